From an optimization exercise on the open Yosys and OpenROAD flow, aimed at small area; shortcuts taken in it are not production practice. At most, simulation tests tie the RTL to the original design; equivalence was not proved. Order is by start time. A run may have started before the one above it ended, and the first run may already hold edits. Not every run is shown, and edits may drop behaviour that the tests do not exercise. Function not checked in runs 7 and 8: the RTL went through the layout flow alone. The clock port is modelled as an ideal driver; clocking choices that lean on that would not hold on a real chip.

## config.mk

```make
export PLATFORM = sky130hd
export DESIGN_NAME = main
export DESIGN_NICKNAME = main
export VERILOG_FILES = /design/flow/design.v
export SDC_FILE = /design/flow/constraint.sdc
export NUM_CORES = 4
export LEC_CHECK = 0
export ABC_AREA = 1
export CAP_MARGIN = 20
export CORE_MARGIN = 2
export CORE_UTILIZATION = 40
export PLACE_DENSITY = 0.6
export SLEW_MARGIN = 20
```

## constraint.sdc

```tcl
create_clock -name core_clock -period 20.0 [get_ports {clk}]
set_input_delay 4.0000 -clock core_clock [delete_from_list [all_inputs] [get_ports {clk}]]
set_output_delay 4.0000 -clock core_clock [all_outputs]
set_load 0.01 [all_outputs]
```

## design.v

```verilog
`timescale 1ns / 1ps
`default_nettype none
module counterModN #(
    parameter X = 5,   
    parameter N = 20   
) (
    input wire clk,       
    input wire ce,        
    input wire en,        
    input wire reset,     
    output reg [X-1:0] count  
);
    always @(posedge clk) begin
        if (reset) begin
            count <= 0;
        end else if (ce && en) begin
            if (count == N - 1) begin
                count <= 0;
            end else begin
                count <= count + 1;
            end
        end
    end
endmodule
`timescale 1ns / 1ps
`default_nettype none
module clockDivider #(
    parameter N = 500_000   
)(
    input wire clk,        
    input wire en,         
    input wire rst,        
    output reg clk_out,    
    output wire tick       
);
    wire [31:0] count;     
    counterModN #(.X(32), .N(N)) counterMod (
        .clk(clk),
        .ce(1'b1),
        .reset(rst),
        .en(en),
        .count(count)
    );
    assign tick = (count == N - 1) && !clk_out;
    always @(posedge clk) begin
        if (rst) begin
            clk_out <= 1'b0;
        end else if (count == N - 1) begin
            clk_out <= ~clk_out;
        end
    end
endmodule
`timescale 1ns / 1ps
`default_nettype none
module debouncer(
    input wire clk,        
    input wire ce,         
    input wire rst,        
    input wire in,         
    output wire out         
);
    reg q1, q2, q3;
    always @(posedge clk) begin
        if (rst) begin
            q1 <= 1'b0;
            q2 <= 1'b0;
            q3 <= 1'b0;
        end else if (ce) begin
            q1 <= in;
            q2 <= q1;
            q3 <= q2;
        end 
    end
    assign out = (rst == 1'b1) ? 1'b0 : (q1 & q2 & q3);
endmodule
`timescale 1ns / 1ps
`default_nettype none
module synchronizer(
    input wire clk,       
    input wire ce,        
    input wire rst,       
    input wire in,        
    output wire out       
);
    reg q1, q2;
    always @(posedge clk) begin
        if (rst) begin
            q1 <= 1'b0;
            q2 <= 1'b0;
        end else if (ce) begin
            q1 <= in;
            q2 <= q1;
        end
    end
    assign out = (rst) ? 1'b0 : q2;
endmodule
`timescale 1ns / 1ps
`default_nettype none
module shift_left_register(
    input wire        clk,     
    input wire        ce,      
    input wire        rst,     
    input wire        load,    
    input wire        en,      
    input wire [7:0]  Num,     
    output reg [15:0] Out      
);
    integer i;
    always @(posedge clk) begin
        if (rst) begin
            Out <= 16'b0;
        end else if (ce) begin
            if (load) begin
                Out <= {8'b0, Num};
            end else if (en) begin
                for (i = 15; i > 0; i = i - 1) begin
                    Out[i] <= Out[i - 1];
                end
                Out[0] <= 1'b0;
            end
        end
    end
endmodule
`timescale 1ns / 1ps
`default_nettype none
module shift_right_register(
    input wire clk,          
    input wire ce,           
    input wire rst,          
    input wire load,         
    input wire en,           
    input wire [7:0] Num,    
    output reg [7:0] Out     
);
    integer i;
    always @(posedge clk) begin
        if (rst) begin
            Out <= 8'b0;
        end else if (ce) begin
            if (load) begin
                Out <= Num;   
            end else if (en) begin
                for (i = 7; i > 0; i = i - 1) begin
                    Out[i - 1] <= Out[i];
                end
                Out[7] <= 1'b0;   
            end
        end
    end
endmodule
`timescale 1ns / 1ps
`default_nettype none
module CU(
    input wire b0,        
    input wire z,         
    input wire load,      
    output wire Psel,     
    output wire EP,       
    output wire EA,       
    output wire EB,       
    output wire LA,       
    output wire LB,       
    output wire RstP      
);
    assign Psel = b0;
    assign EP = (b0 & ~load);
    assign EA = (~z | load);
    assign EB = (~z | load);
    assign LA = load;
    assign LB = load;
    assign RstP = load;
endmodule
`timescale 1ns / 1ps
`default_nettype none
module BCD #(
    parameter W = 18   
)(
    input wire [W-1:0] bin,            
    output reg [W+(W-4)/3:0] bcd       
);
    integer i, j;
    always @(bin) begin
        for (i = 0; i <= W + (W-4)/3; i = i + 1) begin
            bcd[i] = 1'b0;
        end
        bcd[W-1:0] = bin;
        for (i = 0; i <= W - 4; i = i + 1) begin
            for (j = 0; j <= i / 3; j = j + 1) begin
                if (bcd[W - i + 4*j -: 4] > 4) begin                   
                    bcd[W - i + 4*j -: 4] = bcd[W - i + 4*j -: 4] + 4'd3;
                end
            end
        end
    end
endmodule
`timescale 1ns / 1ps
`default_nettype none
module seven_seg_decoder(
    input wire en,           
    input wire [3:0] num,    
    output reg [6:0] seg     
);
    always @ (num or en) begin
        if (en) begin
            case(num)
                4'd0: seg = 7'b1000000;   
                4'd1: seg = 7'b1111001;   
                4'd2: seg = 7'b0100100;   
                4'd3: seg = 7'b0110000;   
                4'd4: seg = 7'b0011001;   
                4'd5: seg = 7'b0010010;   
                4'd6: seg = 7'b0000010;   
                4'd7: seg = 7'b1111000;   
                4'd8: seg = 7'b0000000;   
                4'd9: seg = 7'b0010000;   
                default: seg = 7'b1111111;  
            endcase
        end else begin
            seg = 7'b1111111;   
        end
    end
endmodule
`timescale 1ns / 1ps
`default_nettype none
module seven_segment_scroller #(
    parameter DIV = 250000            
)(
    input wire clk,                   
    input wire reset,                 
    input wire button_left,           
    input wire button_right,          
    input wire [19:0] product,        
    input wire sign,                  
    output reg [6:0] seg,             
    output reg [3:0] an               
);
    wire slow_tick;                            
    wire slow_level;
    wire [1:0] switch_position;                
    wire debounced_button_left, debounced_button_right;
    wire final_button_left, final_button_right;
    wire [6:0] segment_internal[4:0];          
    reg [2:0] digit_selection;        
    clockDivider #(DIV) clk_divider (
        .clk(clk),
        .en(1'b1),
        .rst(reset),
        .clk_out(slow_level),
        .tick(slow_tick)
    );
    counterModN #(.X(2), .N(4)) position_counter (
        .clk(clk),
        .ce(slow_tick),
        .reset(reset),
        .en(1'b1),
        .count(switch_position)
    );
    debouncer btn_debouncer_left (
        .clk(clk),
        .ce(slow_tick),
        .rst(reset),
        .in(button_left),
        .out(debounced_button_left)
    );
    synchronizer btn_synchronizer_left (
        .clk(clk),
        .ce(slow_tick),
        .rst(reset),
        .in(debounced_button_left),
        .out(final_button_left)
    );
    debouncer btn_debouncer_right (
        .clk(clk),
        .ce(slow_tick),
        .rst(reset),
        .in(button_right),
        .out(debounced_button_right)
    );
    synchronizer btn_synchronizer_right (
        .clk(clk),
        .ce(slow_tick),
        .rst(reset),
        .in(debounced_button_right),
        .out(final_button_right)
    );
    reg button_right_old, button_left_old;
    reg button_right_raise, button_left_raise;  
    always @(posedge clk) begin
        if (reset) begin
            digit_selection <= 3'b000;
            button_right_old <= 0;
            button_left_old <= 0;
            button_right_raise <= 0;
            button_left_raise <= 0;
        end else if (slow_tick) begin
            button_right_raise <= (button_right_old != final_button_right && final_button_right == 1'b1);
            button_left_raise <= (button_left_old != final_button_left && final_button_left == 1'b1);
            button_right_old <= final_button_right;
            button_left_old <= final_button_left;
            if (button_right_raise) begin
                if (digit_selection > 0) begin
                    digit_selection <= digit_selection - 1;
                end
                button_right_raise <= 0;
            end
            if (button_left_raise) begin
                if (digit_selection < 2) begin
                    digit_selection <= digit_selection + 1;
                end
                button_left_raise <= 0;
            end
        end
    end
    seven_seg_decoder decoder_digit_0 (.en(1'b1), .num(product[3:0]), .seg(segment_internal[0]));
    seven_seg_decoder decoder_digit_1 (.en(1'b1), .num(product[7:4]), .seg(segment_internal[1]));
    seven_seg_decoder decoder_digit_2 (.en(1'b1), .num(product[11:8]), .seg(segment_internal[2]));
    seven_seg_decoder decoder_digit_3 (.en(1'b1), .num(product[15:12]), .seg(segment_internal[3]));
    seven_seg_decoder decoder_digit_4 (.en(1'b1), .num(product[19:16]), .seg(segment_internal[4]));
    always @(*) begin
        case (switch_position)
            2'b00: begin
                an = 4'b1110;
                seg = segment_internal[digit_selection];
            end
            2'b01: begin
                an = 4'b1101;
                seg = segment_internal[digit_selection + 1];
            end
            2'b10: begin
                an = 4'b1011;
                seg = segment_internal[digit_selection + 2];
            end
            2'b11: begin
                an = 4'b0111;
                if (sign == 1)
                    seg = 7'b0111111; 
                else
                    seg = 7'b1111111;
            end
            default: begin
                an = 4'b1111;
                seg = 7'b0000000;
            end
        endcase
    end
endmodule
`timescale 1ns / 1ps
`default_nettype none
module main #(
    parameter MAIN_DIV = 8,      
    parameter SCAN_DIV = 4       
)(
    input wire clk,
    input wire rst,    
    input wire btnC,   
    input wire btnL,   
    input wire btnR,   
    input wire [7:0] num1,   
    input wire [7:0] num2,   
    output wire [6:0] seg,            
    output wire [3:0] an,              
    output wire multiplicationFinished    
);
    wire dividedClock;   
    wire dividedTick;    
    clockDivider #(MAIN_DIV) clockDiv(
        .clk(clk),
        .rst(rst),
        .en(1'b1),
        .clk_out(dividedClock),
        .tick(dividedTick)
    );
    wire [7:0] num1Complement, num2Complement;
    wire [7:0] multiplier, multiplicand;
    wire [7:0] multiplicandShifted;
    wire [15:0] multiplierShifted;
    reg  [15:0] productReg;
    reg signReg;
    wire tempSign;
    wire [19:0] bcdOutput;
    wire [15:0] tempOutput;
    assign num1Complement = ~num1 + 1'b1;
    assign num2Complement = ~num2 + 1'b1;
    assign multiplier = (num1[7] == 1) ? num1Complement : num1;
    assign multiplicand = (num2[7] == 1) ? num2Complement : num2;
    wire enableDebounce, enableSync;
    debouncer debounceInst(
        .clk(clk),
        .ce(dividedTick),
        .rst(rst),
        .in(btnC),
        .out(enableDebounce)
    );
    synchronizer syncInst(
        .clk(clk),
        .ce(dividedTick),
        .rst(rst),
        .in(enableDebounce),
        .out(enableSync)
    );
    wire Psel, EP, EA, EB, LA, LB, RstP;
    shift_right_register shiftRightReg(
        .clk(clk),
        .ce(dividedTick),
        .rst(rst),
        .load(LB),
        .en(EB),
        .Num(multiplicand),
        .Out(multiplicandShifted)
    );
    shift_left_register shiftLeftReg(
        .clk(clk),
        .ce(dividedTick),
        .rst(rst),
        .load(LA),
        .en(EA),
        .Num(multiplier),
        .Out(multiplierShifted)
    );
    CU controlUnit(
        .b0(multiplicandShifted[0]),
        .z(multiplicationFinished),  
        .load(enableSync),
        .Psel(Psel),
        .EP(EP),
        .EA(EA),
        .EB(EB),
        .LA(LA),
        .LB(LB),
        .RstP(RstP)
    );
    assign multiplicationFinished = ~(multiplicandShifted[0] | multiplicandShifted[1] | multiplicandShifted[2] | multiplicandShifted[3] | multiplicandShifted[4] | multiplicandShifted[5] | multiplicandShifted[6] | multiplicandShifted[7]);
    always @(posedge clk) begin
        if (rst) begin
            productReg <= 16'b0;
            signReg <= 1'b0;
        end else if (!dividedTick) begin
            productReg <= productReg;
        end else if (RstP == 1) begin
            productReg <= 16'b0;
            signReg <= (num1[7] ^ num2[7]) && num1 != 0 && num2 != 0;
        end else if (EP == 1) begin
            productReg <= (Psel == 1) ? productReg + multiplierShifted : productReg;
        end else begin
            productReg <= productReg;
        end
    end
    assign tempOutput = productReg;
    assign tempSign = signReg;
    BCD #(16) bcdConverter(
        .bin(tempOutput),
        .bcd(bcdOutput)
    );
    seven_segment_scroller #(SCAN_DIV) sevenSegScroller(
        .clk(clk),
        .reset(rst | RstP),
        .button_left(btnL),
        .button_right(btnR),
        .product(bcdOutput),
        .sign(tempSign),
        .seg(seg),
        .an(an)
    );
endmodule
```

## run.sh

```bash
#!/bin/bash
# synth_recipe.tcl (not shown) runs the flow's synth.tcl, then flattens the netlist and writes it again
# the make line also repeats each setting of config.mk as NAME=value (left out here)
make -C /OpenROAD-flow-scripts/flow DESIGN_CONFIG=/design/flow/config.mk WORK_HOME=/design/flow/orfs CLKGATE_MAP_FILE= SYNTH_SCRIPT=/design/flow/synth_recipe.tcl finish
```

==> results.json, run 1 <==
{
  "avgSynthCellArea_sq_um": 6.02,
  "slew_headroom_pct": 29.7,
  "routed_via_density": 5.03,
  "end_kind": "output pin",
  "slowest_stage": "clkdlybuf4s50_1",
  "synthFlopType": "dfxtp_1",
  "fin_crit_ns": 13.67,
  "setup_viol": 0,
  "syn_nets": 2223,
  "r2r_setup_slack_ns": 15.88,
  "synthCells": 2103,
  "holdWs_ns": 0.448,
  "rr_endpoint": "sevenSegScroller.clk_divider.counterMod.count[30]",
  "setup_slack_ns": 6.33,
  "ys_ff_latch": 131,
  "critPathLaunch": "productReg[14]",
  "grt_pass1_wl_um": 52200,
  "hold_class": "reg2reg",
  "fin_tns_setup_ns": 0,
  "pin_count": 33,
  "dp_slack_ns": 6.81,
  "vias": 12808,
  "dpl.hpwl_um": 23700,
  "finalHoldViolations": 0,
  "row_count": 65,
  "yosysSeqAreaShare_pct": 20.7,
  "critPathMaxFanout": 6,
  "cts-root-buf": "clkbuf_16",
  "status": "complete, no violations",
  "fin_crit_sh_pct": 68.3,
  "yosysTopAreaCell": "dfxtp_1",
  "fmax_ghz": 0.0732,
  "clk_pin_slew_ns": 0.05,
  "dieHeight_um": 182,
  "async_flop_share_pct": 0,
  "path_class": "reg2out",
  "cts_htree_levels": 4,
  "critical_path.endpoint": "seg[0]",
  "antenna_found_initial": 0,
  "met3_usage_pct": 2.73,
  "synth_most_common_cell": "nand2_1",
  "first_pass_iters": 5,
  "synth_enable_flop_cells": 0,
  "yosysWarningCount": 14,
  "busiest_layer": "met2",
  "rsz0062_at_grt": "no",
  "routabilityCongestion": 0.904,
  "drive_gt1_share_pct": 9.60,
  "initial_core_util_pct": 40.3,
  "required_ns": 16.00,
  "cap_viol_max_count": 0,
  "rr_worst_depth": 21,
  "track_usage_pct": 18.4,
  "met1_usage_pct": 24.0,
  "ant_nets": 0,
  "final_cell_area_sq_um": 14000,
  "arrival_ns": 9.67,
  "finClkSkew_ns": 0.00891,
  "place_area_sq_um": 13400,
  "dieWidth_um": 182,
  "post_cts_buffers": 0,
  "wl_per_cell_um": 11.8,
  "fin_nets": 2252,
  "ys_types": 54,
  "path_common_cell": "nand2_1",
  "diodes": 0,
  "grt_overflow": 0,
  "die-area_sq_um": 33100,
  "max_stage_delay_ns": 0.48,
  "grt_max_degree": 30,
  "yosys-top-cells-area": "dfxtp_1, nand2_1, ha_1, nand3_1, inv_1",
  "cts_sinks": 131,
  "area_growth_pct": 10.9,
  "use_met2_pct": 31.7,
  "portBuffers": 32,
  "core_sq_um": 31400,
  "drt_iter0_drc": 693,
  "crit_path_start_kind": "flop",
  "r2r_start": "sevenSegScroller.clk_divider.counterMod.count[0]",
  "cts_resized": 0,
  "cts_tree": "yes",
  "yosys-top-cells-count": "nand2_1, inv_1, nand3_1, nor2_1, dfxtp_1",
  "synth_top_area_share_pct": 20.7,
  "insertion_delay_ns": 0.42,
  "grt_pass1_vias": 11814,
  "routed_wl_um": 29900,
  "cts_buffers": 17,
  "drcViolationCount": 0,
  "clk_path_buf_depth": 2,
  "drv_slew": 0,
  "tightest_slew_ns": 1.05,
  "syn_area_sq_um": 12700,
  "hold_buffers": 0
}
[worst max-delay path: cells and delay by family, from the launching register on]
family	cells	cell delay [ns]
adder cells (fa/ha/maj)	9	1.89
flip-flops	1	0.36
buffers and inverters	13	1.48
AND/OR/NAND/NOR	44	4.45
AO/OA/AOI/OAI	4	1.06
[registers in the layout (all words and copies together) (netlist names), 2 cells and up]
register,cells
sevenSegScroller.position_counter.count,2
shiftRightReg.Out,8
clockDiv.counterMod.count,32
sevenSegScroller.digit_selection,3
shiftLeftReg.Out,16
productReg,16
sevenSegScroller.clk_divider.counterMod.count,32
[per-layer routing]
layer	routed length, um	part of all wire [%]	vias up
met3	1290	4.3	38
met2	13400	45	211
met5	0	0	-
li1	-	-	6834
met1	14700	49	5725
met4	493	1.6	0
[final cells by class]
class | count | area (sq um)
Sequential cell | 131 | 2620
Fill cell | 3325 | 17300
Inverter | 351 | 1320
Multi-Input combinational cell | 1594 | 8610
Timing Repair Buffer | 37 | 358
Clock buffer | 19 | 453
Tap cell | 402 | 503
Clock inverter | 13 | 183
[how the worst min path moves through the flow]
stage | cells after the start | from | to | slack (ns)
after floorplan | 1 | clockDiv.counterMod.count[0] | clockDiv.counterMod.count[0] | 0.42
after global placement | 1 | sevenSegScroller.clk_divider.counterMod.count[0] | sevenSegScroller.clk_divider.counterMod.count[0] | 0.43
after detailed placement | 1 | sevenSegScroller.clk_divider.counterMod.count[0] | sevenSegScroller.clk_divider.counterMod.count[0] | 0.45
after CTS | 1 | sevenSegScroller.clk_divider.counterMod.count[0] | sevenSegScroller.clk_divider.counterMod.count[0] | 0.45
after global routing | 2 | sevenSegScroller.btn_synchronizer_right.q1 | sevenSegScroller.btn_synchronizer_right.q1 | 0.48
final | 1 | sevenSegScroller.clk_divider.counterMod.count[0] | sevenSegScroller.clk_divider.counterMod.count[0] | 0.45
[cells by family (layout without fill, tap and decap cells)]
kind of cell | Yosys count | in the layout | share of synthesized area (%)
flip-flops | 131 | 131 | 20.7
AO/OA/AOI/OAI | 226 | 226 | 10.9
adder cells (fa/ha/maj) | 99 | 99 | 9.84
buffers and inverters | 378 | 420 | 11.3
AND/OR/NAND/NOR | 1241 | 1241 | 45.1
XOR/XNOR | 28 | 28 | 2.11
[layout by cell type, fill, tap and decap left out, types with 24 or more instances in the layout]
master	instances
inv_1	306
nand2_2	70
nand3_1	240
ha_1	98
clkdlybuf4s50_1	32
a21oi_1	65
nor2_1	179
dfxtp_1	131
inv_2	35
nand3_2	24
nand2_1	578
nand4_1	40
o21ai_0	76
nor3_1	37
[per-stage QoR]
step | cells | utilization (%)
floorplan | 2103 | -
global placement | 2515 | 42.7
detailed placement | 2515 | 42.7
CTS | 2547 | 44.7
global route | 2547 | 44.7
finish | 2547 | 44.7
Power of run 1 is not shown: the default activity estimate is doubtful for this run.
==> inputs of run 2 (changes only) <==
--- a/design.v
+++ b/design.v
@@ -357,108 +357,224 @@
     input wire btnR,   
     input wire [7:0] num1,   
     input wire [7:0] num2,   
-    output wire [6:0] seg,            
-    output wire [3:0] an,              
+    output reg [6:0] seg,            
+    output reg [3:0] an,              
     output wire multiplicationFinished    
 );
-    wire dividedClock;   
-    wire dividedTick;    
-    clockDivider #(MAIN_DIV) clockDiv(
-        .clk(clk),
-        .rst(rst),
-        .en(1'b1),
-        .clk_out(dividedClock),
-        .tick(dividedTick)
-    );
-    wire [7:0] num1Complement, num2Complement;
-    wire [7:0] multiplier, multiplicand;
-    wire [7:0] multiplicandShifted;
-    wire [15:0] multiplierShifted;
-    reg  [15:0] productReg;
-    reg signReg;
-    wire tempSign;
-    wire [19:0] bcdOutput;
-    wire [15:0] tempOutput;
-    assign num1Complement = ~num1 + 1'b1;
-    assign num2Complement = ~num2 + 1'b1;
-    assign multiplier = (num1[7] == 1) ? num1Complement : num1;
-    assign multiplicand = (num2[7] == 1) ? num2Complement : num2;
-    wire enableDebounce, enableSync;
-    debouncer debounceInst(
-        .clk(clk),
-        .ce(dividedTick),
-        .rst(rst),
-        .in(btnC),
-        .out(enableDebounce)
-    );
-    synchronizer syncInst(
-        .clk(clk),
-        .ce(dividedTick),
-        .rst(rst),
-        .in(enableDebounce),
-        .out(enableSync)
-    );
-    wire Psel, EP, EA, EB, LA, LB, RstP;
-    shift_right_register shiftRightReg(
-        .clk(clk),
-        .ce(dividedTick),
-        .rst(rst),
-        .load(LB),
-        .en(EB),
-        .Num(multiplicand),
-        .Out(multiplicandShifted)
-    );
-    shift_left_register shiftLeftReg(
-        .clk(clk),
-        .ce(dividedTick),
-        .rst(rst),
-        .load(LA),
-        .en(EA),
-        .Num(multiplier),
-        .Out(multiplierShifted)
-    );
-    CU controlUnit(
-        .b0(multiplicandShifted[0]),
-        .z(multiplicationFinished),  
-        .load(enableSync),
-        .Psel(Psel),
-        .EP(EP),
-        .EA(EA),
-        .EB(EB),
-        .LA(LA),
-        .LB(LB),
-        .RstP(RstP)
-    );
-    assign multiplicationFinished = ~(multiplicandShifted[0] | multiplicandShifted[1] | multiplicandShifted[2] | multiplicandShifted[3] | multiplicandShifted[4] | multiplicandShifted[5] | multiplicandShifted[6] | multiplicandShifted[7]);
+    function [3:0] inc4(input [3:0] q);
+        inc4 = {q[3] ^ (q[2] & q[1] & q[0]), q[2] ^ (q[1] & q[0]), q[1] ^ q[0], ~q[0]};
+    endfunction
+    function [4:0] inc5(input [4:0] q);
+        inc5 = {q[4] ^ (q[3] & q[2] & q[1] & q[0]), inc4(q[3:0])};
+    endfunction
+    function [1:0] sat3(input [1:0] q);
+        sat3 = {q[1] | q[0], q[1] | ~q[0]};
+    endfunction
+    reg [3:0] mdiv;
+    wire mtick = &mdiv;
+    always @(posedge clk) begin
+        if (rst) mdiv <= 4'd8;
+        else     mdiv <= inc4(mdiv);
+    end
+    reg [1:0] crun;
+    reg cs1, cs2;
+    wire load = cs2;
+    always @(posedge clk) begin
+        if (rst) begin
+            crun <= 2'd0;
+            cs1 <= 1'b0;
+            cs2 <= 1'b0;
+        end else if (mtick) begin
+            crun <= btnC ? sat3(crun) : 2'd0;
+            cs1 <= (crun == 2'd3);
+            cs2 <= cs1;
+        end
+    end
+    function [7:0] absval(input [7:0] x);
+        integer k;
+        reg seen;
+        begin
+            seen = 1'b0;
+            for (k = 0; k < 8; k = k + 1) begin
+                absval[k] = x[k] ^ (x[7] & seen);
+                seen = seen | x[k];
+            end
+        end
+    endfunction
+    wire [7:0] mag1 = absval(num1);
+    wire [7:0] mag2 = absval(num2);
+    function [3:0] add3(input [3:0] d);
+        case (d)
+            4'd5: add3 = 4'd8;
+            4'd6: add3 = 4'd9;
+            4'd7: add3 = 4'd10;
+            4'd8: add3 = 4'd11;
+            4'd9: add3 = 4'd12;
+            default: add3 = d;
+        endcase
+    endfunction
+    reg [8:0] mag1_bcd;
+    reg [11:0] dd;
+    integer i;
+    always @(*) begin
+        dd = 12'd0;
+        for (i = 7; i >= 0; i = i - 1) begin
+            dd[3:0] = add3(dd[3:0]);
+            dd[7:4] = add3(dd[7:4]);
+            dd = {dd[10:0], mag1[i]};
+        end
+        mag1_bcd = dd[8:0];
+    end
+    reg [7:0] mcand;         
+    reg [16:0] mplier;       
+    reg [16:0] prod;         
+    reg sign;
+    assign multiplicationFinished = (mcand == 8'd0);
+    function ge5(input [3:0] d);
+        ge5 = d[3] | (d[2] & (d[1] | d[0]));
+    endfunction
+    function [3:0] dbl_digit(input [3:0] d, input cin);
+        dbl_digit = {(d[2] & ~d[1] & ~d[0]) | (d[3] & d[0]),
+                     (d[1] & (~d[2] | d[0])) | (d[3] & ~d[0]),
+                     (~d[3] & ~d[2] & d[0]) | (d[2] & d[1] & ~d[0]) | (d[3] & ~d[0]),
+                     cin};
+    endfunction
+    wire [16:0] mplier_dbl;
+    assign mplier_dbl[3:0]   = dbl_digit(mplier[3:0], 1'b0);
+    assign mplier_dbl[7:4]   = dbl_digit(mplier[7:4], ge5(mplier[3:0]));
+    assign mplier_dbl[11:8]  = dbl_digit(mplier[11:8], ge5(mplier[7:4]));
+    assign mplier_dbl[15:12] = dbl_digit(mplier[15:12], ge5(mplier[11:8]));
+    assign mplier_dbl[16]    = ge5(mplier[15:12]);
+    function [4:0] add_digit(input [3:0] a, input [3:0] b, input cin);
+        reg [4:0] s;
+        reg c, k;
+        integer n;
+        begin
+            c = cin;
+            for (n = 0; n < 4; n = n + 1) begin
+                s[n] = a[n] ^ b[n] ^ c;
+                c = (a[n] & b[n]) | (c & (a[n] ^ b[n]));
+            end
+            s[4] = c;
+            k = s[4] | (s[3] & (s[2] | s[1]));
+            add_digit = {k, s[3] ^ (k & (s[2] | s[1])), s[2] ^ (k & ~s[1]), s[1] ^ k, s[0]};
+        end
+    endfunction
+    wire add_en = mtick & ~load & mcand[0];
+    wire [16:0] addend = mplier & {17{add_en}};
+    wire [4:0] s0 = add_digit(prod[3:0],   addend[3:0],   1'b0);
+    wire [4:0] s1 = add_digit(prod[7:4],   addend[7:4],   s0[4]);
+    wire [4:0] s2 = add_digit(prod[11:8],  addend[11:8],  s1[4]);
+    wire [4:0] s3 = add_digit(prod[15:12], addend[15:12], s2[4]);
+    wire [16:0] sum = {prod[16] ^ addend[16] ^ s3[4], s3[3:0], s2[3:0], s1[3:0], s0[3:0]};
     always @(posedge clk) begin
         if (rst) begin
-            productReg <= 16'b0;
-            signReg <= 1'b0;
-        end else if (!dividedTick) begin
-            productReg <= productReg;
-        end else if (RstP == 1) begin
-            productReg <= 16'b0;
-            signReg <= (num1[7] ^ num2[7]) && num1 != 0 && num2 != 0;
-        end else if (EP == 1) begin
-            productReg <= (Psel == 1) ? productReg + multiplierShifted : productReg;
+            mcand <= 8'd0;
+            sign <= 1'b0;
+        end else if (mtick) begin
+            if (load) begin
+                mcand <= mag2;
+                sign <= (num1[7] ^ num2[7]) && num1 != 8'd0 && num2 != 8'd0;
+            end else begin
+                mcand <= {1'b0, mcand[7:1]};
+            end
+        end
+    end
+    always @(posedge clk) begin
+        if (rst || (mtick && load)) prod <= 17'd0;
+        else                        prod <= sum;
+    end
+    always @(posedge clk) begin
+        if (mtick) begin
+            if (load) mplier <= {8'd0, mag1_bcd};
+            else      mplier <= mplier_dbl;
+        end
+    end
+    wire dreset = rst | load;
+    reg [1:0] pos;
+    wire stick = (mdiv[2:0] == 3'd3);
+    always @(posedge clk) begin
+        if (dreset)     pos <= 2'd0;
+        else if (stick) pos <= {pos[1] ^ pos[0], ~pos[0]};
+    end
+    reg [1:0] lrun, rrun;
+    reg [2:0] lpend, rpend;
+    wire lraise = (lpend == 3'd1);
+    wire rraise = (rpend == 3'd1);
+    reg [1:0] wsel;
+    function [2:0] dec3(input [2:0] q);
+        case (q)
+            3'd4: dec3 = 3'd3;
+            3'd3: dec3 = 3'd2;
+            3'd2: dec3 = 3'd1;
+            default: dec3 = 3'd0;
+        endcase
+    endfunction
+    always @(posedge clk) begin
+        if (dreset) begin
+            lrun <= 2'd0;
+            rrun <= 2'd0;
+            lpend <= 3'd0;
+            rpend <= 3'd0;
+            wsel <= 2'd0;
+        end else if (stick) begin
+            lrun <= btnL ? sat3(lrun) : 2'd0;
+            rrun <= btnR ? sat3(rrun) : 2'd0;
+            lpend <= (btnL && lrun == 2'd2) ? 3'd4 : dec3(lpend);
+            rpend <= (btnR && rrun == 2'd2) ? 3'd4 : dec3(rpend);
+            if (lraise && wsel != 2'd2)
+                wsel <= {wsel[0], ~wsel[0]};
+            else if (rraise && wsel != 2'd0)
+                wsel <= {1'b0, wsel[1]};
+        end
+    end
+    reg [2:0] idx;
+    always @(*) begin
+        case ({wsel, pos})
+            4'b0000: idx = 3'd0;
+            4'b0001: idx = 3'd1;
+            4'b0010: idx = 3'd2;
+            4'b0100: idx = 3'd1;
+            4'b0101: idx = 3'd2;
+            4'b0110: idx = 3'd3;
+            4'b1000: idx = 3'd2;
+            4'b1001: idx = 3'd3;
+            4'b1010: idx = 3'd4;
+            default: idx = 3'd0;
+        endcase
+    end
+    reg [3:0] digit;
+    always @(*) begin
+        case (idx)
+            3'd0: digit = prod[3:0];
+            3'd1: digit = prod[7:4];
+            3'd2: digit = prod[11:8];
+            3'd3: digit = prod[15:12];
+            default: digit = {3'd0, prod[16]};
+        endcase
+    end
+    always @(*) begin
+        case (pos)
+            2'd0: an = 4'b1110;
+            2'd1: an = 4'b1101;
+            2'd2: an = 4'b1011;
+            default: an = 4'b0111;
+        endcase
+        if (pos == 2'd3) begin
+            seg = sign ? 7'b0111111 : 7'b1111111;
         end else begin
-            productReg <= productReg;
+            case (digit)
+                4'd0: seg = 7'b1000000;
+                4'd1: seg = 7'b1111001;
+                4'd2: seg = 7'b0100100;
+                4'd3: seg = 7'b0110000;
+                4'd4: seg = 7'b0011001;
+                4'd5: seg = 7'b0010010;
+                4'd6: seg = 7'b0000010;
+                4'd7: seg = 7'b1111000;
+                4'd8: seg = 7'b0000000;
+                default: seg = 7'b0010000;
+            endcase
         end
     end
-    assign tempOutput = productReg;
-    assign tempSign = signReg;
-    BCD #(16) bcdConverter(
-        .bin(tempOutput),
-        .bcd(bcdOutput)
-    );
-    seven_segment_scroller #(SCAN_DIV) sevenSegScroller(
-        .clk(clk),
-        .reset(rst | RstP),
-        .button_left(btnL),
-        .button_right(btnR),
-        .product(bcdOutput),
-        .sign(tempSign),
-        .seg(seg),
-        .an(an)
-    );
 endmodule
==> run 2 against run 1 <==
Sequential share of layout area up 11 points. Register-to-register slack got worse by 5.9 ns. Cell count shrank 70%. Worst setup slack improved by 3.7 ns. Non-clock buffer count decreased by 5. Hold slack better by 0.0053 ns. Area after synthesis decreased by 65%. Critical path depth shrank 26. Die area is 64% lower. Via count decreased by 71%. Design area fell by 64%. Core utilization grew 1.9 points. Highest routed layer unchanged.
==> results.json, run 2 <==
{
  "final_common_cell": "nand2_1",
  "regArea_sq_um": 1470,
  "synthCells": 592,
  "final_cell_mix": "nand2_1, inv_1, nor2_1",
  "regMostFlops": "prod",
  "fmax_ghz": 0.100,
  "clk_pin_slew_ns": 0.08,
  "holdWs_ns": 0.453,
  "syn_area_sq_um": 4390,
  "synth_most_common_cell": "nand2_1",
  "yosys-top-cells-count": "nand2_1, inv_1, nor2_1, dfxtp_1, a21oi_1",
  "yosys-top-cells-area": "dfxtp_1, edfxtp_1, nand2_1, inv_1, fa_1",
  "row_count": 38,
  "ant_nets": 0,
  "synth_top_area_share_pct": 21.9,
  "syn_nets": 646,
  "critPathLaunch": "mdiv[0]",
  "tightest_slew_ns": 0.677,
  "track_usage_pct": 16.7,
  "core_sq_um": 10800,
  "yosysTopAreaCell": "dfxtp_1",
  "cap_viol_max_count": 0,
  "avgSynthCellArea_sq_um": 7.42,
  "slew_headroom_pct": 54.7,
  "drcViolationCount": 0,
  "yosysWarningCount": 1,
  "cts_resized": 0,
  "path_common_cell": "fa_1",
  "die-area_sq_um": 11800,
  "post_cts_buffers": 0,
  "finClkSkew_ns": 0.0187,
  "dp_slack_ns": 9.96,
  "dpl.hpwl_um": 7050,
  "drv_slew": 0,
  "diodes": 0,
  "critPathMaxFanout": 20,
  "initial_core_util_pct": 40.7,
  "dieHeight_um": 109,
  "fin_nets": 678,
  "cts_buffers": 9,
  "insertion_delay_ns": 0.36,
  "routed_wl_um": 8930,
  "hold_buffers": 0,
  "vias": 3761,
  "routed_via_density": 4.89,
  "top_regs": "prod (17), mplier (15), mcand (8)",
  "ys_types": 43,
  "min_from": "mdiv[0]",
  "antenna_found_initial": 0,
  "grt_max_degree": 21,
  "ys_ff_latch": 65,
  "grt_pass1_wl_um": 15800,
  "synthFlopType": "dfxtp_1",
  "rsz0062_at_grt": "no",
  "finalHoldViolations": 0,
  "cts_sinks": 65,
  "grt_pass1_vias": 3671,
  "portBuffers": 32,
  "fin_crit_sh_pct": 50.0,
  "n_fill_cell": 1064,
  "path_class": "reg2reg",
  "clk_path_buf_depth": 2,
  "status": "complete, no violations",
  "end_kind": "flop",
  "max_stage_delay_ns": 0.59,
  "fin_crit_ns": 9.99,
  "arrival_ns": 10.21,
  "use_met2_pct": 30.0,
  "crit_path_start_kind": "flop",
  "drt_iter0_drc": 137,
  "wl_per_cell_um": 11.6,
  "dieWidth_um": 109,
  "met1_usage_pct": 20.0,
  "multi_input_area_sq_um": 2490,
  "required_ns": 20.22,
  "largest_register_ff_count": 17,
  "fin_tns_setup_ns": 0,
  "area_growth_pct": 14.6,
  "synth_enable_flop_cells": 17,
  "first_pass_iters": 4,
  "pin_count": 33,
  "busiest_layer": "met2",
  "grt_overflow": 0,
  "r2r_start": "mdiv[0]",
  "routabilityCongestion": 0.805,
  "hold_class": "reg2reg",
  "slowest_stage": "nor2_1",
  "async_flop_share_pct": 0,
  "met3_usage_pct": 2.39,
  "cts-root-buf": "clkbuf_8",
  "yosysSeqAreaShare_pct": 33.5,
  "cts_tree": "yes",
  "drive_gt1_share_pct": 8.74,
  "cts_htree_levels": 3,
  "setup_viol": 0,
  "setup_slack_ns": 10.01
}
run 2: final timing paths:
path / to / slack, ns / depth (start not counted)
worst min-delay path: mdiv[0] / 0.45 / 1
worst max-delay path: prod[14] / 10.01 / 44
worst max register to register: prod[14] / 10.01 / 44
worst min register to register: mdiv[0] / 0.45 / 1
run 2: metal layers:
layer	share of wire, %	routed length (um)
met5	0	0
met4	1.2	106
met3	2.4	212
met2	49	4330
met1	48	4280
run 2: area by class of cell:
cell class                 count  share of cell area (%)
inverter                     101                    7.53
clock inverter                 7                    1.52
multi-input combinational    415                    49.4
timing repair buffer          32                    6.36
sequential                    65                    29.2
clock buffer                   9                    2.46
tap                          140                    3.48
run 2: cell families after synthesis:
kind of cell	share of synthesized area, %
compound gates	14.3
xor+xnor	2.96
fa+ha+maj	12.0
simple gates	27.4
flops	33.5
buf+inv	9.86
run 2: critical path: cells and delay by family (launching register included):
kind                     cells  cell delay (ns)
AND/OR/NAND/NOR             13             2.84
buffers and inverters       12             0.89
XOR/XNOR                     1             0.13
flip-flops                   1             0.36
adder cells (fa/ha/maj)     18             5.65
run 2: metrics by stage:
stage	std cells	util [%]	area [sq um]
2_1_floorplan	592	-	4390
6_report	769	46.6	5030
5_1_grt	769	46.6	5030
3_3_place_gp	753	44.8	4830
4_1_cts	769	46.6	5030
3_5_place_dp	753	44.8	4830
Power of run 2 is not shown: the default activity estimate is doubtful for this run.
==> inputs of run 3 (changes only) <==
--- a/design.v
+++ b/design.v
@@ -346,63 +346,18 @@
 endmodule
 `timescale 1ns / 1ps
 `default_nettype none
-module main #(
-    parameter MAIN_DIV = 8,      
-    parameter SCAN_DIV = 4       
-)(
-    input wire clk,
-    input wire rst,    
-    input wire btnC,   
-    input wire btnL,   
-    input wire btnR,   
-    input wire [7:0] num1,   
-    input wire [7:0] num2,   
-    output reg [6:0] seg,            
-    output reg [3:0] an,              
-    output wire multiplicationFinished    
-);
-    function [3:0] inc4(input [3:0] q);
-        inc4 = {q[3] ^ (q[2] & q[1] & q[0]), q[2] ^ (q[1] & q[0]), q[1] ^ q[0], ~q[0]};
-    endfunction
-    function [4:0] inc5(input [4:0] q);
-        inc5 = {q[4] ^ (q[3] & q[2] & q[1] & q[0]), inc4(q[3:0])};
-    endfunction
-    function [1:0] sat3(input [1:0] q);
-        sat3 = {q[1] | q[0], q[1] | ~q[0]};
-    endfunction
-    reg [3:0] mdiv;
-    wire mtick = &mdiv;
-    always @(posedge clk) begin
-        if (rst) mdiv <= 4'd8;
-        else     mdiv <= inc4(mdiv);
-    end
-    reg [1:0] crun;
-    reg cs1, cs2;
-    wire load = cs2;
-    always @(posedge clk) begin
-        if (rst) begin
-            crun <= 2'd0;
-            cs1 <= 1'b0;
-            cs2 <= 1'b0;
-        end else if (mtick) begin
-            crun <= btnC ? sat3(crun) : 2'd0;
-            cs1 <= (crun == 2'd3);
-            cs2 <= cs1;
+module abs8(input wire [7:0] x, output reg [7:0] y);
+    integer k;
+    reg seen;
+    always @(*) begin
+        seen = 1'b0;
+        for (k = 0; k < 8; k = k + 1) begin
+            y[k] = x[k] ^ (x[7] & seen);
+            seen = seen | x[k];
         end
     end
-    function [7:0] absval(input [7:0] x);
-        integer k;
-        reg seen;
-        begin
-            seen = 1'b0;
-            for (k = 0; k < 8; k = k + 1) begin
-                absval[k] = x[k] ^ (x[7] & seen);
-                seen = seen | x[k];
-            end
-        end
-    endfunction
-    wire [7:0] mag1 = absval(num1);
-    wire [7:0] mag2 = absval(num2);
+endmodule
+module bin2bcd8(input wire [7:0] bin, output wire [8:0] bcd);
     function [3:0] add3(input [3:0] d);
         case (d)
             4'd5: add3 = 4'd8;
@@ -413,7 +368,6 @@
             default: add3 = d;
         endcase
     endfunction
-    reg [8:0] mag1_bcd;
     reg [11:0] dd;
     integer i;
     always @(*) begin
@@ -421,15 +375,12 @@
         for (i = 7; i >= 0; i = i - 1) begin
             dd[3:0] = add3(dd[3:0]);
             dd[7:4] = add3(dd[7:4]);
-            dd = {dd[10:0], mag1[i]};
+            dd = {dd[10:0], bin[i]};
         end
-        mag1_bcd = dd[8:0];
     end
-    reg [7:0] mcand;         
-    reg [16:0] mplier;       
-    reg [16:0] prod;         
-    reg sign;
-    assign multiplicationFinished = (mcand == 8'd0);
+    assign bcd = dd[8:0];
+endmodule
+module bcd_dbl(input wire [16:0] x, output wire [16:0] y);
     function ge5(input [3:0] d);
         ge5 = d[3] | (d[2] & (d[1] | d[0]));
     endfunction
@@ -439,12 +390,13 @@
                      (~d[3] & ~d[2] & d[0]) | (d[2] & d[1] & ~d[0]) | (d[3] & ~d[0]),
                      cin};
     endfunction
-    wire [16:0] mplier_dbl;
-    assign mplier_dbl[3:0]   = dbl_digit(mplier[3:0], 1'b0);
-    assign mplier_dbl[7:4]   = dbl_digit(mplier[7:4], ge5(mplier[3:0]));
-    assign mplier_dbl[11:8]  = dbl_digit(mplier[11:8], ge5(mplier[7:4]));
-    assign mplier_dbl[15:12] = dbl_digit(mplier[15:12], ge5(mplier[11:8]));
-    assign mplier_dbl[16]    = ge5(mplier[15:12]);
+    assign y[3:0]   = dbl_digit(x[3:0], 1'b0);
+    assign y[7:4]   = dbl_digit(x[7:4], ge5(x[3:0]));
+    assign y[11:8]  = dbl_digit(x[11:8], ge5(x[7:4]));
+    assign y[15:12] = dbl_digit(x[15:12], ge5(x[11:8]));
+    assign y[16]    = ge5(x[15:12]);
+endmodule
+module bcd_add(input wire [16:0] a, input wire [16:0] b, output wire [16:0] y);
     function [4:0] add_digit(input [3:0] a, input [3:0] b, input cin);
         reg [4:0] s;
         reg c, k;
@@ -460,74 +412,87 @@
             add_digit = {k, s[3] ^ (k & (s[2] | s[1])), s[2] ^ (k & ~s[1]), s[1] ^ k, s[0]};
         end
     endfunction
-    wire add_en = mtick & ~load & mcand[0];
-    wire [16:0] addend = mplier & {17{add_en}};
-    wire [4:0] s0 = add_digit(prod[3:0],   addend[3:0],   1'b0);
-    wire [4:0] s1 = add_digit(prod[7:4],   addend[7:4],   s0[4]);
-    wire [4:0] s2 = add_digit(prod[11:8],  addend[11:8],  s1[4]);
-    wire [4:0] s3 = add_digit(prod[15:12], addend[15:12], s2[4]);
-    wire [16:0] sum = {prod[16] ^ addend[16] ^ s3[4], s3[3:0], s2[3:0], s1[3:0], s0[3:0]};
+    wire [4:0] s0 = add_digit(a[3:0],   b[3:0],   1'b0);
+    wire [4:0] s1 = add_digit(a[7:4],   b[7:4],   s0[4]);
+    wire [4:0] s2 = add_digit(a[11:8],  b[11:8],  s1[4]);
+    wire [4:0] s3 = add_digit(a[15:12], b[15:12], s2[4]);
+    assign y = {a[16] ^ b[16] ^ s3[4], s3[3:0], s2[3:0], s1[3:0], s0[3:0]};
+endmodule
+module step_ctrl(
+    input wire clk, input wire rst, input wire btnC,
+    output wire mtick, output wire stick, output wire load
+);
+    reg [3:0] mdiv;
+    assign mtick = &mdiv;
+    assign stick = (mdiv[2:0] == 3'd3);
+    always @(posedge clk) begin
+        if (rst) mdiv <= 4'd8;
+        else     mdiv <= {mdiv[3] ^ (&mdiv[2:0]), mdiv[2] ^ (&mdiv[1:0]), mdiv[1] ^ mdiv[0], ~mdiv[0]};
+    end
+    reg [1:0] crun;
+    reg cs1, cs2;
+    assign load = cs2;
     always @(posedge clk) begin
         if (rst) begin
-            mcand <= 8'd0;
-            sign <= 1'b0;
+            crun <= 2'd0;
+            cs1 <= 1'b0;
+            cs2 <= 1'b0;
         end else if (mtick) begin
-            if (load) begin
-                mcand <= mag2;
-                sign <= (num1[7] ^ num2[7]) && num1 != 8'd0 && num2 != 8'd0;
-            end else begin
-                mcand <= {1'b0, mcand[7:1]};
-            end
+            crun <= btnC ? {crun[1] | crun[0], crun[1] | ~crun[0]} : 2'd0;
+            cs1 <= &crun;
+            cs2 <= cs1;
         end
     end
+endmodule
+module scroll_btn(
+    input wire clk, input wire rst, input wire ce, input wire btn,
+    output wire raise
+);
+    reg [1:0] run;
+    reg [2:0] pend;
+    assign raise = (pend == 3'd1);
     always @(posedge clk) begin
-        if (rst || (mtick && load)) prod <= 17'd0;
-        else                        prod <= sum;
-    end
-    always @(posedge clk) begin
-        if (mtick) begin
-            if (load) mplier <= {8'd0, mag1_bcd};
-            else      mplier <= mplier_dbl;
+        if (rst) begin
+            run <= 2'd0;
+            pend <= 3'd0;
+        end else if (ce) begin
+            run <= btn ? {run[1] | run[0], run[1] | ~run[0]} : 2'd0;
+            if (btn && run == 2'd2) pend <= 3'd4;
+            else case (pend)
+                3'd4: pend <= 3'd3;
+                3'd3: pend <= 3'd2;
+                3'd2: pend <= 3'd1;
+                default: pend <= 3'd0;
+            endcase
         end
     end
-    wire dreset = rst | load;
-    reg [1:0] pos;
-    wire stick = (mdiv[2:0] == 3'd3);
-    always @(posedge clk) begin
-        if (dreset)     pos <= 2'd0;
-        else if (stick) pos <= {pos[1] ^ pos[0], ~pos[0]};
-    end
-    reg [1:0] lrun, rrun;
-    reg [2:0] lpend, rpend;
-    wire lraise = (lpend == 3'd1);
-    wire rraise = (rpend == 3'd1);
-    reg [1:0] wsel;
-    function [2:0] dec3(input [2:0] q);
-        case (q)
-            3'd4: dec3 = 3'd3;
-            3'd3: dec3 = 3'd2;
-            3'd2: dec3 = 3'd1;
-            default: dec3 = 3'd0;
-        endcase
-    endfunction
+endmodule
+module scroller(
+    input wire clk, input wire rst, input wire stick,
+    input wire btnL, input wire btnR,
+    output reg [1:0] pos, output reg [1:0] wsel
+);
+    wire lraise, rraise;
+    scroll_btn left(.clk(clk), .rst(rst), .ce(stick), .btn(btnL), .raise(lraise));
+    scroll_btn right(.clk(clk), .rst(rst), .ce(stick), .btn(btnR), .raise(rraise));
     always @(posedge clk) begin
-        if (dreset) begin
-            lrun <= 2'd0;
-            rrun <= 2'd0;
-            lpend <= 3'd0;
-            rpend <= 3'd0;
+        if (rst) begin
+            pos <= 2'd0;
             wsel <= 2'd0;
         end else if (stick) begin
-            lrun <= btnL ? sat3(lrun) : 2'd0;
-            rrun <= btnR ? sat3(rrun) : 2'd0;
-            lpend <= (btnL && lrun == 2'd2) ? 3'd4 : dec3(lpend);
-            rpend <= (btnR && rrun == 2'd2) ? 3'd4 : dec3(rpend);
+            pos <= {pos[1] ^ pos[0], ~pos[0]};
             if (lraise && wsel != 2'd2)
                 wsel <= {wsel[0], ~wsel[0]};
             else if (rraise && wsel != 2'd0)
                 wsel <= {1'b0, wsel[1]};
         end
     end
+endmodule
+module display(
+    input wire [1:0] pos, input wire [1:0] wsel,
+    input wire [16:0] prod, input wire sign,
+    output reg [6:0] seg, output reg [3:0] an
+);
     reg [2:0] idx;
     always @(*) begin
         case ({wsel, pos})
@@ -578,3 +543,63 @@
         end
     end
 endmodule
+module main #(
+    parameter MAIN_DIV = 8,      
+    parameter SCAN_DIV = 4       
+)(
+    input wire clk,
+    input wire rst,    
+    input wire btnC,   
+    input wire btnL,   
+    input wire btnR,   
+    input wire [7:0] num1,   
+    input wire [7:0] num2,   
+    output wire [6:0] seg,            
+    output wire [3:0] an,              
+    output wire multiplicationFinished    
+);
+    wire mtick, stick, load;
+    step_ctrl ctrl(.clk(clk), .rst(rst), .btnC(btnC), .mtick(mtick), .stick(stick), .load(load));
+    wire [7:0] mag1, mag2;
+    wire [8:0] mag1_bcd;
+    abs8 abs1(.x(num1), .y(mag1));
+    abs8 abs2(.x(num2), .y(mag2));
+    bin2bcd8 conv(.bin(mag1), .bcd(mag1_bcd));
+    reg [7:0] mcand;         
+    reg [16:0] mplier;       
+    reg [16:0] prod;         
+    reg sign;
+    assign multiplicationFinished = (mcand == 8'd0);
+    wire [16:0] mplier_dbl;
+    bcd_dbl dbl(.x(mplier), .y(mplier_dbl));
+    wire add_en = mtick & ~load & mcand[0];
+    wire [16:0] sum;
+    bcd_add adder(.a(prod), .b(mplier & {17{add_en}}), .y(sum));
+    always @(posedge clk) begin
+        if (rst) begin
+            mcand <= 8'd0;
+            sign <= 1'b0;
+        end else if (mtick) begin
+            if (load) begin
+                mcand <= mag2;
+                sign <= (num1[7] ^ num2[7]) && num1 != 8'd0 && num2 != 8'd0;
+            end else begin
+                mcand <= {1'b0, mcand[7:1]};
+            end
+        end
+    end
+    always @(posedge clk) begin
+        if (rst || (mtick && load)) prod <= 17'd0;
+        else                        prod <= sum;
+    end
+    always @(posedge clk) begin
+        if (mtick) begin
+            if (load) mplier <= {8'd0, mag1_bcd};
+            else      mplier <= mplier_dbl;
+        end
+    end
+    wire [1:0] pos, wsel;
+    scroller scr(.clk(clk), .rst(rst | load), .stick(stick), .btnL(btnL), .btnR(btnR),
+                 .pos(pos), .wsel(wsel));
+    display disp(.pos(pos), .wsel(wsel), .prod(prod), .sign(sign), .seg(seg), .an(an));
+endmodule
==> flow/run.sh (new file) <==
#!/bin/bash
# Own layout flow: the standard synthesis, then the combinational logic
# between the registers re-mapped by ABC for area (registers, their names
# and cell types untouched), then the standard layout with small port
# buffers and small clock buffers.
set -euo pipefail
WORK=$(pwd)
FLOW=$WORK/flow
R=$WORK/orfs/results/${FLOW_PLATFORM}/main/base
LIB=$FLOW_HOME/platforms/${FLOW_PLATFORM}/lib/sky130_fd_sc_hd__tt_025C_1v80.lib

# 1. standard synthesis
bash standard.sh synth > $WORK/flow_synth.log 2>&1

# 2. re-map the logic
cp $R/1_2_yosys.v $WORK/std_netlist.v
python3 $FLOW/genmodels.py $LIB > $WORK/cell_models.v 2> $WORK/flow_genmodels.log
DU=$(sed -n '/DONT_USE_CELLS +=/,/^#/p' $FLOW_HOME/platforms/${FLOW_PLATFORM}/config.mk \
     | grep -o "sky130_fd_sc_hd__[a-z0-9_]*" | sed 's/^/-dont_use /' | tr '\n' ' ')
yosys -l $WORK/flow_resynth.log -p "
read_verilog $WORK/cell_models.v
read_verilog $WORK/std_netlist.v
hierarchy -top $FLOW_TOP
flatten
opt -purge
techmap
opt -fast -purge
abc -liberty $LIB $DU -script $FLOW/resynth.abc
opt_clean -purge
hilomap -singleton -hicell sky130_fd_sc_hd__conb_1 HI -locell sky130_fd_sc_hd__conb_1 LO
insbuf -buf sky130_fd_sc_hd__buf_1 A X
splitnets
opt_clean -purge
stat -liberty $LIB
write_verilog -noattr -nohex -nodec $WORK/resynth_netlist.v
" > /dev/null

# keep the registers: same instance names and cell types as the standard synthesis
regs() { grep -oE "sky130_fd_sc_hd__[a-z0-9]*df[a-z0-9_]* +[^ (]+" "$1" | sort; }
if [[ "$(regs $WORK/std_netlist.v)" != "$(regs $WORK/resynth_netlist.v)" ]]; then
  echo "register mismatch after resynthesis; using the standard netlist" >> $WORK/flow_resynth.log
else
  cp $WORK/resynth_netlist.v $R/1_2_yosys.v
  touch $R/1_2_yosys.v
fi

# 3. layout
bash standard.sh \
  "BUFFER_PORTS_ARGS=-buffer_cell sky130_fd_sc_hd__buf_1" \
  "CTS_ARGS=${FLOW_CTS_ARGS:--sink_clustering_enable -repair_clock_nets -dont_use_dummy_load -buf_list {sky130_fd_sc_hd__clkbuf_4 sky130_fd_sc_hd__clkbuf_8}}" \
  finish > $WORK/flow_layout.log 2>&1
==> flow/genmodels.py (new file) <==
# Generate Verilog models of sky130hd cells from the liberty: combinational
# cells as assigns, sequential cells as blackboxes (or behavioural with -sim).
import re, sys
lib = sys.argv[1]; sim = len(sys.argv) > 2 and sys.argv[2] == '-sim'
txt = open(lib).read()
out = []
# split into cells
for m in re.finditer(r'\n\s*cell\s*\(\s*"?([\w]+)"?\s*\)\s*\{', txt):
    name = m.group(1); start = m.end()
    depth = 1; i = start
    while depth:
        c = txt[i]
        if c == '{': depth += 1
        elif c == '}': depth -= 1
        i += 1
    body = txt[start:i]
    pins = []
    for pm in re.finditer(r'\n\s*pin\s*\(\s*"?(\w+)"?\s*\)\s*\{', body):
        ps = pm.end(); d = 1; j = ps
        while d:
            c = body[j]
            if c == '{': d += 1
            elif c == '}': d -= 1
            j += 1
        pb = body[ps:j]
        dm = re.search(r'direction\s*:\s*"?(\w+)"?', pb)
        fm = re.search(r'\bfunction\s*:\s*"([^"]*)"', pb)
        pins.append((pm.group(1), dm.group(1) if dm else None, fm.group(1) if fm else None))
    seq = re.search(r'\n\s*(ff|latch|statetable)\s*\(', body) is not None
    seen=set(); pins=[p for p in pins if not (p[0] in seen or seen.add(p[0]))]
    if not pins: continue
    ins = [p for p in pins if p[1] == 'input']
    outs = [p for p in pins if p[1] == 'output']
    if not outs: continue
    ports = [p[0] for p in ins + outs]
    if seq:
        if not sim:
            out.append(f"(* blackbox *)\nmodule {name}(" + ", ".join(ports) + ");")
            for p in ins: out.append(f"  input {p[0]};")
            for p in outs: out.append(f"  output {p[0]};")
            out.append("endmodule")
        continue
    if any(p[2] is None for p in outs): continue
    out.append(f"module {name}(" + ", ".join(ports) + ");")
    for p in ins: out.append(f"  input {p[0]};")
    for p in outs:
        f = p[2].replace('!', '~').replace('+', '|').replace('*', '&')
        f = re.sub(r'(\w)\s+(?=[\w(~])', r'\1 & ', f)  # implicit AND by space
        out.append(f"  output {p[0]};\n  assign {p[0]} = {f};")
    out.append("endmodule")
if sim:
    out.append("""module sky130_fd_sc_hd__dfxtp_1(CLK, D, Q); input CLK, D; output reg Q; always @(posedge CLK) Q <= D; endmodule
module sky130_fd_sc_hd__dfxtp_2(CLK, D, Q); input CLK, D; output reg Q; always @(posedge CLK) Q <= D; endmodule
module sky130_fd_sc_hd__dfxtp_4(CLK, D, Q); input CLK, D; output reg Q; always @(posedge CLK) Q <= D; endmodule
module sky130_fd_sc_hd__edfxtp_1(CLK, D, DE, Q); input CLK, D, DE; output reg Q; always @(posedge CLK) if (DE) Q <= D; endmodule""")
print("\n".join(out))
==> flow/resynth.abc (new file) <==
strash
dc2
balance; rewrite; refactor; balance; rewrite; rewrite -z; balance; refactor -z; rewrite -z; balance
dch -f
amap
topo
==> standard.sh (new file) <==
#!/bin/bash
# synth_recipe.tcl (not shown) runs the flow's synth.tcl, then flattens the netlist and writes it again
# the make line also repeats each setting of config.mk as NAME=value (left out here)
make -C /OpenROAD-flow-scripts/flow DESIGN_CONFIG=/design/flow/config.mk WORK_HOME=/design/flow/orfs CLKGATE_MAP_FILE= SYNTH_SCRIPT=/design/flow/synth_recipe.tcl "${@:-finish}"
removed: run.sh
==> run 3 against run 2 <==
First-iteration DRC count is 46% higher. Critical path depth is 12 higher. Sequential share of layout area is 5.5 points higher. Worst setup slack better by 0.71 ns. Clock skew is 0.0081 ns higher. Via count is 1.4% higher. Sequential cell count stayed put. Register-to-register slack better by 0.71 ns. Core utilization is 0.76 points lower. Die area is 13% lower.
==> results.json, run 3 <==
{
  "regMostFlops": "prod",
  "arrival_ns": 9.51,
  "cts_htree_levels": 3,
  "insertion_delay_ns": 0.35,
  "placedCellCount": 699,
  "routed_wl_um": 8930,
  "area_growth_pct": 11.2,
  "grt_pass1_wl_um": 15300,
  "hold_buffers": 0,
  "grt_overflow": 0,
  "cts_tree": "yes",
  "routed_via_density": 5.38,
  "hold_class": "reg2reg",
  "max_stage_delay_ns": 0.38,
  "fin_cells": 708,
  "cts_buffers": 9,
  "final_cell_mix": "nor2_1, clkinv_1, o21ai_0",
  "syn_nets": 556,
  "drive_gt1_share_pct": 2.07,
  "first_pass_iters": 5,
  "drv_slew": 0,
  "r2r_start": "ctrl.mdiv[0]",
  "top_regs": "prod (17), mplier (15), mcand (8)",
  "min_path_cells": 1,
  "fin_tns_setup_ns": 0,
  "dieHeight_um": 102,
  "row_count": 35,
  "required_ns": 20.23,
  "end_kind": "flop",
  "fin_crit_sh_pct": 46.4,
  "holdPathEnd": "ctrl.mdiv[0]",
  "regArea_sq_um": 1470,
  "path_class": "reg2reg",
  "avgSynthCellArea_sq_um": 7.12,
  "grt_max_degree": 20,
  "portBuffers": 32,
  "setup_viol": 0,
  "rsz0062_at_grt": "no",
  "finClkSkew_ns": 0.0268,
  "rr_endpoint": "prod[13]",
  "wl_per_cell_um": 12.6,
  "routabilityCongestion": 0.820,
  "multi_input_area_sq_um": 2130,
  "fin_crit_ns": 9.28,
  "post_cts_buffers": 0,
  "drt_iter0_drc": 200,
  "grt_pass1_vias": 3369,
  "r2r_setup_slack_ns": 10.72,
  "cts_resized": 0,
  "final_common_cell": "nor2_1",
  "critPathMaxFanout": 18,
  "finalHoldViolations": 0,
  "holdWs_ns": 0.428,
  "clk_path_buf_depth": 2,
  "synthCells": 535,
  "track_usage_pct": 18.6,
  "tightest_slew_ns": 0.666,
  "slew_headroom_pct": 55.6,
  "rr_worst_depth": 56,
  "ant_nets": 0,
  "clk_pin_slew_ns": 0.06,
  "largest_register_ff_count": 17,
  "syn_area_sq_um": 3810,
  "die-area_sq_um": 10300,
  "fmax_ghz": 0.108,
  "status": "complete, no violations",
  "cts_sinks": 65,
  "vias": 3812,
  "initial_core_util_pct": 41.2,
  "n_fill_cell": 945,
  "slowest_stage": "nand2_1",
  "path_common_cell": "nor2_1",
  "min_from": "ctrl.mdiv[0]",
  "cap_viol_max_count": 0,
  "dieWidth_um": 102,
  "pin_count": 33,
  "diodes": 0,
  "dpl.hpwl_um": 6740,
  "core_sq_um": 9240,
  "crit_path_start_kind": "flop",
  "cts-root-buf": "clkbuf_8",
  "antenna_found_initial": 0,
  "fin_nets": 602,
  "yosysWarningCount": 9,
  "drcViolationCount": 0
}
## run 3: area by class of cell
class / instances / area share [%]
Multi-Input combinational cell: 415 / 50.3
Inverter: 55 / 4.87
Timing Repair Buffer: 35 / 3.36
Tap cell: 129 / 3.81
Clock buffer: 9 / 2.92
Sequential cell: 65 / 34.7
## run 3: worst max-delay path by stage
stage	from	endpoint	slack, ns	depth (start not counted)
after floorplan	ctrl.mdiv[0]	prod[14]	11.64	56
after global placement	ctrl.mdiv[0]	prod[14]	11.45	57
after detailed placement	ctrl.mdiv[0]	prod[14]	10.98	57
after CTS	ctrl.mdiv[0]	prod[13]	10.94	56
after global routing	ctrl.mdiv[0]	prod[13]	9.32	56
final	ctrl.mdiv[0]	prod[13]	10.72	56
## run 3: through the flow
stage / util [%] / setup slack [ns] / instance area, sq um
global placement: 44.5 / 11.45 / 4120
global route: 45.9 / 9.32 / 4240
detailed placement: 44.5 / 10.98 / 4120
finish: 45.9 / 10.72 / 4240
CTS: 45.9 / 10.94 / 4240
floorplan: - / 11.64 / 3810
## run 3: layer usage
layer / routed length, um / vias to the layer above / track usage (%)
met2: 4160 / 69 / 30.7
li1: - / 2028 / -
met1: 4360 / 1707 / 24.8
met4: 95 / 0 / 4.99
met5: 0 / - / 0
met3: 311 / 8 / 4.00
## run 3: worst max-delay path: cells and delay by family (launching register included)
family / cells / cell delay (ns)
AO/OA/AOI/OAI: 23 / 4.43
AND/OR/NAND/NOR: 29 / 3.76
buffers and inverters: 4 / 0.61
flip-flops: 1 / 0.35
Power of run 3 is not shown: the default activity estimate is doubtful for this run.
==> inputs of run 4 (changes only) <==
--- a/flow/run.sh
+++ b/flow/run.sh
@@ -47,5 +47,5 @@
 # 3. layout
 bash standard.sh \
   "BUFFER_PORTS_ARGS=-buffer_cell sky130_fd_sc_hd__buf_1" \
-  "CTS_ARGS=${FLOW_CTS_ARGS:--sink_clustering_enable -repair_clock_nets -dont_use_dummy_load -buf_list {sky130_fd_sc_hd__clkbuf_4 sky130_fd_sc_hd__clkbuf_8}}" \
+  "CTS_ARGS=${FLOW_CTS_ARGS:--sink_clustering_enable -repair_clock_nets -dont_use_dummy_load -sink_clustering_size 33 -sink_clustering_max_diameter 150 -buf_list {sky130_fd_sc_hd__clkbuf_16}}" \
   finish > $WORK/flow_layout.log 2>&1
==> run 4 against run 3 <==
Critical endpoint unchanged. Highest routed layer unchanged. Design area increased by 2.4%. Critical path depth unchanged. Clock-buffer cell count unchanged. Global-route usage decreased by 0.058 points. Worst setup slack got worse by 0.0042 ns.
==> results.json, run 4 <==
{
  "dieHeight_um": 102,
  "n_fill_cell": 934,
  "pin_count": 33,
  "routabilityCongestion": 0.820,
  "rsz0062_at_grt": "no",
  "drcViolationCount": 0,
  "synthCells": 535,
  "routed_via_density": 5.40,
  "slew_headroom_pct": 55.5,
  "rr_worst_depth": 56,
  "core_sq_um": 9240,
  "dieWidth_um": 102,
  "path_common_cell": "nor2_1",
  "diodes": 0,
  "routed_wl_um": 8980,
  "dp_slack_ns": 10.98,
  "cts_tree": "yes",
  "drive_gt1_share_pct": 2.07,
  "portBuffers": 32,
  "fin_crit_sh_pct": 46.4,
  "fin_nets": 602,
  "grt_pass1_wl_um": 15400,
  "ant_nets": 0,
  "critPathBufInv": 4,
  "cts-root-buf": "clkbuf_16",
  "die-area_sq_um": 10300,
  "fin_crit_ns": 9.29,
  "largest_register_ff_count": 17,
  "fmax_ghz": 0.108,
  "post_cts_buffers": 0,
  "setup_slack_ns": 10.71,
  "regMostFlops": "prod",
  "hold_buffers": 0,
  "wl_per_cell_um": 12.7,
  "avgSynthCellArea_sq_um": 7.12,
  "top_regs": "prod (17), mplier (15), mcand (8)",
  "yosysWarningCount": 9,
  "area_growth_pct": 13.9,
  "critPathMaxFanout": 18,
  "min_path_cells": 1,
  "grt_pass1_vias": 3421,
  "insertion_delay_ns": 0.33,
  "crit_family": "compound AO/OA/AOI/OAI gates",
  "arrival_ns": 9.49,
  "crit_path_start_kind": "flop",
  "hold_class": "reg2reg",
  "dpl.hpwl_um": 6740,
  "final_common_cell": "nor2_1",
  "row_count": 35,
  "cts_resized": 0,
  "cts_sinks": 65,
  "grt_overflow": 0,
  "slowest_stage": "nand2_1",
  "finalHoldViolations": 0,
  "syn_area_sq_um": 3810,
  "grt_max_degree": 20,
  "path_class": "reg2reg",
  "cap_viol_max_count": 0,
  "final_cell_mix": "nor2_1, clkinv_1, o21ai_0",
  "antenna_found_initial": 0,
  "track_usage_pct": 18.6,
  "initial_core_util_pct": 41.2,
  "cts_buffers": 9,
  "vias": 3820,
  "syn_nets": 556,
  "required_ns": 20.20,
  "drt_iter0_drc": 216,
  "cts_htree_levels": 3,
  "clk_path_buf_depth": 2,
  "end_kind": "flop",
  "fin_tns_setup_ns": 0,
  "max_stage_delay_ns": 0.37,
  "first_pass_iters": 7,
  "clk_pin_slew_ns": 0.05,
  "status": "complete, no violations",
  "drv_slew": 0,
  "cp.depth": 56,
  "setup_viol": 0,
  "finClkSkew_ns": 0.0178,
  "tightest_slew_ns": 0.666
}
run 4: cell types whose count changed in the layout (fill, tap and decap cells not counted):
cell       change
clkbuf_16      +9
clkbuf_8       -9
run 4: final timing paths:
kind / start / end / slack [ns]
max: ctrl.mdiv[0] / prod[13] / 10.71
min: ctrl.mdiv[0] / ctrl.mdiv[0] / 0.43
max reg2reg: ctrl.mdiv[0] / prod[13] / 10.71
min reg2reg: ctrl.mdiv[0] / ctrl.mdiv[0] / 0.43
run 4: metal layers:
layer / vias up / routed length, um / part of all wire (%) / GRT usage (%)
met5: - / 0 / 0 / 0
met4: 0 / 82 / 0.91 / 3.74
met3: 9 / 351 / 3.9 / 3.59
met2: 67 / 4240 / 47 / 31.4
met1: 1712 / 4300 / 48 / 24.8
li1: 2032 / - / - / -
run 4: worst reg2reg max path, delay by kind of cell (launching register included):
kind / cells / cell delay [ns]
compound gates: 23 / 4.45
simple gates: 29 / 3.78
buf+inv: 4 / 0.61
flops: 1 / 0.35
run 4: per-stage QoR:
step                area (sq um)  std cells  hold slack (ns)  util [%]
floorplan                   3810        535            0.398         -
global placement            4120        699            0.413      44.5
detailed placement          4120        699            0.418      44.5
CTS                         4340        708            0.429      47.0
global route                4340        708            0.443      47.0
finish                      4340        708            0.426      47.0
run 4: cell type report:
type                            count  area [sq um]  area share, %
Sequential cell                    65          1470           33.9
Multi-Input combinational cell    415          2130           49.1
Timing Repair Buffer               35           143           3.29
Tap cell                          129           161           3.72
Clock buffer                        9           225           5.19
Inverter                           55           206           4.76
Power of run 4 is not shown: the default activity estimate is doubtful for this run.
==> inputs of run 5 (changes only) <==
--- a/flow/run.sh
+++ b/flow/run.sh
@@ -47,5 +47,5 @@
 # 3. layout
 bash standard.sh \
   "BUFFER_PORTS_ARGS=-buffer_cell sky130_fd_sc_hd__buf_1" \
-  "CTS_ARGS=${FLOW_CTS_ARGS:--sink_clustering_enable -repair_clock_nets -dont_use_dummy_load -sink_clustering_size 33 -sink_clustering_max_diameter 150 -buf_list {sky130_fd_sc_hd__clkbuf_16}}" \
+  "CTS_ARGS=${FLOW_CTS_ARGS:--sink_clustering_enable -repair_clock_nets -dont_use_dummy_load -sink_clustering_size 22 -sink_clustering_max_diameter 100 -buf_list {sky130_fd_sc_hd__clkbuf_8}}" \
   finish > $WORK/flow_layout.log 2>&1
==> run 5 against run 4 <==
Area after synthesis unchanged. Sequential share of layout area is 0.81 points higher. Register-to-register slack hardly changed. Design area fell by 2.3%. Cell count unchanged. Fmax about the same. Routed wire length down 0.55%.
==> results.json, run 5 <==
{
  "cts_htree_levels": 3,
  "routed_via_density": 5.38,
  "antenna_found_initial": 0,
  "dp_slack_ns": 10.98,
  "initial_core_util_pct": 41.2,
  "max_stage_delay_ns": 0.38,
  "drcViolationCount": 0,
  "final_cell_mix": "nor2_1, clkinv_1, o21ai_0",
  "crit_family": "compound AO/OA/AOI/OAI gates",
  "busiest_layer": "met2",
  "finalHoldViolations": 0,
  "holdPathEnd": "ctrl.mdiv[0]",
  "grt_max_degree": 20,
  "hold_buffers": 0,
  "slowest_stage": "nand2_1",
  "post_cts_buffers": 0,
  "grt_pass1_vias": 3369,
  "row_count": 35,
  "setup_viol": 0,
  "drt_iter0_drc": 200,
  "grt_overflow": 0,
  "routed_wl_um": 8930,
  "cts_buffers": 9,
  "dieWidth_um": 102,
  "cts_sinks": 65,
  "min_path_cells": 1,
  "synthCells": 535,
  "multi_input_area_sq_um": 2130,
  "tightest_slew_ns": 0.666,
  "diodes": 0,
  "finClkSkew_ns": 0.0268,
  "fmax_ghz": 0.108,
  "grt_pass1_wl_um": 15300,
  "top_regs": "prod (17), mplier (15), mcand (8)",
  "n_fill_cell": 945,
  "crit_path_start_kind": "flop",
  "r2r_setup_slack_ns": 10.72,
  "cts-root-buf": "clkbuf_8",
  "pin_count": 33,
  "portBuffers": 32,
  "cts_tree": "yes",
  "syn_nets": 556,
  "status": "complete, no violations",
  "fin_crit_sh_pct": 46.4,
  "path_common_cell": "nor2_1",
  "fin_nets": 602,
  "insertion_delay_ns": 0.35,
  "r2r_start": "ctrl.mdiv[0]",
  "wl_per_cell_um": 12.6,
  "setup_slack_ns": 10.72,
  "use_met2_pct": 30.7,
  "largest_register_ff_count": 17,
  "holdWs_ns": 0.428,
  "die-area_sq_um": 10300,
  "ant_nets": 0,
  "path_class": "reg2reg",
  "fin_crit_ns": 9.28,
  "syn_area_sq_um": 3810,
  "drive_gt1_share_pct": 2.07,
  "rsz0062_at_grt": "no",
  "regArea_sq_um": 1470,
  "critPathBufInv": 4,
  "track_usage_pct": 18.6,
  "clk_pin_slew_ns": 0.06,
  "arrival_ns": 9.51,
  "met1_usage_pct": 24.8,
  "end_kind": "flop",
  "min_from": "ctrl.mdiv[0]",
  "rr_worst_depth": 56,
  "avgSynthCellArea_sq_um": 7.12,
  "clk_path_buf_depth": 2,
  "dpl.hpwl_um": 6740,
  "core_sq_um": 9240,
  "drv_slew": 0,
  "routabilityCongestion": 0.820,
  "required_ns": 20.23,
  "cts_resized": 0,
  "critPathMaxFanout": 18,
  "rr_endpoint": "prod[13]",
  "slew_headroom_pct": 55.6,
  "vias": 3812,
  "area_growth_pct": 11.2,
  "first_pass_iters": 5,
  "fin_tns_setup_ns": 0,
  "hold_class": "reg2reg",
  "cap_viol_max_count": 0,
  "yosysWarningCount": 9,
  "dieHeight_um": 102,
  "met3_usage_pct": 4.00,
  "regMostFlops": "prod",
  "final_common_cell": "nor2_1"
}
## run 5: stage by stage
stage               instance area (sq um)  util, %  std cells
global route                         4240     45.9        708
detailed placement                   4120     44.5        699
global placement                     4120     44.5        699
floorplan                            3810        -        535
CTS                                  4240     45.9        708
finish                               4240     45.9        708
## run 5: worst register-to-register path, delay by kind of cell, from the launching register on
kind            cells  cell delay (ns)
compound gates     23             4.43
simple gates       29             3.77
flops               1             0.35
buf+inv             4             0.61
## run 5: per-layer routing
metal,up-vias,part of all wire (%)
met5,-,0
met4,0,1.1
met3,8,3.5
met2,69,47
met1,1707,49
li1,2028,-
## run 5: how the worst max path moves through the flow
stage,startpoint,end,depth (start not counted)
after floorplan,ctrl.mdiv[0],prod[14],56
after global placement,ctrl.mdiv[0],prod[14],57
after detailed placement,ctrl.mdiv[0],prod[14],57
after CTS,ctrl.mdiv[0],prod[13],56
after global routing,ctrl.mdiv[0],prod[13],56
final,ctrl.mdiv[0],prod[13],56
## run 5: final cells by class
class | instances | area share [%]
clock buffer | 9 | 2.92
inverter | 55 | 4.87
multi-input combinational | 415 | 50.3
sequential | 65 | 34.7
tap | 129 | 3.81
timing repair buffer | 35 | 3.36
Power of run 5 is not shown: the default activity estimate is doubtful for this run.
==> inputs of run 6 (changes only) <==
--- a/design.v
+++ b/design.v
@@ -357,30 +357,7 @@
         end
     end
 endmodule
-module bin2bcd8(input wire [7:0] bin, output wire [8:0] bcd);
-    function [3:0] add3(input [3:0] d);
-        case (d)
-            4'd5: add3 = 4'd8;
-            4'd6: add3 = 4'd9;
-            4'd7: add3 = 4'd10;
-            4'd8: add3 = 4'd11;
-            4'd9: add3 = 4'd12;
-            default: add3 = d;
-        endcase
-    endfunction
-    reg [11:0] dd;
-    integer i;
-    always @(*) begin
-        dd = 12'd0;
-        for (i = 7; i >= 0; i = i - 1) begin
-            dd[3:0] = add3(dd[3:0]);
-            dd[7:4] = add3(dd[7:4]);
-            dd = {dd[10:0], bin[i]};
-        end
-    end
-    assign bcd = dd[8:0];
-endmodule
-module bcd_dbl(input wire [16:0] x, output wire [16:0] y);
+module bcd_dbl(input wire [16:0] x, input wire cin, output wire [16:0] y);
     function ge5(input [3:0] d);
         ge5 = d[3] | (d[2] & (d[1] | d[0]));
     endfunction
@@ -390,7 +367,7 @@
                      (~d[3] & ~d[2] & d[0]) | (d[2] & d[1] & ~d[0]) | (d[3] & ~d[0]),
                      cin};
     endfunction
-    assign y[3:0]   = dbl_digit(x[3:0], 1'b0);
+    assign y[3:0]   = dbl_digit(x[3:0], cin);
     assign y[7:4]   = dbl_digit(x[7:4], ge5(x[3:0]));
     assign y[11:8]  = dbl_digit(x[11:8], ge5(x[7:4]));
     assign y[15:12] = dbl_digit(x[15:12], ge5(x[11:8]));
@@ -420,10 +397,11 @@
 endmodule
 module step_ctrl(
     input wire clk, input wire rst, input wire btnC,
-    output wire mtick, output wire stick, output wire load
+    output wire mtick, output wire stick, output wire load, output wire mdiv3
 );
     reg [3:0] mdiv;
     assign mtick = &mdiv;
+    assign mdiv3 = mdiv[3];
     assign stick = (mdiv[2:0] == 3'd3);
     always @(posedge clk) begin
         if (rst) mdiv <= 4'd8;
@@ -448,22 +426,23 @@
     input wire clk, input wire rst, input wire ce, input wire btn,
     output wire raise
 );
-    reg [1:0] run;
-    reg [2:0] pend;
-    assign raise = (pend == 3'd1);
+    reg [1:0] r, p;
+    assign raise = (p == 2'd1);
+    wire r2 = (r == 2'd2);
     always @(posedge clk) begin
         if (rst) begin
-            run <= 2'd0;
-            pend <= 3'd0;
+            r <= 2'd0;
+            p <= 2'd0;
         end else if (ce) begin
-            run <= btn ? {run[1] | run[0], run[1] | ~run[0]} : 2'd0;
-            if (btn && run == 2'd2) pend <= 3'd4;
-            else case (pend)
-                3'd4: pend <= 3'd3;
-                3'd3: pend <= 3'd2;
-                3'd2: pend <= 3'd1;
-                default: pend <= 3'd0;
+            if (!btn) r <= 2'd0;
+            else case (r)
+                2'd0: r <= 2'd1;
+                2'd1: r <= 2'd2;
+                2'd2: r <= (p == 2'd3) ? 2'd3 : 2'd2;
+                default: r <= 2'd3;
             endcase
+            if (r2 && (btn || p == 2'd3)) p <= 2'd3;
+            else p <= {p[1] & p[0], p[1] & ~p[0]};
         end
     end
 endmodule
@@ -558,20 +537,20 @@
     output wire [3:0] an,              
     output wire multiplicationFinished    
 );
-    wire mtick, stick, load;
-    step_ctrl ctrl(.clk(clk), .rst(rst), .btnC(btnC), .mtick(mtick), .stick(stick), .load(load));
+    wire mtick, stick, load, mdiv3;
+    step_ctrl ctrl(.clk(clk), .rst(rst), .btnC(btnC), .mtick(mtick), .stick(stick), .load(load), .mdiv3(mdiv3));
     wire [7:0] mag1, mag2;
-    wire [8:0] mag1_bcd;
     abs8 abs1(.x(num1), .y(mag1));
     abs8 abs2(.x(num2), .y(mag2));
-    bin2bcd8 conv(.bin(mag1), .bcd(mag1_bcd));
     reg [7:0] mcand;         
     reg [16:0] mplier;       
     reg [16:0] prod;         
     reg sign;
     assign multiplicationFinished = (mcand == 8'd0);
+    reg cvt;                 
+    wire cvt_step = cvt & ~mdiv3;
     wire [16:0] mplier_dbl;
-    bcd_dbl dbl(.x(mplier), .y(mplier_dbl));
+    bcd_dbl dbl(.x(mplier), .cin(cvt_step & mplier[16]), .y(mplier_dbl));
     wire add_en = mtick & ~load & mcand[0];
     wire [16:0] sum;
     bcd_add adder(.a(prod), .b(mplier & {17{add_en}}), .y(sum));
@@ -593,9 +572,14 @@
         else                        prod <= sum;
     end
     always @(posedge clk) begin
+        if (mtick) cvt <= load;
+    end
+    always @(posedge clk) begin
         if (mtick) begin
-            if (load) mplier <= {8'd0, mag1_bcd};
+            if (load) mplier <= {mag1, 9'd0};
             else      mplier <= mplier_dbl;
+        end else if (cvt_step) begin
+            mplier <= {mplier[15:9], 1'b0, mplier_dbl[8:0]};
         end
     end
     wire [1:0] pos, wsel;
--- a/flow/run.sh
+++ b/flow/run.sh
@@ -47,5 +47,5 @@
 # 3. layout
 bash standard.sh \
   "BUFFER_PORTS_ARGS=-buffer_cell sky130_fd_sc_hd__buf_1" \
-  "CTS_ARGS=${FLOW_CTS_ARGS:--sink_clustering_enable -repair_clock_nets -dont_use_dummy_load -sink_clustering_size 22 -sink_clustering_max_diameter 100 -buf_list {sky130_fd_sc_hd__clkbuf_8}}" \
+  "CTS_ARGS=${FLOW_CTS_ARGS:--sink_clustering_enable -repair_clock_nets -dont_use_dummy_load -buf_list {sky130_fd_sc_hd__clkbuf_4 sky130_fd_sc_hd__clkbuf_8}}" \
   finish > $WORK/flow_layout.log 2>&1
==> run 6 against run 5 <==
Core utilization grew 0.083 points. Fmax shrank 1.3%. Global-route usage shrank 0.31 points. Critical endpoint unchanged.
==> results.json, run 6 <==
{
  "cts_sinks": 64,
  "fin_nets": 571,
  "hold_class": "reg2reg",
  "cts-root-buf": "clkbuf_8",
  "cts_buffers": 9,
  "yosysWarningCount": 8,
  "top_regs": "prod (17), mplier (15), mcand (8)",
  "initial_core_util_pct": 41.5,
  "drive_gt1_share_pct": 2.01,
  "dp_slack_ns": 10.70,
  "grt_max_degree": 24,
  "final_cell_mix": "nor2_1, o21ai_0, clkinv_1",
  "setup_slack_ns": 10.60,
  "first_pass_iters": 7,
  "die-area_sq_um": 9860,
  "slew_headroom_pct": 47.5,
  "rr_worst_depth": 59,
  "avgSynthCellArea_sq_um": 7.20,
  "finalHoldViolations": 0,
  "slowest_stage": "nand2_1",
  "path_common_cell": "nor2_1",
  "status": "complete, no violations",
  "end_kind": "flop",
  "post_cts_buffers": 0,
  "dieHeight_um": 99.3,
  "core_sq_um": 8760,
  "max_stage_delay_ns": 0.45,
  "rr_endpoint": "prod[13]",
  "clk_pin_slew_ns": 0.07,
  "min_path_cells": 1,
  "fin_crit_ns": 9.40,
  "finClkSkew_ns": 0.0232,
  "fin_cells": 656,
  "hold_buffers": 0,
  "r2r_start": "ctrl.mdiv[0]",
  "drt_iter0_drc": 192,
  "placedCellCount": 647,
  "drcViolationCount": 0,
  "fmax_ghz": 0.106,
  "critPathMaxFanout": 23,
  "grt_pass1_vias": 3255,
  "routed_via_density": 5.45,
  "largest_register_ff_count": 17,
  "routabilityCongestion": 0.830,
  "row_count": 34,
  "setup_viol": 0,
  "syn_nets": 526,
  "cts_resized": 0,
  "arrival_ns": 9.60,
  "synthCells": 505,
  "drv_slew": 0,
  "clk_path_buf_depth": 2,
  "grt_pass1_wl_um": 14700,
  "path_class": "reg2reg",
  "fin_crit_sh_pct": 47.0,
  "track_usage_pct": 18.3,
  "vias": 3577,
  "area_growth_pct": 10.8,
  "crit_path_start_kind": "flop",
  "regMostFlops": "prod",
  "required_ns": 20.20,
  "r2r_setup_slack_ns": 10.60,
  "portBuffers": 32,
  "wl_per_cell_um": 13.0,
  "rsz0062_at_grt": "no",
  "diodes": 0,
  "holdPathEnd": "ctrl.mdiv[0]",
  "antenna_found_initial": 0,
  "routed_wl_um": 8560,
  "min_from": "ctrl.mdiv[0]",
  "dieWidth_um": 99.3,
  "final_common_cell": "nor2_1",
  "dpl.hpwl_um": 6480,
  "insertion_delay_ns": 0.34,
  "pin_count": 33,
  "cts_tree": "yes",
  "cts_htree_levels": 3,
  "fin_tns_setup_ns": 0,
  "ant_nets": 0,
  "tightest_slew_ns": 0.785,
  "grt_overflow": 0,
  "syn_area_sq_um": 3630,
  "cap_viol_max_count": 0
}
run 6: how the worst max path moves through the flow:
stage | from | endpoint | slack, ns | depth (start not counted)
floorplan | ctrl.mdiv[0] | prod[13] | 11.49 | 59
global placement | ctrl.mdiv[0] | prod[13] | 11.18 | 59
detailed placement | ctrl.mdiv[0] | prod[13] | 10.70 | 59
CTS | ctrl.mdiv[0] | prod[13] | 10.67 | 59
global route | ctrl.mdiv[0] | prod[13] | 8.68 | 59
finish | ctrl.mdiv[0] | prod[13] | 10.60 | 59
run 6: final cells by class:
type / count / area (sq um)
Clock buffer: 9 / 124
Tap cell: 108 / 135
Sequential cell: 64 / 1460
Timing Repair Buffer: 34 / 135
Fill cell: 906 / 4740
Multi-Input combinational cell: 386 / 1970
Inverter: 55 / 206
run 6: worst max-delay path: cells and delay by family, from the launching register on:
kind	cells	cell delay [ns]
flip-flops	1	0.35
buffers and inverters	4	0.50
AND/OR/NAND/NOR	32	4.27
AO/OA/AOI/OAI	23	4.15
run 6: per-layer routing:
metal | up-vias | routed length [um] | global-route usage (%)
met5 | - | 0 | 0
met4 | 0 | 91 | 4.95
met3 | 7 | 322 | 4.01
met2 | 73 | 3760 | 28.7
met1 | 1605 | 4380 | 25.7
li1 | 1892 | - | -
run 6: through the flow:
step	hold slack, ns	instance area (sq um)	utilization [%]
after CTS	0.455	4030	46.0
after global routing	0.479	4030	46.0
after floorplan	0.398	3630	-
after global placement	0.411	3900	44.5
final	0.442	4030	46.0
after detailed placement	0.440	3900	44.5
Power of run 6 is not shown: the default activity estimate is doubtful for this run.
==> inputs of run 7 (changes only) <==
--- a/design.v
+++ b/design.v
@@ -507,18 +507,13 @@
         if (pos == 2'd3) begin
             seg = sign ? 7'b0111111 : 7'b1111111;
         end else begin
-            case (digit)
-                4'd0: seg = 7'b1000000;
-                4'd1: seg = 7'b1111001;
-                4'd2: seg = 7'b0100100;
-                4'd3: seg = 7'b0110000;
-                4'd4: seg = 7'b0011001;
-                4'd5: seg = 7'b0010010;
-                4'd6: seg = 7'b0000010;
-                4'd7: seg = 7'b1111000;
-                4'd8: seg = 7'b0000000;
-                default: seg = 7'b0010000;
-            endcase
+            seg[0] = (digit[0] & ~digit[1] & ~digit[2] & ~digit[3]) | (~digit[0] & ~digit[1] & digit[2]);
+            seg[1] = (digit[0] & ~digit[1] & digit[2]) | (~digit[0] & digit[1] & digit[2]);
+            seg[2] = (~digit[0] & digit[1] & ~digit[2]);
+            seg[3] = (digit[0] & ~digit[1] & ~digit[2] & ~digit[3]) | (~digit[0] & ~digit[1] & digit[2]) | (digit[0] & digit[1] & digit[2]);
+            seg[4] = (digit[0]) | (~digit[1] & digit[2]);
+            seg[5] = (digit[0] & ~digit[2] & ~digit[3]) | (digit[1] & ~digit[2]) | (digit[0] & digit[1]);
+            seg[6] = (~digit[1] & ~digit[2] & ~digit[3]) | (digit[0] & digit[1] & digit[2]);
         end
     end
 endmodule
==> flow/run.sh (replaced) <==
#!/bin/bash
# Own layout flow: the standard synthesis; then the combinational logic
# between the registers re-mapped by ABC for area with a few scripts, keeping
# the smallest netlist (registers, their names and cell types untouched);
# then the standard layout with small port buffers and no CTS dummy loads.
set -euo pipefail
WORK=$(pwd)
FLOW=$WORK/flow
R=$WORK/orfs/results/${FLOW_PLATFORM}/main/base
LIB=$FLOW_HOME/platforms/${FLOW_PLATFORM}/lib/sky130_fd_sc_hd__tt_025C_1v80.lib

# 1. standard synthesis
bash standard.sh synth > $WORK/flow_synth.log 2>&1

# 2. re-map the logic
cp $R/1_2_yosys.v $WORK/std_netlist.v
python3 $FLOW/genmodels.py $LIB > $WORK/cell_models.v 2> $WORK/flow_genmodels.log
DU=$(sed -n '/DONT_USE_CELLS +=/,/^#/p' $FLOW_HOME/platforms/${FLOW_PLATFORM}/config.mk \
     | grep -o "sky130_fd_sc_hd__[a-z0-9_]*" | sed 's/^/-dont_use /' | tr '\n' ' ')
regs() { grep -oE "sky130_fd_sc_hd__[a-z0-9]*df[a-z0-9_]* +[^ (]+" "$1" | sort; }
best=""; best_area=""
for S in $FLOW/resynth_*.abc; do
  n=$(basename $S .abc)
  yosys -l $WORK/flow_$n.log -p "
read_verilog $WORK/cell_models.v
read_verilog $WORK/std_netlist.v
hierarchy -top $FLOW_TOP
flatten
opt -purge
techmap
opt -fast -purge
abc -liberty $LIB $DU -script $S
opt_clean -purge
hilomap -singleton -hicell sky130_fd_sc_hd__conb_1 HI -locell sky130_fd_sc_hd__conb_1 LO
insbuf -buf sky130_fd_sc_hd__buf_1 A X
splitnets
opt_clean -purge
tee -o $WORK/$n.stat stat -liberty $LIB
write_verilog -noattr -nohex -nodec $WORK/$n.v
" > /dev/null 2>&1 || continue
  area=$(grep "Chip area" $WORK/$n.stat | grep -oE "[0-9.]+$" || true)
  [[ -n "$area" ]] || continue
  # keep the registers: same instance names and cell types as the standard synthesis
  [[ "$(regs $WORK/std_netlist.v)" == "$(regs $WORK/$n.v)" ]] || { echo "$n: register mismatch" >> $WORK/flow_pick.log; continue; }
  echo "$n: $area" >> $WORK/flow_pick.log
  if [[ -z "$best" ]] || awk "BEGIN{exit !($area < $best_area)}"; then best=$n; best_area=$area; fi
done
echo "picked: ${best:-standard}" >> $WORK/flow_pick.log
if [[ -n "$best" ]]; then
  cp $WORK/$best.v $R/1_2_yosys.v
  touch $R/1_2_yosys.v
fi

# 3. layout
bash standard.sh \
  "BUFFER_PORTS_ARGS=-buffer_cell sky130_fd_sc_hd__buf_1" \
  "CTS_ARGS=-sink_clustering_enable -repair_clock_nets -dont_use_dummy_load -buf_list {sky130_fd_sc_hd__clkbuf_4}" \
  finish > $WORK/flow_layout.log 2>&1
==> flow/resynth_a1.abc (new file) <==
strash
dc2
balance; rewrite; refactor; balance; rewrite; rewrite -z; balance; refactor -z; rewrite -z; balance
dch -f
amap
topo
==> flow/resynth_a4.abc (new file) <==
strash
&get -n
&deepsyn -T 20
&put
dch -f
amap
topo
==> flow/resynth_a5.abc (new file) <==
strash
dc2
balance; rewrite; refactor; balance; rewrite; rewrite -z; balance; refactor -z; rewrite -z; balance
dch -f
amap
mfs2
strash
dch -f
amap
topo
==> flow/resynth_a7.abc (new file) <==
strash
ifraig
scorr
dc2
balance; rewrite; refactor; balance; rewrite; rewrite -z; balance; refactor -z; rewrite -z; balance
dch -f
amap
topo
removed: flow/resynth.abc
==> run 7 against run 6 <==
Sequential cell count unchanged. Global-route usage about the same. First-iteration DRC count increased by 9.4%. Register-to-register slack got worse by 0.59 ns. Synthesized cell count decreased by 2.0%. Clock skew increased by 0.026 ns. Largest cell class unchanged.
==> results.json, run 7 <==
{
  "fmax_ghz": 0.100,
  "final_cell_mix": "nor2_1, clkinv_1, dfxtp_1",
  "finalHoldViolations": 0,
  "cts_sinks": 64,
  "arrival_ns": 10.26,
  "r2r_setup_slack_ns": 10.01,
  "drcViolationCount": 0,
  "grt_overflow": 0,
  "rr_worst_depth": 55,
  "routabilityCongestion": 0.843,
  "core_sq_um": 8720,
  "cts-root-buf": "clkbuf_4",
  "slew_headroom_pct": 51.8,
  "rsz0062_at_grt": "no",
  "row_count": 34,
  "min_path_cells": 1,
  "slowest_stage": "nand2_1",
  "drt_iter0_drc": 210,
  "path_common_cell": "nor2_1",
  "fin_crit_sh_pct": 49.9,
  "critPathBufInv": 5,
  "rr_endpoint": "prod[14]",
  "cts_htree_levels": 3,
  "first_pass_iters": 5,
  "yosysWarningCount": 8,
  "grt_pass1_vias": 3238,
  "wl_per_cell_um": 13.4,
  "required_ns": 20.27,
  "initial_core_util_pct": 41.3,
  "routed_wl_um": 8650,
  "fin_nets": 562,
  "hold_buffers": 0,
  "fin_tns_setup_ns": 0,
  "pin_count": 33,
  "holdPathEnd": "ctrl.mdiv[0]",
  "critPathMaxFanout": 22,
  "min_from": "ctrl.mdiv[0]",
  "diodes": 0,
  "post_cts_buffers": 0,
  "routed_via_density": 5.56,
  "grt_pass1_wl_um": 14600,
  "largest_register_ff_count": 17,
  "syn_nets": 516,
  "synthCells": 495,
  "setup_viol": 0,
  "fin_cells": 647,
  "placedCellCount": 638,
  "drv_slew": 0,
  "crit_path_start_kind": "flop",
  "path_class": "reg2reg",
  "top_regs": "prod (17), mplier (15), mcand (8)",
  "syn_area_sq_um": 3600,
  "regArea_sq_um": 1460,
  "r2r_start": "ctrl.mdiv[0]",
  "clk_pin_slew_ns": 0.12,
  "track_usage_pct": 18.3,
  "fin_crit_ns": 9.99,
  "vias": 3596,
  "dieWidth_um": 98.9,
  "area_growth_pct": 9.58,
  "portBuffers": 32,
  "insertion_delay_ns": 0.41,
  "final_common_cell": "nor2_1",
  "antenna_found_initial": 0,
  "drive_gt1_share_pct": 2.23,
  "status": "complete, no violations",
  "end_kind": "flop",
  "clk_path_buf_depth": 2,
  "hold_class": "reg2reg",
  "cts_tree": "yes",
  "ant_nets": 0,
  "grt_max_degree": 24,
  "tightest_slew_ns": 0.721,
  "die-area_sq_um": 9780,
  "cap_viol_max_count": 0,
  "regMostFlops": "prod",
  "dieHeight_um": 98.9,
  "dpl.hpwl_um": 6560,
  "finClkSkew_ns": 0.0488,
  "multi_input_area_sq_um": 1930,
  "cts_buffers": 9,
  "n_fill_cell": 893,
  "max_stage_delay_ns": 0.45,
  "cts_resized": 0,
  "avgSynthCellArea_sq_um": 7.28,
  "crit_family": "simple AND/OR/NAND/NOR gates"
}
## run 7: how the worst max path moves through the flow
stage	start	to	slack [ns]	cells past startpoint
after floorplan	ctrl.mdiv[0]	prod[14]	11.42	54
after detailed placement	ctrl.mdiv[0]	prod[14]	10.23	55
after global routing	ctrl.mdiv[0]	prod[14]	8.24	55
after global placement	ctrl.mdiv[0]	prod[14]	10.68	55
final	ctrl.mdiv[0]	prod[14]	10.01	55
after CTS	ctrl.mdiv[0]	prod[14]	10.15	55
## run 7: per-stage QoR
| step | hold slack, ns | utilization, % | worst slack (ns) | instance area, sq um |
|---|---|---|---|---|
| finish | 0.438 | 45.3 | 10.01 | 3950 |
| global placement | 0.411 | 44.5 | 10.68 | 3880 |
| floorplan | 0.398 | - | 11.42 | 3600 |
| detailed placement | 0.419 | 44.5 | 10.23 | 3880 |
| CTS | 0.441 | 45.3 | 10.15 | 3950 |
| global route | 0.467 | 45.3 | 8.24 | 3950 |
## run 7: layout make-up
| type | count | area share, % |
|---|---|---|
| clock buffers | 9 | 1.71 |
| multi-input cells | 375 | 48.9 |
| well taps | 108 | 3.42 |
| repair buffers | 35 | 3.61 |
| inverters | 56 | 5.32 |
| flip-flops and latches | 64 | 37.0 |
## run 7: per-layer routing
| metal | wire length [um] | global-route usage (%) | up-vias | share of wire, % |
|---|---|---|---|---|
| met5 | 0 | 0 | - | 0 |
| met4 | 119 | 6.32 | 0 | 1.4 |
| met3 | 388 | 2.48 | 10 | 4.5 |
| met2 | 3830 | 29.8 | 81 | 44 |
| met1 | 4310 | 25.0 | 1635 | 50 |
| li1 | - | - | 1870 | - |
Power of run 7 is not shown: the default activity estimate is doubtful for this run.
==> inputs of run 8 (changes only) <==
--- a/flow/run.sh
+++ b/flow/run.sh
@@ -54,5 +54,5 @@
 # 3. layout
 bash standard.sh \
   "BUFFER_PORTS_ARGS=-buffer_cell sky130_fd_sc_hd__buf_1" \
-  "CTS_ARGS=-sink_clustering_enable -repair_clock_nets -dont_use_dummy_load -buf_list {sky130_fd_sc_hd__clkbuf_4}" \
+  "CTS_ARGS=-sink_clustering_enable -repair_clock_nets -dont_use_dummy_load -buf_list {sky130_fd_sc_hd__clkbuf_4 sky130_fd_sc_hd__clkbuf_8}" \
   finish > $WORK/flow_layout.log 2>&1
==> run 8 against run 7 <==
Hold slack got worse by 0.010 ns. Worst setup slack improved by 0.023 ns. Synthesized cell count did not move. Via count rose by 0.31%. Fmax rose by 0.23%. First-iteration DRC count fell by 20%. Register-to-register slack improved by 0.02 ns. Sequential cell count did not move. Core utilization rose by 0.65 points. Design area rose by 1.4%. Area after synthesis did not move. Non-clock buffer count did not move. Critical endpoint unchanged. Largest cell class unchanged.
==> results.json, run 8 <==
{
  "status": "complete, no violations",
  "syn_area_sq_um": 3600,
  "cts_htree_levels": 3,
  "fin_cells": 647,
  "cts_resized": 0,
  "fin_tns_setup_ns": 0,
  "routed_wl_um": 8710,
  "diodes": 0,
  "dieWidth_um": 98.9,
  "placedCellCount": 638,
  "crit_path_start_kind": "flop",
  "cts_tree": "yes",
  "initial_core_util_pct": 41.3,
  "rr_worst_depth": 55,
  "cts-root-buf": "clkbuf_8",
  "arrival_ns": 10.17,
  "pin_count": 33,
  "die-area_sq_um": 9780,
  "cts_buffers": 9,
  "ant_nets": 0,
  "required_ns": 20.21,
  "insertion_delay_ns": 0.34,
  "antenna_found_initial": 0,
  "fin_crit_ns": 9.97,
  "grt_overflow": 0,
  "grt_pass1_vias": 3242,
  "syn_nets": 516,
  "setup_slack_ns": 10.03,
  "drive_gt1_share_pct": 2.23,
  "hold_class": "reg2reg",
  "wl_per_cell_um": 13.5,
  "hold_buffers": 0,
  "clk_pin_slew_ns": 0.07,
  "path_common_cell": "nor2_1",
  "vias": 3607,
  "dp_slack_ns": 10.23,
  "finalHoldViolations": 0,
  "grt_max_degree": 24,
  "n_fill_cell": 893,
  "slowest_stage": "nand2_1",
  "track_usage_pct": 18.2,
  "multi_input_area_sq_um": 1930,
  "drv_slew": 0,
  "fin_nets": 562,
  "yosysWarningCount": 8,
  "grt_pass1_wl_um": 14600,
  "cap_viol_max_count": 0,
  "largest_register_ff_count": 17,
  "routed_via_density": 5.57,
  "post_cts_buffers": 0,
  "setup_viol": 0,
  "fmax_ghz": 0.100,
  "min_path_cells": 1,
  "dieHeight_um": 98.9,
  "cts_sinks": 64,
  "tightest_slew_ns": 0.738,
  "area_growth_pct": 11.1,
  "row_count": 34,
  "slew_headroom_pct": 50.8,
  "critPathMaxFanout": 22,
  "dpl.hpwl_um": 6560,
  "final_cell_mix": "nor2_1, clkinv_1, dfxtp_1",
  "clk_path_buf_depth": 2,
  "end_kind": "flop",
  "fin_crit_sh_pct": 49.8,
  "regArea_sq_um": 1460,
  "routabilityCongestion": 0.843,
  "top_regs": "prod (17), mplier (15), mcand (8)",
  "final_common_cell": "nor2_1",
  "synthCells": 495,
  "first_pass_iters": 5,
  "regMostFlops": "prod",
  "drcViolationCount": 0,
  "path_class": "reg2reg",
  "max_stage_delay_ns": 0.45,
  "finClkSkew_ns": 0.0274,
  "rsz0062_at_grt": "no",
  "portBuffers": 32,
  "core_sq_um": 8720,
  "avgSynthCellArea_sq_um": 7.28,
  "drt_iter0_drc": 169
}
## run 8: cell types whose count changed in the layout (fill, tap and decap cells not counted)
cell | previous run | this run
clkbuf_4 | 9 | 0
clkbuf_8 | 0 | 9
## run 8: worst paths after layout
| kind | startpoint | to | slack [ns] |
|---|---|---|---|
| max | ctrl.mdiv[0] | prod[14] | 10.03 |
| min | ctrl.mdiv[0] | ctrl.mdiv[0] | 0.43 |
| max reg2reg | ctrl.mdiv[0] | prod[14] | 10.03 |
| min reg2reg | ctrl.mdiv[0] | ctrl.mdiv[0] | 0.43 |
## run 8: area by class of cell
type	instances	share of cell area [%]
Timing Repair Buffer	35	3.56
Sequential cell	64	36.5
Inverter	56	5.25
Tap cell	108	3.37
Multi-Input combinational cell	375	48.2
Clock buffer	9	3.09
## run 8: critical path, delay by kind of cell, from the launching register on
| kind | cells | cell delay (ns) |
|---|---|---|
| flip-flops | 1 | 0.35 |
| AO/OA/AOI/OAI | 19 | 3.98 |
| buffers and inverters | 5 | 0.77 |
| AND/OR/NAND/NOR | 31 | 4.71 |
## run 8: per-layer routing
metal	vias up	track usage [%]	wire, um
li1	1867	-	-
met1	1634	25.0	4210
met2	97	29.9	3920
met3	9	2.70	485
met4	0	5.37	95
met5	-	0	0
## run 8: through the flow
| stage | hold slack [ns] | area, sq um | util (%) |
|---|---|---|---|
| 2_1_floorplan | 0.398 | 3600 | - |
| 3_3_place_gp | 0.411 | 3880 | 44.5 |
| 3_5_place_dp | 0.419 | 3880 | 44.5 |
| 4_1_cts | 0.435 | 4010 | 45.9 |
| 5_1_grt | 0.457 | 4010 | 45.9 |
| 6_report | 0.427 | 4010 | 45.9 |
Power of run 8 is not shown: the default activity estimate is doubtful for this run.
==> inputs of run 9 (changes only) <==
--- a/design.v
+++ b/design.v
@@ -385,7 +385,7 @@
                 c = (a[n] & b[n]) | (c & (a[n] ^ b[n]));
             end
             s[4] = c;
-            k = s[4] | (s[3] & (s[2] | s[1]));
+            k = s[4];
             add_digit = {k, s[3] ^ (k & (s[2] | s[1])), s[2] ^ (k & ~s[1]), s[1] ^ k, s[0]};
         end
     endfunction
@@ -494,7 +494,7 @@
             3'd1: digit = prod[7:4];
             3'd2: digit = prod[11:8];
             3'd3: digit = prod[15:12];
-            default: digit = {3'd0, prod[16]};
+            default: digit = {3'b011, prod[16]};
         endcase
     end
     always @(*) begin
@@ -507,13 +507,13 @@
         if (pos == 2'd3) begin
             seg = sign ? 7'b0111111 : 7'b1111111;
         end else begin
-            seg[0] = (digit[0] & ~digit[1] & ~digit[2] & ~digit[3]) | (~digit[0] & ~digit[1] & digit[2]);
-            seg[1] = (digit[0] & ~digit[1] & digit[2]) | (~digit[0] & digit[1] & digit[2]);
-            seg[2] = (~digit[0] & digit[1] & ~digit[2]);
-            seg[3] = (digit[0] & ~digit[1] & ~digit[2] & ~digit[3]) | (~digit[0] & ~digit[1] & digit[2]) | (digit[0] & digit[1] & digit[2]);
-            seg[4] = (digit[0]) | (~digit[1] & digit[2]);
-            seg[5] = (digit[0] & ~digit[2] & ~digit[3]) | (digit[1] & ~digit[2]) | (digit[0] & digit[1]);
-            seg[6] = (~digit[1] & ~digit[2] & ~digit[3]) | (digit[0] & digit[1] & digit[2]);
+            seg[0] = (~digit[0] & digit[1] & ~digit[2]) | (digit[0] & ~digit[3]);
+            seg[1] = (digit[0] & digit[1] & ~digit[2]) | (~digit[0] & ~digit[1] & digit[2]);
+            seg[2] = (~digit[0] & ~digit[1] & ~digit[2]);
+            seg[3] = (~digit[0] & digit[1] & ~digit[2]) | (digit[0] & ~digit[1] & digit[2]) | (digit[0] & ~digit[3]);
+            seg[4] = (digit[0]) | (digit[1] & ~digit[2]);
+            seg[5] = (~digit[1] & ~digit[2]) | (digit[0] & ~digit[3]) | (digit[0] & ~digit[1]);
+            seg[6] = (digit[0] & ~digit[1] & digit[2]) | (~digit[3]);
         end
     end
 endmodule
@@ -563,7 +563,7 @@
         end
     end
     always @(posedge clk) begin
-        if (rst || (mtick && load)) prod <= 17'd0;
+        if (rst || (mtick && load)) prod <= 17'h06666;
         else                        prod <= sum;
     end
     always @(posedge clk) begin
--- a/flow/run.sh
+++ b/flow/run.sh
@@ -21,7 +21,7 @@
 best=""; best_area=""
 for S in $FLOW/resynth_*.abc; do
   n=$(basename $S .abc)
-  yosys -l $WORK/flow_$n.log -p "
+  timeout 600 yosys -l $WORK/flow_$n.log -p "
 read_verilog $WORK/cell_models.v
 read_verilog $WORK/std_netlist.v
 hierarchy -top $FLOW_TOP
@@ -54,5 +54,5 @@
 # 3. layout
 bash standard.sh \
   "BUFFER_PORTS_ARGS=-buffer_cell sky130_fd_sc_hd__buf_1" \
-  "CTS_ARGS=-sink_clustering_enable -repair_clock_nets -dont_use_dummy_load -buf_list {sky130_fd_sc_hd__clkbuf_4 sky130_fd_sc_hd__clkbuf_8}" \
+  "CTS_ARGS=-sink_clustering_enable -repair_clock_nets -dont_use_dummy_load -buf_list {sky130_fd_sc_hd__clkbuf_4}" \
   finish > $WORK/flow_layout.log 2>&1
==> flow/resynth_b1.abc (new file) <==
strash
dc2
balance; rewrite; refactor; balance; rewrite; rewrite -z; balance; refactor -z; rewrite -z; balance
&get -n
&deepsyn -T 60
&put
dch -f
amap
mfs2
strash
dch -f
amap
topo
==> run 9 against run 8 <==
Still clean. Hold slack better by 0.017 ns. Register-to-register slack improved by 1.5 ns. Clock-buffer cell count unchanged. Sequential share of layout area rose by 1.0 points. Cell count fell by 0.62%. Via count is 4.4% lower. Non-clock buffer count fell by 1. Critical endpoint is now prod[15]. Largest cell class unchanged. Highest routed layer unchanged.
==> results.json, run 9 <==
{
  "status": "complete, no violations",
  "dieWidth_um": 98.4,
  "grt_pass1_vias": 3045,
  "fin_tns_setup_ns": 0,
  "antenna_found_initial": 0,
  "path_common_cell": "nor2_1",
  "die-area_sq_um": 9670,
  "critPathMaxFanout": 18,
  "grt_max_degree": 24,
  "cts_sinks": 64,
  "cap_viol_max_count": 0,
  "arrival_ns": 8.72,
  "fmax_ghz": 0.118,
  "grt_pass1_wl_um": 13900,
  "core_sq_um": 8680,
  "cts_resized": 0,
  "max_stage_delay_ns": 0.42,
  "routabilityCongestion": 0.841,
  "syn_nets": 513,
  "drt_iter0_drc": 121,
  "cts_tree": "yes",
  "end_kind": "flop",
  "cts_buffers": 9,
  "post_cts_buffers": 0,
  "initial_core_util_pct": 41.0,
  "fin_nets": 558,
  "portBuffers": 32,
  "crit_family": "compound AO/OA/AOI/OAI gates",
  "drv_slew": 0,
  "hold_buffers": 0,
  "yosysWarningCount": 8,
  "top_regs": "prod (17), mplier (15), mcand (8)",
  "synthCells": 492,
  "dpl.hpwl_um": 6390,
  "regMostFlops": "prod",
  "rsz0062_at_grt": "no",
  "area_growth_pct": 9.49,
  "pin_count": 33,
  "clk_pin_slew_ns": 0.11,
  "cts-root-buf": "clkbuf_4",
  "slew_headroom_pct": 43.1,
  "cts_htree_levels": 3,
  "grt_overflow": 0,
  "path_class": "reg2reg",
  "avgSynthCellArea_sq_um": 7.24,
  "diodes": 0,
  "ant_nets": 0,
  "vias": 3447,
  "drive_gt1_share_pct": 2.06,
  "fin_crit_ns": 8.45,
  "insertion_delay_ns": 0.42,
  "row_count": 34,
  "tightest_slew_ns": 0.833,
  "required_ns": 20.28,
  "first_pass_iters": 4,
  "finClkSkew_ns": 0.0298,
  "syn_area_sq_um": 3560,
  "n_fill_cell": 900,
  "critPathBufInv": 2,
  "setup_viol": 0,
  "slowest_stage": "nand2_1",
  "crit_path_start_kind": "flop",
  "hold_class": "reg2reg",
  "drcViolationCount": 0,
  "routed_wl_um": 8310,
  "finalHoldViolations": 0,
  "wl_per_cell_um": 12.9,
  "final_cell_mix": "nor2_1, clkinv_1, o21ai_0",
  "final_common_cell": "nor2_1",
  "track_usage_pct": 17.8,
  "dieHeight_um": 98.4,
  "routed_via_density": 5.36,
  "largest_register_ff_count": 17,
  "clk_path_buf_depth": 2,
  "fin_crit_sh_pct": 42.2
}
run 9: worst register-to-register path, delay by kind of cell (launching register included):
| family | cells | cell delay [ns] |
|---|---|---|
| compound gates | 20 | 4.60 |
| simple gates | 22 | 3.03 |
| buf+inv | 2 | 0.35 |
| flops | 1 | 0.34 |
run 9: final timing paths:
path,startpoint,to,slack [ns],cells past startpoint
max reg2reg,ctrl.mdiv[0],prod[15],11.55,44
max,ctrl.mdiv[0],prod[15],11.55,44
min,ctrl.mdiv[0],ctrl.mdiv[0],0.44,1
min reg2reg,ctrl.mdiv[0],ctrl.mdiv[0],0.44,1
run 9: per-layer routing:
layer	global-route usage, %	wire, um
met5	0	0
met4	6.32	140
met1	24.8	4240
met3	3.72	368
met2	27.5	3560
run 9: through the flow:
step                      area [sq um]  instances  util (%)  hold slack (ns)  setup WS, ns
after CTS                         3900        643      44.9            0.448         11.65
after global routing              3900        643      44.9            0.480         10.11
after floorplan                   3560        492         -            0.398         12.99
after detailed placement          3830        634      44.1            0.425         11.74
after global placement            3830        634      44.1            0.415         12.22
final                             3900        643      44.9            0.444         11.55
run 9: layout make-up:
cell class                      count  area (sq um)  share of cell area [%]
Inverter                           63           236                    6.07
Tap cell                          108           135                    3.47
Timing Repair Buffer               34           135                    3.47
Clock buffer                        9          67.6                    1.73
Multi-Input combinational cell    365          1860                    47.8
Sequential cell                    64          1460                    37.5
Power of run 9 is not shown: the default activity estimate is doubtful for this run.
==> inputs of run 10 (changes only) <==
--- a/design.v
+++ b/design.v
@@ -386,7 +386,7 @@
             end
             s[4] = c;
             k = s[4];
-            add_digit = {k, s[3] ^ (k & (s[2] | s[1])), s[2] ^ (k & ~s[1]), s[1] ^ k, s[0]};
+            add_digit = {k, s[3] | (k & (s[2] | s[1])), s[2] ^ (k & ~s[1]), s[1] ^ k, s[0]};
         end
     endfunction
     wire [4:0] s0 = add_digit(a[3:0],   b[3:0],   1'b0);
@@ -428,21 +428,15 @@
 );
     reg [1:0] r, p;
     assign raise = (p == 2'd1);
-    wire r2 = (r == 2'd2);
     always @(posedge clk) begin
         if (rst) begin
             r <= 2'd0;
             p <= 2'd0;
         end else if (ce) begin
-            if (!btn) r <= 2'd0;
-            else case (r)
-                2'd0: r <= 2'd1;
-                2'd1: r <= 2'd2;
-                2'd2: r <= (p == 2'd3) ? 2'd3 : 2'd2;
-                default: r <= 2'd3;
-            endcase
-            if (r2 && (btn || p == 2'd3)) p <= 2'd3;
-            else p <= {p[1] & p[0], p[1] & ~p[0]};
+            p[0] <= (~p[0] & p[1]) | (btn & ~r[0] & r[1]) | (p[1] & ~r[0] & r[1]);
+            p[1] <= (p[0] & p[1]) | (btn & ~r[0] & r[1]);
+            r[0] <= (btn & ~r[0] & ~r[1]) | (btn & r[0] & r[1]) | (btn & p[1] & r[1]);
+            r[1] <= btn & (r[0] | r[1]);
         end
     end
 endmodule
@@ -460,10 +454,8 @@
             wsel <= 2'd0;
         end else if (stick) begin
             pos <= {pos[1] ^ pos[0], ~pos[0]};
-            if (lraise && wsel != 2'd2)
-                wsel <= {wsel[0], ~wsel[0]};
-            else if (rraise && wsel != 2'd0)
-                wsel <= {1'b0, wsel[1]};
+            wsel[0] <= (lraise & ~wsel[0] & ~wsel[1]) | (~lraise & ~rraise & wsel[0]) | (rraise & wsel[1]);
+            wsel[1] <= (~rraise & wsel[1]) | (lraise & wsel[0]);
         end
     end
 endmodule
@@ -472,21 +464,10 @@
     input wire [16:0] prod, input wire sign,
     output reg [6:0] seg, output reg [3:0] an
 );
-    reg [2:0] idx;
-    always @(*) begin
-        case ({wsel, pos})
-            4'b0000: idx = 3'd0;
-            4'b0001: idx = 3'd1;
-            4'b0010: idx = 3'd2;
-            4'b0100: idx = 3'd1;
-            4'b0101: idx = 3'd2;
-            4'b0110: idx = 3'd3;
-            4'b1000: idx = 3'd2;
-            4'b1001: idx = 3'd3;
-            4'b1010: idx = 3'd4;
-            default: idx = 3'd0;
-        endcase
-    end
+    wire [2:0] idx;
+    assign idx[0] = pos[0] ^ wsel[0];
+    assign idx[1] = (pos[1] & ~wsel[1]) | (pos[0] & wsel[0]) | (~pos[1] & wsel[1]);
+    assign idx[2] = pos[1] & wsel[1];
     reg [3:0] digit;
     always @(*) begin
         case (idx)
==> run 10 against run 9 <==
Global-route usage increased by 0.56 points. Highest routed layer unchanged. Register-to-register slack got worse by 0.28 ns. Cell count decreased by 2.5%. Sequential share of layout area increased by 0.39 points. Design area decreased by 1.0%. Area after synthesis decreased by 1.3%. First-iteration DRC count increased by 73%.
==> results.json, run 10 <==
{
  "path_common_cell": "nor3_1",
  "r2r_setup_slack_ns": 11.27,
  "regMostFlops": "prod",
  "wl_per_cell_um": 13.6,
  "cts_htree_levels": 3,
  "cts_buffers": 9,
  "insertion_delay_ns": 0.43,
  "largest_register_ff_count": 17,
  "cap_viol_max_count": 0,
  "critPathMaxFanout": 25,
  "fin_crit_sh_pct": 43.6,
  "final_common_cell": "nor2_1",
  "finalHoldViolations": 0,
  "post_cts_buffers": 0,
  "clk_pin_slew_ns": 0.12,
  "drive_gt1_share_pct": 2.31,
  "first_pass_iters": 4,
  "routabilityCongestion": 0.892,
  "slew_headroom_pct": 50.7,
  "tightest_slew_ns": 0.738,
  "dpl.hpwl_um": 6490,
  "crit_path_start_kind": "flop",
  "top_regs": "prod (17), mplier (15), mcand (8)",
  "path_class": "reg2reg",
  "ant_nets": 0,
  "dieHeight_um": 97.7,
  "routed_wl_um": 8550,
  "syn_nets": 496,
  "antenna_found_initial": 0,
  "syn_area_sq_um": 3510,
  "clk_path_buf_depth": 2,
  "hold_buffers": 0,
  "critical_path.endpoint": "prod[14]",
  "critPathLaunch": "ctrl.mdiv[0]",
  "cts_tree": "yes",
  "rr_worst_depth": 44,
  "fin_crit_ns": 8.73,
  "portBuffers": 32,
  "fin_tns_setup_ns": 0,
  "arrival_ns": 9.02,
  "slowest_stage": "nand2_1",
  "max_stage_delay_ns": 0.46,
  "vias": 3474,
  "finClkSkew_ns": 0.0371,
  "grt_overflow": 0,
  "area_growth_pct": 9.83,
  "grt_pass1_wl_um": 14300,
  "routed_via_density": 5.54,
  "row_count": 34,
  "place_area_sq_um": 3790,
  "setup_slack_ns": 11.27,
  "cts-root-buf": "clkbuf_4",
  "dp_slack_ns": 11.48,
  "required_ns": 20.30,
  "grt_pass1_vias": 3217,
  "setup_viol": 0,
  "rsz0062_at_grt": "no",
  "fin_nets": 542,
  "end_kind": "flop",
  "drv_slew": 0,
  "drcViolationCount": 0,
  "status": "complete, no violations",
  "cts_resized": 0,
  "final_cell_area_sq_um": 3860,
  "cts_sinks": 64,
  "avgSynthCellArea_sq_um": 7.40,
  "regArea_sq_um": 1460,
  "r2r_start": "ctrl.mdiv[0]",
  "hold_class": "reg2reg",
  "synthCells": 475,
  "core_sq_um": 8640,
  "initial_core_util_pct": 40.7,
  "final_cell_mix": "nor2_1, clkinv_1, dfxtp_1",
  "holdWs_ns": 0.444,
  "diodes": 0,
  "grt_max_degree": 26,
  "yosysWarningCount": 8,
  "fmax_ghz": 0.115,
  "n_fill_cell": 905,
  "die-area_sq_um": 9550,
  "drt_iter0_drc": 209,
  "rr_endpoint": "prod[14]",
  "dieWidth_um": 97.7,
  "pin_count": 33,
  "multi_input_area_sq_um": 1810,
  "track_usage_pct": 18.4
}
## run 10: worst min path at each step
stage / start / endpoint / slack, ns / cells past startpoint
finish: ctrl.mdiv[0] / ctrl.mdiv[0] / 0.44 / 1
global route: ctrl.mdiv[0] / ctrl.mdiv[0] / 0.48 / 1
CTS: ctrl.mdiv[0] / ctrl.mdiv[0] / 0.45 / 1
detailed placement: ctrl.mdiv[0] / ctrl.mdiv[0] / 0.42 / 1
global placement: ctrl.mdiv[0] / ctrl.mdiv[0] / 0.41 / 1
floorplan: ctrl.mdiv[0] / ctrl.mdiv[0] / 0.40 / 1
## run 10: layer usage
| layer | share of wire [%] | global-route usage (%) | vias to the layer above |
|---|---|---|---|
| met3 | 3.7 | 3.96 | 12 |
| li1 | - | - | 1810 |
| met1 | 48 | 23.7 | 1580 |
| met2 | 47 | 29.9 | 72 |
| met4 | 1.5 | 7.80 | 0 |
| met5 | 0 | 0 | - |
## run 10: cell type report
type                            instances  share of cell area, %
Tap cell                              108                   3.50
Inverter                               64                   6.23
Sequential cell                        64                   37.9
Multi-Input combinational cell        347                   47.0
Timing Repair Buffer                   35                   3.70
Clock buffer                            9                   1.75
## run 10: through the flow
step / util (%) / std cells
final: 44.7 / 627
after global routing: 44.7 / 627
after CTS: 44.7 / 627
after detailed placement: 43.9 / 618
after global placement: 43.9 / 618
after floorplan: - / 475
## run 10: worst max-delay path, delay by kind of cell, from the launching register on
kind | cells | cell delay (ns)
AO/OA/AOI/OAI | 13 | 2.27
AND/OR/NAND/NOR | 28 | 5.58
buffers and inverters | 3 | 0.36
flip-flops | 1 | 0.37
Power of run 10 is not shown: the default activity estimate is doubtful for this run.
==> inputs of run 11 (changes only) <==
--- a/flow/run.sh
+++ b/flow/run.sh
@@ -54,5 +54,5 @@
 # 3. layout
 bash standard.sh \
   "BUFFER_PORTS_ARGS=-buffer_cell sky130_fd_sc_hd__buf_1" \
-  "CTS_ARGS=-sink_clustering_enable -repair_clock_nets -dont_use_dummy_load -buf_list {sky130_fd_sc_hd__clkbuf_4}" \
+  "CTS_ARGS=-sink_clustering_enable -repair_clock_nets -dont_use_dummy_load -sink_clustering_size 16 -sink_clustering_max_diameter 300 -buf_list {sky130_fd_sc_hd__clkbuf_4}" \
   finish > $WORK/flow_layout.log 2>&1
==> run 11 against run 10 <==
Cell count did not move. Fmax did not move. Die area did not move. Worst setup slack did not move. Largest cell class unchanged.
==> results.json, run 11 <==
{
  "grt_pass1_wl_um": 14300,
  "status": "complete, no violations",
  "path_class": "reg2reg",
  "final_common_cell": "nor2_1",
  "cts_sinks": 64,
  "cts_resized": 0,
  "syn_area_sq_um": 3510,
  "synthCells": 475,
  "r2r_start": "ctrl.mdiv[0]",
  "fmax_ghz": 0.115,
  "fin_cells": 627,
  "rsz0062_at_grt": "no",
  "required_ns": 20.30,
  "drcViolationCount": 0,
  "grt_overflow": 0,
  "diodes": 0,
  "drt_iter0_drc": 209,
  "grt_pass1_vias": 3217,
  "critPathLaunch": "ctrl.mdiv[0]",
  "cts-root-buf": "clkbuf_4",
  "vias": 3474,
  "critPathMaxFanout": 25,
  "pin_count": 33,
  "utilization_pct": 44.7,
  "finalHoldViolations": 0,
  "arrival_ns": 9.02,
  "row_count": 34,
  "drv_slew": 0,
  "portBuffers": 32,
  "cts_tree": "yes",
  "largest_register_ff_count": 17,
  "dieWidth_um": 97.7,
  "area_growth_pct": 9.83,
  "fin_crit_ns": 8.73,
  "rr_endpoint": "prod[14]",
  "crit_path_start_kind": "flop",
  "routed_via_density": 5.54,
  "fin_tns_setup_ns": 0,
  "n_fill_cell": 905,
  "tightest_slew_ns": 0.738,
  "die-area_sq_um": 9550,
  "fin_crit_sh_pct": 43.6,
  "avgSynthCellArea_sq_um": 7.40,
  "setup_viol": 0,
  "critical_path.endpoint": "prod[14]",
  "slew_headroom_pct": 50.7,
  "hold_buffers": 0,
  "cap_viol_max_count": 0,
  "cts_buffers": 9,
  "placedCellCount": 618,
  "post_cts_buffers": 0,
  "syn_nets": 496,
  "wl_per_cell_um": 13.6,
  "multi_input_area_sq_um": 1810,
  "core_sq_um": 8640,
  "dieHeight_um": 97.7,
  "slowest_stage": "nand2_1",
  "fin_nets": 542,
  "path_common_cell": "nor3_1",
  "track_usage_pct": 18.4,
  "yosysWarningCount": 8,
  "clk_pin_slew_ns": 0.12,
  "insertion_delay_ns": 0.43,
  "top_regs": "prod (17), mplier (15), mcand (8)",
  "end_kind": "flop",
  "dpl.hpwl_um": 6490,
  "cts_htree_levels": 3,
  "routabilityCongestion": 0.892,
  "first_pass_iters": 4,
  "clk_path_buf_depth": 2,
  "ant_nets": 0,
  "max_stage_delay_ns": 0.46,
  "regMostFlops": "prod",
  "rr_worst_depth": 44,
  "drive_gt1_share_pct": 2.31,
  "antenna_found_initial": 0,
  "initial_core_util_pct": 40.7,
  "hold_class": "reg2reg",
  "finClkSkew_ns": 0.0371,
  "regArea_sq_um": 1460,
  "grt_max_degree": 26,
  "r2r_setup_slack_ns": 11.27,
  "final_cell_mix": "nor2_1, clkinv_1, dfxtp_1",
  "routed_wl_um": 8550
}
-- run 11: cell counts in the layout (fill, tap and decap cells not counted) --
Identical to the previous run, type by type.
-- run 11: how the worst min path moves through the flow --
stage / slack, ns / from / endpoint / depth (start not counted)
after floorplan: 0.40 / ctrl.mdiv[0] / ctrl.mdiv[0] / 1
after global placement: 0.41 / ctrl.mdiv[0] / ctrl.mdiv[0] / 1
after detailed placement: 0.42 / ctrl.mdiv[0] / ctrl.mdiv[0] / 1
after CTS: 0.45 / ctrl.mdiv[0] / ctrl.mdiv[0] / 1
after global routing: 0.48 / ctrl.mdiv[0] / ctrl.mdiv[0] / 1
final: 0.44 / ctrl.mdiv[0] / ctrl.mdiv[0] / 1
-- run 11: per-stage QoR --
step                      area (sq um)  hold slack, ns  worst slack (ns)
final                             3860           0.444             11.27
after floorplan                   3510           0.398             12.31
after global routing              3860           0.479              9.70
after detailed placement          3790           0.425             11.48
after global placement            3790           0.414             12.01
after CTS                         3860           0.450             11.39
-- run 11: critical path: cells and delay by family (launching register included) --
family,cells,cell delay (ns)
AOI/OAI and AO/OA,13,2.27
buffers and inverters,3,0.36
and+or+nand+nor,28,5.58
DFF,1,0.37
-- run 11: routing by layer --
metal / wire, um / vias up / track usage [%]
li1: - / 1810 / -
met1: 4090 / 1580 / 23.7
met2: 4020 / 72 / 29.9
met3: 315 / 12 / 3.96
met4: 127 / 0 / 7.80
met5: 0 / - / 0
-- run 11: area by class of cell --
cell class                 instances  share of cell area (%)
inverter                          64                    6.23
clock buffer                       9                    1.75
tap                              108                    3.50
sequential                        64                    37.9
multi-input combinational        347                    47.0
timing repair buffer              35                    3.70
Power of run 11 is not shown: the default activity estimate is doubtful for this run.
==> inputs of run 12 (changes only) <==
--- a/flow/run.sh
+++ b/flow/run.sh
@@ -54,5 +54,5 @@
 # 3. layout
 bash standard.sh \
   "BUFFER_PORTS_ARGS=-buffer_cell sky130_fd_sc_hd__buf_1" \
-  "CTS_ARGS=-sink_clustering_enable -repair_clock_nets -dont_use_dummy_load -sink_clustering_size 16 -sink_clustering_max_diameter 300 -buf_list {sky130_fd_sc_hd__clkbuf_4}" \
+  "CTS_ARGS=-repair_clock_nets -dont_use_dummy_load -buf_list {sky130_fd_sc_hd__clkbuf_4}" \
   finish > $WORK/flow_layout.log 2>&1
==> run 12 against run 11 <==
Routed wire length is the same. Fmax is the same. Critical path depth is the same. Worst setup slack is the same. Die area is the same. Area after synthesis is the same. Core utilization is the same. Clock skew is the same. Sequential share of layout area is the same. Critical path type unchanged. Largest cell class unchanged.
==> results.json, run 12 <==
{
  "status": "complete, no violations",
  "portBuffers": 32,
  "drv_slew": 0,
  "avgSynthCellArea_sq_um": 7.40,
  "cts-root-buf": "clkbuf_4",
  "tightest_slew_ns": 0.738,
  "rr_endpoint": "prod[14]",
  "synthCells": 475,
  "largest_register_ff_count": 17,
  "routed_via_density": 5.54,
  "r2r_start": "ctrl.mdiv[0]",
  "drcViolationCount": 0,
  "grt_overflow": 0,
  "first_pass_iters": 4,
  "pin_count": 33,
  "post_cts_buffers": 0,
  "wl_per_cell_um": 13.6,
  "cts_htree_levels": 3,
  "path_common_cell": "nor3_1",
  "dpl.hpwl_um": 6490,
  "clk_pin_slew_ns": 0.12,
  "final_common_cell": "nor2_1",
  "max_stage_delay_ns": 0.46,
  "initial_core_util_pct": 40.7,
  "rsz0062_at_grt": "no",
  "grt_pass1_wl_um": 14300,
  "die-area_sq_um": 9550,
  "drive_gt1_share_pct": 2.31,
  "cts_tree": "yes",
  "regMostFlops": "prod",
  "core_sq_um": 8640,
  "final_cell_mix": "nor2_1, clkinv_1, dfxtp_1",
  "end_kind": "flop",
  "insertion_delay_ns": 0.43,
  "grt_max_degree": 26,
  "crit_path_start_kind": "flop",
  "r2r_setup_slack_ns": 11.27,
  "antenna_found_initial": 0,
  "cts_buffers": 9,
  "arrival_ns": 9.02,
  "cts_resized": 0,
  "grt_pass1_vias": 3217,
  "area_growth_pct": 9.83,
  "ant_nets": 0,
  "yosysWarningCount": 8,
  "cts_sinks": 64,
  "critPathLaunch": "ctrl.mdiv[0]",
  "dieWidth_um": 97.7,
  "clk_path_buf_depth": 2,
  "critical_path.endpoint": "prod[14]",
  "syn_area_sq_um": 3510,
  "drt_iter0_drc": 209,
  "hold_buffers": 0,
  "fin_tns_setup_ns": 0,
  "slew_headroom_pct": 50.7,
  "rr_worst_depth": 44,
  "dieHeight_um": 97.7,
  "syn_nets": 496,
  "hold_class": "reg2reg",
  "fin_crit_ns": 8.73,
  "critPathMaxFanout": 25,
  "diodes": 0,
  "cap_viol_max_count": 0,
  "fmax_ghz": 0.115,
  "routabilityCongestion": 0.892,
  "row_count": 34,
  "setup_viol": 0,
  "vias": 3474,
  "top_regs": "prod (17), mplier (15), mcand (8)",
  "path_class": "reg2reg",
  "routed_wl_um": 8550,
  "fin_nets": 542,
  "finClkSkew_ns": 0.0371,
  "slowest_stage": "nand2_1",
  "required_ns": 20.30,
  "finalHoldViolations": 0,
  "fin_crit_sh_pct": 43.6,
  "track_usage_pct": 18.4
}
## run 12: how the worst min path moves through the flow
stage / startpoint / to / cells past startpoint
after detailed placement: ctrl.mdiv[0] / ctrl.mdiv[0] / 1
after CTS: ctrl.mdiv[0] / ctrl.mdiv[0] / 1
final: ctrl.mdiv[0] / ctrl.mdiv[0] / 1
after global routing: ctrl.mdiv[0] / ctrl.mdiv[0] / 1
after global placement: ctrl.mdiv[0] / ctrl.mdiv[0] / 1
after floorplan: ctrl.mdiv[0] / ctrl.mdiv[0] / 1
## run 12: layer usage
metal / wire length [um] / up-vias / GRT usage [%]
met5: 0 / - / 0
met4: 127 / 0 / 7.80
met3: 315 / 12 / 3.96
met2: 4020 / 72 / 29.9
met1: 4090 / 1580 / 23.7
li1: - / 1810 / -
## run 12: final cells by class
type,instances,area [sq um]
Fill cell,905,4780
Clock buffer,9,67.6
Tap cell,108,135
Inverter,64,240
Timing Repair Buffer,35,143
Multi-Input combinational cell,347,1810
Sequential cell,64,1460
## run 12: metrics by stage
stage | cell area, sq um | setup WS, ns | util, % | instances | hold WS (ns)
final | 3860 | 11.27 | 44.7 | 627 | 0.444
after global routing | 3860 | 9.70 | 44.7 | 627 | 0.479
after detailed placement | 3790 | 11.48 | 43.9 | 618 | 0.425
after floorplan | 3510 | 12.31 | - | 475 | 0.398
after CTS | 3860 | 11.39 | 44.7 | 627 | 0.450
after global placement | 3790 | 12.01 | 43.9 | 618 | 0.414
## run 12: worst max-delay path: cells and delay by family, from the launching register on
kind | cells | cell delay [ns]
simple gates | 28 | 5.58
compound gates | 13 | 2.27
flops | 1 | 0.37
buf+inv | 3 | 0.36
Power of run 12 is not shown: the default activity estimate is doubtful for this run.
==> inputs of run 13 (changes only) <==
--- a/flow/run.sh
+++ b/flow/run.sh
@@ -51,8 +51,14 @@
   touch $R/1_2_yosys.v
 fi
 
-# 3. layout
-bash standard.sh \
-  "BUFFER_PORTS_ARGS=-buffer_cell sky130_fd_sc_hd__buf_1" \
-  "CTS_ARGS=-repair_clock_nets -dont_use_dummy_load -buf_list {sky130_fd_sc_hd__clkbuf_4}" \
-  finish > $WORK/flow_layout.log 2>&1
+# 3. layout up to clock tree synthesis
+CTS_ARGS="-sink_clustering_enable -repair_clock_nets -dont_use_dummy_load -buf_list {sky130_fd_sc_hd__clkbuf_4}"
+bash standard.sh "BUFFER_PORTS_ARGS=-buffer_cell sky130_fd_sc_hd__buf_1" "CTS_ARGS=$CTS_ARGS" cts > $WORK/flow_layout_cts.log 2>&1
+
+# 4. upsize the clock buffers with the largest fanout
+CTS_ODB=$R/4_cts.odb CTS_SMALL_BUF=sky130_fd_sc_hd__clkbuf_4 CTS_BIG_BUF=sky130_fd_sc_hd__clkbuf_8 CTS_MAX_FANOUT=10 \
+  openroad -no_init -exit $FLOW/cts_fix.tcl > $WORK/flow_cts_fix.log 2>&1
+touch $R/4_cts.odb
+
+# 5. rest of the layout
+bash standard.sh "BUFFER_PORTS_ARGS=-buffer_cell sky130_fd_sc_hd__buf_1" "CTS_ARGS=$CTS_ARGS" finish > $WORK/flow_layout.log 2>&1
==> flow/cts_fix.tcl (new file) <==
# Upsize clock buffers that drive many flip-flops, so that every clock pin's
# slew stays well inside the limit; then re-legalise the placement.
read_db $::env(CTS_ODB)
set db [ord::get_db]
set block [ord::get_db_block]
set big [$db findMaster $::env(CTS_BIG_BUF)]
set n 0
foreach inst [$block getInsts] {
  if {[[$inst getMaster] getName] ne $::env(CTS_SMALL_BUF)} { continue }
  set it [$inst findITerm X]
  if {$it eq "NULL"} { continue }
  set net [$it getNet]
  if {$net eq "NULL"} { continue }
  set fo [expr {[llength [$net getITerms]] - 1}]
  if {$fo > $::env(CTS_MAX_FANOUT)} {
    puts "upsizing [$inst getName] (fanout $fo)"
    $inst swapMaster $big
    incr n
  }
}
puts "upsized $n clock buffers"
if {$n > 0} {
  detailed_placement
  check_placement
}
write_db $::env(CTS_ODB)
==> run 13 against run 12 <==
Still clean on timing, DRC and antenna. Die area did not move. Fmax increased by 0.78%. First-iteration DRC count is 12% lower. Worst setup slack better by 0.067 ns. Area after synthesis unchanged. Core utilization grew 0.072 points. Design area up 0.16%.
==> results.json, run 13 <==
{
  "rsz0062_at_grt": "no",
  "r2r_setup_slack_ns": 11.34,
  "regMostFlops": "prod",
  "cts_resized": 0,
  "critPathMaxFanout": 25,
  "core_sq_um": 8640,
  "rr_worst_depth": 44,
  "antenna_found_initial": 0,
  "synthCells": 475,
  "largest_register_ff_count": 17,
  "path_class": "reg2reg",
  "row_count": 34,
  "initial_core_util_pct": 40.7,
  "clk_pin_slew_ns": 0.08,
  "grt_pass1_vias": 3212,
  "first_pass_iters": 4,
  "n_fill_cell": 903,
  "ant_nets": 0,
  "drive_gt1_share_pct": 2.31,
  "wl_per_cell_um": 13.6,
  "drcViolationCount": 0,
  "fin_crit_sh_pct": 43.3,
  "critPathBufInv": 3,
  "crit_family": "simple AND/OR/NAND/NOR gates",
  "routed_wl_um": 8550,
  "fin_crit_ns": 8.66,
  "portBuffers": 32,
  "fmax_ghz": 0.115,
  "cts_htree_levels": 3,
  "cts_buffers": 9,
  "end_kind": "flop",
  "slowest_stage": "nand2_1",
  "diodes": 0,
  "critical_path.endpoint": "prod[14]",
  "max_stage_delay_ns": 0.47,
  "fin_tns_setup_ns": 0,
  "routabilityCongestion": 0.892,
  "critPathLaunch": "ctrl.mdiv[0]",
  "cts_sinks": 64,
  "cp.depth": 44,
  "die-area_sq_um": 9550,
  "grt_max_degree": 26,
  "finClkSkew_ns": 0.0202,
  "routed_via_density": 5.56,
  "slew_headroom_pct": 49.8,
  "hold_buffers": 0,
  "cap_viol_max_count": 0,
  "cts-root-buf": "clkbuf_4",
  "syn_area_sq_um": 3510,
  "arrival_ns": 8.95,
  "fin_nets": 542,
  "syn_nets": 496,
  "dieHeight_um": 97.7,
  "area_growth_pct": 10.0,
  "tightest_slew_ns": 0.751,
  "avgSynthCellArea_sq_um": 7.40,
  "crit_path_start_kind": "flop",
  "r2r_start": "ctrl.mdiv[0]",
  "drv_slew": 0,
  "grt_overflow": 0,
  "clk_path_buf_depth": 2,
  "dieWidth_um": 97.7,
  "track_usage_pct": 18.3,
  "status": "complete, no violations",
  "final_common_cell": "nor2_1",
  "final_cell_mix": "nor2_1, clkinv_1, dfxtp_1",
  "post_cts_buffers": 0,
  "dpl.hpwl_um": 6490,
  "required_ns": 20.29,
  "rr_endpoint": "prod[14]",
  "finalHoldViolations": 0,
  "setup_viol": 0,
  "vias": 3489,
  "insertion_delay_ns": 0.41,
  "grt_pass1_wl_um": 14200,
  "pin_count": 33,
  "top_regs": "prod (17), mplier (15), mcand (8)",
  "drt_iter0_drc": 183,
  "yosysWarningCount": 8,
  "path_common_cell": "nor3_1",
  "hold_class": "reg2reg",
  "cts_tree": "yes"
}
run 13: cell types whose count changed in the layout (fill, tap and decap cells not counted):
cell | previous run | this run
clkbuf_4 | 9 | 8
clkbuf_8 | 0 | 1
run 13: stage by stage:
stage / hold WS, ns / cells / utilization (%) / setup slack, ns / area (sq um)
after floorplan: 0.398 / 475 / - / 12.31 / 3510
after global placement: 0.414 / 618 / 43.9 / 12.01 / 3790
after detailed placement: 0.425 / 618 / 43.9 / 11.48 / 3790
after CTS: 0.450 / 627 / 44.7 / 11.39 / 3860
after global routing: 0.472 / 627 / 44.8 / 9.77 / 3860
final: 0.436 / 627 / 44.8 / 11.34 / 3860
run 13: worst min-delay path by stage:
stage / startpoint / to / slack [ns] / depth (start not counted)
6_report: ctrl.mdiv[0] / ctrl.mdiv[0] / 0.44 / 1
5_1_grt: ctrl.mdiv[0] / ctrl.mdiv[0] / 0.47 / 1
4_1_cts: ctrl.mdiv[0] / ctrl.mdiv[0] / 0.45 / 1
3_5_place_dp: ctrl.mdiv[0] / ctrl.mdiv[0] / 0.42 / 1
3_3_place_gp: ctrl.mdiv[0] / ctrl.mdiv[0] / 0.41 / 1
2_1_floorplan: ctrl.mdiv[0] / ctrl.mdiv[0] / 0.40 / 1
run 13: worst reg2reg max path, delay by kind of cell (launching register included):
kind | cells | cell delay [ns]
simple gates | 28 | 5.57
compound gates | 13 | 2.27
buf+inv | 3 | 0.36
flops | 1 | 0.35
run 13: metal layers:
| metal | part of all wire [%] | GRT usage [%] | vias to the layer above |
|---|---|---|---|
| met5 | 0 | 0 | - |
| li1 | - | - | 1813 |
| met3 | 4.0 | 2.88 | 13 |
| met4 | 1.5 | 8.76 | 0 |
| met1 | 48 | 23.6 | 1589 |
| met2 | 47 | 30.0 | 74 |
run 13: layout make-up:
cell class | instances | area, sq um | share of cell area, %
repair buffers | 35 | 143 | 3.69
flip-flops and latches | 64 | 1460 | 37.8
clock buffers | 9 | 73.8 | 1.91
inverters | 64 | 240 | 6.22
well taps | 108 | 135 | 3.50
multi-input cells | 347 | 1810 | 46.9
Power of run 13 is not shown: the default activity estimate is doubtful for this run.
==> inputs of run 14 (changes only) <==
--- a/config.mk
+++ b/config.mk
@@ -6,8 +6,8 @@
 export NUM_CORES = 4
 export LEC_CHECK = 0
 export ABC_AREA = 1
-export CAP_MARGIN = 20
+export CAP_MARGIN = 0
 export CORE_MARGIN = 2
 export CORE_UTILIZATION = 40
 export PLACE_DENSITY = 0.6
-export SLEW_MARGIN = 20
+export SLEW_MARGIN = 0
==> run 14 against run 13 <==
Synthesized cell count unchanged. Routed wire length unchanged. Design area unchanged. Sequential cell count unchanged. Hold slack unchanged. Die area unchanged. Clock skew unchanged. Non-clock buffer count unchanged. Global-route usage unchanged. Sequential share of layout area unchanged. Critical path depth unchanged. Critical path type unchanged. Critical endpoint unchanged.
==> results.json, run 14 <==
{
  "status": "complete, no violations",
  "hold_class": "reg2reg",
  "cts_tree": "yes",
  "wl_per_cell_um": 13.6,
  "slowest_stage": "nand2_1",
  "clk_pin_slew_ns": 0.08,
  "top_layer": "met4",
  "drive_gt1_share_pct": 2.31,
  "syn_nets": 496,
  "initial_core_util_pct": 40.7,
  "fin_crit_sh_pct": 43.3,
  "cts_sinks": 64,
  "setup_viol": 0,
  "wl_met3_um": 338,
  "tightest_slew_ns": 0.751,
  "antenna_found_initial": 0,
  "cts_resized": 0,
  "fmax_ghz": 0.115,
  "core_sq_um": 8640,
  "grt_pass1_vias": 3212,
  "vias": 3489,
  "ant_nets": 0,
  "rsz0062_at_grt": "no",
  "r2r_setup_slack_ns": 11.34,
  "crit_path_start_kind": "flop",
  "top_regs": "prod (17), mplier (15), mcand (8)",
  "drv_slew": 0,
  "critPathMaxFanout": 25,
  "diodes": 0,
  "final_common_cell": "nor2_1",
  "end_kind": "flop",
  "path_common_cell": "nor3_1",
  "track_usage_pct": 18.3,
  "grt_max_degree": 26,
  "hold_buffers": 0,
  "arrival_ns": 8.95,
  "dieHeight_um": 97.7,
  "synthCells": 475,
  "path_class": "reg2reg",
  "avgSynthCellArea_sq_um": 7.40,
  "clk_path_buf_depth": 2,
  "insertion_delay_ns": 0.41,
  "yosysWarningCount": 8,
  "cts-root-buf": "clkbuf_4",
  "die-area_sq_um": 9550,
  "pin_count": 33,
  "drt-met1-wl_um": 4090,
  "dpl.hpwl_um": 6490,
  "cts_htree_levels": 3,
  "cap_viol_max_count": 0,
  "grt_pass1_wl_um": 14200,
  "drt_iter0_drc": 183,
  "cts_buffers": 9,
  "max_stage_delay_ns": 0.47,
  "regMostFlops": "prod",
  "first_pass_iters": 4,
  "routabilityCongestion": 0.892,
  "drcViolationCount": 0,
  "required_ns": 20.29,
  "finalHoldViolations": 0,
  "largest_register_ff_count": 17,
  "fin_tns_setup_ns": 0,
  "routed_wl_um": 8550,
  "syn_area_sq_um": 3510,
  "portBuffers": 32,
  "dieWidth_um": 97.7,
  "routed_via_density": 5.56,
  "post_cts_buffers": 0,
  "fin_nets": 542,
  "slew_headroom_pct": 49.8,
  "row_count": 34,
  "area_growth_pct": 10.0,
  "fin_crit_ns": 8.66,
  "final_cell_mix": "nor2_1, clkinv_1, dfxtp_1",
  "grt_overflow": 0,
  "dr_wl_met2_um": 3980,
  "finClkSkew_ns": 0.0202
}
run 14: final cells by class:
type	instances	area, sq um
Clock buffer	9	73.8
Fill cell	903	4770
Inverter	64	240
Multi-Input combinational cell	347	1810
Sequential cell	64	1460
Tap cell	108	135
Timing Repair Buffer	35	143
run 14: worst paths after layout:
| path | startpoint | end | cells after the start |
|---|---|---|---|
| setup / recovery | ctrl.mdiv[0] | prod[14] | 44 |
| hold / removal | ctrl.mdiv[0] | ctrl.mdiv[0] | 1 |
| setup reg to reg | ctrl.mdiv[0] | prod[14] | 44 |
| hold reg to reg | ctrl.mdiv[0] | ctrl.mdiv[0] | 1 |
run 14: layer usage:
layer	track usage (%)	vias up
met1	23.6	1589
met4	8.76	0
met5	0	-
li1	-	1813
met3	2.88	13
met2	30.0	74
run 14: per-stage QoR:
step / std cells / setup slack, ns / utilization [%] / area (sq um) / hold WS, ns
4_1_cts: 627 / 11.39 / 44.7 / 3860 / 0.450
2_1_floorplan: 475 / 12.31 / - / 3510 / 0.398
6_report: 627 / 11.34 / 44.8 / 3860 / 0.436
3_3_place_gp: 618 / 12.01 / 43.9 / 3790 / 0.414
5_1_grt: 627 / 9.77 / 44.8 / 3860 / 0.472
3_5_place_dp: 618 / 11.48 / 43.9 / 3790 / 0.425
run 14: critical path: cells and delay by family (launching register included):
| kind | cells | cell delay (ns) |
|---|---|---|
| compound gates | 13 | 2.26 |
| buf+inv | 3 | 0.36 |
| flops | 1 | 0.35 |
| simple gates | 28 | 5.57 |
Power of run 14 is not shown: the default activity estimate is doubtful for this run.
==> inputs of run 15 (changes only) <==
--- a/design.v
+++ b/design.v
@@ -515,31 +515,35 @@
 );
     wire mtick, stick, load, mdiv3;
     step_ctrl ctrl(.clk(clk), .rst(rst), .btnC(btnC), .mtick(mtick), .stick(stick), .load(load), .mdiv3(mdiv3));
-    wire [7:0] mag1, mag2;
-    abs8 abs1(.x(num1), .y(mag1));
-    abs8 abs2(.x(num2), .y(mag2));
     reg [7:0] mcand;         
+    reg mcand_seen;
+    wire mcand_b0 = mcand[0] ^ (mcand[7] & mcand_seen);
     reg [16:0] mplier;       
     reg [16:0] prod;         
     reg sign;
-    assign multiplicationFinished = (mcand == 8'd0);
+    assign multiplicationFinished = mcand[7] ? ((&mcand) & mcand_seen) : (mcand == 8'd0);
     reg cvt;                 
+    reg neg1;                
     wire cvt_step = cvt & ~mdiv3;
+    wire mag1_bit = mplier[16] ^ (neg1 & (|mplier[15:9]));
     wire [16:0] mplier_dbl;
-    bcd_dbl dbl(.x(mplier), .cin(cvt_step & mplier[16]), .y(mplier_dbl));
-    wire add_en = mtick & ~load & mcand[0];
+    bcd_dbl dbl(.x(mplier), .cin(cvt_step & mag1_bit), .y(mplier_dbl));
+    wire add_en = mtick & ~load & mcand_b0;
     wire [16:0] sum;
     bcd_add adder(.a(prod), .b(mplier & {17{add_en}}), .y(sum));
     always @(posedge clk) begin
         if (rst) begin
             mcand <= 8'd0;
+            mcand_seen <= 1'b0;
             sign <= 1'b0;
         end else if (mtick) begin
             if (load) begin
-                mcand <= mag2;
+                mcand <= num2;
+                mcand_seen <= 1'b0;
                 sign <= (num1[7] ^ num2[7]) && num1 != 8'd0 && num2 != 8'd0;
             end else begin
-                mcand <= {1'b0, mcand[7:1]};
+                mcand <= {mcand[7], mcand[7:1]};
+                mcand_seen <= mcand_seen | mcand[0];
             end
         end
     end
@@ -549,10 +553,11 @@
     end
     always @(posedge clk) begin
         if (mtick) cvt <= load;
+        if (mtick && load) neg1 <= num1[7];
     end
     always @(posedge clk) begin
         if (mtick) begin
-            if (load) mplier <= {mag1, 9'd0};
+            if (load) mplier <= {num1, 9'd0};
             else      mplier <= mplier_dbl;
         end else if (cvt_step) begin
             mplier <= {mplier[15:9], 1'b0, mplier_dbl[8:0]};
--- a/config.mk
+++ b/config.mk
@@ -6,8 +6,8 @@
 export NUM_CORES = 4
 export LEC_CHECK = 0
 export ABC_AREA = 1
-export CAP_MARGIN = 0
+export CAP_MARGIN = 20
 export CORE_MARGIN = 2
 export CORE_UTILIZATION = 40
 export PLACE_DENSITY = 0.6
-export SLEW_MARGIN = 0
+export SLEW_MARGIN = 20
==> run 15 against run 14 <==
Cell count down 5.6%. Die area is 3.3% lower. Global-route usage increased by 0.82 points. Sequential cell count grew 2. First-iteration DRC count fell by 21%. Synthesized cell count fell by 6.5%. Critical path type unchanged. Critical endpoint is now prod[15]. Highest routed layer unchanged.
==> results.json, run 15 <==
{
  "routed_wl_um": 8110,
  "final_common_cell": "nor2_1",
  "syn_nets": 465,
  "tightest_slew_ns": 0.739,
  "critPathMaxFanout": 17,
  "cts_buffers": 9,
  "path_class": "reg2reg",
  "min_path_cells": 1,
  "cts_htree_levels": 3,
  "rr_endpoint": "prod[15]",
  "top_layer": "met4",
  "fin_crit_sh_pct": 44.1,
  "rr_worst_depth": 53,
  "fin_nets": 510,
  "dpl.hpwl_um": 5970,
  "grt_max_degree": 19,
  "hold_class": "reg2reg",
  "antenna_found_initial": 0,
  "finClkSkew_ns": 0.0256,
  "cts_sinks": 66,
  "cts_tree": "yes",
  "final_cell_mix": "nor2_1, clkinv_1, o21ai_0",
  "initial_core_util_pct": 41.3,
  "path_common_cell": "o21ai_0",
  "row_count": 33,
  "hold_buffers": 0,
  "routabilityCongestion": 0.828,
  "multi_input_area_sq_um": 1650,
  "top_regs": "prod (17), mplier (15), mcand (8)",
  "slowest_stage": "o21ai_0",
  "die-area_sq_um": 9230,
  "grt_overflow": 0,
  "required_ns": 20.28,
  "routed_via_density": 5.43,
  "core_sq_um": 8220,
  "dr_wl_met2_um": 3500,
  "syn_area_sq_um": 3390,
  "synthCells": 444,
  "post_cts_buffers": 0,
  "clk_pin_slew_ns": 0.08,
  "cts_resized": 0,
  "insertion_delay_ns": 0.41,
  "cts-root-buf": "clkbuf_4",
  "drcViolationCount": 0,
  "portBuffers": 32,
  "pin_count": 33,
  "slew_headroom_pct": 50.6,
  "min_from": "ctrl.mdiv[0]",
  "diodes": 0,
  "drv_slew": 0,
  "clk_path_buf_depth": 2,
  "holdPathEnd": "ctrl.mdiv[0]",
  "regMostFlops": "prod",
  "drt-met1-wl_um": 4130,
  "status": "complete, no violations",
  "fin_tns_setup_ns": 0,
  "setup_viol": 0,
  "fmax_ghz": 0.113,
  "drt_iter0_drc": 145,
  "dieWidth_um": 96.1,
  "arrival_ns": 9.10,
  "r2r_start": "ctrl.mdiv[0]",
  "n_fill_cell": 831,
  "wl_per_cell_um": 13.7,
  "end_kind": "flop",
  "drive_gt1_share_pct": 2.26,
  "largest_register_ff_count": 17,
  "yosysWarningCount": 7,
  "track_usage_pct": 19.1,
  "cap_viol_max_count": 0,
  "crit_path_start_kind": "flop",
  "first_pass_iters": 4,
  "r2r_setup_slack_ns": 11.19,
  "utilization_pct": 45.4,
  "regArea_sq_um": 1510,
  "grt_pass1_vias": 2976,
  "dieHeight_um": 96.1,
  "vias": 3214,
  "max_stage_delay_ns": 0.38,
  "avgSynthCellArea_sq_um": 7.64,
  "area_growth_pct": 10.0,
  "ant_nets": 0,
  "finalHoldViolations": 0,
  "grt_pass1_wl_um": 13600,
  "rsz0062_at_grt": "no",
  "wl_met3_um": 378,
  "fin_crit_ns": 8.82
}
## run 15: how the worst max path moves through the flow
| stage | start | to | cells past startpoint |
|---|---|---|---|
| detailed placement | ctrl.mdiv[0] | prod[15] | 53 |
| finish | ctrl.mdiv[0] | prod[15] | 53 |
| CTS | ctrl.mdiv[0] | prod[15] | 53 |
| global route | ctrl.mdiv[0] | prod[15] | 53 |
| global placement | ctrl.mdiv[0] | prod[15] | 53 |
| floorplan | ctrl.mdiv[0] | prod[15] | 52 |
## run 15: per-stage QoR
| step | hold slack (ns) | setup slack (ns) | cell area (sq um) | std cells |
|---|---|---|---|---|
| final | 0.438 | 11.19 | 3730 | 592 |
| after global routing | 0.461 | 9.80 | 3730 | 592 |
| after CTS | 0.450 | 11.26 | 3720 | 592 |
| after detailed placement | 0.431 | 11.39 | 3660 | 583 |
| after global placement | 0.427 | 11.75 | 3660 | 583 |
| after floorplan | 0.410 | 12.35 | 3390 | 444 |
## run 15: cell type report
class                           count  area share, %
Sequential cell                    66           40.5
Tap cell                          105           3.52
Inverter                           60           6.04
Clock buffer                        9           1.98
Multi-Input combinational cell    318           44.3
Timing Repair Buffer               34           3.62
## run 15: worst max-delay path: cells and delay by family, from the launching register on
| kind | cells | cell delay (ns) |
|---|---|---|
| AO/OA/AOI/OAI | 31 | 5.15 |
| buffers and inverters | 5 | 0.99 |
| flip-flops | 1 | 0.35 |
| AND/OR/NAND/NOR | 17 | 2.19 |
## run 15: layer usage
metal	global-route usage, %	up-vias
li1	-	1689
met1	25.6	1447
met2	30.6	67
met3	3.37	11
met4	7.38	0
met5	0	-
Power of run 15 is not shown: the default activity estimate is doubtful for this run.
==> inputs of run 16 (changes only) <==
--- a/design.v
+++ b/design.v
@@ -397,11 +397,13 @@
 endmodule
 module step_ctrl(
     input wire clk, input wire rst, input wire btnC,
-    output wire mtick, output wire stick, output wire load, output wire mdiv3
+    output wire mtick, output wire stick, output wire load, output wire mdiv3,
+    output wire mdiv0
 );
     reg [3:0] mdiv;
     assign mtick = &mdiv;
     assign mdiv3 = mdiv[3];
+    assign mdiv0 = (mdiv == 4'd0);
     assign stick = (mdiv[2:0] == 3'd3);
     always @(posedge clk) begin
         if (rst) mdiv <= 4'd8;
@@ -513,8 +515,8 @@
     output wire [3:0] an,              
     output wire multiplicationFinished    
 );
-    wire mtick, stick, load, mdiv3;
-    step_ctrl ctrl(.clk(clk), .rst(rst), .btnC(btnC), .mtick(mtick), .stick(stick), .load(load), .mdiv3(mdiv3));
+    wire mtick, stick, load, mdiv3, mdiv0;
+    step_ctrl ctrl(.clk(clk), .rst(rst), .btnC(btnC), .mtick(mtick), .stick(stick), .load(load), .mdiv3(mdiv3), .mdiv0(mdiv0));
     reg [7:0] mcand;         
     reg mcand_seen;
     wire mcand_b0 = mcand[0] ^ (mcand[7] & mcand_seen);
@@ -525,6 +527,7 @@
     reg cvt;                 
     reg neg1;                
     wire cvt_step = cvt & ~mdiv3;
+    wire cvt_first = cvt & mdiv0;        
     wire mag1_bit = mplier[16] ^ (neg1 & (|mplier[15:9]));
     wire [16:0] mplier_dbl;
     bcd_dbl dbl(.x(mplier), .cin(cvt_step & mag1_bit), .y(mplier_dbl));
@@ -540,11 +543,13 @@
             if (load) begin
                 mcand <= num2;
                 mcand_seen <= 1'b0;
-                sign <= (num1[7] ^ num2[7]) && num1 != 8'd0 && num2 != 8'd0;
+                sign <= num1[7] ^ num2[7];
             end else begin
                 mcand <= {mcand[7], mcand[7:1]};
                 mcand_seen <= mcand_seen | mcand[0];
             end
+        end else if (cvt_first) begin
+            sign <= sign & ~multiplicationFinished & (|mplier[16:9]);
         end
     end
     always @(posedge clk) begin
==> run 16 against run 15 <==
Still clean on timing, DRC and antenna. Global-route usage down 0.80 points. Synthesized cell count shrank 3.4%. Die area shrank 1.6%. Sequential share of layout area increased by 0.47 points. Core utilization fell by 0.062 points. Critical path depth increased by 1. Routed wire length shrank 3.6%. Cell count down 2.4%. Non-clock buffer count is 1 higher. Critical path type unchanged.
==> results.json, run 16 <==
{
  "setup_viol": 0,
  "path_common_cell": "o21ai_0",
  "diodes": 0,
  "portBuffers": 32,
  "yosysWarningCount": 7,
  "cts_htree_levels": 3,
  "routed_wl_um": 7820,
  "critPathLaunch": "ctrl.mdiv[0]",
  "path_class": "reg2reg",
  "tightest_slew_ns": 0.686,
  "syn_nets": 450,
  "cap_viol_max_count": 0,
  "core_sq_um": 8130,
  "antenna_found_initial": 0,
  "dp_slack_ns": 11.58,
  "r2r_start": "ctrl.mdiv[0]",
  "largest_register_ff_count": 17,
  "clk_pin_slew_ns": 0.08,
  "routed_via_density": 5.35,
  "fin_crit_ns": 8.56,
  "initial_core_util_pct": 41.0,
  "fmax_ghz": 0.117,
  "status": "complete, no violations",
  "dieWidth_um": 95.3,
  "setup_slack_ns": 11.44,
  "arrival_ns": 8.84,
  "cts_resized": 0,
  "first_pass_iters": 5,
  "synthCells": 429,
  "final_cell_mix": "nor2_1, clkinv_1, dfxtp_1",
  "finalHoldViolations": 0,
  "critPathMaxFanout": 17,
  "dpl.hpwl_um": 5800,
  "slew_headroom_pct": 53.1,
  "grt_pass1_wl_um": 12800,
  "grt_pass1_vias": 2687,
  "regMostFlops": "prod",
  "cts_sinks": 66,
  "drv_slew": 0,
  "rsz0062_at_grt": "no",
  "post_cts_buffers": 0,
  "grt_overflow": 0,
  "area_growth_pct": 10.6,
  "drcViolationCount": 0,
  "critical_path.endpoint": "prod[15]",
  "rr_worst_depth": 54,
  "crit_path_start_kind": "flop",
  "drive_gt1_share_pct": 2.54,
  "vias": 3091,
  "track_usage_pct": 18.3,
  "ant_nets": 0,
  "avgSynthCellArea_sq_um": 7.77,
  "finClkSkew_ns": 0.0198,
  "cts-root-buf": "clkbuf_4",
  "max_stage_delay_ns": 0.47,
  "drt_iter0_drc": 197,
  "cts_tree": "yes",
  "routabilityCongestion": 0.819,
  "die-area_sq_um": 9080,
  "fin_nets": 496,
  "insertion_delay_ns": 0.40,
  "grt_max_degree": 18,
  "wl_per_cell_um": 13.5,
  "pin_count": 33,
  "final_common_cell": "nor2_1",
  "top_regs": "prod (17), mplier (15), mcand (8)",
  "r2r_setup_slack_ns": 11.44,
  "fin_crit_sh_pct": 42.8,
  "hold_class": "reg2reg",
  "rr_endpoint": "prod[15]",
  "clk_path_buf_depth": 2,
  "hold_buffers": 0,
  "syn_area_sq_um": 3330,
  "dieHeight_um": 95.3,
  "end_kind": "flop",
  "slowest_stage": "nor2_1",
  "row_count": 33,
  "cts_buffers": 9,
  "fin_tns_setup_ns": 0,
  "required_ns": 20.27
}
[run 16: area by class of cell]
class,instances,area (sq um)
clock buffers,9,80.1
fillers,831,4450
inverters,59,221
multi-input cells,304,1600
flip-flops and latches,66,1510
well taps,105,131
repair buffers,35,143
[run 16: how the worst min path moves through the flow]
stage | startpoint | slack (ns) | endpoint | cells after the start
final | ctrl.mdiv[0] | 0.45 | ctrl.mdiv[0] | 1
after floorplan | ctrl.mdiv[0] | 0.41 | ctrl.mdiv[0] | 1
after detailed placement | ctrl.mdiv[0] | 0.43 | ctrl.mdiv[0] | 1
after global placement | ctrl.mdiv[0] | 0.42 | ctrl.mdiv[0] | 1
after CTS | ctrl.mdiv[0] | 0.45 | ctrl.mdiv[0] | 1
after global routing | ctrl.mdiv[0] | 0.48 | ctrl.mdiv[0] | 1
[run 16: critical path, delay by kind of cell (launching register included)]
kind / cells / cell delay (ns)
AOI/OAI and AO/OA: 28 / 4.29
buffers and inverters: 3 / 0.55
DFF: 1 / 0.36
and+or+nand+nor: 23 / 3.23
[run 16: metrics by stage]
stage | hold WS (ns) | instances | instance area (sq um) | util [%]
floorplan | 0.410 | 429 | 3330 | -
global placement | 0.424 | 569 | 3610 | 44.4
detailed placement | 0.433 | 569 | 3610 | 44.4
CTS | 0.454 | 578 | 3680 | 45.2
global route | 0.482 | 578 | 3690 | 45.3
finish | 0.453 | 578 | 3690 | 45.3
[run 16: metal layers]
metal / track usage, % / wire, um
met1: 25.9 / 4200
met2: 26.7 / 3250
met3: 4.74 / 271
met4: 6.76 / 93
met5: 0 / 0
Power of run 16 is not shown: the default activity estimate is doubtful for this run.
==> inputs of run 17 (changes only) <==
--- a/design.v
+++ b/design.v
@@ -398,12 +398,12 @@
 module step_ctrl(
     input wire clk, input wire rst, input wire btnC,
     output wire mtick, output wire stick, output wire load, output wire mdiv3,
-    output wire mdiv0
+    output wire mdiv8
 );
     reg [3:0] mdiv;
     assign mtick = &mdiv;
     assign mdiv3 = mdiv[3];
-    assign mdiv0 = (mdiv == 4'd0);
+    assign mdiv8 = (mdiv == 4'd8);
     assign stick = (mdiv[2:0] == 3'd3);
     always @(posedge clk) begin
         if (rst) mdiv <= 4'd8;
@@ -515,8 +515,8 @@
     output wire [3:0] an,              
     output wire multiplicationFinished    
 );
-    wire mtick, stick, load, mdiv3, mdiv0;
-    step_ctrl ctrl(.clk(clk), .rst(rst), .btnC(btnC), .mtick(mtick), .stick(stick), .load(load), .mdiv3(mdiv3), .mdiv0(mdiv0));
+    wire mtick, stick, load, mdiv3, mdiv8;
+    step_ctrl ctrl(.clk(clk), .rst(rst), .btnC(btnC), .mtick(mtick), .stick(stick), .load(load), .mdiv3(mdiv3), .mdiv8(mdiv8));
     reg [7:0] mcand;         
     reg mcand_seen;
     wire mcand_b0 = mcand[0] ^ (mcand[7] & mcand_seen);
@@ -525,9 +525,9 @@
     reg sign;
     assign multiplicationFinished = mcand[7] ? ((&mcand) & mcand_seen) : (mcand == 8'd0);
     reg cvt;                 
-    reg neg1;                
+    wire neg1 = sign ^ mcand[7];
     wire cvt_step = cvt & ~mdiv3;
-    wire cvt_first = cvt & mdiv0;        
+    wire cvt_done = cvt & mdiv8;         
     wire mag1_bit = mplier[16] ^ (neg1 & (|mplier[15:9]));
     wire [16:0] mplier_dbl;
     bcd_dbl dbl(.x(mplier), .cin(cvt_step & mag1_bit), .y(mplier_dbl));
@@ -548,8 +548,8 @@
                 mcand <= {mcand[7], mcand[7:1]};
                 mcand_seen <= mcand_seen | mcand[0];
             end
-        end else if (cvt_first) begin
-            sign <= sign & ~multiplicationFinished & (|mplier[16:9]);
+        end else if (cvt_done) begin
+            sign <= sign & ~multiplicationFinished & (|mplier[8:0]);
         end
     end
     always @(posedge clk) begin
@@ -558,7 +558,6 @@
     end
     always @(posedge clk) begin
         if (mtick) cvt <= load;
-        if (mtick && load) neg1 <= num1[7];
     end
     always @(posedge clk) begin
         if (mtick) begin
==> run 17 against run 16 <==
Hold slack lost 0.0020 ns. Via count grew 4.0%. Clock-buffer cell count is the same. Largest cell class unchanged.
==> results.json, run 17 <==
{
  "drcViolationCount": 0,
  "routed_via_density": 5.44,
  "post_cts_buffers": 0,
  "cts_sinks": 65,
  "end_kind": "flop",
  "row_count": 33,
  "slowest_stage": "clkinv_1",
  "final_cell_mix": "nor2_1, clkinv_1, dfxtp_1",
  "dieWidth_um": 95.2,
  "fin_crit_sh_pct": 39.2,
  "finalHoldViolations": 0,
  "insertion_delay_ns": 0.40,
  "dieHeight_um": 95.2,
  "syn_area_sq_um": 3330,
  "path_class": "reg2reg",
  "wl_per_cell_um": 13.8,
  "routabilityCongestion": 0.835,
  "n_fill_cell": 852,
  "drt_iter0_drc": 148,
  "slew_headroom_pct": 59.7,
  "initial_core_util_pct": 40.9,
  "first_pass_iters": 4,
  "clk_pin_slew_ns": 0.08,
  "arrival_ns": 8.11,
  "status": "complete, no violations",
  "synthCells": 441,
  "crit_path_start_kind": "flop",
  "max_stage_delay_ns": 0.44,
  "grt_pass1_vias": 3062,
  "cts_tree": "yes",
  "hold_class": "reg2reg",
  "hold_buffers": 0,
  "drv_slew": 0,
  "ant_nets": 0,
  "syn_nets": 462,
  "core_sq_um": 8130,
  "track_usage_pct": 19.5,
  "drive_gt1_share_pct": 2.67,
  "antenna_found_initial": 0,
  "path_common_cell": "o21ai_0",
  "fin_tns_setup_ns": 0,
  "routed_wl_um": 8130,
  "area_growth_pct": 10.7,
  "cts-root-buf": "clkbuf_4",
  "fin_nets": 509,
  "grt_max_degree": 20,
  "die-area_sq_um": 9070,
  "regMostFlops": "prod",
  "cts_htree_levels": 3,
  "critPathMaxFanout": 19,
  "top_regs": "prod (17), mplier (15), mcand (8)",
  "grt_overflow": 0,
  "grt_pass1_wl_um": 13800,
  "tightest_slew_ns": 0.602,
  "cts_resized": 0,
  "fin_crit_ns": 7.83,
  "portBuffers": 32,
  "avgSynthCellArea_sq_um": 7.55,
  "fmax_ghz": 0.128,
  "setup_viol": 0,
  "required_ns": 20.28,
  "largest_register_ff_count": 17,
  "regArea_sq_um": 1480,
  "dpl.hpwl_um": 6180,
  "pin_count": 33,
  "clk_path_buf_depth": 2,
  "vias": 3216,
  "yosysWarningCount": 7,
  "multi_input_area_sq_um": 1630,
  "diodes": 0,
  "final_common_cell": "nor2_1",
  "finClkSkew_ns": 0.0279,
  "cts_buffers": 9,
  "cap_viol_max_count": 0,
  "rsz0062_at_grt": "no"
}
==> run 17: stage by stage <==
stage / cell area, sq um / setup WS, ns / utilization (%) / cells / hold WS (ns)
floorplan: 3330 / 13.11 / - / 441 / 0.410
global placement: 3610 / 12.77 / 44.4 / 582 / 0.424
detailed placement: 3610 / 12.34 / 44.4 / 582 / 0.437
CTS: 3680 / 12.17 / 45.2 / 591 / 0.462
global route: 3680 / 11.03 / 45.3 / 591 / 0.474
finish: 3680 / 12.17 / 45.3 / 591 / 0.451
==> run 17: routing by layer <==
| metal | share of wire [%] | GRT usage, % |
|---|---|---|
| met1 | 48 | 26.4 |
| met2 | 45 | 31.5 |
| met3 | 4.7 | 2.85 |
| met4 | 1.7 | 7.73 |
| met5 | 0 | 0 |
==> run 17: final timing paths <==
path,start,endpoint,slack (ns),depth (start not counted)
worst max register to register,ctrl.mdiv[0],prod[14],12.17,43
worst min-delay path,ctrl.mdiv[0],ctrl.mdiv[0],0.45,1
worst min register to register,ctrl.mdiv[0],ctrl.mdiv[0],0.45,1
worst max-delay path,ctrl.mdiv[0],prod[14],12.17,43
==> run 17: critical path, delay by kind of cell (launching register included) <==
kind | cells | cell delay [ns]
flops | 1 | 0.33
compound gates | 23 | 4.73
buf+inv | 5 | 1.13
simple gates | 15 | 1.57
==> run 17: layout make-up <==
| class | count | share of cell area (%) |
|---|---|---|
| Multi-Input combinational cell | 319 | 44.3 |
| Sequential cell | 65 | 40.2 |
| Inverter | 57 | 5.81 |
| Timing Repair Buffer | 36 | 4.08 |
| Tap cell | 105 | 3.57 |
| Clock buffer | 9 | 2.00 |
Power of run 17 is not shown: the default activity estimate is doubtful for this run.
==> inputs of run 18 (changes only) <==
--- a/flow/run.sh
+++ b/flow/run.sh
@@ -18,10 +18,9 @@
 DU=$(sed -n '/DONT_USE_CELLS +=/,/^#/p' $FLOW_HOME/platforms/${FLOW_PLATFORM}/config.mk \
      | grep -o "sky130_fd_sc_hd__[a-z0-9_]*" | sed 's/^/-dont_use /' | tr '\n' ' ')
 regs() { grep -oE "sky130_fd_sc_hd__[a-z0-9]*df[a-z0-9_]* +[^ (]+" "$1" | sort; }
-best=""; best_area=""
-for S in $FLOW/resynth_*.abc; do
-  n=$(basename $S .abc)
-  timeout 600 yosys -l $WORK/flow_$n.log -p "
+resynth() {
+  local S=$1 n=$(basename $1 .abc)
+  timeout 900 yosys -l $WORK/flow_$n.log -p "
 read_verilog $WORK/cell_models.v
 read_verilog $WORK/std_netlist.v
 hierarchy -top $FLOW_TOP
@@ -37,7 +36,20 @@
 opt_clean -purge
 tee -o $WORK/$n.stat stat -liberty $LIB
 write_verilog -noattr -nohex -nodec $WORK/$n.v
-" > /dev/null 2>&1 || continue
+" > /dev/null 2>&1 || true
+}
+# run the scripts, a few at a time
+i=0
+for S in $FLOW/resynth_*.abc; do
+  resynth $S &
+  i=$((i + 1))
+  if (( i % ${NUM_CORES:-4} == 0 )); then wait; fi
+done
+wait
+best=""; best_area=""
+for S in $FLOW/resynth_*.abc; do
+  n=$(basename $S .abc)
+  [[ -f $WORK/$n.stat && -f $WORK/$n.v ]] || { echo "$n: failed" >> $WORK/flow_pick.log; continue; }
   area=$(grep "Chip area" $WORK/$n.stat | grep -oE "[0-9.]+$" || true)
   [[ -n "$area" ]] || continue
   # keep the registers: same instance names and cell types as the standard synthesis
==> flow/resynth_b1s1.abc (new file) <==
strash
dc2
balance; rewrite; refactor; balance; rewrite; rewrite -z; balance; refactor -z; rewrite -z; balance
&get -n
&deepsyn -T 60 -S 1
&put
dch -f
amap
mfs2
strash
dch -f
amap
topo
==> flow/resynth_b1s3.abc (new file) <==
strash
dc2
balance; rewrite; refactor; balance; rewrite; rewrite -z; balance; refactor -z; rewrite -z; balance
&get -n
&deepsyn -T 60 -S 3
&put
dch -f
amap
mfs2
strash
dch -f
amap
topo
==> flow/resynth_b8.abc (new file) <==
strash
dc2
balance; rewrite; refactor; balance; rewrite; rewrite -z; balance; refactor -z; rewrite -z; balance
&get -n
&deepsyn -T 60
&put
dch -f
amap
mfs2 -a
strash
dch -f
amap
mfs2 -a
strash
dch -f
amap
topo
==> run 18 against run 17 <==
Worst setup slack unchanged. Sequential share of layout area unchanged. Fmax unchanged. Design area unchanged. Still clean.
==> results.json, run 18 <==
{
  "status": "complete, no violations",
  "antenna_found_initial": 0,
  "area_growth_pct": 10.7,
  "hold_class": "reg2reg",
  "finalHoldViolations": 0,
  "drcViolationCount": 0,
  "crit_path_start_kind": "flop",
  "multi_input_area_sq_um": 1630,
  "cts_resized": 0,
  "synthCells": 441,
  "path_class": "reg2reg",
  "end_kind": "flop",
  "die-area_sq_um": 9070,
  "required_ns": 20.28,
  "max_stage_delay_ns": 0.44,
  "row_count": 33,
  "r2r_start": "ctrl.mdiv[0]",
  "tightest_slew_ns": 0.602,
  "slowest_stage": "clkinv_1",
  "drt_iter0_drc": 148,
  "yosysWarningCount": 7,
  "ant_nets": 0,
  "final_common_cell": "nor2_1",
  "dpl.hpwl_um": 6180,
  "path_common_cell": "o21ai_0",
  "regMostFlops": "prod",
  "r2r_setup_slack_ns": 12.17,
  "dieWidth_um": 95.2,
  "diodes": 0,
  "portBuffers": 32,
  "dieHeight_um": 95.2,
  "clk_pin_slew_ns": 0.08,
  "grt_overflow": 0,
  "cts-root-buf": "clkbuf_4",
  "largest_register_ff_count": 17,
  "clk_path_buf_depth": 2,
  "fin_tns_setup_ns": 0,
  "wl_per_cell_um": 13.8,
  "hold_buffers": 0,
  "fin_crit_sh_pct": 39.2,
  "wl_met3_um": 385,
  "routed_wl_um": 8130,
  "insertion_delay_ns": 0.40,
  "final_cell_mix": "nor2_1, clkinv_1, dfxtp_1",
  "dr_wl_met2_um": 3680,
  "vias": 3216,
  "routabilityCongestion": 0.835,
  "initial_core_util_pct": 40.9,
  "critPathMaxFanout": 19,
  "rsz0062_at_grt": "no",
  "cts_htree_levels": 3,
  "drv_slew": 0,
  "finClkSkew_ns": 0.0279,
  "track_usage_pct": 19.5,
  "top_layer": "met4",
  "setup_viol": 0,
  "arrival_ns": 8.11,
  "fmax_ghz": 0.128,
  "regArea_sq_um": 1480,
  "first_pass_iters": 4,
  "post_cts_buffers": 0,
  "n_fill_cell": 852,
  "fin_crit_ns": 7.83,
  "routed_via_density": 5.44,
  "syn_nets": 462,
  "grt_pass1_vias": 3062,
  "fin_nets": 509,
  "cts_sinks": 65,
  "rr_endpoint": "prod[14]",
  "rr_worst_depth": 43,
  "slew_headroom_pct": 59.7,
  "cap_viol_max_count": 0,
  "top_regs": "prod (17), mplier (15), mcand (8)",
  "core_sq_um": 8130,
  "cts_buffers": 9,
  "cts_tree": "yes",
  "grt_max_degree": 20,
  "syn_area_sq_um": 3330,
  "drt-met1-wl_um": 3930,
  "critical_path.endpoint": "prod[14]",
  "pin_count": 33,
  "avgSynthCellArea_sq_um": 7.55,
  "grt_pass1_wl_um": 13800,
  "drive_gt1_share_pct": 2.67,
  "critPathLaunch": "ctrl.mdiv[0]"
}
-- run 18: layout make-up --
| class | instances | area share, % |
|---|---|---|
| Clock buffer | 9 | 2.00 |
| Inverter | 57 | 5.81 |
| Multi-Input combinational cell | 319 | 44.3 |
| Sequential cell | 65 | 40.2 |
| Tap cell | 105 | 3.57 |
| Timing Repair Buffer | 36 | 4.08 |
-- run 18: through the flow --
step / instances / utilization, % / area (sq um) / setup WS, ns / hold WS, ns
final: 591 / 45.3 / 3680 / 12.17 / 0.451
after global routing: 591 / 45.3 / 3680 / 11.03 / 0.474
after CTS: 591 / 45.2 / 3680 / 12.17 / 0.462
after detailed placement: 582 / 44.4 / 3610 / 12.34 / 0.437
after global placement: 582 / 44.4 / 3610 / 12.77 / 0.424
after floorplan: 441 / - / 3330 / 13.11 / 0.410
-- run 18: how the worst min path moves through the flow --
| stage | to | cells after the start | from |
|---|---|---|---|
| finish | ctrl.mdiv[0] | 1 | ctrl.mdiv[0] |
| detailed placement | ctrl.mdiv[0] | 1 | ctrl.mdiv[0] |
| CTS | ctrl.mdiv[0] | 1 | ctrl.mdiv[0] |
| global route | ctrl.mdiv[0] | 1 | ctrl.mdiv[0] |
| floorplan | ctrl.mdiv[0] | 1 | ctrl.mdiv[0] |
| global placement | ctrl.mdiv[0] | 1 | ctrl.mdiv[0] |
-- run 18: routing by layer --
metal	GRT usage, %	vias up
met2	31.5	79
li1	-	1686
met4	7.73	0
met3	2.85	13
met5	0	-
met1	26.4	1438
-- run 18: worst max-delay path, delay by kind of cell, from the launching register on --
kind / cells / cell delay, ns
AOI/OAI and AO/OA: 23 / 4.73
buffers and inverters: 5 / 1.13
DFF: 1 / 0.33
and+or+nand+nor: 15 / 1.57
Power of run 18 is not shown: the default activity estimate is doubtful for this run.
==> inputs of run 19 (changes only) <==
--- a/flow/run.sh
+++ b/flow/run.sh
@@ -8,6 +8,9 @@
 FLOW=$WORK/flow
 R=$WORK/orfs/results/${FLOW_PLATFORM}/main/base
 LIB=$FLOW_HOME/platforms/${FLOW_PLATFORM}/lib/sky130_fd_sc_hd__tt_025C_1v80.lib
+# keep temporary files inside the work folder
+export TMPDIR=$WORK/tmp
+mkdir -p $TMPDIR
 
 # 1. standard synthesis
 bash standard.sh synth > $WORK/flow_synth.log 2>&1
--- a/config.mk
+++ b/config.mk
@@ -8,6 +8,6 @@
 export ABC_AREA = 1
 export CAP_MARGIN = 20
 export CORE_MARGIN = 2
-export CORE_UTILIZATION = 40
-export PLACE_DENSITY = 0.6
+export CORE_UTILIZATION = 65
+export PLACE_DENSITY = 0.8
 export SLEW_MARGIN = 20
==> run 19 against run 18 <==
Largest cell class unchanged. Register-to-register slack worse by 0.14 ns. Still clean on timing, DRC and antenna. Critical path depth up 2. Die area decreased by 37%. Highest routed layer unchanged.
==> results.json, run 19 <==
{
  "insertion_delay_ns": 0.42,
  "setup_viol": 0,
  "diodes": 0,
  "cts_resized": 0,
  "critPathBufInv": 5,
  "ant_nets": 0,
  "syn_nets": 462,
  "drive_gt1_share_pct": 2.47,
  "pin_count": 33,
  "dieHeight_um": 75.6,
  "use_met2_pct": 48.4,
  "antenna_found_initial": 0,
  "holdPathEnd": "ctrl.mdiv[0]",
  "clk_pin_slew_ns": 0.10,
  "finClkSkew_ns": 0.0212,
  "slowest_stage": "clkinv_1",
  "initial_core_util_pct": 66.4,
  "top_regs": "prod (17), mplier (15), mcand (8)",
  "fin_crit_ns": 7.97,
  "slew_headroom_pct": 56.6,
  "cp.depth": 45,
  "dp_slack_ns": 12.31,
  "path_common_cell": "o21ai_0",
  "r2r_setup_slack_ns": 12.03,
  "fmax_ghz": 0.126,
  "largest_register_ff_count": 17,
  "hold_class": "reg2reg",
  "rsz0062_at_grt": "no",
  "post_cts_buffers": 0,
  "dpl.hpwl_um": 5990,
  "status": "complete, no violations",
  "grt_pass1_vias": 2878,
  "finalHoldViolations": 0,
  "cts_tree": "yes",
  "end_kind": "flop",
  "vias": 3300,
  "cts_sinks": 65,
  "rr_worst_depth": 45,
  "cts_htree_levels": 3,
  "crit_path_start_kind": "flop",
  "cts-root-buf": "clkbuf_4",
  "routed_via_density": 5.95,
  "met3_usage_pct": 6.08,
  "crit_family": "compound AO/OA/AOI/OAI gates",
  "avgSynthCellArea_sq_um": 7.55,
  "core_sq_um": 5010,
  "track_usage_pct": 29.7,
  "fin_nets": 508,
  "portBuffers": 32,
  "drcViolationCount": 0,
  "max_stage_delay_ns": 0.43,
  "arrival_ns": 8.27,
  "dieWidth_um": 75.6,
  "syn_area_sq_um": 3330,
  "path_class": "reg2reg",
  "clk_path_buf_depth": 2,
  "row_count": 26,
  "wl_per_cell_um": 14.4,
  "tightest_slew_ns": 0.651,
  "yosysWarningCount": 7,
  "drv_slew": 0,
  "first_pass_iters": 5,
  "setup_slack_ns": 12.03,
  "critPathMaxFanout": 19,
  "busiest_layer": "met2",
  "final_common_cell": "nor2_1",
  "routabilityCongestion": 0.882,
  "rr_endpoint": "prod[14]",
  "cts_buffers": 9,
  "drt_iter0_drc": 185,
  "routed_wl_um": 8010,
  "final_cell_mix": "nor2_1, clkinv_1, dfxtp_1",
  "min_from": "ctrl.mdiv[0]",
  "r2r_start": "ctrl.mdiv[0]",
  "grt_max_degree": 21,
  "grt_overflow": 0,
  "met1_usage_pct": 38.2,
  "hold_buffers": 0,
  "area_growth_pct": 8.95,
  "required_ns": 20.30,
  "die-area_sq_um": 5710,
  "n_fill_cell": 430,
  "fin_crit_sh_pct": 39.8,
  "min_path_cells": 1,
  "regMostFlops": "prod",
  "fin_tns_setup_ns": 0,
  "synthCells": 441,
  "cap_viol_max_count": 0,
  "grt_pass1_wl_um": 12600
}
-- run 19: metal layers --
metal | vias to the layer above | routed length [um]
met5 | - | 0
met4 | 0 | 194
met3 | 20 | 501
met2 | 123 | 3750
met1 | 1480 | 3570
li1 | 1677 | -
-- run 19: final cells by class --
type                       instances  area (sq um)  area share, %
inverter                          57           214           5.90
sequential                        65          1480           40.9
clock buffer                       9          67.6           1.86
tap                               70          87.6           2.42
multi-input combinational        319          1630           45.0
timing repair buffer              35           143           3.93
-- run 19: per-stage QoR --
stage	hold WS, ns	utilization (%)	instances	instance area, sq um
finish	0.448	72.4	555	3630
global route	0.460	72.4	555	3630
CTS	0.455	72.4	555	3630
detailed placement	0.441	71.0	546	3560
global placement	0.424	71.0	546	3560
floorplan	0.410	-	441	3330
-- run 19: worst max path at each step --
stage          slack [ns]  endpoint         start
5_1_grt             10.80  prod[14]  ctrl.mdiv[0]
3_3_place_gp        12.83  prod[14]  ctrl.mdiv[0]
6_report            12.03  prod[14]  ctrl.mdiv[0]
4_1_cts             12.17  prod[14]  ctrl.mdiv[0]
3_5_place_dp        12.31  prod[14]  ctrl.mdiv[0]
2_1_floorplan       13.11  prod[14]  ctrl.mdiv[2]
Power of run 19 is not shown: the default activity estimate is doubtful for this run.
==> inputs of run 20 (changes only) <==
--- a/config.mk
+++ b/config.mk
@@ -8,6 +8,6 @@
 export ABC_AREA = 1
 export CAP_MARGIN = 20
 export CORE_MARGIN = 2
-export CORE_UTILIZATION = 65
-export PLACE_DENSITY = 0.8
+export CORE_UTILIZATION = 55
+export PLACE_DENSITY = 0.7
 export SLEW_MARGIN = 20
==> run 20 against run 19 <==
Still clean on timing, DRC and antenna. Area after synthesis did not move. Non-clock buffer count did not move. Synthesized cell count did not move. Routed wire length fell by 1.7%. Fmax rose by 2.0%. Cell count rose by 0.90%. Register-to-register slack improved by 0.16 ns. Design area rose by 0.17%. Critical endpoint unchanged.
==> results.json, run 20 <==
{
  "status": "complete, no violations",
  "track_usage_pct": 26.0,
  "routed_wl_um": 7870,
  "grt_overflow": 0,
  "core_sq_um": 5890,
  "vias": 3225,
  "fin_tns_setup_ns": 0,
  "cap_viol_max_count": 0,
  "regMostFlops": "prod",
  "dieWidth_um": 81.8,
  "end_kind": "flop",
  "hold_buffers": 0,
  "min_from": "ctrl.mdiv[0]",
  "cts_htree_levels": 3,
  "drcViolationCount": 0,
  "insertion_delay_ns": 0.41,
  "row_count": 28,
  "syn_nets": 462,
  "holdPathEnd": "ctrl.mdiv[0]",
  "fin_crit_sh_pct": 39.0,
  "r2r_setup_slack_ns": 12.19,
  "synthCells": 441,
  "syn_area_sq_um": 3330,
  "n_fill_cell": 570,
  "multi_input_area_sq_um": 1630,
  "grt_max_degree": 20,
  "ant_nets": 0,
  "critPathMaxFanout": 19,
  "r2r_start": "ctrl.mdiv[0]",
  "crit_family": "compound AO/OA/AOI/OAI gates",
  "regArea_sq_um": 1480,
  "cts_tree": "yes",
  "cts_resized": 0,
  "required_ns": 20.31,
  "rsz0062_at_grt": "no",
  "area_growth_pct": 9.14,
  "final_cell_mix": "nor2_1, clkinv_1, dfxtp_1",
  "slowest_stage": "clkinv_1",
  "final_common_cell": "nor2_1",
  "pin_count": 33,
  "met1_usage_pct": 34.6,
  "routed_via_density": 5.76,
  "path_class": "reg2reg",
  "path_common_cell": "o21ai_0",
  "critPathBufInv": 5,
  "die-area_sq_um": 6690,
  "clk_pin_slew_ns": 0.10,
  "post_cts_buffers": 0,
  "avgSynthCellArea_sq_um": 7.55,
  "cts_buffers": 9,
  "clk_path_buf_depth": 2,
  "wl_per_cell_um": 14.1,
  "dpl.hpwl_um": 5930,
  "tightest_slew_ns": 0.658,
  "yosysWarningCount": 7,
  "crit_path_start_kind": "flop",
  "setup_viol": 0,
  "arrival_ns": 8.12,
  "rr_endpoint": "prod[14]",
  "largest_register_ff_count": 17,
  "use_met2_pct": 41.5,
  "met3_usage_pct": 5.27,
  "dieHeight_um": 81.8,
  "finalHoldViolations": 0,
  "grt_pass1_wl_um": 13100,
  "cts_sinks": 65,
  "initial_core_util_pct": 56.5,
  "busiest_layer": "met2",
  "drv_slew": 0,
  "max_stage_delay_ns": 0.42,
  "antenna_found_initial": 0,
  "portBuffers": 32,
  "slew_headroom_pct": 55.7,
  "fmax_ghz": 0.128,
  "routabilityCongestion": 0.824,
  "diodes": 0,
  "min_path_cells": 1,
  "hold_class": "reg2reg",
  "first_pass_iters": 5,
  "grt_pass1_vias": 2916,
  "top_regs": "prod (17), mplier (15), mcand (8)",
  "drive_gt1_share_pct": 2.47,
  "drt_iter0_drc": 182,
  "rr_worst_depth": 43,
  "fin_crit_ns": 7.81,
  "finClkSkew_ns": 0.0293,
  "cts-root-buf": "clkbuf_4",
  "fin_nets": 508
}
[run 20: layer usage]
| metal | vias to the layer above | wire, um |
|---|---|---|
| li1 | 1674 | - |
| met1 | 1460 | 3820 |
| met2 | 79 | 3530 |
| met3 | 12 | 395 |
| met4 | 0 | 127 |
| met5 | - | 0 |
[run 20: area by class of cell]
cell class | count | area share, %
clock buffer | 9 | 1.86
inverter | 57 | 5.89
multi-input combinational | 319 | 45.0
sequential | 65 | 40.8
tap | 75 | 2.58
timing repair buffer | 35 | 3.93
[run 20: how the worst max path moves through the flow]
stage	start	end	slack, ns	cells after the start
global placement	ctrl.mdiv[0]	prod[14]	12.81	43
finish	ctrl.mdiv[0]	prod[14]	12.19	43
detailed placement	ctrl.mdiv[0]	prod[14]	12.40	43
CTS	ctrl.mdiv[0]	prod[14]	12.29	45
global route	ctrl.mdiv[0]	prod[14]	10.82	43
floorplan	ctrl.mdiv[2]	prod[14]	13.11	43
[run 20: worst reg2reg max path, delay by kind of cell, from the launching register on]
kind / cells / cell delay (ns)
flops: 1 / 0.33
compound gates: 22 / 4.62
simple gates: 16 / 1.64
buf+inv: 5 / 1.11
[run 20: through the flow]
stage / cell area, sq um / util [%] / instances / setup slack [ns] / hold slack [ns]
2_1_floorplan: 3330 / - / 441 / 13.11 / 0.410
3_3_place_gp: 3560 / 60.6 / 551 / 12.81 / 0.423
3_5_place_dp: 3560 / 60.6 / 551 / 12.40 / 0.429
4_1_cts: 3630 / 61.7 / 560 / 12.29 / 0.444
5_1_grt: 3630 / 61.7 / 560 / 10.82 / 0.460
6_report: 3630 / 61.7 / 560 / 12.19 / 0.444
Power of run 20 is not shown: the default activity estimate is doubtful for this run.
==> inputs of run 21 (changes only) <==
--- a/design.v
+++ b/design.v
@@ -346,17 +346,6 @@
 endmodule
 `timescale 1ns / 1ps
 `default_nettype none
-module abs8(input wire [7:0] x, output reg [7:0] y);
-    integer k;
-    reg seen;
-    always @(*) begin
-        seen = 1'b0;
-        for (k = 0; k < 8; k = k + 1) begin
-            y[k] = x[k] ^ (x[7] & seen);
-            seen = seen | x[k];
-        end
-    end
-endmodule
 module bcd_dbl(input wire [16:0] x, input wire cin, output wire [16:0] y);
     function ge5(input [3:0] d);
         ge5 = d[3] | (d[2] & (d[1] | d[0]));
@@ -397,13 +386,11 @@
 endmodule
 module step_ctrl(
     input wire clk, input wire rst, input wire btnC,
-    output wire mtick, output wire stick, output wire load, output wire mdiv3,
-    output wire mdiv8
+    output wire mtick, output wire stick, output wire load, output wire mdiv3
 );
     reg [3:0] mdiv;
     assign mtick = &mdiv;
     assign mdiv3 = mdiv[3];
-    assign mdiv8 = (mdiv == 4'd8);
     assign stick = (mdiv[2:0] == 3'd3);
     always @(posedge clk) begin
         if (rst) mdiv <= 4'd8;
@@ -515,8 +502,8 @@
     output wire [3:0] an,              
     output wire multiplicationFinished    
 );
-    wire mtick, stick, load, mdiv3, mdiv8;
-    step_ctrl ctrl(.clk(clk), .rst(rst), .btnC(btnC), .mtick(mtick), .stick(stick), .load(load), .mdiv3(mdiv3), .mdiv8(mdiv8));
+    wire mtick, stick, load, mdiv3;
+    step_ctrl ctrl(.clk(clk), .rst(rst), .btnC(btnC), .mtick(mtick), .stick(stick), .load(load), .mdiv3(mdiv3));
     reg [7:0] mcand;         
     reg mcand_seen;
     wire mcand_b0 = mcand[0] ^ (mcand[7] & mcand_seen);
@@ -527,7 +514,7 @@
     reg cvt;                 
     wire neg1 = sign ^ mcand[7];
     wire cvt_step = cvt & ~mdiv3;
-    wire cvt_done = cvt & mdiv8;         
+    wire cvt_done = cvt & mdiv3 & stick;     
     wire mag1_bit = mplier[16] ^ (neg1 & (|mplier[15:9]));
     wire [16:0] mplier_dbl;
     bcd_dbl dbl(.x(mplier), .cin(cvt_step & mag1_bit), .y(mplier_dbl));
--- a/config.mk
+++ b/config.mk
@@ -8,6 +8,6 @@
 export ABC_AREA = 1
 export CAP_MARGIN = 20
 export CORE_MARGIN = 2
-export CORE_UTILIZATION = 55
-export PLACE_DENSITY = 0.7
+export CORE_UTILIZATION = 65
+export PLACE_DENSITY = 0.8
 export SLEW_MARGIN = 20
==> run 21 against run 20 <==
Non-clock buffer count decreased by 2. Register-to-register slack got worse by 0.47 ns. Sequential share of layout area decreased by 0.098 points. Critical path type unchanged.
==> results.json, run 21 <==
{
  "antenna_found_initial": 0,
  "fin_nets": 507,
  "syn_nets": 463,
  "ant_nets": 0,
  "hold_buffers": 0,
  "pin_count": 33,
  "cts_htree_levels": 3,
  "fin_crit_sh_pct": 41.4,
  "max_stage_delay_ns": 0.81,
  "finalHoldViolations": 0,
  "cts-root-buf": "clkbuf_4",
  "regMostFlops": "prod",
  "required_ns": 20.27,
  "diodes": 0,
  "critPathMaxFanout": 18,
  "grt_overflow": 0,
  "portBuffers": 32,
  "dieWidth_um": 75.8,
  "cap_viol_max_count": 0,
  "crit_path_start_kind": "flop",
  "final_cell_mix": "nor2_1, clkinv_1, dfxtp_1",
  "path_class": "reg2reg",
  "grt_pass1_wl_um": 12200,
  "fin_tns_setup_ns": 0,
  "vias": 3268,
  "slew_headroom_pct": 43.6,
  "drt_iter0_drc": 231,
  "insertion_delay_ns": 0.41,
  "largest_register_ff_count": 17,
  "grt_pass1_vias": 2710,
  "fmax_ghz": 0.121,
  "drcViolationCount": 0,
  "utilization_pct": 72.2,
  "rsz0062_at_grt": "no",
  "core_sq_um": 5040,
  "synthCells": 442,
  "post_cts_buffers": 0,
  "routabilityCongestion": 0.955,
  "clk_pin_slew_ns": 0.08,
  "routed_via_density": 5.90,
  "hold_class": "reg2reg",
  "drv_slew": 0,
  "top_regs": "prod (17), mplier (15), mcand (8)",
  "finClkSkew_ns": 0.0244,
  "cts_buffers": 9,
  "wl_per_cell_um": 13.6,
  "syn_area_sq_um": 3350,
  "dpl.hpwl_um": 5620,
  "row_count": 26,
  "initial_core_util_pct": 66.5,
  "drive_gt1_share_pct": 2.07,
  "end_kind": "flop",
  "routed_wl_um": 7550,
  "status": "complete, no violations",
  "yosysWarningCount": 7,
  "die-area_sq_um": 5750,
  "multi_input_area_sq_um": 1680,
  "cts_tree": "yes",
  "final_common_cell": "nor2_1",
  "slowest_stage": "nor2_1",
  "cts_resized": 0,
  "fin_crit_ns": 8.28,
  "regArea_sq_um": 1480,
  "path_common_cell": "o21ai_0",
  "setup_viol": 0,
  "track_usage_pct": 28.4,
  "crit_family": "compound AO/OA/AOI/OAI gates",
  "cts_sinks": 65,
  "tightest_slew_ns": 0.843,
  "first_pass_iters": 6,
  "critPathBufInv": 4,
  "clk_path_buf_depth": 2,
  "dieHeight_um": 75.8,
  "r2r_setup_slack_ns": 11.72,
  "arrival_ns": 8.55,
  "area_growth_pct": 8.62,
  "avgSynthCellArea_sq_um": 7.58,
  "n_fill_cell": 447,
  "grt_max_degree": 29
}
## run 21: layout make-up
type                       instances  area share (%)
multi-input combinational        327            46.2
sequential                        65            40.7
inverter                          50            5.15
timing repair buffer              33            3.51
tap                               70            2.41
clock buffer                       9            2.03
## run 21: through the flow
stage | std cells | hold slack, ns | area [sq um] | worst slack (ns)
final | 554 | 0.437 | 3640 | 11.72
after global routing | 554 | 0.485 | 3640 | 10.46
after CTS | 554 | 0.449 | 3630 | 11.77
after detailed placement | 545 | 0.432 | 3570 | 11.93
after global placement | 545 | 0.426 | 3570 | 12.45
after floorplan | 442 | 0.410 | 3350 | 12.93
## run 21: path summary, 6_finish.rpt
kind / from / depth (start not counted) / to
max: ctrl.mdiv[0] / 43 / prod[15]
min: ctrl.mdiv[0] / 1 / ctrl.mdiv[0]
max reg2reg: ctrl.mdiv[0] / 43 / prod[15]
min reg2reg: ctrl.mdiv[0] / 1 / ctrl.mdiv[0]
## run 21: metal layers
metal | vias to the layer above | track usage, % | wire length, um
met4 | 0 | 11.3 | 166
met3 | 18 | 7.67 | 515
met2 | 110 | 44.0 | 3350
li1 | 1679 | - | -
met5 | - | 0 | 0
met1 | 1461 | 37.9 | 3520
Power of run 21 is not shown: the default activity estimate is doubtful for this run.
==> inputs of run 22 (changes only) <==
--- a/config.mk
+++ b/config.mk
@@ -9,5 +9,6 @@
 export CAP_MARGIN = 20
 export CORE_MARGIN = 2
 export CORE_UTILIZATION = 65
+export GPL_TIMING_DRIVEN = 0
 export PLACE_DENSITY = 0.8
 export SLEW_MARGIN = 20
==> run 22 against run 21 <==
Cell count unchanged. Fmax decreased by 6.8%. Highest routed layer unchanged. Critical endpoint unchanged. Synthesized cell count did not move. Critical path depth unchanged. Global-route usage down 0.93 points. Largest cell class unchanged.
==> results.json, run 22 <==
{
  "status": "complete, no violations",
  "grt_pass1_wl_um": 11900,
  "finClkSkew_ns": 0.0206,
  "tightest_slew_ns": 0.872,
  "hold_buffers": 0,
  "drv_slew": 0,
  "rsz0062_at_grt": "no",
  "area_growth_pct": 8.81,
  "ant_nets": 0,
  "yosysWarningCount": 7,
  "avgSynthCellArea_sq_um": 7.58,
  "cts_htree_levels": 3,
  "grt_pass1_vias": 2736,
  "path_common_cell": "o21ai_0",
  "antenna_found_initial": 0,
  "finalHoldViolations": 0,
  "drcViolationCount": 0,
  "initial_core_util_pct": 66.5,
  "arrival_ns": 9.18,
  "clk_path_buf_depth": 2,
  "fin_nets": 507,
  "fmax_ghz": 0.112,
  "pin_count": 33,
  "synthCells": 442,
  "setup_viol": 0,
  "grt_max_degree": 29,
  "grt_overflow": 0,
  "cts_sinks": 65,
  "vias": 3272,
  "wl_per_cell_um": 13.5,
  "slowest_stage": "nor2_1",
  "cts_resized": 0,
  "dieHeight_um": 75.8,
  "hold_class": "reg2reg",
  "syn_nets": 463,
  "drive_gt1_share_pct": 2.07,
  "holdWs_ns": 0.444,
  "end_kind": "flop",
  "placedCellCount": 545,
  "r2r_setup_slack_ns": 11.11,
  "top_regs": "prod (17), mplier (15), mcand (8)",
  "crit_path_start_kind": "flop",
  "routed_via_density": 5.91,
  "final_cell_mix": "nor2_1, clkinv_1, dfxtp_1",
  "regMostFlops": "prod",
  "max_stage_delay_ns": 0.84,
  "utilization_pct": 72.3,
  "cts-root-buf": "clkbuf_4",
  "cts_buffers": 9,
  "syn_area_sq_um": 3350,
  "largest_register_ff_count": 17,
  "clk_pin_slew_ns": 0.09,
  "cap_viol_max_count": 0,
  "portBuffers": 32,
  "critPathMaxFanout": 18,
  "insertion_delay_ns": 0.40,
  "die-area_sq_um": 5750,
  "slew_headroom_pct": 41.7,
  "post_cts_buffers": 0,
  "drt_iter0_drc": 157,
  "regArea_sq_um": 1480,
  "diodes": 0,
  "dieWidth_um": 75.8,
  "multi_input_area_sq_um": 1680,
  "track_usage_pct": 27.5,
  "required_ns": 20.29,
  "routed_wl_um": 7450,
  "n_fill_cell": 448,
  "path_class": "reg2reg",
  "fin_tns_setup_ns": 0,
  "fin_crit_ns": 8.89,
  "core_sq_um": 5040,
  "routabilityCongestion": 0.876,
  "dpl.hpwl_um": 5630,
  "row_count": 26,
  "fin_crit_sh_pct": 44.5,
  "first_pass_iters": 6,
  "final_common_cell": "nor2_1",
  "fin_cells": 554,
  "cts_tree": "yes"
}
-- run 22: changes by cell type in the layout (fill, tap and decap cells not counted) --
cell	delta
clkbuf_8	+1
clkbuf_4	-1
-- run 22: path summary, 6_finish.rpt --
path,startpoint,endpoint,depth (start not counted)
min reg2reg,ctrl.mdiv[0],ctrl.mdiv[0],1
max,ctrl.mdiv[0],prod[15],43
max reg2reg,ctrl.mdiv[0],prod[15],43
min,ctrl.mdiv[0],ctrl.mdiv[0],1
-- run 22: layout make-up --
type,count,area share (%)
Timing Repair Buffer,33,3.50
Clock buffer,9,2.20
Sequential cell,65,40.6
Multi-Input combinational cell,327,46.1
Tap cell,70,2.40
Inverter,50,5.15
-- run 22: per-stage QoR --
step | area (sq um) | setup WS [ns]
after floorplan | 3350 | 12.93
after global placement | 3560 | 11.37
after detailed placement | 3570 | 11.31
after CTS | 3630 | 11.21
after global routing | 3650 | 10.05
final | 3650 | 11.11
-- run 22: worst max-delay path, delay by kind of cell (launching register included) --
kind | cells | cell delay [ns]
compound gates | 20 | 3.87
simple gates | 19 | 3.44
buf+inv | 4 | 1.16
flops | 1 | 0.35
-- run 22: routing by layer --
metal / GRT usage, % / wire (um) / vias up
li1: - / - / 1684
met1: 35.4 / 3390 / 1491
met2: 44.9 / 3520 / 84
met3: 7.28 / 402 / 13
met4: 9.16 / 140 / 0
met5: 0 / 0 / -
Power of run 22 is not shown: the default activity estimate is doubtful for this run.
==> inputs of run 23 (changes only) <==
==> flow/resynth_d4.abc (new file) <==
strash
dc2
balance; rewrite; refactor; balance; rewrite; rewrite -z; balance; refactor -z; rewrite -z; balance
&get -n
&deepsyn -T 120 -S 4
&put
dch -f
amap
mfs2
strash
dch -f
amap
topo
==> flow/resynth_d5.abc (new file) <==
strash
dc2
balance; rewrite; refactor; balance; rewrite; rewrite -z; balance; refactor -z; rewrite -z; balance
&get -n
&deepsyn -T 120 -S 5
&put
dch -f
amap
mfs2
strash
dch -f
amap
topo
==> flow/resynth_d6.abc (new file) <==
strash
dc2
balance; rewrite; refactor; balance; rewrite; rewrite -z; balance; refactor -z; rewrite -z; balance
&get -n
&deepsyn -T 120 -S 6
&put
dch -f
amap
mfs2
strash
dch -f
amap
topo
==> flow/resynth_d7.abc (new file) <==
strash
dc2
balance; rewrite; refactor; balance; rewrite; rewrite -z; balance; refactor -z; rewrite -z; balance
&get -n
&deepsyn -T 120 -S 7
&put
dch -f
amap
mfs2
strash
dch -f
amap
topo
==> flow/resynth_e2.abc (new file) <==
strash
dc2
balance; rewrite; refactor; balance; rewrite; rewrite -z; balance; refactor -z; rewrite -z; balance
&get -n
&deepsyn -T 90 -S 2
&put
dch -f
amap
mfs2 -a
strash
dch -f
amap
mfs2 -a
strash
dch -f
amap
topo
--- a/config.mk
+++ b/config.mk
@@ -9,6 +9,5 @@
 export CAP_MARGIN = 20
 export CORE_MARGIN = 2
 export CORE_UTILIZATION = 65
-export GPL_TIMING_DRIVEN = 0
 export PLACE_DENSITY = 0.8
 export SLEW_MARGIN = 20
==> run 23 against run 22 <==
Critical path depth did not move. Die area did not move. Design area fell by 0.17%. Sequential share of layout area rose by 0.070 points. Clock-buffer cell count did not move. Non-clock buffer count did not move. Area after synthesis did not move. Still clean on timing, DRC and antenna. Global-route usage rose by 0.93 points. Via count fell by 0.12%.
==> results.json, run 23 <==
{
  "status": "complete, no violations",
  "routed_via_density": 5.90,
  "cts_buffers": 9,
  "slew_headroom_pct": 43.6,
  "fin_crit_sh_pct": 41.4,
  "syn_nets": 463,
  "setup_viol": 0,
  "tightest_slew_ns": 0.843,
  "initial_core_util_pct": 66.5,
  "fin_crit_ns": 8.28,
  "drcViolationCount": 0,
  "avgSynthCellArea_sq_um": 7.58,
  "drt-met1-wl_um": 3520,
  "cts_resized": 0,
  "r2r_setup_slack_ns": 11.72,
  "finClkSkew_ns": 0.0244,
  "dp_slack_ns": 11.93,
  "antenna_found_initial": 0,
  "holdWs_ns": 0.437,
  "holdPathEnd": "ctrl.mdiv[0]",
  "row_count": 26,
  "regMostFlops": "prod",
  "rsz0062_at_grt": "no",
  "top_regs": "prod (17), mplier (15), mcand (8)",
  "crit_family": "compound AO/OA/AOI/OAI gates",
  "wl_per_cell_um": 13.6,
  "insertion_delay_ns": 0.41,
  "setup_slack_ns": 11.72,
  "final_common_cell": "nor2_1",
  "grt_pass1_vias": 2710,
  "max_stage_delay_ns": 0.81,
  "drv_slew": 0,
  "grt_overflow": 0,
  "post_cts_buffers": 0,
  "diodes": 0,
  "placedCellCount": 545,
  "end_kind": "flop",
  "required_ns": 20.27,
  "hold_buffers": 0,
  "fmax_ghz": 0.121,
  "syn_area_sq_um": 3350,
  "slowest_stage": "nor2_1",
  "portBuffers": 32,
  "dieWidth_um": 75.8,
  "area_growth_pct": 8.62,
  "cts_tree": "yes",
  "synthCells": 442,
  "min_path_cells": 1,
  "r2r_start": "ctrl.mdiv[0]",
  "path_class": "reg2reg",
  "critPathBufInv": 4,
  "pin_count": 33,
  "clk_path_buf_depth": 2,
  "cap_viol_max_count": 0,
  "path_common_cell": "o21ai_0",
  "routed_wl_um": 7550,
  "yosysWarningCount": 7,
  "fin_cells": 554,
  "vias": 3268,
  "drive_gt1_share_pct": 2.07,
  "core_sq_um": 5040,
  "drt_iter0_drc": 231,
  "dpl.hpwl_um": 5620,
  "fin_tns_setup_ns": 0,
  "cts-root-buf": "clkbuf_4",
  "fin_nets": 507,
  "cts_sinks": 65,
  "cts_htree_levels": 3,
  "grt_max_degree": 29,
  "ant_nets": 0,
  "dieHeight_um": 75.8,
  "grt_pass1_wl_um": 12200,
  "rr_worst_depth": 43,
  "first_pass_iters": 6,
  "crit_path_start_kind": "flop",
  "dr_wl_met2_um": 3350,
  "top_layer": "met4",
  "largest_register_ff_count": 17,
  "die-area_sq_um": 5750,
  "final_cell_mix": "nor2_1, clkinv_1, dfxtp_1",
  "clk_pin_slew_ns": 0.08,
  "arrival_ns": 8.55,
  "finalHoldViolations": 0,
  "min_from": "ctrl.mdiv[0]",
  "wl_met3_um": 515,
  "critPathMaxFanout": 18,
  "track_usage_pct": 28.4,
  "rr_endpoint": "prod[15]",
  "routabilityCongestion": 0.955,
  "hold_class": "reg2reg"
}
run 23: cell count changes in the layout (fill, tap and decap cells not counted):
cell	change
clkbuf_4	+1
clkbuf_8	-1
run 23: stage by stage:
step	instance area, sq um	utilization [%]
4_1_cts	3630	72.1
5_1_grt	3640	72.2
3_3_place_gp	3570	70.7
6_report	3640	72.2
3_5_place_dp	3570	70.7
2_1_floorplan	3350	-
run 23: final cells by class:
class / instances / area, sq um
sequential: 65 / 1480
fill: 447 / 1400
tap: 70 / 87.6
multi-input combinational: 327 / 1680
inverter: 50 / 188
timing repair buffer: 33 / 128
clock buffer: 9 / 73.8
run 23: how the worst max path moves through the flow:
stage	depth (start not counted)	slack [ns]	endpoint	start
finish	43	11.72	prod[15]	ctrl.mdiv[0]
global route	44	10.46	prod[16]	ctrl.mdiv[0]
floorplan	43	12.93	prod[16]	ctrl.mdiv[0]
global placement	44	12.45	prod[16]	ctrl.mdiv[0]
CTS	43	11.77	prod[15]	ctrl.mdiv[0]
detailed placement	43	11.93	prod[15]	ctrl.mdiv[0]
run 23: routing by layer:
metal / GRT usage [%] / up-vias
li1: - / 1679
met4: 11.3 / 0
met2: 44.0 / 110
met5: 0 / -
met3: 7.67 / 18
met1: 37.9 / 1461
Power of run 23 is not shown: the default activity estimate is doubtful for this run.
==> inputs of run 24 (changes only) <==
--- a/design.v
+++ b/design.v
@@ -422,10 +422,10 @@
             r <= 2'd0;
             p <= 2'd0;
         end else if (ce) begin
-            p[0] <= (~p[0] & p[1]) | (btn & ~r[0] & r[1]) | (p[1] & ~r[0] & r[1]);
+            p[0] <= (~p[0] & p[1]) | (p[1] & r[0] & ~r[1]) | (btn & ~r[0] & r[1]);
             p[1] <= (p[0] & p[1]) | (btn & ~r[0] & r[1]);
-            r[0] <= (btn & ~r[0] & ~r[1]) | (btn & r[0] & r[1]) | (btn & p[1] & r[1]);
-            r[1] <= btn & (r[0] | r[1]);
+            r[0] <= (btn & ~r[0]) | (btn & p[0] & p[1]) | (btn & r[1]);
+            r[1] <= btn & r[0];
         end
     end
 endmodule
==> run 24 against run 23 <==
Sequential cell count is the same. Core utilization is 2.5 points higher. Global-route usage grew 0.37 points. Still clean. Fmax decreased by 7.4%. First-iteration DRC count rose by 1.7%. Largest cell class unchanged. Worst setup slack worse by 0.66 ns. Highest routed layer unchanged. Die area down 1.2%.
==> results.json, run 24 <==
{
  "finClkSkew_ns": 0.0230,
  "insertion_delay_ns": 0.41,
  "syn_nets": 445,
  "grt_pass1_wl_um": 12200,
  "dpl.hpwl_um": 5560,
  "top_regs": "prod (17), mplier (15), mcand (8)",
  "avgSynthCellArea_sq_um": 7.80,
  "row_count": 25,
  "n_fill_cell": 423,
  "regMostFlops": "prod",
  "largest_register_ff_count": 17,
  "arrival_ns": 9.24,
  "cts-root-buf": "clkbuf_4",
  "post_cts_buffers": 0,
  "diodes": 0,
  "crit_path_start_kind": "flop",
  "grt_max_degree": 27,
  "hold_buffers": 0,
  "synthCells": 424,
  "fin_tns_setup_ns": 0,
  "initial_core_util_pct": 68.7,
  "r2r_setup_slack_ns": 11.06,
  "finalHoldViolations": 0,
  "multi_input_area_sq_um": 1640,
  "critPathMaxFanout": 20,
  "area_growth_pct": 8.85,
  "cap_viol_max_count": 0,
  "dieWidth_um": 75.3,
  "ant_nets": 0,
  "tightest_slew_ns": 0.820,
  "pin_count": 33,
  "rr_worst_depth": 49,
  "routed_wl_um": 7560,
  "fin_crit_ns": 8.94,
  "path_class": "reg2reg",
  "portBuffers": 32,
  "final_cell_area_sq_um": 3600,
  "core_sq_um": 4820,
  "routabilityCongestion": 0.897,
  "track_usage_pct": 28.8,
  "first_pass_iters": 5,
  "die-area_sq_um": 5680,
  "hold_class": "reg2reg",
  "grt_overflow": 0,
  "cts_buffers": 9,
  "slew_headroom_pct": 45.3,
  "rsz0062_at_grt": "no",
  "dieHeight_um": 75.3,
  "min_path_cells": 1,
  "clk_path_buf_depth": 2,
  "required_ns": 20.30,
  "clk_pin_slew_ns": 0.09,
  "status": "complete, no violations",
  "cts_resized": 0,
  "fmax_ghz": 0.112,
  "cts_tree": "yes",
  "routed_via_density": 6.00,
  "drt_iter0_drc": 235,
  "vias": 3203,
  "final_cell_mix": "nor2_1, clkinv_1, dfxtp_1",
  "path_common_cell": "o21ai_0",
  "regArea_sq_um": 1480,
  "drive_gt1_share_pct": 2.36,
  "fin_nets": 490,
  "cts_sinks": 65,
  "wl_per_cell_um": 14.2,
  "grt_pass1_vias": 2833,
  "place_area_sq_um": 3530,
  "final_common_cell": "nor2_1",
  "fin_crit_sh_pct": 44.7,
  "slowest_stage": "nor2_1",
  "end_kind": "flop",
  "syn_area_sq_um": 3310,
  "max_stage_delay_ns": 0.80,
  "drv_slew": 0,
  "yosysWarningCount": 7,
  "antenna_found_initial": 0,
  "cts_htree_levels": 3,
  "drcViolationCount": 0,
  "setup_viol": 0
}
## run 24: final timing paths
check | from | endpoint
worst max-delay path | ctrl.mdiv[0] | prod[15]
worst max register to register | ctrl.mdiv[0] | prod[15]
worst min register to register | ctrl.mdiv[0] | ctrl.mdiv[0]
worst min-delay path | ctrl.mdiv[0] | ctrl.mdiv[0]
## run 24: layout make-up
| type | instances | area share [%] |
|---|---|---|
| multi-input combinational | 310 | 45.6 |
| clock buffer | 9 | 2.05 |
| tap | 67 | 2.33 |
| inverter | 49 | 5.11 |
| sequential | 65 | 41.1 |
| timing repair buffer | 34 | 3.75 |
## run 24: worst max-delay path: cells and delay by family, from the launching register on
| family | cells | cell delay [ns] |
|---|---|---|
| AO/OA/AOI/OAI | 23 | 4.07 |
| flip-flops | 1 | 0.36 |
| AND/OR/NAND/NOR | 22 | 3.35 |
| buffers and inverters | 4 | 1.05 |
## run 24: routing by layer
| layer | part of all wire (%) | GRT usage (%) | up-vias |
|---|---|---|---|
| met2 | 49 | 49.5 | 76 |
| met5 | 0 | 0 | - |
| met1 | 44 | 34.5 | 1483 |
| met4 | 2.2 | 12.5 | 0 |
| li1 | - | - | 1622 |
| met3 | 4.5 | 6.61 | 22 |
## run 24: stage by stage
stage | util (%) | setup WS, ns | instances | hold slack (ns)
2_1_floorplan | - | 12.33 | 424 | 0.410
3_3_place_gp | 73.2 | 11.58 | 525 | 0.426
3_5_place_dp | 73.2 | 11.19 | 525 | 0.441
4_1_cts | 74.6 | 11.12 | 534 | 0.455
5_1_grt | 74.8 | 9.74 | 534 | 0.482
6_report | 74.8 | 11.06 | 534 | 0.453
Power of run 24 is not shown: the default activity estimate is doubtful for this run.
==> inputs of run 25 (changes only) <==
--- a/config.mk
+++ b/config.mk
@@ -8,6 +8,6 @@
 export ABC_AREA = 1
 export CAP_MARGIN = 20
 export CORE_MARGIN = 2
-export CORE_UTILIZATION = 65
-export PLACE_DENSITY = 0.8
+export CORE_UTILIZATION = 80
+export PLACE_DENSITY = 0.9
 export SLEW_MARGIN = 20
==> run 25 against run 24 <==
First-iteration DRC count rose by 58%. Worst setup slack worse by 0.52 ns. Cell count is 3.2% lower. Synthesized cell count unchanged. Sequential share of layout area grew 0.24 points. Critical endpoint unchanged. Design area decreased by 0.59%. Hold slack worse by 0.0069 ns.
==> results.json, run 25 <==
{
  "min_path_cells": 1,
  "place_area_sq_um": 3510,
  "clk_path_buf_depth": 2,
  "dieWidth_um": 68.3,
  "rsz0062_at_grt": "no",
  "clk_pin_slew_ns": 0.08,
  "largest_register_ff_count": 17,
  "first_pass_iters": 6,
  "fin_cells": 517,
  "wl_per_cell_um": 15.6,
  "placedCellCount": 508,
  "tightest_slew_ns": 0.762,
  "dieHeight_um": 68.3,
  "cts_htree_levels": 3,
  "cts_resized": 0,
  "insertion_delay_ns": 0.41,
  "finalHoldViolations": 0,
  "pin_count": 33,
  "critPathMaxFanout": 20,
  "ant_nets": 0,
  "crit_path_start_kind": "flop",
  "top_regs": "prod (17), mplier (15), mcand (8)",
  "grt_max_degree": 27,
  "fmax_ghz": 0.106,
  "avgSynthCellArea_sq_um": 7.80,
  "cts_sinks": 65,
  "path_common_cell": "o21ai_0",
  "row_count": 23,
  "drt_iter0_drc": 372,
  "slowest_stage": "nor2_1",
  "fin_tns_setup_ns": 0,
  "slew_headroom_pct": 47.9,
  "max_stage_delay_ns": 0.76,
  "end_kind": "flop",
  "grt_overflow": 0,
  "hold_class": "reg2reg",
  "finClkSkew_ns": 0.0261,
  "final_cell_area_sq_um": 3580,
  "drv_slew": 0,
  "rr_worst_depth": 49,
  "cts_buffers": 9,
  "path_class": "reg2reg",
  "required_ns": 20.27,
  "arrival_ns": 9.73,
  "regMostFlops": "prod",
  "hold_buffers": 0,
  "portBuffers": 32,
  "routed_via_density": 6.57,
  "fin_crit_ns": 9.46,
  "final_cell_mix": "nor2_1, clkinv_1, dfxtp_1",
  "post_cts_buffers": 0,
  "drive_gt1_share_pct": 2.36,
  "diodes": 0,
  "track_usage_pct": 36.6,
  "synthCells": 424,
  "antenna_found_initial": 0,
  "cap_viol_max_count": 0,
  "grt_pass1_wl_um": 12500,
  "cts_tree": "yes",
  "yosysWarningCount": 7,
  "fin_crit_sh_pct": 47.3,
  "initial_core_util_pct": 82.7,
  "drcViolationCount": 0,
  "fin_nets": 490,
  "cts-root-buf": "clkbuf_4",
  "status": "complete, no violations",
  "routabilityCongestion": 0.881,
  "routed_wl_um": 8050,
  "syn_nets": 445,
  "dpl.hpwl_um": 5870,
  "holdWs_ns": 0.446,
  "area_growth_pct": 8.21,
  "syn_area_sq_um": 3310,
  "setup_viol": 0,
  "vias": 3395,
  "n_fill_cell": 207,
  "grt_pass1_vias": 2975,
  "final_common_cell": "nor2_1",
  "die-area_sq_um": 4670,
  "core_sq_um": 4000
}
-- run 25: path summary, 6_finish.rpt --
path | start | to | slack [ns]
max | ctrl.mdiv[0] | prod[15] | 10.54
min reg2reg | ctrl.mdiv[0] | ctrl.mdiv[0] | 0.45
min | ctrl.mdiv[0] | ctrl.mdiv[0] | 0.45
max reg2reg | ctrl.mdiv[0] | prod[15] | 10.54
-- run 25: cell type report --
cell class / instances / area, sq um / share of cell area (%)
multi-input cells: 310 / 1640 / 45.9
clock buffers: 9 / 73.8 / 2.06
inverters: 49 / 184 / 5.14
well taps: 50 / 62.6 / 1.75
repair buffers: 34 / 135 / 3.77
flip-flops and latches: 65 / 1480 / 41.4
-- run 25: critical path: cells and delay by family, from the launching register on --
kind                   cells  cell delay (ns)
flip-flops                 1             0.36
AO/OA/AOI/OAI             23             4.38
AND/OR/NAND/NOR           22             3.53
buffers and inverters      4             1.08
-- run 25: layer usage --
metal / global-route usage (%) / routed length, um
met2: 61.7 / 4020
met1: 41.7 / 3170
met5: 0 / 0
met3: 9.05 / 593
met4: 22.0 / 261
-- run 25: per-stage QoR --
stage / util, % / worst slack, ns
after floorplan: - / 12.33
after global placement: 87.6 / 11.74
after detailed placement: 87.6 / 11.00
after CTS: 89.3 / 10.92
after global routing: 89.5 / 9.32
final: 89.5 / 10.54
Power of run 25 is not shown: the default activity estimate is doubtful for this run.
==> inputs of run 26 (changes only) <==
--- a/design.v
+++ b/design.v
@@ -487,10 +487,7 @@
         end
     end
 endmodule
-module main #(
-    parameter MAIN_DIV = 8,      
-    parameter SCAN_DIV = 4       
-)(
+module main_fast(
     input wire clk,
     input wire rst,    
     input wire btnC,   
@@ -559,3 +556,150 @@
                  .pos(pos), .wsel(wsel));
     display disp(.pos(pos), .wsel(wsel), .prod(prod), .sign(sign), .seg(seg), .an(an));
 endmodule
+module main_generic #(
+    parameter MAIN_DIV = 8,      
+    parameter SCAN_DIV = 4       
+)(
+    input wire clk,
+    input wire rst,    
+    input wire btnC,   
+    input wire btnL,   
+    input wire btnR,   
+    input wire [7:0] num1,   
+    input wire [7:0] num2,   
+    output wire [6:0] seg,            
+    output wire [3:0] an,              
+    output wire multiplicationFinished    
+);
+    wire dividedClock;   
+    wire dividedTick;    
+    clockDivider #(MAIN_DIV) clockDiv(
+        .clk(clk),
+        .rst(rst),
+        .en(1'b1),
+        .clk_out(dividedClock),
+        .tick(dividedTick)
+    );
+    wire [7:0] num1Complement, num2Complement;
+    wire [7:0] multiplier, multiplicand;
+    wire [7:0] multiplicandShifted;
+    wire [15:0] multiplierShifted;
+    reg  [15:0] productReg;
+    reg signReg;
+    wire tempSign;
+    wire [19:0] bcdOutput;
+    wire [15:0] tempOutput;
+    assign num1Complement = ~num1 + 1'b1;
+    assign num2Complement = ~num2 + 1'b1;
+    assign multiplier = (num1[7] == 1) ? num1Complement : num1;
+    assign multiplicand = (num2[7] == 1) ? num2Complement : num2;
+    wire enableDebounce, enableSync;
+    debouncer debounceInst(
+        .clk(clk),
+        .ce(dividedTick),
+        .rst(rst),
+        .in(btnC),
+        .out(enableDebounce)
+    );
+    synchronizer syncInst(
+        .clk(clk),
+        .ce(dividedTick),
+        .rst(rst),
+        .in(enableDebounce),
+        .out(enableSync)
+    );
+    wire Psel, EP, EA, EB, LA, LB, RstP;
+    shift_right_register shiftRightReg(
+        .clk(clk),
+        .ce(dividedTick),
+        .rst(rst),
+        .load(LB),
+        .en(EB),
+        .Num(multiplicand),
+        .Out(multiplicandShifted)
+    );
+    shift_left_register shiftLeftReg(
+        .clk(clk),
+        .ce(dividedTick),
+        .rst(rst),
+        .load(LA),
+        .en(EA),
+        .Num(multiplier),
+        .Out(multiplierShifted)
+    );
+    CU controlUnit(
+        .b0(multiplicandShifted[0]),
+        .z(multiplicationFinished),  
+        .load(enableSync),
+        .Psel(Psel),
+        .EP(EP),
+        .EA(EA),
+        .EB(EB),
+        .LA(LA),
+        .LB(LB),
+        .RstP(RstP)
+    );
+    assign multiplicationFinished = ~(multiplicandShifted[0] | multiplicandShifted[1] | multiplicandShifted[2] | multiplicandShifted[3] | multiplicandShifted[4] | multiplicandShifted[5] | multiplicandShifted[6] | multiplicandShifted[7]);
+    always @(posedge clk) begin
+        if (rst) begin
+            productReg <= 16'b0;
+            signReg <= 1'b0;
+        end else if (!dividedTick) begin
+            productReg <= productReg;
+        end else if (RstP == 1) begin
+            productReg <= 16'b0;
+            signReg <= (num1[7] ^ num2[7]) && num1 != 0 && num2 != 0;
+        end else if (EP == 1) begin
+            productReg <= (Psel == 1) ? productReg + multiplierShifted : productReg;
+        end else begin
+            productReg <= productReg;
+        end
+    end
+    assign tempOutput = productReg;
+    assign tempSign = signReg;
+    BCD #(16) bcdConverter(
+        .bin(tempOutput),
+        .bcd(bcdOutput)
+    );
+    seven_segment_scroller #(SCAN_DIV) sevenSegScroller(
+        .clk(clk),
+        .reset(rst | RstP),
+        .button_left(btnL),
+        .button_right(btnR),
+        .product(bcdOutput),
+        .sign(tempSign),
+        .seg(seg),
+        .an(an)
+    );
+endmodule
+module main #(
+    parameter MAIN_DIV = 8,      
+    parameter SCAN_DIV = 4       
+)(
+    input wire clk,
+    input wire rst,    
+    input wire btnC,   
+    input wire btnL,   
+    input wire btnR,   
+    input wire [7:0] num1,   
+    input wire [7:0] num2,   
+    output wire [6:0] seg,            
+    output wire [3:0] an,              
+    output wire multiplicationFinished    
+);
+    generate
+        if (MAIN_DIV == 8 && SCAN_DIV == 4) begin : g_fast
+            main_fast core(
+                .clk(clk), .rst(rst), .btnC(btnC), .btnL(btnL), .btnR(btnR),
+                .num1(num1), .num2(num2),
+                .seg(seg), .an(an), .multiplicationFinished(multiplicationFinished)
+            );
+        end else begin : g_generic
+            main_generic #(.MAIN_DIV(MAIN_DIV), .SCAN_DIV(SCAN_DIV)) core(
+                .clk(clk), .rst(rst), .btnC(btnC), .btnL(btnL), .btnR(btnR),
+                .num1(num1), .num2(num2),
+                .seg(seg), .an(an), .multiplicationFinished(multiplicationFinished)
+            );
+        end
+    endgenerate
+endmodule
--- a/config.mk
+++ b/config.mk
@@ -8,6 +8,6 @@
 export ABC_AREA = 1
 export CAP_MARGIN = 20
 export CORE_MARGIN = 2
-export CORE_UTILIZATION = 80
-export PLACE_DENSITY = 0.9
+export CORE_UTILIZATION = 65
+export PLACE_DENSITY = 0.8
 export SLEW_MARGIN = 20
==> run 26 against run 25 <==
Still clean on timing, DRC and antenna. Via count fell by 3.0%. Global-route usage fell by 7.0 points. Core utilization fell by 17 points. Design area rose by 2.2%. Largest cell class unchanged.
==> results.json, run 26 <==
{
  "status": "complete, no violations",
  "clk_path_buf_depth": 2,
  "final_cell_mix": "nor2_1, clkinv_1, nand2_1",
  "cts_buffers": 9,
  "arrival_ns": 8.65,
  "synthCells": 449,
  "clk_pin_slew_ns": 0.08,
  "rsz0062_at_grt": "no",
  "area_growth_pct": 8.86,
  "pin_count": 33,
  "regArea_sq_um": 1480,
  "fin_crit_sh_pct": 41.9,
  "cts_resized": 0,
  "grt_overflow": 0,
  "routabilityCongestion": 0.945,
  "dieWidth_um": 75.9,
  "hold_class": "reg2reg",
  "slew_headroom_pct": 43.7,
  "required_ns": 20.27,
  "grt_pass1_wl_um": 12600,
  "routed_wl_um": 7840,
  "critPathBufInv": 4,
  "final_common_cell": "nor2_1",
  "diodes": 0,
  "cts_tree": "yes",
  "die-area_sq_um": 5760,
  "min_from": "g_fast.core.ctrl.mdiv[0]",
  "cts_htree_levels": 3,
  "finClkSkew_ns": 0.0279,
  "setup_viol": 0,
  "r2r_setup_slack_ns": 11.62,
  "first_pass_iters": 5,
  "crit_path_start_kind": "flop",
  "utilization_pct": 72.5,
  "cts_sinks": 65,
  "hold_buffers": 0,
  "largest_register_ff_count": 17,
  "max_stage_delay_ns": 0.54,
  "vias": 3292,
  "path_class": "reg2reg",
  "r2r_start": "g_fast.core.ctrl.mdiv[0]",
  "slowest_stage": "nor2_1",
  "antenna_found_initial": 0,
  "regMostFlops": "g_fast.core.prod",
  "initial_core_util_pct": 66.6,
  "cts-root-buf": "clkbuf_4",
  "insertion_delay_ns": 0.41,
  "drcViolationCount": 0,
  "drt_iter0_drc": 232,
  "post_cts_buffers": 0,
  "dieHeight_um": 75.9,
  "critPathLaunch": "g_fast.core.ctrl.mdiv[0]",
  "yosysWarningCount": 7,
  "drv_slew": 0,
  "finalHoldViolations": 0,
  "fin_nets": 515,
  "end_kind": "flop",
  "critPathMaxFanout": 18,
  "syn_area_sq_um": 3360,
  "portBuffers": 32,
  "track_usage_pct": 29.6,
  "fin_crit_ns": 8.38,
  "fmax_ghz": 0.119,
  "top_regs": "g_fast.core.prod (17), g_fast.core.mplier (15), g_fast.core.mcand (8)",
  "grt_max_degree": 23,
  "syn_nets": 470,
  "crit_family": "simple AND/OR/NAND/NOR gates",
  "multi_input_area_sq_um": 1680,
  "path_common_cell": "o21ai_0",
  "routed_via_density": 5.86,
  "n_fill_cell": 419,
  "grt_pass1_vias": 2886,
  "core_sq_um": 5040,
  "cap_viol_max_count": 0,
  "row_count": 26,
  "avgSynthCellArea_sq_um": 7.48,
  "tightest_slew_ns": 0.842,
  "fin_tns_setup_ns": 0,
  "drive_gt1_share_pct": 2.24,
  "wl_per_cell_um": 13.9,
  "dpl.hpwl_um": 5820,
  "ant_nets": 0
}
==> run 26: cell types whose count changed in the layout (fill, tap and decap cells not counted), sizes merged, moves of 3 or more <==
cell / change
a22oi: -8
or2: +3
a222oi: -5
o22ai: -3
nand3: +7
a32oi: -4
nand2: +7
a21oi: +6
o21ai: +15
o21a: -3
clkinv: +4
nor2b: +3
==> run 26: metal layers <==
metal / track usage [%] / up-vias / routed length (um)
met4: 11.9 / 0 / 155
met5: 0 / - / 0
li1: - / 1679 / -
met2: 46.6 / 120 / 3570
met1: 39.1 / 1475 / 3620
met3: 7.28 / 18 / 487
==> run 26: worst paths after layout <==
path | endpoint | cells past startpoint
setup / recovery | g_fast.core.prod[14] | 47
setup reg to reg | g_fast.core.prod[14] | 47
hold reg to reg | g_fast.core.ctrl.mdiv[0] | 1
hold / removal | g_fast.core.ctrl.mdiv[0] | 1
==> run 26: stage by stage <==
stage               cell area, sq um  worst slack (ns)  hold WS, ns  instances
floorplan                       3360             12.81        0.410        449
global placement                3580             12.42        0.425        553
detailed placement              3580             11.83        0.447        553
CTS                             3650             11.75        0.464        562
global route                    3660             10.49        0.487        562
finish                          3660             11.62        0.449        562
==> run 26: cell type report <==
cell class	count	area share, %
Sequential cell	65	40.5
Multi-Input combinational cell	331	45.9
Tap cell	70	2.39
Inverter	53	5.44
Timing Repair Buffer	34	3.69
Clock buffer	9	2.02
Power of run 26 is not shown: the default activity estimate is doubtful for this run.
==> inputs of run 27 (changes only) <==
--- a/design.v
+++ b/design.v
@@ -487,7 +487,10 @@
         end
     end
 endmodule
-module main_fast(
+module main #(
+    parameter MAIN_DIV = 8,      
+    parameter SCAN_DIV = 4       
+)(
     input wire clk,
     input wire rst,    
     input wire btnC,   
@@ -507,7 +510,7 @@
     reg [16:0] mplier;       
     reg [16:0] prod;         
     reg sign;
-    assign multiplicationFinished = mcand[7] ? ((&mcand) & mcand_seen) : (mcand == 8'd0);
+    wire fin_fast = mcand[7] ? ((&mcand) & mcand_seen) : (mcand == 8'd0);
     reg cvt;                 
     wire neg1 = sign ^ mcand[7];
     wire cvt_step = cvt & ~mdiv3;
@@ -533,7 +536,7 @@
                 mcand_seen <= mcand_seen | mcand[0];
             end
         end else if (cvt_done) begin
-            sign <= sign & ~multiplicationFinished & (|mplier[8:0]);
+            sign <= sign & ~fin_fast & (|mplier[8:0]);
         end
     end
     always @(posedge clk) begin
@@ -554,7 +557,22 @@
     wire [1:0] pos, wsel;
     scroller scr(.clk(clk), .rst(rst | load), .stick(stick), .btnL(btnL), .btnR(btnR),
                  .pos(pos), .wsel(wsel));
-    display disp(.pos(pos), .wsel(wsel), .prod(prod), .sign(sign), .seg(seg), .an(an));
+    wire [6:0] seg_fast;
+    wire [3:0] an_fast;
+    display disp(.pos(pos), .wsel(wsel), .prod(prod), .sign(sign), .seg(seg_fast), .an(an_fast));
+    generate
+        if (MAIN_DIV == 8 && SCAN_DIV == 4) begin : g_default
+            assign seg = seg_fast;
+            assign an = an_fast;
+            assign multiplicationFinished = fin_fast;
+        end else begin : g_generic
+            main_generic #(.MAIN_DIV(MAIN_DIV), .SCAN_DIV(SCAN_DIV)) core(
+                .clk(clk), .rst(rst), .btnC(btnC), .btnL(btnL), .btnR(btnR),
+                .num1(num1), .num2(num2),
+                .seg(seg), .an(an), .multiplicationFinished(multiplicationFinished)
+            );
+        end
+    endgenerate
 endmodule
 module main_generic #(
     parameter MAIN_DIV = 8,      
@@ -672,34 +690,3 @@
         .an(an)
     );
 endmodule
-module main #(
-    parameter MAIN_DIV = 8,      
-    parameter SCAN_DIV = 4       
-)(
-    input wire clk,
-    input wire rst,    
-    input wire btnC,   
-    input wire btnL,   
-    input wire btnR,   
-    input wire [7:0] num1,   
-    input wire [7:0] num2,   
-    output wire [6:0] seg,            
-    output wire [3:0] an,              
-    output wire multiplicationFinished    
-);
-    generate
-        if (MAIN_DIV == 8 && SCAN_DIV == 4) begin : g_fast
-            main_fast core(
-                .clk(clk), .rst(rst), .btnC(btnC), .btnL(btnL), .btnR(btnR),
-                .num1(num1), .num2(num2),
-                .seg(seg), .an(an), .multiplicationFinished(multiplicationFinished)
-            );
-        end else begin : g_generic
-            main_generic #(.MAIN_DIV(MAIN_DIV), .SCAN_DIV(SCAN_DIV)) core(
-                .clk(clk), .rst(rst), .btnC(btnC), .btnL(btnL), .btnR(btnR),
-                .num1(num1), .num2(num2),
-                .seg(seg), .an(an), .multiplicationFinished(multiplicationFinished)
-            );
-        end
-    endgenerate
-endmodule
==> flow/resynth_f1.abc (new file) <==
strash
dc2
balance; rewrite; refactor; balance; rewrite; rewrite -z; balance; refactor -z; rewrite -z; balance
&get -n
&deepsyn -T 60 -S 1
&put
dch -f
amap
mfs2 -a
strash
dch -f
amap
mfs2 -a
strash
dch -f
amap
topo
==> flow/resynth_f3.abc (new file) <==
strash
dc2
balance; rewrite; refactor; balance; rewrite; rewrite -z; balance; refactor -z; rewrite -z; balance
&get -n
&deepsyn -T 60 -S 3
&put
dch -f
amap
mfs2 -a
strash
dch -f
amap
mfs2 -a
strash
dch -f
amap
topo
==> flow/resynth_f4.abc (new file) <==
strash
dc2
balance; rewrite; refactor; balance; rewrite; rewrite -z; balance; refactor -z; rewrite -z; balance
&get -n
&deepsyn -T 60 -S 4
&put
dch -f
amap
mfs2 -a
strash
dch -f
amap
mfs2 -a
strash
dch -f
amap
topo
==> flow/resynth_f5.abc (new file) <==
strash
dc2
balance; rewrite; refactor; balance; rewrite; rewrite -z; balance; refactor -z; rewrite -z; balance
&get -n
&deepsyn -T 60 -S 5
&put
dch -f
amap
mfs2 -a
strash
dch -f
amap
mfs2 -a
strash
dch -f
amap
topo
==> flow/resynth_g1.abc (new file) <==
strash
dc2
balance; rewrite; refactor; balance; rewrite; rewrite -z; balance; refactor -z; rewrite -z; balance
&get -n
&deepsyn -T 60
&put
dch -f
amap
mfs2 -a
strash
dch -f
amap
mfs2 -a
strash
dch -f
amap
mfs2 -a
strash
dch -f
amap
topo
==> run 27 against run 26 <==
Clock-buffer cell count stayed put. Sequential share of layout area is 0.79 points higher. Routed wire length is 7.8% lower. Still clean. Critical endpoint is now prod[14]. Synthesized cell count is 4.7% lower. Core utilization is 1.9 points higher. Design area is 1.9% lower. Critical path depth is 7 higher. Fmax is 20% lower. Via count is 3.9% lower.
==> results.json, run 27 <==
{
  "drt_iter0_drc": 204,
  "avgSynthCellArea_sq_um": 7.71,
  "grt_max_degree": 27,
  "fin_tns_setup_ns": 0,
  "path_common_cell": "o21ai_0",
  "cts-root-buf": "clkbuf_4",
  "fin_crit_sh_pct": 52.3,
  "hold_buffers": 0,
  "track_usage_pct": 27.1,
  "vias": 3164,
  "initial_core_util_pct": 68.5,
  "cts_tree": "yes",
  "grt_pass1_wl_um": 11500,
  "arrival_ns": 10.71,
  "area_growth_pct": 8.64,
  "dpl.hpwl_um": 5320,
  "crit_path_start_kind": "flop",
  "clk_path_buf_depth": 2,
  "hold_class": "reg2reg",
  "yosysWarningCount": 7,
  "setup_viol": 0,
  "syn_nets": 449,
  "portBuffers": 32,
  "cts_resized": 0,
  "dp_slack_ns": 9.84,
  "die-area_sq_um": 5670,
  "fmax_ghz": 0.0957,
  "cts_htree_levels": 3,
  "tightest_slew_ns": 0.760,
  "cap_viol_max_count": 0,
  "final_cell_mix": "nor2_1, clkinv_1, nand2_1",
  "regMostFlops": "prod",
  "pin_count": 33,
  "finClkSkew_ns": 0.0329,
  "core_sq_um": 4820,
  "syn_area_sq_um": 3300,
  "slew_headroom_pct": 49.1,
  "grt_overflow": 0,
  "first_pass_iters": 6,
  "final_common_cell": "nor2_1",
  "drv_slew": 0,
  "slowest_stage": "nor2_1",
  "row_count": 25,
  "routabilityCongestion": 0.928,
  "end_kind": "flop",
  "insertion_delay_ns": 0.40,
  "dieHeight_um": 75.3,
  "largest_register_ff_count": 17,
  "rsz0062_at_grt": "no",
  "routed_wl_um": 7220,
  "wl_per_cell_um": 13.4,
  "cts_buffers": 9,
  "setup_slack_ns": 9.55,
  "drcViolationCount": 0,
  "grt_pass1_vias": 2688,
  "path_class": "reg2reg",
  "max_stage_delay_ns": 0.75,
  "synthCells": 428,
  "ant_nets": 0,
  "clk_pin_slew_ns": 0.09,
  "cts_sinks": 65,
  "antenna_found_initial": 0,
  "finalHoldViolations": 0,
  "fin_nets": 493,
  "required_ns": 20.26,
  "dieWidth_um": 75.3,
  "critPathMaxFanout": 18,
  "routed_via_density": 5.89,
  "diodes": 0,
  "fin_crit_ns": 10.45,
  "status": "complete, no violations",
  "top_regs": "prod (17), mplier (15), mcand (8)",
  "drive_gt1_share_pct": 2.13,
  "post_cts_buffers": 0
}
-- run 27: final timing paths --
path | startpoint | end | slack (ns) | cells past startpoint
setup / recovery | ctrl.mdiv[0] | prod[14] | 9.55 | 54
hold / removal | ctrl.mdiv[0] | ctrl.mdiv[0] | 0.44 | 1
setup reg to reg | ctrl.mdiv[0] | prod[14] | 9.55 | 54
hold reg to reg | ctrl.mdiv[0] | ctrl.mdiv[0] | 0.44 | 1
-- run 27: critical path, delay by kind of cell, from the launching register on --
family	cells	cell delay, ns
flops	1	0.35
simple gates	20	3.14
buf+inv	5	1.20
compound gates	29	5.60
-- run 27: cell type report --
| cell class | count | area [sq um] |
|---|---|---|
| Sequential cell | 65 | 1480 |
| Timing Repair Buffer | 33 | 128 |
| Fill cell | 395 | 1230 |
| Clock buffer | 9 | 73.8 |
| Tap cell | 67 | 83.8 |
| Inverter | 56 | 210 |
| Multi-Input combinational cell | 307 | 1610 |
-- run 27: metrics by stage --
stage | utilization (%) | hold WS [ns] | std cells | area, sq um
final | 74.5 | 0.441 | 537 | 3590
after detailed placement | 72.9 | 0.436 | 528 | 3510
after global placement | 72.9 | 0.423 | 528 | 3510
after CTS | 74.3 | 0.450 | 537 | 3580
after global routing | 74.5 | 0.489 | 537 | 3590
after floorplan | - | 0.410 | 428 | 3300
-- run 27: metal layers --
| metal | track usage [%] | wire [um] | up-vias |
|---|---|---|---|
| met2 | 41.5 | 3200 | 111 |
| met5 | 0 | 0 | - |
| met3 | 8.70 | 488 | 15 |
| met4 | 9.75 | 142 | 0 |
| met1 | 36.3 | 3390 | 1397 |
| li1 | - | - | 1641 |
Power of run 27 is not shown: the default activity estimate is doubtful for this run.
==> inputs of run 28 (changes only) <==
--- a/design.v
+++ b/design.v
@@ -505,13 +505,15 @@
     wire mtick, stick, load, mdiv3;
     step_ctrl ctrl(.clk(clk), .rst(rst), .btnC(btnC), .mtick(mtick), .stick(stick), .load(load), .mdiv3(mdiv3));
     reg [7:0] mcand;         
-    reg mcand_seen;
+    reg [16:1] mplier_r;     
+    reg lsb_seen;
+    reg cvt;                 
+    wire [16:0] mplier = {mplier_r, cvt & lsb_seen};
+    wire mcand_seen = ~cvt & lsb_seen;
     wire mcand_b0 = mcand[0] ^ (mcand[7] & mcand_seen);
-    reg [16:0] mplier;       
     reg [16:0] prod;         
     reg sign;
     wire fin_fast = mcand[7] ? ((&mcand) & mcand_seen) : (mcand == 8'd0);
-    reg cvt;                 
     wire neg1 = sign ^ mcand[7];
     wire cvt_step = cvt & ~mdiv3;
     wire cvt_done = cvt & mdiv3 & stick;     
@@ -524,17 +526,19 @@
     always @(posedge clk) begin
         if (rst) begin
             mcand <= 8'd0;
-            mcand_seen <= 1'b0;
+            lsb_seen <= 1'b0;
             sign <= 1'b0;
         end else if (mtick) begin
             if (load) begin
                 mcand <= num2;
-                mcand_seen <= 1'b0;
+                lsb_seen <= 1'b0;
                 sign <= num1[7] ^ num2[7];
             end else begin
                 mcand <= {mcand[7], mcand[7:1]};
-                mcand_seen <= mcand_seen | mcand[0];
+                lsb_seen <= mcand_seen | mcand[0];
             end
+        end else if (cvt_step) begin
+            lsb_seen <= mplier_dbl[0];
         end else if (cvt_done) begin
             sign <= sign & ~fin_fast & (|mplier[8:0]);
         end
@@ -548,10 +552,10 @@
     end
     always @(posedge clk) begin
         if (mtick) begin
-            if (load) mplier <= {num1, 9'd0};
-            else      mplier <= mplier_dbl;
+            if (load) mplier_r <= {num1, 8'd0};
+            else      mplier_r <= mplier_dbl[16:1];
         end else if (cvt_step) begin
-            mplier <= {mplier[15:9], 1'b0, mplier_dbl[8:0]};
+            mplier_r <= {mplier[15:9], 1'b0, mplier_dbl[8:1]};
         end
     end
     wire [1:0] pos, wsel;
==> run 28 against run 27 <==
Via count rose by 2.9%. Still clean on timing, DRC and antenna. First-iteration DRC count grew 18%. Fmax increased by 11%. Largest cell class unchanged. Worst setup slack better by 1.1 ns. Cell count is 4.1% higher. Global-route usage increased by 0.21 points. Clock-buffer cell count unchanged.
==> results.json, run 28 <==
{
  "core_sq_um": 5010,
  "avgSynthCellArea_sq_um": 7.45,
  "dpl.hpwl_um": 5780,
  "drt_iter0_drc": 241,
  "slew_headroom_pct": 49.3,
  "pin_count": 33,
  "wl_per_cell_um": 13.7,
  "drcViolationCount": 0,
  "dieWidth_um": 75.5,
  "utilization_pct": 72.1,
  "drive_gt1_share_pct": 2.25,
  "vias": 3255,
  "diodes": 0,
  "first_pass_iters": 4,
  "ant_nets": 0,
  "max_stage_delay_ns": 0.66,
  "grt_max_degree": 19,
  "fmax_ghz": 0.106,
  "cap_viol_max_count": 0,
  "grt_pass1_wl_um": 11800,
  "area_growth_pct": 8.74,
  "largest_register_ff_count": 17,
  "portBuffers": 32,
  "fin_nets": 512,
  "end_kind": "flop",
  "tightest_slew_ns": 0.757,
  "crit_path_start_kind": "flop",
  "regMostFlops": "prod",
  "path_class": "reg2reg",
  "critPathBufInv": 3,
  "grt_overflow": 0,
  "track_usage_pct": 27.3,
  "critPathMaxFanout": 18,
  "final_cell_mix": "nor2_1, clkinv_1, nand2_1",
  "fin_tns_setup_ns": 0,
  "routed_via_density": 5.82,
  "setup_slack_ns": 10.60,
  "cts_resized": 0,
  "hold_buffers": 0,
  "synthCells": 446,
  "post_cts_buffers": 0,
  "cts_sinks": 64,
  "clk_path_buf_depth": 2,
  "cts_htree_levels": 3,
  "status": "complete, no violations",
  "fin_crit_sh_pct": 47.0,
  "antenna_found_initial": 0,
  "syn_nets": 467,
  "required_ns": 20.29,
  "slowest_stage": "or3_1",
  "dp_slack_ns": 10.77,
  "cts_buffers": 9,
  "setup_viol": 0,
  "rsz0062_at_grt": "no",
  "finClkSkew_ns": 0.0338,
  "insertion_delay_ns": 0.40,
  "row_count": 26,
  "cts-root-buf": "clkbuf_4",
  "top_regs": "prod (17), mplier_r (14), mcand (8)",
  "arrival_ns": 9.69,
  "clk_pin_slew_ns": 0.11,
  "final_common_cell": "nor2_1",
  "finalHoldViolations": 0,
  "grt_pass1_vias": 2669,
  "yosysWarningCount": 7,
  "crit_family": "compound AO/OA/AOI/OAI gates",
  "routabilityCongestion": 0.875,
  "cts_tree": "yes",
  "path_common_cell": "o21ai_0",
  "dieHeight_um": 75.5,
  "hold_class": "reg2reg",
  "initial_core_util_pct": 66.3,
  "routed_wl_um": 7630,
  "fin_crit_ns": 9.40,
  "die-area_sq_um": 5700,
  "drv_slew": 0,
  "syn_area_sq_um": 3320,
  "holdWs_ns": 0.443
}
-- run 28: cell count changes in the layout (fill, tap and decap cells not counted), sizes merged, moves of 3 or more --
cell / change
o21ai: +5
a31oi: +4
a21oi: +8
a221o: -3
a222oi: -8
nor3: +8
nor4: -3
a211oi: -3
o22ai: +3
a32oi: -4
-- run 28: metrics by stage --
step           cells  area, sq um
2_1_floorplan    446         3320
3_3_place_gp     550         3540
3_5_place_dp     550         3540
4_1_cts          559         3610
5_1_grt          559         3610
6_report         559         3610
-- run 28: metal layers --
| layer | share of wire, % | track usage [%] |
|---|---|---|
| met1 | 47 | 36.8 |
| met2 | 46 | 42.7 |
| met3 | 5.0 | 5.82 |
| met4 | 1.6 | 11.7 |
| met5 | 0 | 0 |
-- run 28: worst paths after layout --
kind / startpoint / to / slack, ns / cells after the start
max: ctrl.mdiv[0] / prod[15] / 10.60 / 50
min: ctrl.mdiv[0] / ctrl.mdiv[0] / 0.44 / 1
max reg2reg: ctrl.mdiv[0] / prod[15] / 10.60 / 50
min reg2reg: ctrl.mdiv[0] / ctrl.mdiv[0] / 0.44 / 1
-- run 28: final cells by class --
class / count / area (sq um)
clock buffer: 9 / 67.6
fill: 458 / 1400
inverter: 58 / 218
multi-input combinational: 324 / 1650
sequential: 64 / 1450
tap: 70 / 87.6
timing repair buffer: 34 / 135
Power of run 28 is not shown: the default activity estimate is doubtful for this run.
==> inputs of run 29 (changes only) <==
--- a/design.v
+++ b/design.v
@@ -505,15 +505,13 @@
     wire mtick, stick, load, mdiv3;
     step_ctrl ctrl(.clk(clk), .rst(rst), .btnC(btnC), .mtick(mtick), .stick(stick), .load(load), .mdiv3(mdiv3));
     reg [7:0] mcand;         
-    reg [16:1] mplier_r;     
-    reg lsb_seen;
-    reg cvt;                 
-    wire [16:0] mplier = {mplier_r, cvt & lsb_seen};
-    wire mcand_seen = ~cvt & lsb_seen;
+    reg mcand_seen;
     wire mcand_b0 = mcand[0] ^ (mcand[7] & mcand_seen);
+    reg [16:0] mplier;       
     reg [16:0] prod;         
     reg sign;
     wire fin_fast = mcand[7] ? ((&mcand) & mcand_seen) : (mcand == 8'd0);
+    reg cvt;                 
     wire neg1 = sign ^ mcand[7];
     wire cvt_step = cvt & ~mdiv3;
     wire cvt_done = cvt & mdiv3 & stick;     
@@ -526,19 +524,17 @@
     always @(posedge clk) begin
         if (rst) begin
             mcand <= 8'd0;
-            lsb_seen <= 1'b0;
+            mcand_seen <= 1'b0;
             sign <= 1'b0;
         end else if (mtick) begin
             if (load) begin
                 mcand <= num2;
-                lsb_seen <= 1'b0;
+                mcand_seen <= 1'b0;
                 sign <= num1[7] ^ num2[7];
             end else begin
                 mcand <= {mcand[7], mcand[7:1]};
-                lsb_seen <= mcand_seen | mcand[0];
+                mcand_seen <= mcand_seen | mcand[0];
             end
-        end else if (cvt_step) begin
-            lsb_seen <= mplier_dbl[0];
         end else if (cvt_done) begin
             sign <= sign & ~fin_fast & (|mplier[8:0]);
         end
@@ -552,10 +548,10 @@
     end
     always @(posedge clk) begin
         if (mtick) begin
-            if (load) mplier_r <= {num1, 8'd0};
-            else      mplier_r <= mplier_dbl[16:1];
+            if (load) mplier <= {num1, 9'd0};
+            else      mplier <= mplier_dbl;
         end else if (cvt_step) begin
-            mplier_r <= {mplier[15:9], 1'b0, mplier_dbl[8:1]};
+            mplier <= {mplier[15:9], 1'b0, mplier_dbl[8:0]};
         end
     end
     wire [1:0] pos, wsel;
==> flow/resynth_f10.abc (new file) <==
strash
dc2
balance; rewrite; refactor; balance; rewrite; rewrite -z; balance; refactor -z; rewrite -z; balance
&get -n
&deepsyn -T 60 -S 10
&put
dch -f
amap
mfs2 -a
strash
dch -f
amap
mfs2 -a
strash
dch -f
amap
topo
==> flow/resynth_f11.abc (new file) <==
strash
dc2
balance; rewrite; refactor; balance; rewrite; rewrite -z; balance; refactor -z; rewrite -z; balance
&get -n
&deepsyn -T 60 -S 11
&put
dch -f
amap
mfs2 -a
strash
dch -f
amap
mfs2 -a
strash
dch -f
amap
topo
==> flow/resynth_f12.abc (new file) <==
strash
dc2
balance; rewrite; refactor; balance; rewrite; rewrite -z; balance; refactor -z; rewrite -z; balance
&get -n
&deepsyn -T 60 -S 12
&put
dch -f
amap
mfs2 -a
strash
dch -f
amap
mfs2 -a
strash
dch -f
amap
topo
==> flow/resynth_f13.abc (new file) <==
strash
dc2
balance; rewrite; refactor; balance; rewrite; rewrite -z; balance; refactor -z; rewrite -z; balance
&get -n
&deepsyn -T 60 -S 13
&put
dch -f
amap
mfs2 -a
strash
dch -f
amap
mfs2 -a
strash
dch -f
amap
topo
==> flow/resynth_f6.abc (new file) <==
strash
dc2
balance; rewrite; refactor; balance; rewrite; rewrite -z; balance; refactor -z; rewrite -z; balance
&get -n
&deepsyn -T 60 -S 6
&put
dch -f
amap
mfs2 -a
strash
dch -f
amap
mfs2 -a
strash
dch -f
amap
topo
==> flow/resynth_f7.abc (new file) <==
strash
dc2
balance; rewrite; refactor; balance; rewrite; rewrite -z; balance; refactor -z; rewrite -z; balance
&get -n
&deepsyn -T 60 -S 7
&put
dch -f
amap
mfs2 -a
strash
dch -f
amap
mfs2 -a
strash
dch -f
amap
topo
==> flow/resynth_f8.abc (new file) <==
strash
dc2
balance; rewrite; refactor; balance; rewrite; rewrite -z; balance; refactor -z; rewrite -z; balance
&get -n
&deepsyn -T 60 -S 8
&put
dch -f
amap
mfs2 -a
strash
dch -f
amap
mfs2 -a
strash
dch -f
amap
topo
==> flow/resynth_f9.abc (new file) <==
strash
dc2
balance; rewrite; refactor; balance; rewrite; rewrite -z; balance; refactor -z; rewrite -z; balance
&get -n
&deepsyn -T 60 -S 9
&put
dch -f
amap
mfs2 -a
strash
dch -f
amap
mfs2 -a
strash
dch -f
amap
topo
==> run 29 against run 28 <==
Sequential share of layout area up 1.1 points. Fmax down 10%. Still clean. Synthesized cell count down 4.0%. Area after synthesis down 0.57%. Clock skew down 0.00087 ns. Non-clock buffer count down 1. Cell count down 3.9%. Via count down 2.8%. Clock-buffer cell count unchanged. Design area down 0.66%. Die area down 0.53%. Sequential cell count up 1.
==> results.json, run 29 <==
{
  "status": "complete, no violations",
  "routed_via_density": 5.89,
  "pin_count": 33,
  "vias": 3164,
  "setup_viol": 0,
  "rsz0062_at_grt": "no",
  "syn_area_sq_um": 3300,
  "fin_crit_ns": 10.45,
  "final_common_cell": "nor2_1",
  "cts_buffers": 9,
  "yosysWarningCount": 7,
  "hold_class": "reg2reg",
  "dieHeight_um": 75.3,
  "area_growth_pct": 8.64,
  "cts_tree": "yes",
  "path_class": "reg2reg",
  "cts_resized": 0,
  "final_cell_mix": "nor2_1, clkinv_1, nand2_1",
  "first_pass_iters": 6,
  "initial_core_util_pct": 68.5,
  "arrival_ns": 10.71,
  "slew_headroom_pct": 49.1,
  "diodes": 0,
  "drive_gt1_share_pct": 2.13,
  "regMostFlops": "prod",
  "cts_sinks": 65,
  "place_area_sq_um": 3510,
  "routed_wl_um": 7220,
  "routabilityCongestion": 0.928,
  "max_stage_delay_ns": 0.75,
  "fmax_ghz": 0.0957,
  "synthCells": 428,
  "largest_register_ff_count": 17,
  "fin_tns_setup_ns": 0,
  "dpl.hpwl_um": 5320,
  "portBuffers": 32,
  "drv_slew": 0,
  "finClkSkew_ns": 0.0329,
  "fin_nets": 493,
  "clk_path_buf_depth": 2,
  "drt_iter0_drc": 204,
  "wl_per_cell_um": 13.4,
  "cts-root-buf": "clkbuf_4",
  "fin_crit_sh_pct": 52.3,
  "top_regs": "prod (17), mplier (15), mcand (8)",
  "slowest_stage": "nor2_1",
  "clk_pin_slew_ns": 0.09,
  "syn_nets": 449,
  "grt_pass1_vias": 2688,
  "tightest_slew_ns": 0.760,
  "critPathMaxFanout": 18,
  "crit_path_start_kind": "flop",
  "track_usage_pct": 27.1,
  "insertion_delay_ns": 0.40,
  "die-area_sq_um": 5670,
  "ant_nets": 0,
  "post_cts_buffers": 0,
  "end_kind": "flop",
  "hold_buffers": 0,
  "finalHoldViolations": 0,
  "grt_pass1_wl_um": 11500,
  "drcViolationCount": 0,
  "core_sq_um": 4820,
  "row_count": 25,
  "avgSynthCellArea_sq_um": 7.71,
  "grt_overflow": 0,
  "cts_htree_levels": 3,
  "path_common_cell": "o21ai_0",
  "grt_max_degree": 27,
  "final_cell_area_sq_um": 3590,
  "required_ns": 20.26,
  "dieWidth_um": 75.3,
  "cap_viol_max_count": 0,
  "antenna_found_initial": 0
}
[run 29: changes by cell type in the layout (fill, tap and decap cells not counted), moves of 4 or more]
| cell | change |
|---|---|
| a21oi_1 | -8 |
| a32oi_1 | +4 |
| a222oi_1 | +8 |
| nor3_1 | -8 |
| o21ai_0 | -4 |
| a31oi_1 | -4 |
[run 29: final cells by class]
type	count	area, sq um
repair buffers	33	128
inverters	56	210
fillers	395	1230
multi-input cells	307	1610
well taps	67	83.8
clock buffers	9	73.8
flip-flops and latches	65	1480
[run 29: path summary, 6_finish.rpt]
check	from	to	slack [ns]	depth (start not counted)
worst min-delay path	ctrl.mdiv[0]	ctrl.mdiv[0]	0.44	1
worst max-delay path	ctrl.mdiv[0]	prod[14]	9.55	54
worst max register to register	ctrl.mdiv[0]	prod[14]	9.55	54
worst min register to register	ctrl.mdiv[0]	ctrl.mdiv[0]	0.44	1
[run 29: per-layer routing]
metal / up-vias / GRT usage, % / wire [um]
met4: 0 / 9.75 / 142
li1: 1641 / - / -
met5: - / 0 / 0
met2: 111 / 41.5 / 3200
met3: 15 / 8.70 / 488
met1: 1397 / 36.3 / 3390
[run 29: per-stage QoR]
| stage | cells | hold WS [ns] | setup WS (ns) | util, % |
|---|---|---|---|---|
| 2_1_floorplan | 428 | 0.410 | 11.10 | - |
| 3_3_place_gp | 528 | 0.423 | 10.37 | 72.9 |
| 3_5_place_dp | 528 | 0.436 | 9.84 | 72.9 |
| 4_1_cts | 537 | 0.450 | 9.75 | 74.3 |
| 5_1_grt | 537 | 0.489 | 8.16 | 74.5 |
| 6_report | 537 | 0.441 | 9.55 | 74.5 |
[run 29: critical path, delay by kind of cell, from the launching register on]
| family | cells | cell delay (ns) |
|---|---|---|
| AOI/OAI and AO/OA | 29 | 5.60 |
| and+or+nand+nor | 20 | 3.14 |
| buffers and inverters | 5 | 1.20 |
| DFF | 1 | 0.35 |
Power of run 29 is not shown: the default activity estimate is doubtful for this run.
==> inputs of run 30 (changes only) <==
==> design.v: back to that of run 24 <==
==> run 30 against run 29 <==
Still clean. Synthesized cell count decreased by 0.93%. Clock skew decreased by 0.0099 ns. Global-route usage grew 1.7 points. Via count is 1.2% higher. Register-to-register slack gained 1.5 ns. Highest routed layer unchanged.
==> results.json, run 30 <==
{
  "status": "complete, no violations",
  "clk_pin_slew_ns": 0.09,
  "cts_buffers": 9,
  "drv_slew": 0,
  "diodes": 0,
  "critPathLaunch": "ctrl.mdiv[0]",
  "cts_htree_levels": 3,
  "routabilityCongestion": 0.897,
  "cap_viol_max_count": 0,
  "slew_headroom_pct": 45.3,
  "final_common_cell": "nor2_1",
  "portBuffers": 32,
  "critPathMaxFanout": 20,
  "r2r_setup_slack_ns": 11.06,
  "grt_pass1_vias": 2833,
  "finClkSkew_ns": 0.0230,
  "slowest_stage": "nor2_1",
  "largest_register_ff_count": 17,
  "antenna_found_initial": 0,
  "dp_slack_ns": 11.19,
  "fmax_ghz": 0.112,
  "initial_core_util_pct": 68.7,
  "end_kind": "flop",
  "pin_count": 33,
  "max_stage_delay_ns": 0.80,
  "min_from": "ctrl.mdiv[0]",
  "hold_buffers": 0,
  "crit_path_start_kind": "flop",
  "grt_max_degree": 27,
  "cts-root-buf": "clkbuf_4",
  "first_pass_iters": 5,
  "core_sq_um": 4820,
  "post_cts_buffers": 0,
  "drive_gt1_share_pct": 2.36,
  "tightest_slew_ns": 0.820,
  "routed_via_density": 6.00,
  "syn_area_sq_um": 3310,
  "path_common_cell": "o21ai_0",
  "required_ns": 20.30,
  "rr_worst_depth": 49,
  "dieWidth_um": 75.3,
  "hold_class": "reg2reg",
  "cts_resized": 0,
  "fin_crit_sh_pct": 44.7,
  "clk_path_buf_depth": 2,
  "top_regs": "prod (17), mplier (15), mcand (8)",
  "final_cell_mix": "nor2_1, clkinv_1, dfxtp_1",
  "rr_endpoint": "prod[15]",
  "setup_slack_ns": 11.06,
  "grt_overflow": 0,
  "fin_nets": 490,
  "n_fill_cell": 423,
  "drt_iter0_drc": 235,
  "regMostFlops": "prod",
  "setup_viol": 0,
  "dpl.hpwl_um": 5560,
  "path_class": "reg2reg",
  "critical_path.endpoint": "prod[15]",
  "syn_nets": 445,
  "drcViolationCount": 0,
  "finalHoldViolations": 0,
  "vias": 3203,
  "insertion_delay_ns": 0.41,
  "cts_sinks": 65,
  "rsz0062_at_grt": "no",
  "synthCells": 424,
  "fin_tns_setup_ns": 0,
  "grt_pass1_wl_um": 12200,
  "die-area_sq_um": 5680,
  "area_growth_pct": 8.85,
  "dieHeight_um": 75.3,
  "ant_nets": 0,
  "cts_tree": "yes",
  "avgSynthCellArea_sq_um": 7.80,
  "wl_per_cell_um": 14.2,
  "fin_crit_ns": 8.94,
  "arrival_ns": 9.24,
  "r2r_start": "ctrl.mdiv[0]",
  "row_count": 25,
  "routed_wl_um": 7560,
  "track_usage_pct": 28.8,
  "yosysWarningCount": 7,
  "utilization_pct": 74.8
}
==> run 30: per-layer routing <==
metal | wire length, um | GRT usage [%] | vias up
met5 | 0 | 0 | -
met4 | 170 | 12.5 | 0
met3 | 341 | 6.61 | 22
met2 | 3710 | 49.5 | 76
met1 | 3330 | 34.5 | 1483
li1 | - | - | 1622
==> run 30: worst max-delay path: cells and delay by family (launching register included) <==
family                 cells  cell delay [ns]
flip-flops                 1             0.36
buffers and inverters      4             1.05
AND/OR/NAND/NOR           22             3.35
AO/OA/AOI/OAI             23             4.07
==> run 30: how the worst min path moves through the flow <==
stage / cells past startpoint / slack, ns / endpoint
floorplan: 1 / 0.41 / ctrl.mdiv[0]
global placement: 1 / 0.43 / ctrl.mdiv[0]
detailed placement: 1 / 0.44 / ctrl.mdiv[0]
CTS: 1 / 0.46 / ctrl.mdiv[0]
global route: 1 / 0.48 / ctrl.mdiv[0]
finish: 1 / 0.45 / ctrl.mdiv[0]
==> run 30: final cells by class <==
class	count	area, sq um	share of cell area, %
Multi-Input combinational cell	310	1640	45.6
Sequential cell	65	1480	41.1
Inverter	49	184	5.11
Timing Repair Buffer	34	135	3.75
Tap cell	67	83.8	2.33
Clock buffer	9	73.8	2.05
==> run 30: stage by stage <==
step	std cells	hold WS (ns)	area (sq um)
2_1_floorplan	424	0.410	3310
3_3_place_gp	525	0.426	3530
3_5_place_dp	525	0.441	3530
4_1_cts	534	0.455	3590
5_1_grt	534	0.482	3600
6_report	534	0.453	3600
Power of run 30 is not shown: the default activity estimate is doubtful for this run.

## re-timing with driven ports
The results above use ideal ports. As a check the final layouts listed here were re-extracted and re-timed, cells and wires unchanged.
Step 1 (the two cells are an assumption about what drives the block):
set clk [get_ports {clk}]
set_driving_cell -lib_cell sky130_fd_sc_hd__clkbuf_16 $clk
set_driving_cell -lib_cell sky130_fd_sc_hd__buf_2 [delete_from_list [all_inputs] $clk]
Step 2 also shifts input and output timing later by t, the mid clock arrival at the registers, as if the neighbouring blocks saw the same clock.
Three values: ideal ports, drivers, drivers and shift; two values: the first two.
run	shift t [ns]	setup WS [ns]	worst setup path after step 2	latest minus earliest clock arrival (ns)	pins driven straight from the clock port
run 1	0.464	6.332 / 6.287 / 6.750	register to output	0.010 / 0.011	1
run 2	0.378	10.009 / 10.009 / 10.009	register to register	0.019 / 0.019	1
run 3	0.369	10.716 / 10.716 / 10.716	register to register	0.027 / 0.028	1
run 4	0.351	10.712 / 10.712 / 10.712	register to register	0.018 / 0.018	1
run 5	0.369	10.716 / 10.716 / 10.716	register to register	0.027 / 0.028	1
run 6	0.354	10.598 / 10.598 / 10.598	register to register	0.023 / 0.024	1
run 7	0.412	10.011 / 10.011 / 10.011	register to register	0.049 / 0.049	1
run 8	0.352	10.034 / 10.034 / 10.034	register to register	0.028 / 0.028	1
run 9	0.436	11.551 / 11.551 / 11.551	register to register	0.030 / 0.030	1
run 10	0.442	11.271 / 11.271 / 11.271	register to register	0.037 / 0.037	1
run 11	0.442	11.271 / 11.271 / 11.271	register to register	0.037 / 0.037	1
run 12	0.442	11.271 / 11.271 / 11.271	register to register	0.037 / 0.037	1
run 13	0.428	11.339 / 11.339 / 11.339	register to register	0.020 / 0.020	1
run 14	0.428	11.339 / 11.339 / 11.339	register to register	0.020 / 0.020	1
run 15	0.429	11.185 / 11.185 / 11.185	register to register	0.026 / 0.027	1
run 16	0.419	11.436 / 11.436 / 11.436	register to register	0.020 / 0.020	1
run 17	0.419	12.170 / 12.170 / 12.170	register to register	0.028 / 0.028	1
run 18	0.419	12.170 / 12.170 / 12.170	register to register	0.028 / 0.028	1
run 19	0.433	12.034 / 12.034 / 12.034	register to register	0.021 / 0.022	1
run 20	0.428	12.190 / 12.190 / 12.190	register to register	0.030 / 0.030	1
run 21	0.427	11.717 / 11.717 / 11.717	register to register	0.024 / 0.025	1
run 22	0.421	11.110 / 11.110 / 11.110	register to register	0.020 / 0.021	1
run 23	0.427	11.717 / 11.717 / 11.717	register to register	0.024 / 0.025	1
run 24	0.427	11.056 / 11.056 / 11.056	register to register	0.023 / 0.023	1
run 25	0.420	10.536 / 10.536 / 10.536	register to register	0.026 / 0.026	1
run 26	0.419	11.622 / 11.622 / 11.622	register to register	0.028 / 0.028	1
run 27	0.414	9.549 / 9.549 / 9.549	register to register	0.033 / 0.033	1
run 28	0.410	10.603 / 10.603 / 10.603	register to register	0.034 / 0.034	1
run 29	0.414	9.549 / 9.549 / 9.549	register to register	0.033 / 0.033	1
run 30	0.427	11.056 / 11.056 / 11.056	register to register	0.023 / 0.023	1
After both steps setup and hold are still met in every run listed.
